From an optimization exercise on the open Yosys and OpenROAD flow, aimed at small area; shortcuts taken in it are not production practice.
The RTL was checked by simulation tests, not by an equivalence proof against the original design.
Runs are listed by start time; runs that overlapped did not see each other's results, and the first one shown may already differ from the original design.
Not every run is shown, and edits may drop behaviour that the tests do not exercise.
Power is estimated from default activity; no workload was simulated.

## flow/design.v

```verilog
module yuv_to_rgb (
input            clk             ,  
input            rst_n           ,  
input            start_conversion,  
input      [7:0] y               , 
input      [7:0] u               ,
input      [7:0] v               ,
output reg [7:0] r               , 
output reg [7:0] g               , 
output reg [7:0] b               ,
output reg       pixel_ready        
);
parameter signed [15:0] C_1_402 = 16'h059C;   
parameter signed [15:0] C_0_344 = 16'h0160;   
parameter signed [15:0] C_0_714 = 16'h02DB;   
parameter signed [15:0] C_1_772 = 16'h0716;   
wire signed [15:0] y_s;
wire signed [15:0] u_s;
wire signed [15:0] v_s;
wire signed [31:0] r_temp;
wire signed [31:0] g_temp;
wire signed [31:0] b_temp;
assign y_s = y;
assign u_s = u - 128;   
assign v_s = v - 128;   
assign r_temp = y_s + ((v_s * C_1_402) >>> 10);
assign g_temp = y_s - ((u_s * C_0_344) >>> 10) - ((v_s * C_0_714) >>> 10);
assign b_temp = y_s + ((u_s * C_1_772) >>> 10);
always @(posedge clk or negedge rst_n)	
	if (~rst_n)	            r <= 8'h00; else
	if (start_conversion) begin	
		if (r_temp < 0)	    r <= 8'h00; else
		if (r_temp > 255) 	r <= 8'hFF; else
											    r <= r_temp[7:0];
	end
always @(posedge clk or negedge rst_n)	
	if (~rst_n)	            g <= 8'h00; else
	if (start_conversion) begin	
		if (g_temp < 0)	    g <= 8'h00; else
		if (g_temp > 255) 	g <= 8'hFF; else
											    g <= g_temp[7:0];
	end
always @(posedge clk or negedge rst_n)	
	if (~rst_n)	            b <= 8'h00; else
	if (start_conversion) begin	
		if (b_temp < 0)	    b <= 8'h00; else
		if (b_temp > 255) 	b <= 8'hFF; else
											    b <= b_temp[7:0];
	end
always @(posedge clk or negedge rst_n)
	if (~rst_n)     	        pixel_ready <= 1'b0; else
	if (pixel_ready)          pixel_ready <= 1'b0; else
	if (start_conversion)	    pixel_ready <= 1'b1;
endmodule
module yuv422_to_rgb (
input             pclk               ,  
input             presetn            ,  
input      [31:0] paddr              ,  
input      [31:0] pwdata             ,  
output reg [31:0] prdata             ,  
input         	  pwrite             ,  
input         	  psel               ,  
input         	  penable            , 
output            pslverr            ,  
output            pready             ,  
output reg        irq                ,  
output reg [95:0] rgb_out               
);
localparam IDLE    = 3'd0;
localparam LOAD    = 3'd1;
localparam CONVERT = 3'd2;
reg  [7:0] yuv_mem [0:7];     
reg  [7:0] y0;                
reg  [7:0] u0;                
reg  [7:0] y1;                
reg  [7:0] v0;                
reg  [7:0] y2;                
reg  [7:0] u1;                
reg  [7:0] y3;                
reg  [7:0] v1;                
wire [7:0] r0;                
wire [7:0] g0;                
wire [7:0] b0;                
wire [7:0] r1;                
wire [7:0] g1;                
wire [7:0] b1;                
wire [7:0] r2;                
wire [7:0] g2;                
wire [7:0] b2;                
wire [7:0] r3;                
wire [7:0] g3;                
wire [7:0] b3;                
reg        cnt_writes;        
reg  [2:0] state;             
reg        start_conversion;  
wire [3:0] result_ready;      
yuv_to_rgb conv0 (.clk(pclk), .rst_n(presetn), .start_conversion(start_conversion), .y(y0), .u(u0), .v(v0), .r(r0), .g(g0), .b(b0), .pixel_ready(result_ready[0]));
yuv_to_rgb conv1 (.clk(pclk), .rst_n(presetn), .start_conversion(start_conversion), .y(y1), .u(u0), .v(v0), .r(r1), .g(g1), .b(b1), .pixel_ready(result_ready[1]));
yuv_to_rgb conv2 (.clk(pclk), .rst_n(presetn), .start_conversion(start_conversion), .y(y2), .u(u1), .v(v1), .r(r2), .g(g2), .b(b2), .pixel_ready(result_ready[2]));
yuv_to_rgb conv3 (.clk(pclk), .rst_n(presetn), .start_conversion(start_conversion), .y(y3), .u(u1), .v(v1), .r(r3), .g(g3), .b(b3), .pixel_ready(result_ready[3]));
assign pready  = 1'b1;
assign pslverr = 1'b0;
always @(posedge pclk or negedge presetn)
	if (~presetn)	prdata <= 32'd0; else
	if (psel & ~penable & ~pwrite)	
		case(paddr[7:0])
			8'h20: prdata <= (state == IDLE) ? {32'hFFFFFFFF} : {32'd0};
			8'h30: prdata <= {rgb_out[95:72], 8'd0};   
			8'h34: prdata <= {rgb_out[71:48], 8'd0};   
			8'h38: prdata <= {rgb_out[47:24], 8'd0};   
			8'h3c: prdata <= {rgb_out[23:0], 8'd0};   
		endcase           
always @(posedge pclk or negedge presetn)
	if (~presetn)	                        cnt_writes <= 'd0; else
	if (psel & penable & pready & pwrite)	cnt_writes <= cnt_writes + 'd1;
always @(posedge pclk or negedge presetn)
	if (~presetn)	                                     start_conversion <= 1'b0; else
	if (start_conversion)                              start_conversion <= 1'b0; else
	if (psel & penable & pready & pwrite & cnt_writes) start_conversion <= 1'b1;
always @(posedge pclk or negedge presetn)
	if (~presetn)      	irq <= 1'b0; else
	if (irq)					  irq <= 1'b0; else
	if (&result_ready)	irq <= 1'b1;
always @(posedge pclk or negedge presetn)
	if (~presetn)	                                                  state <= IDLE; else
	case(state)
		IDLE    : if (psel & ~penable & pwrite)                       state <= LOAD;     
		LOAD    : if (psel & penable & pready & pwrite & cnt_writes)  state <= CONVERT;  
		CONVERT : if (&result_ready)                                  state <= IDLE;     
	endcase
always @(posedge pclk or negedge presetn)
	if (~presetn) begin	yuv_mem[0] <= 8'd0;
	                    yuv_mem[1] <= 8'd0;
	                    yuv_mem[2] <= 8'd0;
	                    yuv_mem[3] <= 8'd0;
	                    yuv_mem[4] <= 8'd0;
	                    yuv_mem[5] <= 8'd0;
	                    yuv_mem[6] <= 8'd0;
	                    yuv_mem[7] <= 8'd0; end else
	if (psel & pwrite & ~penable) 
		case (paddr[7:0])                               
      8'h10: begin yuv_mem[0] <= pwdata[7:0];           
									 yuv_mem[1] <= pwdata[15:8];          
									 yuv_mem[2] <= pwdata[23:16];         
									 yuv_mem[3] <= pwdata[31:24]; end     
      8'h14: begin yuv_mem[4] <= pwdata[7:0];           
                   yuv_mem[5] <= pwdata[15:8];          
                   yuv_mem[6] <= pwdata[23:16];         
                   yuv_mem[7] <= pwdata[31:24]; end     
    endcase
always @(posedge pclk or negedge presetn)
	if (~presetn)	            rgb_out <= 96'd0; else
	if (&result_ready)	      rgb_out <= {r0, g0, b0, r1, g1, b1, r2, g2, b2, r3, g3, b3};  
always @(posedge pclk or negedge presetn)
	if (~presetn)	                    y0 <= 'd0; else
	if ((state == LOAD) & cnt_writes) y0 <= yuv_mem[0];
always @(posedge pclk or negedge presetn)
	if (~presetn)	                    u0 <= 'd0; else
	if ((state == LOAD) & cnt_writes) u0 <= yuv_mem[1];
always @(posedge pclk or negedge presetn)
	if (~presetn)	                    y1 <= 'd0; else
	if ((state == LOAD) & cnt_writes) y1 <= yuv_mem[2];
always @(posedge pclk or negedge presetn)
	if (~presetn)	                    v0 <= 'd0; else
	if ((state == LOAD) & cnt_writes) v0 <= yuv_mem[3];
always @(posedge pclk or negedge presetn)
	if (~presetn)	                    y2 <= 'd0; else
	if ((state == LOAD) & cnt_writes) y2 <= yuv_mem[4];
always @(posedge pclk or negedge presetn)
	if (~presetn)	                    u1 <= 'd0; else
	if ((state == LOAD) & cnt_writes) u1 <= yuv_mem[5];
always @(posedge pclk or negedge presetn)
	if (~presetn)	                    y3 <= 'd0; else
	if ((state == LOAD) & cnt_writes) y3 <= yuv_mem[6];
always @(posedge pclk or negedge presetn)
	if (~presetn)	                    v1 <= 'd0; else
	if ((state == LOAD) & cnt_writes) v1 <= yuv_mem[7];
endmodule
```

## flow/run.sh

```bash
#!/bin/bash
# synth_recipe.tcl (not shown) runs the flow's synth.tcl, then flattens the netlist and writes it again
# the make line also repeats each setting of config.mk as NAME=value (left out here)
make -C /OpenROAD-flow-scripts/flow DESIGN_CONFIG=/design/flow/config.mk WORK_HOME=/design/flow/orfs CLKGATE_MAP_FILE= SYNTH_SCRIPT=/design/flow/synth_recipe.tcl finish
```

## flow/config.mk

```make
export PLATFORM = sky130hd
export DESIGN_NAME = yuv422_to_rgb
export DESIGN_NICKNAME = yuv422_to_rgb
export VERILOG_FILES = /design/flow/design.v
export SDC_FILE = /design/flow/constraint.sdc
export NUM_CORES = 4
export LEC_CHECK = 0
export CAP_MARGIN = 20
export CORE_MARGIN = 2
export CORE_UTILIZATION = 40
export SLEW_MARGIN = 20
```

## flow/constraint.sdc

```tcl
create_clock -name core_clock -period 9.0 [get_ports {pclk}]
set_input_delay 1.8000 -clock core_clock [delete_from_list [all_inputs] [get_ports {pclk}]]
set_output_delay 1.8000 -clock core_clock [all_outputs]
set_load 0.01 [all_outputs]
```

==> impl_metrics.ini, run 1 <==
[worst_hold_path]
hold_path.class = register to register
hold_start = irq
hold_path_end = irq
hold_depth = 1

[power]
vdd_drop_max_uv = 140
p_clk_share_pct = 23.0
p_per_area_nw_per_um2 = 212
seqPwrFrac_pct = 27.4
combPwrFrac_pct = 49.6
totalPowerFinal_mw = 7.12
swShare_pct = 40.9
p_leak_nw = 17.5
p_switching_mw = 2.91
intPower_mw = 4.20

[setup_path]
worstReg2RegEnd = conv1.g[4]
critical_path_arrival_ns = 8.33
worstReg2RegStart = v0[1]
required_ns = 9.51
path_max_fanout = 8
rrSetupSlack_ns = 1.19
r2r_cells = 26
crit_path_end_kind = register
crit_type = register to register
critPathLaunchType = register

[logic_synthesis]
yosys_warnings = 3
synth-simple-area-share_pct = 5.73
synth_async_sr_flop_share_pct = 100
synth_top_family_by_area = adder cells
synth_xor_area_share_pct = 4.40
synthAdderAreaFrac_pct = 30.3
syn_avg_cell_area_um2 = 10.5
synth_mux_area_share_pct = 9.33
syn_nets = 3480
synthesis.area_um2 = 29400
netlist_instances = 2791
synth-compound-area-share_pct = 13.3
ys_types = 70
ys_ff_latch = 354
ys_seq_area_share_pct = 30.1
synth_flop_cell = dfrtp_1
synth_edf_count = 0

[final_layout]
largest_register_ff_count = 96
reg_top3 = rgb_out (96), yuv_mem (64), prdata (25)
fillers = 6701
final_nets = 3633
top_register = rgb_out
num_antenna_cells = 0
utilization_pct = 46.0
area_delta_synth_final_pct = 14.1
layout-drive-gt1-share_pct = 12.4
final_area_um2 = 33600

[timing]
fin_tns_setup_ns = 0
worst_slew_pin_slew_ns = 1.04
slew_headroom_pct = 30.5
grt_setup_unrepaired = no
max_freq_mhz = 128
maxSlewViolCount = 0
holdWs_ns = 0.426
fin_crit_ns = 7.81
finalHoldViolations = 0
fin_crit_sh_pct = 86.8
finalSetupViolCount = 0
timing.clock.skew_ns = 0.0315

[cts]
cts.path.max_buffers = 3
cts_tree = yes
cts_sinks = 354
ctsResizeCount = 0
clockRootBuffer = clkbuf_16
numCtsBuffers = 39
cts_hold_buf = 0
clk_pin_slew_ns = 0.06
post_cts_buffers = 0
worstSkewPairLatency_ns = 0.58
htree_levels = 2

[floorplanning]
core-area_um2 = 73000
die_x_um = 275
num_rows = 99
die_h_um = 275
pin_count = 200
die-area_um2 = 75800
start_util_pct = 40.4

[global_routing]
grt_max_degree = 181
antenna_found_initial = 3
grt_pass1_vias = 21467
overflow = 0
globalRouteTotalUtil_pct = 20.9
grt_pass1_wl_mm = 122

[detailed_routing]
vias = 20821
drt_first_pass_iters = 5
drc = 0
avgViaCountPerCell = 5.29
drt-total-wl_mm = 78.5
routedWlPerCell_um = 20.0
final_antenna_net_count = 0
drt-initial-drc-count = 1151

[placement]
placed_area_um2 = 32200
dp_hpwl_mm = 64.6
gp_congestion = 0.898
io_buffers = 173

[job]
cap_violations = 0

[run_status]
status = no timing/DRC/antenna violations
## power groups by stage
stage	combinational (mW)	clock, mW	sequential [mW]
CTS	3.54	1.68	1.95
global placement	3.43	0	1.97
detailed placement	3.51	0	1.98
finish	3.53	1.64	1.95
global route	3.99	1.75	1.97
floorplan	2.61	0	1.90
## routing by layer
| metal | routed length (µm) | track usage [%] | vias up |
|---|---|---|---|
| li1 | - | - | 9980 |
| met1 | 34900 | 27.4 | 10343 |
| met2 | 38800 | 37.0 | 404 |
| met3 | 2770 | 2.17 | 94 |
| met4 | 2050 | 5.56 | 0 |
| met5 | 0 | 0 | - |
## critical path, stage by stage, from the launching register on
cell      delay [ns]
dfrtp_1         0.55
inv_1           0.15
ha_1            0.37
fa_1            0.51
fa_1            0.50
inv_1           0.05
fa_1            0.54
inv_1           0.05
fa_1            0.51
inv_1           0.04
ha_1            0.26
a21oi_1         0.07
o21ai_0         0.32
a31oi_1         0.19
xnor2_1         0.36
inv_1           0.11
fa_1            0.45
ha_1            0.35
a21o_1          0.18
a21oi_1         0.22
o21ai_0         0.13
a21oi_1         0.23
o21bai_1        0.08
a21oi_1         0.37
o21ai_0         0.21
mux2i_1         0.61
o221a_2         0.32
## cell usage in the layout, fill, tap and decap left out, drive strengths merged, types with 8 or more instances in the layout
master,n
xnor2,103
mux2,188
o221ai,35
mux2i,9
dfrtp,354
o211ai,8
o21ai,140
nand2b,11
nor3,24
o221a,34
a211oi,15
mux4,24
nor2b,17
clkinv,14
a311oi,16
nand2,116
a21o,56
clkbuf,47
fa,154
nand3,15
a221o,10
nor2,119
inv,448
a41oi,24
o21a,29
buf,20
a21oi,106
o21bai,34
ha,466
xor2,45
clkdlybuf4s50,171
or2,14
## worst max path at each step
stage / from / to / slack (ns) / depth (start not counted)
final: v0[1] / conv1.g[4] / 1.19 / 26
after global routing: v0[6] / conv1.g[5] / 0.63 / 28
after CTS: v1[1] / conv2.g[4] / 1.15 / 26
after detailed placement: v1[1] / conv2.g[4] / 1.18 / 26
after global placement: v1[1] / conv2.g[5] / 1.14 / 26
after floorplan: v0[7] / conv1.g[0] / 1.97 / 28
## stage by stage
| step | worst slack [ns] | std cells |
|---|---|---|
| global placement | 1.14 | 3860 |
| floorplan | 1.97 | 2791 |
| CTS | 1.15 | 3931 |
| global route | 0.635 | 3933 |
| finish | 1.19 | 3933 |
| detailed placement | 1.18 | 3860 |
## synth_stat cells (all sizes together), types with 15 or more instances
cell      n  share of area (%)
o21bai   34               0.87
a211oi   15               0.43
xor2     45                1.3
nor3     24               0.41
clkbuf   59               0.75
dfrtp   354                 30
o221a    34                1.3
nand2   116                1.5
a21o     56                1.4
mux4     24                1.8
o221ai   35                1.1
buf      20               0.37
o21ai   140                2.4
ha      466                 20
mux2    188                7.2
a311oi   16               0.48
fa      154                 10
xnor2   103                3.1
nor2b    17               0.36
nand3    15               0.25
inv     447                5.7
a41oi    24               0.71
nor2    119                1.5
a21oi   106                1.8
o21a     29               0.74
## final cells by class
class	count	area (µm²)	area share, %
multi-input cells	1911	18600	55.4
well taps	959	1200	3.57
clock buffers	47	1050	3.11
flip-flops and latches	354	8860	26.4
clock inverters	24	283	0.842
inverters	447	1680	4.99
repair buffers	191	1920	5.71
## cells by family (layout without fill, tap and decap cells)
logic type	after synthesis	in the layout
fa+ha+maj	620	620
other cells	2	2
xor+xnor	148	148
mux	221	221
flops	354	354
buf+inv	526	709
compound gates	560	560
simple gates	360	360
==> run 2, diff against run 1 <==
==> flow/design.v (replaced) <==
module yuv_to_rgb (
input      [31:0] yuv,   
output     [47:0] rgb    
);
function [19:0] add;   
input [19:0] a, b; input cin;
integer i; reg c;
begin c = cin;
  for (i = 0; i < 20; i = i + 1) begin
    add[i] = a[i] ^ b[i] ^ c;
    c = (a[i] & b[i]) | (c & (a[i] ^ b[i]));
  end
end endfunction
function [7:0] addclamp;   
input [7:0] y; input [8:0] t;
integer i; reg c; reg [7:0] s;
begin c = 1'b0;
  for (i = 0; i < 8; i = i + 1) begin
    s[i] = y[i] ^ t[i] ^ c;
    c = (y[i] & t[i]) | (c & (y[i] ^ t[i]));
  end
  addclamp = (c == t[8]) ? s : {8{c}};
end endfunction
wire [7:0] y0 = yuv[7:0];
wire [7:0] u  = yuv[15:8];
wire [7:0] y1 = yuv[23:16];
wire [7:0] v  = yuv[31:24];
wire [19:0] us = {{12{~u[7]}}, ~u[7], u[6:0]};
wire [19:0] vs = {{12{~v[7]}}, ~v[7], v[6:0]};
wire [19:0] pr = add(add(add(vs<<10, vs<<8, 1'b0), add(vs<<7, vs<<4, 1'b0), 1'b0), add(vs<<3, vs<<2, 1'b0), 1'b0);
wire [19:0] pgu = add(add(us<<8, us<<6, 1'b0), us<<5, 1'b0);
wire [19:0] pgv = add(add(add(vs<<9, vs<<7, 1'b0), add(vs<<6, vs<<4, 1'b0), 1'b0), add(add(vs<<3, vs<<1, 1'b0), vs, 1'b0), 1'b0);
wire [19:0] pb = add(add(add(us<<10, us<<9, 1'b0), add(us<<8, us<<4, 1'b0), 1'b0), add(us<<2, us<<1, 1'b0), 1'b0);
wire [19:0] ng = add(~{{10{pgu[19]}}, pgu[19:10]}, ~{{10{pgv[19]}}, pgv[19:10]}, 1'b0) + 20'd2;
assign rgb = {addclamp(y0, pr[18:10]), addclamp(y0, ng[8:0]), addclamp(y0, pb[18:10]),
              addclamp(y1, pr[18:10]), addclamp(y1, ng[8:0]), addclamp(y1, pb[18:10])};
endmodule
module yuv422_to_rgb (
input             pclk               ,
input             presetn            ,
input      [31:0] paddr              ,
input      [31:0] pwdata             ,
output reg [31:0] prdata             ,
input             pwrite             ,
input             psel               ,
input             penable            ,
output            pslverr            ,
output            pready             ,
output reg        irq                ,
output reg [95:0] rgb_out
);
wire wr_setup  = psel & ~penable &  pwrite;
wire rd_setup  = psel & ~penable & ~pwrite;
wire wr_access = psel &  penable &  pwrite;
reg        cnt_writes;
reg        loaded;      
reg        conv1;       
reg        conv2;       
reg        wr_yuv;      
reg [47:0] pix_mem [0:1];
wire idle = ~loaded & ~conv1 & ~conv2;
assign pready  = 1'b1;
assign pslverr = 1'b0;
always @(posedge pclk or negedge presetn)
	if (~presetn) begin
		cnt_writes <= 1'b0;
		loaded     <= 1'b0;
		conv1      <= 1'b0;
		conv2      <= 1'b0;
		irq        <= 1'b0;
		wr_yuv     <= 1'b0;
	end else begin
		if (wr_access) cnt_writes <= ~cnt_writes;
		conv1  <= wr_access & cnt_writes & ~conv1;
		conv2  <= conv1 & ~conv2;
		irq    <= conv2 & ~irq;
		loaded <= loaded ? ~(wr_access & cnt_writes) : (wr_setup & ~conv1 & ~conv2);
		wr_yuv <= wr_setup & (paddr[7:0] == 8'h10 || paddr[7:0] == 8'h14);
	end
wire [47:0] pix_new;
yuv_to_rgb conv (.yuv(pwdata), .rgb(pix_new));
always @(posedge pclk or negedge presetn)
	if (~presetn) begin
		pix_mem[0] <= {2{24'h008800}};
		pix_mem[1] <= {2{24'h008800}};
	end else if (wr_yuv)
		pix_mem[paddr[2]] <= pix_new;
always @(posedge pclk or negedge presetn)
	if (~presetn) rgb_out <= 96'd0; else
	if (conv2)    rgb_out <= {pix_mem[0], pix_mem[1]};
reg [23:0] pix;
always @(*)
	case (paddr[3:2])
		2'd0: pix = rgb_out[95:72];
		2'd1: pix = rgb_out[71:48];
		2'd2: pix = rgb_out[47:24];
		default: pix = rgb_out[23:0];
	endcase
always @(posedge pclk or negedge presetn)
	if (~presetn) prdata <= 32'd0; else
	if (rd_setup)
		case (paddr[7:0])
			8'h20: prdata <= {32{idle}};
			8'h30, 8'h34, 8'h38, 8'h3c: prdata <= {pix, 8'd0};
		endcase
endmodule
==> impl_metrics.ini, run 2 <==
[logic_synthesis]
synth_flop_cell = dfrtp_1
ys_ff_latch = 223
syn_nets = 1375
synth-simple-area-share_pct = 5.67
synthAdderAreaFrac_pct = 24.7
post-synth-top-count-cell = dfrtp_1
yosys_warnings = 3
synthesis.area_um2 = 13800
synth_mux_area_share_pct = 11.7
synth_top_family_by_area = adder cells
synthTopCellsByCount = 215 x dfrtp_1, 148 x inv_1, 147 x fa_1
ys_seq_area_share_pct = 40.4
synth_top_area_cell = dfrtp_1
synth_edf_count = 0
synth-compound-area-share_pct = 10.1
ys_types = 50
synth_xor_area_share_pct = 1.09
synth_async_sr_flop_share_pct = 100
netlist.area_leader.share_pct = 38.9
netlist_instances = 1125
synth_area_leaders = dfrtp_1 39%, fa_1 21%, mux2_2 7.8%
syn_avg_cell_area_um2 = 12.3

[final_layout]
mostFrequentLayoutCell = dfrtp_1
final_nets = 1612
utilization_pct = 52.5
num_antenna_cells = 0
fillers = 2977
layout_common_cells = 214 x dfrtp_1, 162 x clkdlybuf4s50_1, 119 x inv_1
area_delta_synth_final_pct = 30.3
reg_top3 = pix_mem (96), rgb_out (96), prdata (25)
layout-drive-gt1-share_pct = 31.4

[setup_path]
path_max_fanout = 3
max_stage_delay_ns = 0.54
critical-path-slowest-cell = fa_2
crit_path_end_kind = register
critical_path_arrival_ns = 10.20
rrSetupSlack_ns = 6.90
required_ns = 9.43
crit_type = primary input to register
cp_common_cell = fa_2
critPathLaunchType = primary input
r2r_cells = 2
worstReg2RegEnd = rgb_out[17]
crit_start = pwdata[24]
worstReg2RegStart = conv2

[global_routing]
antenna_found_initial = 0
grt_pass1_wl_mm = 55.7
grt_max_degree = 93
grt_pass1_vias = 10028
overflow = 0
globalRouteTotalUtil_pct = 19.7

[detailed_routing]
drc = 0
avgViaCountPerCell = 5.12
drt_first_pass_iters = 5
vias = 9390
final_antenna_net_count = 0
drt-initial-drc-count = 385
drt-total-wl_mm = 34.9
routedWlPerCell_um = 19.0

[timing]
finalSetupViolCount = 32
finalHoldViolations = 0
setup_ws_ns = -0.768
fin_crit_ns = 9.77
timing.clock.skew_ns = 0.0238
fin_crit_sh_pct = 109
worst_slew_pin_slew_ns = 1.05
maxSlewViolCount = 0
grt_setup_unrepaired = yes
slew_headroom_pct = 30.2
max_freq_mhz = 102

[worst_hold_path]
hold_depth = 1
hold_path.class = register to register
hold_start = irq
hold_path_end = irq

[floorplanning]
die-area_um2 = 36100
num_rows = 68
core-area_um2 = 34300
pin_count = 200
die_h_um = 190
start_util_pct = 40.3
die_x_um = 190

[cts]
cts_sinks = 223
cts_tree = yes
numCtsBuffers = 24
htree_levels = 1
clk_pin_slew_ns = 0.06
worstSkewPairLatency_ns = 0.53
cts_hold_buf = 0
clockRootBuffer = clkbuf_16
cts.path.max_buffers = 3

[job]
cap_violations = 0

[run_status]
so_faults = negative setup slack
status = finished with violations

[placement]
io_buffers = 173
dp_hpwl_mm = 26.3
gp_congestion = 0.848
[run 2: changes by cell type after synthesis, moves of 25 or more]
cell      change
ha_1        -432
inv_1       -299
dfrtp_1     -139
nor2_1      -102
xnor2_1      -97
mux2_2       -92
a21oi_1      -87
o21ai_0      -82
a21o_1       -52
xor2_1       -42
o21bai_1     -34
o221a_2      -34
clkbuf_1     -25
o221ai_1     -25
[run 2: worst max path at each step]
stage / end / slack, ns
floorplan: pix_mem[0][37] / -1.06
finish: pix_mem[1][39] / -0.77
global route: pix_mem[1][39] / -1.0
CTS: pix_mem[1][39] / -0.88
detailed placement: pix_mem[0][15] / -1.78
global placement: pix_mem[1][39] / -1.66
[run 2: repair_timing]
action / in CTS / in global routing
pin swaps: 42 / 52
hold endpoints to repair: 0 / 0
resized for setup: 91 / 95
endpoints found under the setup margin: 96 / 96
buffers inserted: 5 / 5
[run 2: area by class of cell]
type	count	area (µm²)	area share (%)
Clock buffer	34	668	3.71
Clock inverter	9	141	0.785
Inverter	148	564	3.13
Multi-Input combinational cell	690	7930	44.0
Sequential cell	223	5590	31.1
Tap cell	455	569	3.16
Timing Repair Buffer	275	2550	14.1
[run 2: routing by layer]
metal	part of all wire, %	track usage (%)	vias up
met5	0	0	-
met4	1.8	4.32	0
met3	4.2	1.70	39
met2	49	33.1	197
met1	45	27.9	4873
li1	-	-	4281
[run 2: metrics by stage]
stage               cell area [µm²]  instances  setup TNS, ns  hold slack (ns)  setup WS [ns]
detailed placement            16600       1781        -113.92            0.423          -1.78
CTS                           17700       1829         -22.78            0.431         -0.878
global placement              16600       1781        -103.03            0.420          -1.66
floorplan                     13900       1125         -28.87            0.443          -1.06
finish                        18000       1834         -17.88            0.423         -0.768
global route                  18000       1834         -25.62            0.478         -0.997
[run 2: kinds of logic after synthesis]
logic type	after synthesis
AO/OA/AOI/OAI	192
XOR/XNOR	12
adder cells (fa/ha/maj)	185
buffers and inverters	212
flip-flops	223
multiplexers	120
other	2
AND/OR/NAND/NOR	179
[run 2: worst max-delay path, delay by kind of cell]
kind / cells / cell delay, ns
fa+ha+maj: 19 / 6.94
buf+inv: 8 / 0.46
simple gates: 1 / 0.04
xor+xnor: 1 / 0.17
compound gates: 3 / 0.81
Power of run 2 is left out: the tool's default activity adds up to more than one toggle a clock period on the data nets, which glitch-free logic cannot reach.
==> run 3, diff against run 2 <==
==> flow/design.v (replaced) <==
module yuv_terms (
input      [7:0]  U,
input      [7:0]  V,
output     [26:0] t
);
wire t1 = V[1] | V[0];
wire t2 = V[2] | t1;
wire t3 = ~V[0];
wire t4 = (V[3] & t3) | (V[3] & t2) | (t3 & t2);
wire t5 = ~V[1];
wire t6 = (V[4] & t5) | (V[4] & t4) | (t5 & t4);
wire t7 = ~V[2];
wire t8, t9;
fa fa_t8 (.a(V[5]), .b(t7), .c(V[0]), .s(t8), .co(t9));
wire t10 = t8 & t6;
wire t11 = ~V[3];
wire t12, t13;
fa fa_t12 (.a(V[6]), .b(t11), .c(V[1]), .s(t12), .co(t13));
wire t14 = (t9 & t12) | (t9 & t10) | (t12 & t10);
wire t15, t16;
fa fa_t15 (.a(V[7]), .b(V[2]), .c(V[0]), .s(t15), .co(t16));
wire t17 = ~V[4];
wire t18, t19;
fa fa_t18 (.a(t17), .b(t13), .c(t15), .s(t18), .co(t19));
wire t20 = t18 | t14;
wire t21 = ~V[5];
wire t22, t23;
fa fa_t22 (.a(t21), .b(V[3]), .c(V[1]), .s(t22), .co(t23));
wire t24, t25;
fa fa_t24 (.a(t16), .b(t22), .c(t19), .s(t24), .co(t25));
wire t26 = t24 ^ t20;
wire t27 = t24 | t20;
wire t28 = ~V[6];
wire t29, t30;
fa fa_t29 (.a(t28), .b(V[4]), .c(V[2]), .s(t29), .co(t30));
wire t31, t32;
fa fa_t31 (.a(t3), .b(t23), .c(t29), .s(t31), .co(t32));
wire t33, t34;
fa fa_t33 (.a(t31), .b(t25), .c(t27), .s(t33), .co(t34));
wire t35 = ~V[7];
wire t36, t37;
fa fa_t36 (.a(t35), .b(V[5]), .c(V[3]), .s(t36), .co(t37));
wire t38, t39;
fa fa_t38 (.a(t5), .b(t30), .c(t36), .s(t38), .co(t39));
wire t40, t41;
fa fa_t40 (.a(t32), .b(t38), .c(t34), .s(t40), .co(t41));
wire t42, t43;
fa fa_t42 (.a(V[6]), .b(V[4]), .c(t7), .s(t42), .co(t43));
wire t44, t45;
fa fa_t44 (.a(t37), .b(t42), .c(t39), .s(t44), .co(t45));
wire t46, t47;
fa fa_t46 (.a(t44), .b(t41), .c(t40), .s(t46), .co(t47));
wire t48, t49;
fa fa_t48 (.a(V[7]), .b(V[5]), .c(t11), .s(t48), .co(t49));
wire t50, t51;
fa fa_t50 (.a(t43), .b(t48), .c(t45), .s(t50), .co(t51));
wire t52, t53;
fa fa_t52 (.a(t50), .b(t47), .c(t46), .s(t52), .co(t53));
wire t54, t55;
fa fa_t54 (.a(V[6]), .b(t17), .c(t49), .s(t54), .co(t55));
wire t56, t57;
fa fa_t56 (.a(t54), .b(t51), .c(t53), .s(t56), .co(t57));
wire t58, t59;
fa fa_t58 (.a(V[7]), .b(t21), .c(t55), .s(t58), .co(t59));
wire t60, t61;
fa fa_t60 (.a(t58), .b(t57), .c(t56), .s(t60), .co(t61));
wire t62, t63;
fa fa_t62 (.a(t28), .b(t59), .c(t61), .s(t62), .co(t63));
wire t64 = t35 ^ t63 ^ t62;
wire t65 = U[1] | U[0];
wire t66, t67;
fa fa_t66 (.a(U[2]), .b(U[0]), .c(t65), .s(t66), .co(t67));
wire t68, t69;
fa fa_t68 (.a(U[3]), .b(U[1]), .c(t67), .s(t68), .co(t69));
wire t70 = t66 | t68;
wire t71 = ~U[0];
wire t72, t73;
fa fa_t72 (.a(U[4]), .b(U[2]), .c(t71), .s(t72), .co(t73));
wire t74 = (t72 & t69) | (t72 & t70) | (t69 & t70);
wire t75 = ~U[1];
wire t76, t77;
fa fa_t76 (.a(U[5]), .b(U[3]), .c(t75), .s(t76), .co(t77));
wire t78 = (t73 & t76) | (t73 & t74) | (t76 & t74);
wire t79 = ~U[2];
wire t80, t81;
fa fa_t80 (.a(U[6]), .b(U[4]), .c(t79), .s(t80), .co(t81));
wire t82 = (t77 & t80) | (t77 & t78) | (t80 & t78);
wire t83, t84;
fa fa_t83 (.a(U[7]), .b(U[5]), .c(U[0]), .s(t83), .co(t84));
wire t85 = ~U[3];
wire t86, t87;
fa fa_t86 (.a(t85), .b(t81), .c(t83), .s(t86), .co(t87));
wire t88 = t86 | t82;
wire t89 = ~U[4];
wire t90, t91;
fa fa_t90 (.a(U[6]), .b(t89), .c(U[1]), .s(t90), .co(t91));
wire t92, t93;
fa fa_t92 (.a(t84), .b(t90), .c(t87), .s(t92), .co(t93));
wire t94 = t92 | t88;
wire t95 = ~U[5];
wire t96, t97;
fa fa_t96 (.a(U[7]), .b(t95), .c(U[2]), .s(t96), .co(t97));
wire t98, t99;
fa fa_t98 (.a(t91), .b(t96), .c(t93), .s(t98), .co(t99));
wire t100 = t98 ^ t94;
wire t101 = t98 & t94;
wire t102, t103;
fa fa_t102 (.a(U[6]), .b(t85), .c(U[0]), .s(t102), .co(t103));
wire t104 = ~t102;
wire t105, t106;
fa fa_t105 (.a(t97), .b(t104), .c(t99), .s(t105), .co(t106));
wire t107 = t105 ^ t101;
wire t108 = t105 & t101;
wire t109, t110;
fa fa_t109 (.a(U[7]), .b(t89), .c(U[1]), .s(t109), .co(t110));
wire t111 = ~t106;
wire t112, t113;
fa fa_t112 (.a(t103), .b(t109), .c(t111), .s(t112), .co(t113));
wire t114 = t112 ^ t108;
wire t115 = t112 & ~t108;
wire t116, t117;
fa fa_t116 (.a(t95), .b(U[2]), .c(t110), .s(t116), .co(t117));
wire t118, t119;
fa fa_t118 (.a(t116), .b(t113), .c(t115), .s(t118), .co(t119));
wire t120 = ~U[6];
wire t121, t122;
fa fa_t121 (.a(t120), .b(U[3]), .c(t117), .s(t121), .co(t122));
wire t123, t124;
fa fa_t123 (.a(t121), .b(t119), .c(t118), .s(t123), .co(t124));
wire t125 = ~U[7];
wire t126, t127;
fa fa_t126 (.a(t125), .b(U[4]), .c(t122), .s(t126), .co(t127));
wire t128, t129;
fa fa_t128 (.a(t126), .b(t124), .c(t123), .s(t128), .co(t129));
wire t130, t131;
fa fa_t130 (.a(U[5]), .b(t127), .c(t129), .s(t130), .co(t131));
wire t132, t133;
fa fa_t132 (.a(U[6]), .b(t131), .c(t130), .s(t132), .co(t133));
wire t134 = U[7] ^ t133 ^ t132;
wire t135 = U[1] | U[0];
wire t136, t137;
fa fa_t136 (.a(U[2]), .b(U[0]), .c(t135), .s(t136), .co(t137));
wire t138, t139;
fa fa_t138 (.a(U[3]), .b(U[1]), .c(t137), .s(t138), .co(t139));
wire t140 = t136 | t138;
wire t141, t142;
fa fa_t141 (.a(U[4]), .b(U[2]), .c(t71), .s(t141), .co(t142));
wire t143 = (t141 & t139) | (t141 & t140) | (t139 & t140);
wire t144 = V[1] | V[0];
wire t145, t146;
fa fa_t145 (.a(V[2]), .b(V[0]), .c(t144), .s(t145), .co(t146));
wire t147, t148;
fa fa_t147 (.a(V[3]), .b(V[1]), .c(t146), .s(t147), .co(t148));
wire t149 = t145 | t147;
wire t150, t151;
fa fa_t150 (.a(V[4]), .b(V[2]), .c(t148), .s(t150), .co(t151));
wire t152 = t149 | t150;
wire t153, t154;
fa fa_t153 (.a(V[5]), .b(V[3]), .c(V[0]), .s(t153), .co(t154));
wire t155, t156;
fa fa_t155 (.a(t153), .b(t151), .c(t152), .s(t155), .co(t156));
wire t157, t158;
fa fa_t157 (.a(V[6]), .b(V[4]), .c(V[1]), .s(t157), .co(t158));
wire t159, t160;
fa fa_t159 (.a(t154), .b(t157), .c(t156), .s(t159), .co(t160));
wire t161 = t155 | t159;
wire t162, t163;
fa fa_t162 (.a(V[7]), .b(V[5]), .c(V[2]), .s(t162), .co(t163));
wire t164, t165;
fa fa_t164 (.a(t158), .b(t162), .c(t160), .s(t164), .co(t165));
wire t166 = t161 & t164;
wire t167, t168;
fa fa_t167 (.a(V[6]), .b(V[3]), .c(V[0]), .s(t167), .co(t168));
wire t169, t170;
fa fa_t169 (.a(t163), .b(t167), .c(t165), .s(t169), .co(t170));
wire t171 = t166 | t169;
wire t172, t173;
fa fa_t172 (.a(V[7]), .b(V[4]), .c(V[1]), .s(t172), .co(t173));
wire t174, t175;
fa fa_t174 (.a(t168), .b(t172), .c(t170), .s(t174), .co(t175));
wire t176 = t171 & t174;
wire t177, t178;
fa fa_t177 (.a(U[5]), .b(U[3]), .c(V[5]), .s(t177), .co(t178));
wire t179, t180;
fa fa_t179 (.a(U[1]), .b(t7), .c(V[0]), .s(t179), .co(t180));
wire t181, t182;
fa fa_t181 (.a(t173), .b(t142), .c(t177), .s(t181), .co(t182));
wire t183 = ~t179;
wire t184, t185;
fa fa_t184 (.a(t183), .b(t181), .c(t143), .s(t184), .co(t185));
wire t186, t187;
fa fa_t186 (.a(t184), .b(t175), .c(t176), .s(t186), .co(t187));
wire t188, t189;
fa fa_t188 (.a(U[6]), .b(U[4]), .c(V[6]), .s(t188), .co(t189));
wire t190, t191;
fa fa_t190 (.a(U[2]), .b(t11), .c(V[1]), .s(t190), .co(t191));
wire t192 = ~t180;
wire t193, t194;
fa fa_t193 (.a(t178), .b(t192), .c(t188), .s(t193), .co(t194));
wire t195 = ~t190;
wire t196, t197;
fa fa_t196 (.a(t195), .b(t182), .c(t193), .s(t196), .co(t197));
wire t198, t199;
fa fa_t198 (.a(t196), .b(t185), .c(t187), .s(t198), .co(t199));
wire t200, t201;
fa fa_t200 (.a(U[7]), .b(U[5]), .c(V[7]), .s(t200), .co(t201));
wire t202, t203;
fa fa_t202 (.a(U[3]), .b(t17), .c(V[2]), .s(t202), .co(t203));
wire t204 = ~t191;
wire t205, t206;
fa fa_t205 (.a(t189), .b(t204), .c(t200), .s(t205), .co(t206));
wire t207 = ~t202;
wire t208, t209;
fa fa_t208 (.a(t207), .b(t194), .c(t205), .s(t208), .co(t209));
wire t210, t211;
fa fa_t210 (.a(t197), .b(t208), .c(t199), .s(t210), .co(t211));
wire t212 = t198 ^ t210;
wire t213 = t198 & t210;
wire t214, t215;
fa fa_t214 (.a(U[6]), .b(t89), .c(V[5]), .s(t214), .co(t215));
wire t216 = ~t201;
wire t217, t218;
fa fa_t217 (.a(V[3]), .b(t216), .c(t203), .s(t217), .co(t218));
wire t219 = ~t217;
wire t220, t221;
fa fa_t220 (.a(t214), .b(t206), .c(t219), .s(t220), .co(t221));
wire t222, t223;
fa fa_t222 (.a(t209), .b(t220), .c(t211), .s(t222), .co(t223));
wire t224 = t213 ^ t222;
wire t225 = t213 | t222;
wire t226, t227;
fa fa_t226 (.a(U[7]), .b(t95), .c(V[6]), .s(t226), .co(t227));
wire t228, t229;
fa fa_t228 (.a(t17), .b(t215), .c(t226), .s(t228), .co(t229));
wire t230 = ~t218;
wire t231, t232;
fa fa_t231 (.a(t230), .b(t228), .c(t221), .s(t231), .co(t232));
wire t233, t234;
fa fa_t233 (.a(t231), .b(t223), .c(t225), .s(t233), .co(t234));
wire t235, t236;
fa fa_t235 (.a(U[6]), .b(t35), .c(V[5]), .s(t235), .co(t236));
wire t237 = ~t235;
wire t238, t239;
fa fa_t238 (.a(t227), .b(t237), .c(t229), .s(t238), .co(t239));
wire t240, t241;
fa fa_t240 (.a(t238), .b(t232), .c(t234), .s(t240), .co(t241));
wire t242, t243;
fa fa_t242 (.a(U[7]), .b(V[6]), .c(t236), .s(t242), .co(t243));
wire t244 = ~t242;
wire t245, t246;
fa fa_t245 (.a(t244), .b(t239), .c(t241), .s(t245), .co(t246));
wire t247 = ~t246;
wire t248, t249;
fa fa_t248 (.a(V[7]), .b(t243), .c(t247), .s(t248), .co(t249));
assign t[0] = t26;
assign t[1] = t33;
assign t[2] = t40;
assign t[3] = t46;
assign t[4] = t52;
assign t[5] = t56;
assign t[6] = t60;
assign t[7] = t62;
assign t[8] = t64;
assign t[9] = t186;
assign t[10] = t198;
assign t[11] = t212;
assign t[12] = t224;
assign t[13] = t233;
assign t[14] = t240;
assign t[15] = t245;
assign t[16] = t248;
assign t[17] = t249;
assign t[18] = t100;
assign t[19] = t107;
assign t[20] = t114;
assign t[21] = t118;
assign t[22] = t123;
assign t[23] = t128;
assign t[24] = t130;
assign t[25] = t132;
assign t[26] = t134;
endmodule
module yuv_to_rgb (
input      [7:0]  y0,
input      [7:0]  y1,
input      [26:0] t,
output     [47:0] rgb
);
wire p1 = y0[0] ^ t[0];
wire p2 = y0[0] & t[0];
wire p3 = ~t[1];
wire p4, p5;
fa fa_p4 (.a(y0[1]), .b(p3), .c(p2), .s(p4), .co(p5));
wire p6, p7;
fa fa_p6 (.a(y0[2]), .b(t[2]), .c(p5), .s(p6), .co(p7));
wire p8, p9;
fa fa_p8 (.a(y0[3]), .b(t[3]), .c(p7), .s(p8), .co(p9));
wire p10 = ~t[4];
wire p11, p12;
fa fa_p11 (.a(y0[4]), .b(p10), .c(p9), .s(p11), .co(p12));
wire p13, p14;
fa fa_p13 (.a(y0[5]), .b(t[5]), .c(p12), .s(p13), .co(p14));
wire p15 = ~t[6];
wire p16, p17;
fa fa_p16 (.a(y0[6]), .b(p15), .c(p14), .s(p16), .co(p17));
wire p18, p19;
fa fa_p18 (.a(y0[7]), .b(t[7]), .c(p17), .s(p18), .co(p19));
wire r_y0_sel = p19 ^ ~t[8];
wire [7:0] r_y0 = {(r_y0_sel ? p19 : p18), (r_y0_sel ? p19 : p16), (r_y0_sel ? p19 : p13), (r_y0_sel ? p19 : p11), (r_y0_sel ? p19 : p8), (r_y0_sel ? p19 : p6), (r_y0_sel ? p19 : p4), (r_y0_sel ? p19 : p1)};
wire p20 = y0[0] ^ t[9];
wire p21 = y0[0] & t[9];
wire p22 = ~t[10];
wire p23, p24;
fa fa_p23 (.a(y0[1]), .b(p22), .c(p21), .s(p23), .co(p24));
wire p25, p26;
fa fa_p25 (.a(y0[2]), .b(t[11]), .c(p24), .s(p25), .co(p26));
wire p27 = ~t[12];
wire p28, p29;
fa fa_p28 (.a(y0[3]), .b(p27), .c(p26), .s(p28), .co(p29));
wire p30, p31;
fa fa_p30 (.a(y0[4]), .b(t[13]), .c(p29), .s(p30), .co(p31));
wire p32, p33;
fa fa_p32 (.a(y0[5]), .b(t[14]), .c(p31), .s(p32), .co(p33));
wire p34, p35;
fa fa_p34 (.a(y0[6]), .b(t[15]), .c(p33), .s(p34), .co(p35));
wire p36 = ~t[16];
wire p37, p38;
fa fa_p37 (.a(y0[7]), .b(p36), .c(p35), .s(p37), .co(p38));
wire g_y0_sel = p38 ^ t[17];
wire [7:0] g_y0 = {(g_y0_sel ? p38 : p37), (g_y0_sel ? p38 : p34), (g_y0_sel ? p38 : p32), (g_y0_sel ? p38 : p30), (g_y0_sel ? p38 : p28), (g_y0_sel ? p38 : p25), (g_y0_sel ? p38 : p23), (g_y0_sel ? p38 : p20)};
wire p39 = y0[0] ^ t[18];
wire p40 = y0[0] & ~t[18];
wire p41 = ~t[19];
wire p42, p43;
fa fa_p42 (.a(y0[1]), .b(p41), .c(p40), .s(p42), .co(p43));
wire p44 = ~t[20];
wire p45, p46;
fa fa_p45 (.a(y0[2]), .b(p44), .c(p43), .s(p45), .co(p46));
wire p47 = ~t[21];
wire p48, p49;
fa fa_p48 (.a(y0[3]), .b(p47), .c(p46), .s(p48), .co(p49));
wire p50 = ~t[22];
wire p51, p52;
fa fa_p51 (.a(y0[4]), .b(p50), .c(p49), .s(p51), .co(p52));
wire p53, p54;
fa fa_p53 (.a(y0[5]), .b(t[23]), .c(p52), .s(p53), .co(p54));
wire p55 = ~t[24];
wire p56, p57;
fa fa_p56 (.a(y0[6]), .b(p55), .c(p54), .s(p56), .co(p57));
wire p58 = ~t[25];
wire p59, p60;
fa fa_p59 (.a(y0[7]), .b(p58), .c(p57), .s(p59), .co(p60));
wire b_y0_sel = p60 ^ t[26];
wire [7:0] b_y0 = {(b_y0_sel ? p60 : p59), (b_y0_sel ? p60 : p56), (b_y0_sel ? p60 : p53), (b_y0_sel ? p60 : p51), (b_y0_sel ? p60 : p48), (b_y0_sel ? p60 : p45), (b_y0_sel ? p60 : p42), (b_y0_sel ? p60 : ~p39)};
wire p61 = y1[0] ^ t[0];
wire p62 = y1[0] & t[0];
wire p63, p64;
fa fa_p63 (.a(y1[1]), .b(p3), .c(p62), .s(p63), .co(p64));
wire p65, p66;
fa fa_p65 (.a(y1[2]), .b(t[2]), .c(p64), .s(p65), .co(p66));
wire p67, p68;
fa fa_p67 (.a(y1[3]), .b(t[3]), .c(p66), .s(p67), .co(p68));
wire p69, p70;
fa fa_p69 (.a(y1[4]), .b(p10), .c(p68), .s(p69), .co(p70));
wire p71, p72;
fa fa_p71 (.a(y1[5]), .b(t[5]), .c(p70), .s(p71), .co(p72));
wire p73, p74;
fa fa_p73 (.a(y1[6]), .b(p15), .c(p72), .s(p73), .co(p74));
wire p75, p76;
fa fa_p75 (.a(y1[7]), .b(t[7]), .c(p74), .s(p75), .co(p76));
wire r_y1_sel = p76 ^ ~t[8];
wire [7:0] r_y1 = {(r_y1_sel ? p76 : p75), (r_y1_sel ? p76 : p73), (r_y1_sel ? p76 : p71), (r_y1_sel ? p76 : p69), (r_y1_sel ? p76 : p67), (r_y1_sel ? p76 : p65), (r_y1_sel ? p76 : p63), (r_y1_sel ? p76 : p61)};
wire p77 = y1[0] ^ t[9];
wire p78 = y1[0] & t[9];
wire p79, p80;
fa fa_p79 (.a(y1[1]), .b(p22), .c(p78), .s(p79), .co(p80));
wire p81, p82;
fa fa_p81 (.a(y1[2]), .b(t[11]), .c(p80), .s(p81), .co(p82));
wire p83, p84;
fa fa_p83 (.a(y1[3]), .b(p27), .c(p82), .s(p83), .co(p84));
wire p85, p86;
fa fa_p85 (.a(y1[4]), .b(t[13]), .c(p84), .s(p85), .co(p86));
wire p87, p88;
fa fa_p87 (.a(y1[5]), .b(t[14]), .c(p86), .s(p87), .co(p88));
wire p89, p90;
fa fa_p89 (.a(y1[6]), .b(t[15]), .c(p88), .s(p89), .co(p90));
wire p91, p92;
fa fa_p91 (.a(y1[7]), .b(p36), .c(p90), .s(p91), .co(p92));
wire g_y1_sel = p92 ^ t[17];
wire [7:0] g_y1 = {(g_y1_sel ? p92 : p91), (g_y1_sel ? p92 : p89), (g_y1_sel ? p92 : p87), (g_y1_sel ? p92 : p85), (g_y1_sel ? p92 : p83), (g_y1_sel ? p92 : p81), (g_y1_sel ? p92 : p79), (g_y1_sel ? p92 : p77)};
wire p93 = y1[0] ^ t[18];
wire p94 = y1[0] & ~t[18];
wire p95, p96;
fa fa_p95 (.a(y1[1]), .b(p41), .c(p94), .s(p95), .co(p96));
wire p97, p98;
fa fa_p97 (.a(y1[2]), .b(p44), .c(p96), .s(p97), .co(p98));
wire p99, p100;
fa fa_p99 (.a(y1[3]), .b(p47), .c(p98), .s(p99), .co(p100));
wire p101, p102;
fa fa_p101 (.a(y1[4]), .b(p50), .c(p100), .s(p101), .co(p102));
wire p103, p104;
fa fa_p103 (.a(y1[5]), .b(t[23]), .c(p102), .s(p103), .co(p104));
wire p105, p106;
fa fa_p105 (.a(y1[6]), .b(p55), .c(p104), .s(p105), .co(p106));
wire p107, p108;
fa fa_p107 (.a(y1[7]), .b(p58), .c(p106), .s(p107), .co(p108));
wire b_y1_sel = p108 ^ t[26];
wire [7:0] b_y1 = {(b_y1_sel ? p108 : p107), (b_y1_sel ? p108 : p105), (b_y1_sel ? p108 : p103), (b_y1_sel ? p108 : p101), (b_y1_sel ? p108 : p99), (b_y1_sel ? p108 : p97), (b_y1_sel ? p108 : p95), (b_y1_sel ? p108 : ~p93)};
assign rgb = {r_y0, g_y0, b_y0, r_y1, g_y1, b_y1};
endmodule
module fa (input a, input b, input c, output s, output co);
assign s  = a ^ b ^ c;
assign co = (a & b) | (a & c) | (b & c);
endmodule
module yuv422_to_rgb (
input             pclk               ,
input             presetn            ,
input      [31:0] paddr              ,
input      [31:0] pwdata             ,
output reg [31:0] prdata             ,
input             pwrite             ,
input             psel               ,
input             penable            ,
output            pslverr            ,
output            pready             ,
output reg        irq                ,
output reg [95:0] rgb_out
);
wire wr_setup  = psel & ~penable &  pwrite;
wire rd_setup  = psel & ~penable & ~pwrite;
wire wr_access = psel &  penable &  pwrite;
reg        cnt_writes;
reg        loaded;      
reg        conv1;       
reg        conv2;       
reg        wr0, wr1;    
reg [15:0] st_y;        
reg [26:0] st_t;        
reg [47:0] pix_mem [0:1];
wire idle = ~loaded & ~conv1 & ~conv2;
assign pready  = 1'b1;
assign pslverr = 1'b0;
always @(posedge pclk or negedge presetn)
	if (~presetn) begin
		cnt_writes <= 1'b0;
		loaded     <= 1'b0;
		conv1      <= 1'b0;
		conv2      <= 1'b0;
		irq        <= 1'b0;
		wr0        <= 1'b0;
		wr1        <= 1'b0;
	end else begin
		if (wr_access) cnt_writes <= ~cnt_writes;
		conv1  <= wr_access & cnt_writes & ~conv1;
		conv2  <= conv1 & ~conv2;
		irq    <= conv2 & ~irq;
		loaded <= loaded ? ~(wr_access & cnt_writes) : (wr_setup & ~conv1 & ~conv2);
		wr0    <= wr_setup & (paddr[7:0] == 8'h10);
		wr1    <= wr_setup & (paddr[7:0] == 8'h14);
	end
wire [26:0] terms;
yuv_terms chroma (.U(pwdata[15:8]), .V(pwdata[31:24]), .t(terms));
always @(posedge pclk) begin
	st_y <= {pwdata[23:16], pwdata[7:0]};
	st_t <= terms;
end
wire [47:0] pix_new;
yuv_to_rgb conv (.y0(st_y[7:0]), .y1(st_y[15:8]), .t(st_t), .rgb(pix_new));
always @(posedge pclk or negedge presetn)
	if (~presetn) begin
		pix_mem[0] <= {2{24'h008800}};
		pix_mem[1] <= {2{24'h008800}};
	end else begin
		if (wr0) pix_mem[0] <= pix_new;
		if (wr1) pix_mem[1] <= pix_new;
	end
always @(posedge pclk or negedge presetn)
	if (~presetn) rgb_out <= 96'd0; else
	if (conv2)    rgb_out <= {pix_mem[0], pix_mem[1]};
reg [23:0] pix;
always @(*)
	case (paddr[3:2])
		2'd0: pix = rgb_out[95:72];
		2'd1: pix = rgb_out[71:48];
		2'd2: pix = rgb_out[47:24];
		default: pix = rgb_out[23:0];
	endcase
always @(posedge pclk or negedge presetn)
	if (~presetn) prdata <= 32'd0; else
	if (rd_setup)
		case (paddr[7:0])
			8'h20: prdata <= {32{idle}};
			8'h30, 8'h34, 8'h38, 8'h3c: prdata <= {pix, 8'd0};
		endcase
endmodule
--- a/flow/config.mk
+++ b/flow/config.mk
@@ -10,2 +10,3 @@
 export CORE_UTILIZATION = 40
 export SLEW_MARGIN = 20
+export SYNTH_HIERARCHICAL = 1
==> impl_metrics.ini, run 3 <==
[logic_synthesis]
synth_edf_count = 0
synth_top_area_cell = dfrtp_1
syn_nets = 1216
synthTopCellsByCount = 216 x dfrtp_1, 192 x mux2_2, 133 x fa_1
netlist_instances = 1002
netlist.area_leader.share_pct = 38.3
synth_flop_cell = dfrtp_1
syn_avg_cell_area_um2 = 14.1
ys_types = 49
synth_area_leaders = dfrtp_1 38%, fa_1 19%, mux2_2 15%
synthesis.area_um2 = 14100
yosys_warnings = 8
synth_async_sr_flop_share_pct = 83.9
ys_ff_latch = 267
post-synth-top-count-cell = dfrtp_1
ys_seq_area_share_pct = 45.8

[floorplanning]
num_rows = 68
pin_count = 200
die-area_um2 = 36800
die_h_um = 192
die_x_um = 192
core-area_um2 = 34600
start_util_pct = 40.8

[final_layout]
final_nets = 1350
num_antenna_cells = 0
final_area_um2 = 16900
mostFrequentLayoutCell = dfrtp_1
area_delta_synth_final_pct = 19.8
layout-drive-gt1-share_pct = 27.2
stdcell_count = 1612
fillers = 3096
reg_top3 = pix_mem (96), rgb_out (96), st_t (27)
utilization_pct = 48.9
layout_common_cells = 213 x dfrtp_1, 192 x mux2_2, 170 x clkdlybuf4s50_1

[setup_path]
critical_path_arrival_ns = 9.15
path_max_fanout = 2
critPathLaunchType = primary input
crit_path_end_kind = register
crit_type = primary input to register
required_ns = 9.41

[global_routing]
grt_max_degree = 143
globalRouteTotalUtil_pct = 17.6
grt_pass1_vias = 8593
overflow = 0
grt_pass1_wl_mm = 50.1
antenna_found_initial = 0

[detailed_routing]
drt-total-wl_mm = 31.5
vias = 8122
drt-initial-drc-count = 420
routedWlPerCell_um = 19.5
avgViaCountPerCell = 5.04
final_antenna_net_count = 0
drt_first_pass_iters = 7
drc = 0

[placement]
place_inst = 1561
io_buffers = 173
placed_area_um2 = 16000
dp_hpwl_mm = 23.1
place_ws_ns = -0.630
gp_congestion = 0.837

[cts]
cts_tree = yes
worstSkewPairLatency_ns = 0.53
clockRootBuffer = clkbuf_16
cts.path.max_buffers = 3
clk_pin_slew_ns = 0.06
numCtsBuffers = 27
cts_sinks = 267
post_cts_buffers = 0
cts_hold_buf = 0
htree_levels = 1

[timing]
setup_ws_ns = 0.262
timing.clock.skew_ns = 0.0145
grt_setup_unrepaired = no
fin_crit_ns = 8.74
fin_crit_sh_pct = 97.1
max_freq_mhz = 114
slew_headroom_pct = 29.4
maxSlewViolCount = 0
worst_slew_pin_slew_ns = 1.06
finalHoldViolations = 0
finalSetupViolCount = 0

[worst_hold_path]
hold_path.class = register to register

[power]
vdd_drop_max_uv = 119
p_leak_nw = 7.56
p_per_area_nw_per_um2 = 238
totalPowerFinal_mw = 4.03

[job]
cap_violations = 0

[run_status]
status = no timing/DRC/antenna violations
## run 3: changes by cell type after synthesis, sizes merged, moves of 22 or more
cell and delta:
dfxtp +43, ha -22, o31ai -26, buf +41, inv -74, nand4 +24, mux2 +96, nand2 -85
a2bb2oi -24, a32oi +24
## run 3: worst max-delay path, stage by stage
cell and delay (ns):
clkdlybuf4s50_1 0.41, inv_1 0.09, nand2_1 0.07, fa_1 0.39, fa_2 0.35, fa_1 0.43
or3_1 0.34, fa_2 0.36, fa_2 0.35, fa_2 0.35, fa_2 0.34, fa_1 0.43
o21a_1 0.13, fa_2 0.37, fa_2 0.36, fa_2 0.35, fa_1 0.43, inv_1 0.07
ha_1 0.14, inv_1 0.05, fa_1 0.38, fa_2 0.35, fa_1 0.36, inv_1 0.07
fa_1 0.40
## run 3: routing by layer
layer  up-vias  wire (µm)  global-route usage, %
met5         -          0                      0
met4         0        414                   3.40
met3        38       1400                   2.21
met2       184      14700                   27.7
met1      4234      15000                   26.3
li1       3666          -                      -
## run 3: cell type report
class,instances,area [µm²],share of cell area (%)
clock buffers,48,835,4.93
clock inverters,2,17.5,0.103
inverters,74,278,1.64
multi-input cells,569,6810,40.2
flip-flops and latches,267,6480,38.3
well taps,455,569,3.36
repair buffers,197,1940,11.4
## run 3: path summary, 6_finish.rpt
path | slack (ns) | startpoint | to | cells after the start
setup / recovery | 0.26 | pwdata[25] | st_t[16] | 25
hold / removal | 0.43 | irq | irq | 1
setup reg to reg | 4.66 | st_y[0] | pix_mem[1][34] | 11
hold reg to reg | 0.43 | irq | irq | 1
max in group asynchronous | 6.24 | presetn | rgb_out[60] | 3
min in group asynchronous | 1.21 | presetn | irq | 1
## run 3: where the power goes
group	leakage, nW	switching, mW	total, mW	internal, mW
clock network	0.414	0.449	1.07	0.623
logic	3.81	0.824	1.51	0.685
registers	3.33	0.115	1.45	1.34
## run 3: what timing repair did
item                                    4_1_cts  5_1_grt
endpoints found under the setup margin        1        1
resized for setup                             2        5
cloned                                        0        0
## run 3: modules after synthesis (local to each module, per instance)
| module | copies in the design | area, µm² | flip-flops and latches |
|---|---|---|---|
| yuv422_to_rgb | 1 | 10100 | 267 |
| yuv_to_rgb | 1 | 806 | 0 |
| yuv_terms | 1 | 573 | 0 |
| fa | 133 | 20.0 | 0 |
## run 3: kinds of logic (layout without fill, tap and decap cells)
kind of cell	after synthesis	count (layout)	synth area share, %
AND/OR/NAND/NOR	111	111	3.84
other	2	2	0.0532
buffers and inverters	166	321	6.10
flip-flops	267	267	45.8
multiplexers	216	216	19.1
AO/OA/AOI/OAI	74	74	3.59
adder cells (fa/ha/maj)	161	161	21.1
XOR/XNOR	5	5	0.310
## run 3: per-stage QoR
stage          TNS [ns]  hold WS, ns
2_1_floorplan         0        0.446
3_5_place_dp      -1.15        0.430
4_1_cts               0        0.438
3_3_place_gp     -0.800        0.419
5_1_grt               0        0.445
6_report              0        0.427
==> run 4, diff against run 3 <==
--- a/flow/design.v
+++ b/flow/design.v
@@ -435,7 +435,6 @@
 reg        conv2;       
 reg        wr0, wr1;    
-reg [15:0] st_y;        
-reg [26:0] st_t;        
-reg [47:0] pix_mem [0:1];
+reg [31:0] yuv_mem [0:1];
+reg [47:0] pix01;       
 wire idle = ~loaded & ~conv1 & ~conv2;
 assign pready  = 1'b1;
@@ -459,30 +458,29 @@
 		wr1    <= wr_setup & (paddr[7:0] == 8'h14);
 	end
-wire [26:0] terms;
-yuv_terms chroma (.U(pwdata[15:8]), .V(pwdata[31:24]), .t(terms));
-always @(posedge pclk) begin
-	st_y <= {pwdata[23:16], pwdata[7:0]};
-	st_t <= terms;
-end
-wire [47:0] pix_new;
-yuv_to_rgb conv (.y0(st_y[7:0]), .y1(st_y[15:8]), .t(st_t), .rgb(pix_new));
 always @(posedge pclk or negedge presetn)
 	if (~presetn) begin
-		pix_mem[0] <= {2{24'h008800}};
-		pix_mem[1] <= {2{24'h008800}};
+		yuv_mem[0] <= 32'd0;
+		yuv_mem[1] <= 32'd0;
 	end else begin
-		if (wr0) pix_mem[0] <= pix_new;
-		if (wr1) pix_mem[1] <= pix_new;
+		if (wr0) yuv_mem[0] <= pwdata;
+		if (wr1) yuv_mem[1] <= pwdata;
 	end
+wire [31:0] cin = conv2 ? yuv_mem[1] : yuv_mem[0];
+wire [26:0] terms;
+wire [47:0] pix;
+yuv_terms chroma (.U(cin[15:8]), .V(cin[31:24]), .t(terms));
+yuv_to_rgb conv (.y0(cin[7:0]), .y1(cin[23:16]), .t(terms), .rgb(pix));
+always @(posedge pclk)
+	pix01 <= pix;
 always @(posedge pclk or negedge presetn)
 	if (~presetn) rgb_out <= 96'd0; else
-	if (conv2)    rgb_out <= {pix_mem[0], pix_mem[1]};
-reg [23:0] pix;
+	if (conv2)    rgb_out <= {pix01, pix};
+reg [23:0] rd_pix;
 always @(*)
 	case (paddr[3:2])
-		2'd0: pix = rgb_out[95:72];
-		2'd1: pix = rgb_out[71:48];
-		2'd2: pix = rgb_out[47:24];
-		default: pix = rgb_out[23:0];
+		2'd0: rd_pix = rgb_out[95:72];
+		2'd1: rd_pix = rgb_out[71:48];
+		2'd2: rd_pix = rgb_out[47:24];
+		default: rd_pix = rgb_out[23:0];
 	endcase
 always @(posedge pclk or negedge presetn)
@@ -491,5 +489,5 @@
 		case (paddr[7:0])
 			8'h20: prdata <= {32{idle}};
-			8'h30, 8'h34, 8'h38, 8'h3c: prdata <= {pix, 8'd0};
+			8'h30, 8'h34, 8'h38, 8'h3c: prdata <= {rd_pix, 8'd0};
 		endcase
 endmodule
==> impl_metrics.ini, run 4 <==
[detailed_routing]
drt-initial-drc-count = 441
vias = 8023
avgViaCountPerCell = 5.08
drt_first_pass_iters = 4
final_antenna_net_count = 0
drt-total-wl_mm = 30.6
drc = 0
routedWlPerCell_um = 19.4

[final_layout]
final_nets = 1325
layout-drive-gt1-share_pct = 30.4
reg_top3 = rgb_out (96), yuv_mem (64), pix01 (48)
top_register = rgb_out
layout_common_cells = 191 x dfrtp_1, 182 x mux2_2, 171 x clkdlybuf4s50_1
num_antenna_cells = 0
largest_register_ff_count = 96
mostFrequentLayoutCell = dfrtp_1
area_delta_synth_final_pct = 22.4

[global_routing]
antenna_found_initial = 0
busiest_layer = met2
grtUsageMet2_pct = 28.8
grt_max_degree = 126
use_met1_pct = 25.5
grt_pass1_vias = 8425
grt_pass1_wl_mm = 49.3
use_met3_pct = 2.80
globalRouteTotalUtil_pct = 17.8
overflow = 0

[setup_path]
worstReg2RegStart = conv2
max_stage_delay_ns = 0.51
crit_buf_inv = 4
required_ns = 9.41
r2r_cells = 29
cp_common_cell = fa_2
rrSetupSlack_ns = 0.1
worstReg2RegEnd = rgb_out[9]
path_max_fanout = 14
crit_type = register to register
crit_path_end_kind = register
path_delay_family = adder cells
critPathLaunchType = register
critical-path-slowest-cell = dfrtp_4
critical_path_arrival_ns = 9.31

[floorplanning]
pin_count = 200
die_x_um = 187
start_util_pct = 40.3
core-area_um2 = 33300
die-area_um2 = 35000
num_rows = 67
die_h_um = 187

[cts]
clockRootBuffer = clkbuf_16
cts_sinks = 240
cts_hold_buf = 0
worstSkewPairLatency_ns = 0.53
cts_tree = yes
cts.path.max_buffers = 3
clk_pin_slew_ns = 0.06
numCtsBuffers = 26
htree_levels = 1

[logic_synthesis]
ys_ff_latch = 240
ys_seq_area_share_pct = 42.9
synth_top_area_cell = dfrtp_1
synth_edf_count = 0
synthTopCellsByCount = 192 x dfrtp_1, 192 x mux2_2, 133 x fa_1
synth_async_sr_flop_share_pct = 80.0
syn_nets = 1191
syn_avg_cell_area_um2 = 13.7
netlist.area_leader.share_pct = 35.8
synthesis.area_um2 = 13400
synth_area_leaders = dfrtp_1 36%, fa_1 20%, mux2_2 16%
yosys_warnings = 8
netlist_instances = 977
synth_flop_cell = dfrtp_1
ys_types = 48

[worst_hold_path]
hold_path.class = register to register
hold_start = irq
hold_path_end = irq
hold_depth = 1

[power]
p_leak_nw = 7.31
vdd_drop_max_uv = 136
p_per_area_nw_per_um2 = 239

[job]
cap_violations = 0

[placement]
dp_hpwl_mm = 22.9
io_buffers = 173
gp_congestion = 0.865

[timing]
worst_slew_pin_slew_ns = 1.09
fin_crit_ns = 8.90
finalHoldViolations = 0
finalSetupViolCount = 0
fin_tns_setup_ns = 0
grt_setup_unrepaired = yes
maxSlewViolCount = 0
timing.clock.skew_ns = 0.0117
fin_crit_sh_pct = 98.9
slew_headroom_pct = 27.0
max_freq_mhz = 112
holdWs_ns = 0.422

[run_status]
status = no timing/DRC/antenna violations
## run 4: kinds of logic (layout without fill, tap and decap cells)
| family | count (synthesis) | count (layout) | share of synthesized area [%] |
|---|---|---|---|
| flip-flops | 240 | 240 | 42.9 |
| multiplexers | 216 | 216 | 20.1 |
| buffers and inverters | 168 | 322 | 6.50 |
| adder cells (fa/ha/maj) | 161 | 161 | 22.2 |
| AND/OR/NAND/NOR | 111 | 111 | 4.04 |
| AO/OA/AOI/OAI | 74 | 74 | 3.77 |
| XOR/XNOR | 5 | 5 | 0.326 |
| other | 2 | 2 | 0.0559 |
## run 4: cell type report
cell class                 count  area (µm²)
tap                          448         561
multi-input combinational    569        6960
inverter                      74         283
timing repair buffer         200        1960
sequential                   240        5770
fill                        2965       16800
clock buffer                  42         801
clock inverter                 6        96.3
## run 4: worst max-delay path by stage
stage,endpoint,cells after the start,start
floorplan,rgb_out[9],34,conv2
detailed placement,rgb_out[39],31,conv2
CTS,rgb_out[15],27,conv2
finish,rgb_out[9],29,conv2
global placement,rgb_out[33],29,conv2
global route,rgb_out[15],29,conv2
## run 4: worst register-to-register path: cells and delay by family, from the launching register on
kind,cells,cell delay (ns)
AO/OA/AOI/OAI,2,0.25
buffers and inverters,4,0.34
multiplexers,2,0.64
AND/OR/NAND/NOR,3,0.49
flip-flops,1,0.51
adder cells (fa/ha/maj),18,6.57
## run 4: report_power, final
| group | switching (mW) | internal (mW) |
|---|---|---|
| Sequential | 0.166 | 1.32 |
| Clock | 0.432 | 0.665 |
| Combinational | 0.606 | 0.728 |
## run 4: stage by stage
step / power [mW] / setup WS (ns) / util [%] / cells / instance area, µm²
CTS: 3.93 / 0.0207 / 49.1 / 1579 / 16400
finish: 3.92 / 0.0979 / 49.4 / 1579 / 16400
detailed placement: 2.83 / -0.0840 / 46.4 / 1530 / 15400
global route: 4.14 / -0.182 / 49.4 / 1579 / 16400
floorplan: 2.29 / -0.0570 / - / 977 / 13600
global placement: 2.80 / 0.0250 / 46.4 / 1530 / 15400
## run 4: routing by layer
layer  vias to the layer above  part of all wire, %
met5                         -                    0
met4                         0                  1.5
met3                        38                  4.7
met2                       185                   48
met1                      4201                   46
li1                       3599                    -
## run 4: Yosys stat by module, one instance, submodules excluded
module | times used | cell area, µm² | flip-flops and latches | cells
yuv422_to_rgb | 1 | 9380 | 240 | 607
yuv_to_rgb | 1 | 806 | 0 | 145
yuv_terms | 1 | 573 | 0 | 92
fa | 133 | 20.0 | 0 | 1
## run 4: what timing repair did
action	CTS	global route
pin swaps	0	3
setup endpoints to repair	7	17
resized for setup	5	19
setup buffers	1	0
==> run 5, diff against run 4 <==
--- a/flow/config.mk
+++ b/flow/config.mk
@@ -9,4 +9,5 @@
 export CORE_MARGIN = 2
 export CORE_UTILIZATION = 40
+export CTS_BUF_LIST = sky130_fd_sc_hd__clkbuf_4
 export SLEW_MARGIN = 20
 export SYNTH_HIERARCHICAL = 1
==> impl_metrics.ini, run 5 <==
[setup_path]
r2r_cells = 31
crit_path_end = rgb_out[39]
critical-path-slowest-cell = dfrtp_4
rrSetupSlack_ns = 0.12
worstReg2RegEnd = rgb_out[39]
path_max_fanout = 5
max_stage_delay_ns = 0.52
worstReg2RegStart = conv2
crit_path_end_kind = register
critPathLaunchType = register
crit_type = register to register
cp_common_cell = fa_2
critical_path_arrival_ns = 9.39
crit_start = conv2
required_ns = 9.51

[power]
combPwrFrac_pct = 34.4
seqPwrFrac_pct = 39.1
p_per_area_nw_per_um2 = 233
swShare_pct = 31.7
vdd_drop_max_uv = 87.6
intPower_mw = 2.61
p_leak_nw = 7.40
p_switching_mw = 1.21
p_clk_share_pct = 26.5

[timing]
max_freq_mhz = 113
grt_setup_unrepaired = yes
fin_crit_sh_pct = 98.7
setup_ws_ns = 0.117
holdWs_ns = 0.421
finalSetupViolCount = 0
slew_headroom_pct = 24.4
worst_slew_pin_slew_ns = 1.13
maxSlewViolCount = 0
finalHoldViolations = 0
fin_crit_ns = 8.88
timing.clock.skew_ns = 0.0524

[cts]
cts.path.max_buffers = 3
cts_tree = yes
htree_levels = 3
worstSkewPairLatency_ns = 0.65
numCtsBuffers = 67
cts_sinks = 240
clk_pin_slew_ns = 0.06
clockRootBuffer = clkbuf_4
cts_hold_buf = 0

[detailed_routing]
final_antenna_net_count = 0
avgViaCountPerCell = 4.97
drt-initial-drc-count = 384
drt_first_pass_iters = 4
drc = 0
drt-total-wl_mm = 30.8
routedWlPerCell_um = 18.6
vias = 8218

[floorplanning]
pin_count = 200
start_util_pct = 40.3
die_h_um = 187
die_x_um = 187
core-area_um2 = 33300
die-area_um2 = 35000
num_rows = 67

[logic_synthesis]
synth_xor_area_share_pct = 0.326
synth-simple-area-share_pct = 4.04
synthTopCellsByCount = 192 x dfrtp_1, 192 x mux2_2, 133 x fa_1
synth_mux_area_share_pct = 20.1
ys_ff_latch = 240
synth_async_sr_flop_share_pct = 80.0
ys_seq_area_share_pct = 42.9
synth-compound-area-share_pct = 3.77
synth_area_leaders = dfrtp_1 36%, fa_1 20%, mux2_2 16%
syn_nets = 1191
syn_avg_cell_area_um2 = 13.7
synth_flop_cell = dfrtp_1
netlist.area_leader.share_pct = 35.8
ys_types = 48
synth_top_family_by_area = adder cells
synth_top_area_cell = dfrtp_1
synth_edf_count = 0
synthesis.area_um2 = 13400
netlist_instances = 977
yosys_warnings = 8
synthAdderAreaFrac_pct = 22.2

[placement]
dp_hpwl_mm = 22.9
io_buffers = 173
place_ws_ns = -0.0840
gp_congestion = 0.865

[global_routing]
globalRouteTotalUtil_pct = 18.1
antenna_found_initial = 1
grt_pass1_wl_mm = 49.8
overflow = 0
grt_max_degree = 126
grt_pass1_vias = 8758

[final_layout]
top_register = rgb_out
layout_common_cells = 191 x dfrtp_1, 185 x mux2_2, 171 x clkdlybuf4s50_1
layout-drive-gt1-share_pct = 34.0
fillers = 3030
multi_input_area_um2 = 6910
final_nets = 1367
mostFrequentLayoutCell = dfrtp_1
largest_register_ff_count = 96
seq_area_um2 = 5770
area_delta_synth_final_pct = 22.1
reg_top3 = rgb_out (96), yuv_mem (64), pix01 (48)

[worst_hold_path]
hold_depth = 1
hold_path.class = register to register

[job]
cap_violations = 0

[run_status]
status = no timing/DRC/antenna violations
run 5: repair_timing:
action	CTS	global route
endpoints found under the setup margin	8	16
buffers inserted	1	1
resized for setup	5	7
pin swaps	0	3
run 5: kinds of logic (layout without fill, tap and decap cells):
family	count (synthesis)	in the layout
AOI/OAI and AO/OA	74	74
muxes	216	216
DFF	240	240
buffers and inverters	168	396
xor gates and xnor gates	5	5
adders and majority gates	161	161
and+or+nand+nor	111	111
other	2	3
run 5: area by class of cell:
| cell class | count | area share (%) |
|---|---|---|
| Timing Repair Buffer | 201 | 12.0 |
| Sequential cell | 240 | 35.2 |
| Antenna cell | 1 | 0.0153 |
| Clock inverter | 15 | 0.595 |
| Tap cell | 448 | 3.42 |
| Clock buffer | 106 | 4.85 |
| Inverter | 74 | 1.73 |
| Multi-Input combinational cell | 569 | 42.2 |
run 5: worst min-delay path by stage:
| stage | startpoint | endpoint |
|---|---|---|
| after floorplan | pix01[0] | rgb_out[48] |
| after global placement | irq | irq |
| after detailed placement | irq | irq |
| after CTS | irq | irq |
| after global routing | irq | irq |
| final | irq | irq |
run 5: critical path: cells and delay by family, from the launching register on:
kind | cells | cell delay, ns
adders and majority gates | 18 | 6.45
DFF | 1 | 0.52
and+or+nand+nor | 3 | 0.49
AOI/OAI and AO/OA | 2 | 0.21
buffers and inverters | 6 | 0.52
muxes | 2 | 0.60
run 5: per-layer routing:
| metal | vias up | share of wire [%] | global-route usage, % |
|---|---|---|---|
| met4 | 0 | 1.5 | 5.13 |
| met3 | 42 | 4.9 | 4.22 |
| met5 | - | 0 | 0 |
| li1 | 3726 | - | - |
| met2 | 206 | 48 | 28.8 |
| met1 | 4244 | 45 | 25.0 |
run 5: through the flow:
| step | cells | TNS, ns | cell area, µm² | util [%] | power [mW] |
|---|---|---|---|---|---|
| final | 1654 | 0 | 16400 | 49.3 | 3.81 |
| after detailed placement | 1530 | -0.288 | 15400 | 46.4 | 2.83 |
| after floorplan | 977 | -0.190 | 13600 | - | 2.29 |
| after CTS | 1652 | 0 | 16400 | 49.1 | 3.86 |
| after global routing | 1654 | -1.51 | 16400 | 49.3 | 4.07 |
| after global placement | 1530 | 0 | 15400 | 46.4 | 2.80 |
run 5: power groups by stage:
stage | combinational, mW | sequential [mW] | clock, mW
floorplan | 0.763 | 1.53 | 0
global placement | 1.29 | 1.51 | 0
detailed placement | 1.31 | 1.51 | 0
CTS | 1.32 | 1.49 | 1.05
global route | 1.43 | 1.52 | 1.11
finish | 1.31 | 1.49 | 1.01
run 5: modules after synthesis, one instance, submodules excluded:
module	area [µm²]	flip-flops and latches	cells	copies in the design
yuv422_to_rgb	9380	240	607	1
yuv_to_rgb	806	0	145	1
yuv_terms	573	0	92	1
fa	20.0	0	1	133
==> run 6, diff against run 5 <==
--- a/flow/config.mk
+++ b/flow/config.mk
@@ -9,5 +9,5 @@
 export CORE_MARGIN = 2
 export CORE_UTILIZATION = 40
-export CTS_BUF_LIST = sky130_fd_sc_hd__clkbuf_4
+export CTS_BUF_LIST = sky130_fd_sc_hd__clkbuf_2
 export SLEW_MARGIN = 20
 export SYNTH_HIERARCHICAL = 1
==> impl_metrics.ini, run 6 <==
[run_status]
status = no timing/DRC/antenna violations

[logic_synthesis]
syn_nets = 1191
ys_seq_area_share_pct = 42.9
synthesis.area_um2 = 13400
synth_edf_count = 0
ys_types = 48
netlist.area_leader.share_pct = 35.8
yosys_warnings = 8
synth_async_sr_flop_share_pct = 80.0
netlist_instances = 977
synth_flop_cell = dfrtp_1
synthTopCellsByCount = 192 x dfrtp_1, 192 x mux2_2, 133 x fa_1
ys_ff_latch = 240
synth_area_leaders = dfrtp_1 36%, fa_1 20%, mux2_2 16%
synth_top_area_cell = dfrtp_1
syn_avg_cell_area_um2 = 13.7

[setup_path]
cp_common_cell = fa_2
critical-path-slowest-cell = dfrtp_4
critical_path_arrival_ns = 9.59
crit_type = register to register
path_max_fanout = 5
max_stage_delay_ns = 0.53
crit_buf_inv = 6
required_ns = 9.70
path_delay_family = adder cells
rrSetupSlack_ns = 0.11
critPathLaunchType = register
crit_path_end_kind = register

[cts]
htree_levels = 3
worstSkewPairLatency_ns = 0.83
numCtsBuffers = 66
cts_sinks = 240
clk_pin_slew_ns = 0.10
cts_tree = yes
cts_hold_buf = 0
cts.path.max_buffers = 3
clockRootBuffer = clkbuf_2

[placement]
gp_congestion = 0.865
dp_hpwl_mm = 22.9
io_buffers = 173
place_ws_ns = -0.0840

[floorplanning]
start_util_pct = 40.3
die-area_um2 = 35000
die_h_um = 187
num_rows = 67
die_x_um = 187
core-area_um2 = 33300
pin_count = 200

[global_routing]
grt_pass1_wl_mm = 49.7
antenna_found_initial = 1
grt_max_degree = 126
globalRouteTotalUtil_pct = 18.2
overflow = 0
grt_pass1_vias = 8753

[timing]
fin_crit_ns = 8.89
grt_setup_unrepaired = yes
finalSetupViolCount = 0
timing.clock.skew_ns = 0.0973
slew_headroom_pct = 26.6
max_freq_mhz = 113
maxSlewViolCount = 0
finalHoldViolations = 0
holdWs_ns = 0.407
setup_ws_ns = 0.113
fin_crit_sh_pct = 98.7
worst_slew_pin_slew_ns = 1.10

[final_layout]
layout-drive-gt1-share_pct = 34.2
utilization_pct = 48.4
area_delta_synth_final_pct = 19.9
fillers = 3044
layout_common_cells = 191 x dfrtp_1, 183 x mux2_2, 171 x clkdlybuf4s50_1
final_nets = 1366
seq_area_um2 = 5770
reg_top3 = rgb_out (96), yuv_mem (64), pix01 (48)
mostFrequentLayoutCell = dfrtp_1
largest_register_ff_count = 96
multi_input_area_um2 = 6930
top_register = rgb_out

[detailed_routing]
final_antenna_net_count = 0
drt-initial-drc-count = 380
drt-total-wl_mm = 31.0
vias = 8225
routedWlPerCell_um = 18.8
drc = 0
avgViaCountPerCell = 4.98
drt_first_pass_iters = 4

[power]
p_leak_nw = 7.33
vdd_drop_max_uv = 81.3
p_per_area_nw_per_um2 = 221

[job]
cap_violations = 0

[worst_hold_path]
hold_path.class = register to register
## run 6: cell counts after synthesis
No cell type changed its count.
## run 6: layer usage
layer  track usage, %  share of wire [%]  vias to the layer above
li1                 -                  -                     3709
met1             24.8                 45                     4240
met2             28.9                 48                      226
met3             4.35                5.7                       50
met4             5.49                1.6                        0
met5                0                  0                        -
## run 6: cell type report
type,instances,share of cell area [%]
Antenna cell,2,0.0311
Multi-Input combinational cell,569,43.0
Clock buffer,104,3.23
Clock inverter,12,0.396
Sequential cell,240,35.8
Timing Repair Buffer,201,12.2
Inverter,74,1.76
Tap cell,448,3.48
## run 6: logic make-up after synthesis
kind of cell               Yosys count  synth area share (%)
DFF                                240                  42.9
muxes                              216                  20.1
buffers and inverters              168                  6.50
adders and majority gates          161                  22.2
and+or+nand+nor                    111                  4.04
AOI/OAI and AO/OA                   74                  3.77
xor gates and xnor gates             5                 0.326
other                                2                0.0559
## run 6: timing repair
action	in CTS	in global routing
cloned	0	0
pin swaps	0	3
setup buffers	1	1
resized for setup	5	12
endpoints found under the setup margin	8	16
## run 6: path summary, 6_finish.rpt
path                           from           to  cells past startpoint
setup / recovery              conv2  rgb_out[39]                     31
hold / removal             pix01[5]  rgb_out[53]                      1
setup reg to reg              conv2  rgb_out[39]                     31
hold reg to reg            pix01[5]  rgb_out[53]                      1
max in group asynchronous   presetn          irq                      2
min in group asynchronous   presetn   prdata[25]                      1
## run 6: modules after synthesis (local to each module, per instance)
module	times used	area, µm²
fa	133	20.0
yuv422_to_rgb	1	9380
yuv_terms	1	573
yuv_to_rgb	1	806
## run 6: stage by stage
step           std cells  setup TNS (ns)  total power, mW  instance area (µm²)
6_report            1650               0             3.56                16100
5_1_grt             1649           -1.33             3.81                16100
4_1_cts             1647               0             3.60                16000
3_5_place_dp        1530          -0.288             2.83                15400
3_3_place_gp        1530               0             2.80                15400
2_1_floorplan        977          -0.190             2.29                13600
## run 6: power breakdown
part	switching, mW	total (mW)	internal, mW	leakage (nW)
combinational	0.600	1.32	0.721	3.98
sequential	0.166	1.49	1.32	2.89
clock	0.448	0.753	0.306	0.461
==> run 7, diff against run 6 <==
==> flow/design.v (replaced) <==
module yuv_terms (
input      [7:0]  U,
input      [7:0]  V,
output     [26:0] t
);
wire t1 = V[1] | V[0];
wire t2 = V[2] | t1;
wire t3 = ~V[0];
wire t4 = (V[3] & t3) | (V[3] & t2) | (t3 & t2);
wire t5 = ~V[1];
wire t6 = (V[4] & t5) | (V[4] & t4) | (t5 & t4);
wire t7 = ~V[2];
wire t8, t9;
fa fa_t8 (.a(V[5]), .b(t7), .c(V[0]), .s(t8), .co(t9));
wire t10 = t8 & t6;
wire t11 = ~V[3];
wire t12, t13;
fa fa_t12 (.a(V[6]), .b(t11), .c(V[1]), .s(t12), .co(t13));
wire t14 = (t9 & t12) | (t9 & t10) | (t12 & t10);
wire t15, t16;
fa fa_t15 (.a(V[7]), .b(V[2]), .c(V[0]), .s(t15), .co(t16));
wire t17 = ~V[4];
wire t18, t19;
fa fa_t18 (.a(t17), .b(t13), .c(t15), .s(t18), .co(t19));
wire t20 = t18 | t14;
wire t21 = ~V[5];
wire t22, t23;
fa fa_t22 (.a(t21), .b(V[3]), .c(V[1]), .s(t22), .co(t23));
wire t24, t25;
fa fa_t24 (.a(t16), .b(t22), .c(t19), .s(t24), .co(t25));
wire t26 = t24 ^ t20;
wire t27 = t24 | t20;
wire t28 = ~V[6];
wire t29, t30;
fa fa_t29 (.a(t28), .b(V[4]), .c(V[2]), .s(t29), .co(t30));
wire t31, t32;
fa fa_t31 (.a(t3), .b(t23), .c(t29), .s(t31), .co(t32));
wire t33, t34;
fa fa_t33 (.a(t31), .b(t25), .c(t27), .s(t33), .co(t34));
wire t35 = ~V[7];
wire t36, t37;
fa fa_t36 (.a(t35), .b(V[5]), .c(V[3]), .s(t36), .co(t37));
wire t38, t39;
fa fa_t38 (.a(t5), .b(t30), .c(t36), .s(t38), .co(t39));
wire t40, t41;
fa fa_t40 (.a(t32), .b(t38), .c(t34), .s(t40), .co(t41));
wire t42, t43;
fa fa_t42 (.a(V[6]), .b(V[4]), .c(t7), .s(t42), .co(t43));
wire t44, t45;
fa fa_t44 (.a(t37), .b(t42), .c(t39), .s(t44), .co(t45));
wire t46, t47;
fa fa_t46 (.a(t44), .b(t41), .c(t40), .s(t46), .co(t47));
wire t48, t49;
fa fa_t48 (.a(V[7]), .b(V[5]), .c(t11), .s(t48), .co(t49));
wire t50, t51;
fa fa_t50 (.a(t43), .b(t48), .c(t45), .s(t50), .co(t51));
wire t52, t53;
fa fa_t52 (.a(t50), .b(t47), .c(t46), .s(t52), .co(t53));
wire t54, t55;
fa fa_t54 (.a(V[6]), .b(t17), .c(t49), .s(t54), .co(t55));
wire t56, t57;
fa fa_t56 (.a(t54), .b(t51), .c(t53), .s(t56), .co(t57));
wire t58, t59;
fa fa_t58 (.a(V[7]), .b(t21), .c(t55), .s(t58), .co(t59));
wire t60, t61;
fa fa_t60 (.a(t58), .b(t57), .c(t56), .s(t60), .co(t61));
wire t62, t63;
fa fa_t62 (.a(t28), .b(t59), .c(t61), .s(t62), .co(t63));
wire t64 = t35 ^ t63 ^ t62;
wire t65 = U[5] ^ U[3];
wire t66 = U[5] & U[3];
wire t67 = U[6] ^ U[4];
wire t68 = U[6] & U[4];
wire t69 = U[7] ^ U[5];
wire t70 = U[7] | U[5];
wire t71 = U[6] ^ U[4];
wire t72 = U[6] & ~U[4];
wire t73 = U[2] ^ U[0];
wire t74 = U[2] & U[0];
wire t75 = U[3] ^ U[1];
wire t76 = U[3] | U[1];
wire t77 = ~U[0];
wire t78, t79;
fa fa_t78 (.a(U[4]), .b(U[2]), .c(t77), .s(t78), .co(t79));
wire t80 = U[1] ^ t65;
wire t81 = ~U[1] | t65;
wire t82 = ~U[2];
wire t83, t84;
fa fa_t83 (.a(t82), .b(t66), .c(t67), .s(t83), .co(t84));
wire t85 = ~t68;
wire t86, t87;
fa fa_t86 (.a(U[3]), .b(t85), .c(t69), .s(t86), .co(t87));
wire t88 = t70 ^ t71;
wire t89 = t70 | ~t71;
wire t90 = ~U[5];
wire t91, t92;
fa fa_t91 (.a(U[7]), .b(t90), .c(t72), .s(t91), .co(t92));
wire t93 = (t74) & (~t75);
wire t94 = (t74) | (~t75);
wire t95 = (t76) & (t78);
wire t96 = (t76) | (t78);
wire t97 = (U[1]) | (U[0]);
wire t98 = (t94) & (t73);
wire t99 = (t93) | (t98);
wire t100 = (t94) & (t97);
wire t101 = (t99) | (t100);
wire t102 = (t96) & (t101);
wire t103 = (t95) | (t102);
wire t104 = (t96) & (t94);
wire t105 = V[5] ^ V[3];
wire t106 = V[5] & V[3];
wire t107 = V[6] ^ V[4];
wire t108 = V[6] | V[4];
wire t109 = V[7] ^ V[5];
wire t110 = V[7] & V[5];
wire t111 = V[6] ^ V[3];
wire t112 = V[6] | V[3];
wire t113 = V[7] ^ V[4];
wire t114 = V[7] & V[4];
wire t115 = V[5] ^ V[2];
wire t116 = V[5] | V[2];
wire t117 = V[6] ^ V[3];
wire t118 = V[6] & V[3];
wire t119 = V[7] ^ V[4];
wire t120 = V[7] | V[4];
wire t121 = V[5] ^ V[3];
wire t122 = V[5] & ~V[3];
wire t123 = V[6] ^ V[4];
wire t124 = V[6] & ~V[4];
wire t125 = V[2] ^ V[0];
wire t126 = V[2] & V[0];
wire t127 = V[3] ^ V[1];
wire t128 = V[3] | V[1];
wire t129 = V[4] ^ V[2];
wire t130 = V[4] | V[2];
wire t131 = V[0] ^ t105;
wire t132 = V[0] | t105;
wire t133 = ~t107;
wire t134, t135;
fa fa_t134 (.a(V[1]), .b(t106), .c(t133), .s(t134), .co(t135));
wire t136, t137;
fa fa_t136 (.a(V[2]), .b(t108), .c(t109), .s(t136), .co(t137));
wire t138 = ~t111;
wire t139, t140;
fa fa_t139 (.a(V[0]), .b(t110), .c(t138), .s(t139), .co(t140));
wire t141, t142;
fa fa_t141 (.a(V[1]), .b(t112), .c(t113), .s(t141), .co(t142));
wire t143 = ~t114;
wire t144, t145;
fa fa_t144 (.a(V[0]), .b(t143), .c(t115), .s(t144), .co(t145));
wire t146, t147;
fa fa_t146 (.a(t5), .b(t116), .c(t117), .s(t146), .co(t147));
wire t148 = ~t118;
wire t149, t150;
fa fa_t149 (.a(V[2]), .b(t148), .c(t119), .s(t149), .co(t150));
wire t151 = t120 ^ t121;
wire t152 = t120 | ~t121;
wire t153 = t122 ^ t123;
wire t154 = t122 | ~t123;
wire t155, t156;
fa fa_t155 (.a(V[7]), .b(t21), .c(t124), .s(t155), .co(t156));
wire t157 = (t126) & (~t127);
wire t158 = (t126) | (~t127);
wire t159 = (t128) & (~t129);
wire t160 = (t128) | (~t129);
wire t161 = (t130) & (~t131);
wire t162 = (t130) | (~t131);
wire t163 = (t132) & (t134);
wire t164 = (t132) | (t134);
wire t165 = (t135) & (t136);
wire t166 = (t135) | (t136);
wire t167 = (t137) & (t139);
wire t168 = (t137) | (t139);
wire t169 = (t140) & (t141);
wire t170 = (t140) | (t141);
wire t171 = (V[1]) | (V[0]);
wire t172 = (t158) & (t125);
wire t173 = (t157) | (t172);
wire t174 = (t162) & (t159);
wire t175 = (t161) | (t174);
wire t176 = (t162) & (t160);
wire t177 = (t166) & (t163);
wire t178 = (t165) | (t177);
wire t179 = (t166) & (t164);
wire t180 = (t170) & (t167);
wire t181 = (t169) | (t180);
wire t182 = (t170) & (t168);
wire t183 = (t158) & (t171);
wire t184 = (t173) | (t183);
wire t185 = (t179) & (t175);
wire t186 = (t178) | (t185);
wire t187 = (t179) & (t176);
wire t188 = (t187) & (t184);
wire t189 = (t186) | (t188);
wire t190 = (t187) & (t158);
wire t191 = (t182) & (t189);
wire t192 = (t181) | (t191);
wire t193 = (t182) & (t190);
wire t194, t195;
fa fa_t194 (.a(t79), .b(t80), .c(t142), .s(t194), .co(t195));
wire t196 = ~t144;
wire t197, t198;
fa fa_t197 (.a(t196), .b(t194), .c(t103), .s(t197), .co(t198));
wire t199 = t197 ^ t192;
wire t200 = t197 & t192;
wire t201, t202;
fa fa_t201 (.a(t81), .b(t83), .c(t146), .s(t201), .co(t202));
wire t203 = ~t145;
wire t204, t205;
fa fa_t204 (.a(t203), .b(t195), .c(t201), .s(t204), .co(t205));
wire t206, t207;
fa fa_t206 (.a(t204), .b(t198), .c(t200), .s(t206), .co(t207));
wire t208 = ~t86;
wire t209, t210;
fa fa_t209 (.a(t84), .b(t147), .c(t208), .s(t209), .co(t210));
wire t211, t212;
fa fa_t211 (.a(t202), .b(t209), .c(t205), .s(t211), .co(t212));
wire t213 = ~t149;
wire t214, t215;
fa fa_t214 (.a(t213), .b(t211), .c(t207), .s(t214), .co(t215));
wire t216 = ~t87;
wire t217, t218;
fa fa_t217 (.a(t88), .b(t151), .c(t216), .s(t217), .co(t218));
wire t219 = ~t150;
wire t220, t221;
fa fa_t220 (.a(t219), .b(t210), .c(t217), .s(t220), .co(t221));
wire t222, t223;
fa fa_t222 (.a(t220), .b(t212), .c(t215), .s(t222), .co(t223));
wire t224, t225;
fa fa_t224 (.a(t89), .b(t152), .c(t153), .s(t224), .co(t225));
wire t226, t227;
fa fa_t226 (.a(t91), .b(t224), .c(t218), .s(t226), .co(t227));
wire t228, t229;
fa fa_t228 (.a(t221), .b(t226), .c(t223), .s(t228), .co(t229));
wire t230, t231;
fa fa_t230 (.a(U[6]), .b(t154), .c(t92), .s(t230), .co(t231));
wire t232, t233;
fa fa_t232 (.a(t155), .b(t225), .c(t230), .s(t232), .co(t233));
wire t234, t235;
fa fa_t234 (.a(t227), .b(t232), .c(t229), .s(t234), .co(t235));
wire t236, t237;
fa fa_t236 (.a(U[6]), .b(U[7]), .c(t28), .s(t236), .co(t237));
wire t238 = ~t236;
wire t239, t240;
fa fa_t239 (.a(t238), .b(t156), .c(t231), .s(t239), .co(t240));
wire t241, t242;
fa fa_t241 (.a(t233), .b(t239), .c(t235), .s(t241), .co(t242));
wire t243, t244;
fa fa_t243 (.a(V[6]), .b(V[7]), .c(t237), .s(t243), .co(t244));
wire t245 = ~t243;
wire t246, t247;
fa fa_t246 (.a(t245), .b(t240), .c(t242), .s(t246), .co(t247));
wire t248 = ~t244;
wire t249 = t248 ^ t247 ^ t246;
wire t250 = U[7] ^ U[5];
wire t251 = U[7] | U[5];
wire t252 = U[6] ^ U[4];
wire t253 = ~U[6] & U[4];
wire t254 = U[7] ^ U[5];
wire t255 = ~U[7] | U[5];
wire t256 = U[6] ^ U[3];
wire t257 = U[6] | ~U[3];
wire t258 = U[7] ^ U[4];
wire t259 = U[7] & ~U[4];
wire t260 = U[5] ^ U[2];
wire t261 = ~U[5] & U[2];
wire t262 = U[6] ^ U[3];
wire t263 = ~U[6] & U[3];
wire t264 = U[2] ^ U[0];
wire t265 = U[2] | U[0];
wire t266 = U[3] ^ U[1];
wire t267 = U[3] | U[1];
wire t268, t269;
fa fa_t268 (.a(U[4]), .b(U[2]), .c(t77), .s(t268), .co(t269));
wire t270 = ~U[1];
wire t271, t272;
fa fa_t271 (.a(U[5]), .b(U[3]), .c(t270), .s(t271), .co(t272));
wire t273, t274;
fa fa_t273 (.a(U[6]), .b(U[4]), .c(t82), .s(t273), .co(t274));
wire t275, t276;
fa fa_t275 (.a(U[3]), .b(t77), .c(t250), .s(t275), .co(t276));
wire t277, t278;
fa fa_t277 (.a(U[1]), .b(t251), .c(t252), .s(t277), .co(t278));
wire t279, t280;
fa fa_t279 (.a(t82), .b(t253), .c(t254), .s(t279), .co(t280));
wire t281, t282;
fa fa_t281 (.a(U[0]), .b(t255), .c(t256), .s(t281), .co(t282));
wire t283 = ~t258;
wire t284, t285;
fa fa_t284 (.a(U[1]), .b(t257), .c(t283), .s(t284), .co(t285));
wire t286 = t259 ^ t260;
wire t287 = t259 | ~t260;
wire t288 = t261 ^ t262;
wire t289 = t261 | ~t262;
wire t290 = ~U[7];
wire t291, t292;
fa fa_t291 (.a(t290), .b(U[4]), .c(t263), .s(t291), .co(t292));
wire t293 = (~t265) & (t266);
wire t294 = (~t265) | (t266);
wire t295 = (~t267) & (~t268);
wire t296 = (~t267) | (~t268);
wire t297 = (~t269) & (~t271);
wire t298 = (~t269) | (~t271);
wire t299 = (~t272) & (~t273);
wire t300 = (~t272) | (~t273);
wire t301 = (~t274) & (t275);
wire t302 = (~t274) | (t275);
wire t303 = (t276) & (~t277);
wire t304 = (t276) | (~t277);
wire t305 = (t296) & (t293);
wire t306 = (t295) | (t305);
wire t307 = (t296) & (t294);
wire t308 = (t300) & (t297);
wire t309 = (t299) | (t308);
wire t310 = (t300) & (t298);
wire t311 = (t304) & (t301);
wire t312 = (t303) | (t311);
wire t313 = (t304) & (t302);
wire t314 = (~U[1]) & (~U[0]);
wire t315 = (t264) | (t314);
wire t316 = (t310) & (t306);
wire t317 = (t309) | (t316);
wire t318 = (t310) & (t307);
wire t319 = (t318) & (t315);
wire t320 = (t317) | (t319);
wire t321 = (t313) & (t320);
wire t322 = (t312) | (t321);
wire t323 = ~t278;
wire t324, t325;
fa fa_t324 (.a(t323), .b(t279), .c(t322), .s(t324), .co(t325));
wire t326, t327;
fa fa_t326 (.a(t280), .b(t281), .c(t325), .s(t326), .co(t327));
wire t328, t329;
fa fa_t328 (.a(t282), .b(t284), .c(t327), .s(t328), .co(t329));
wire t330, t331;
fa fa_t330 (.a(t286), .b(t285), .c(t329), .s(t330), .co(t331));
wire t332, t333;
fa fa_t332 (.a(t287), .b(t288), .c(t331), .s(t332), .co(t333));
wire t334, t335;
fa fa_t334 (.a(t289), .b(t291), .c(t333), .s(t334), .co(t335));
wire t336, t337;
fa fa_t336 (.a(t90), .b(t292), .c(t335), .s(t336), .co(t337));
wire t338 = ~U[6];
wire t339, t340;
fa fa_t339 (.a(U[5]), .b(t338), .c(t337), .s(t339), .co(t340));
wire t341 = U[6] ^ U[7] ^ t340;
assign t[0] = t26;
assign t[1] = t33;
assign t[2] = t40;
assign t[3] = t46;
assign t[4] = t52;
assign t[5] = t56;
assign t[6] = t60;
assign t[7] = t62;
assign t[8] = t64;
assign t[9] = t199;
assign t[10] = t206;
assign t[11] = t214;
assign t[12] = t222;
assign t[13] = t228;
assign t[14] = t234;
assign t[15] = t241;
assign t[16] = t246;
assign t[17] = t249;
assign t[18] = t324;
assign t[19] = t326;
assign t[20] = t328;
assign t[21] = t330;
assign t[22] = t332;
assign t[23] = t334;
assign t[24] = t336;
assign t[25] = t339;
assign t[26] = t341;
endmodule
module yuv_to_rgb (
input      [7:0]  y0,
input      [7:0]  y1,
input      [26:0] t,
output     [47:0] rgb
);
wire p1 = y0[0] ^ t[0];
wire p2 = y0[0] & t[0];
wire p3 = ~t[1];
wire p4, p5;
fa fa_p4 (.a(y0[1]), .b(p2), .c(p3), .s(p4), .co(p5));
wire p6, p7;
fa fa_p6 (.a(y0[2]), .b(t[2]), .c(p5), .s(p6), .co(p7));
wire p8, p9;
fa fa_p8 (.a(y0[3]), .b(p7), .c(t[3]), .s(p8), .co(p9));
wire p10 = ~t[4];
wire p11, p12;
fa fa_p11 (.a(y0[4]), .b(p9), .c(p10), .s(p11), .co(p12));
wire p13, p14;
fa fa_p13 (.a(y0[5]), .b(t[5]), .c(p12), .s(p13), .co(p14));
wire p15 = ~t[6];
wire p16, p17;
fa fa_p16 (.a(y0[6]), .b(p14), .c(p15), .s(p16), .co(p17));
wire p18, p19;
fa fa_p18 (.a(y0[7]), .b(t[7]), .c(p17), .s(p18), .co(p19));
wire r_y0_sel = p19 ^ ~t[8];
wire [7:0] r_y0 = {(r_y0_sel ? p19 : p18), (r_y0_sel ? p19 : p16), (r_y0_sel ? p19 : p13), (r_y0_sel ? p19 : p11), (r_y0_sel ? p19 : p8), (r_y0_sel ? p19 : p6), (r_y0_sel ? p19 : p4), (r_y0_sel ? p19 : p1)};
wire p20 = y0[0] ^ t[9];
wire p21 = y0[0] & t[9];
wire p22, p23;
fa fa_p22 (.a(y0[1]), .b(p21), .c(t[10]), .s(p22), .co(p23));
wire p24, p25;
fa fa_p24 (.a(y0[2]), .b(t[11]), .c(p23), .s(p24), .co(p25));
wire p26, p27;
fa fa_p26 (.a(y0[3]), .b(t[12]), .c(p25), .s(p26), .co(p27));
wire p28, p29;
fa fa_p28 (.a(y0[4]), .b(t[13]), .c(p27), .s(p28), .co(p29));
wire p30, p31;
fa fa_p30 (.a(y0[5]), .b(t[14]), .c(p29), .s(p30), .co(p31));
wire p32, p33;
fa fa_p32 (.a(y0[6]), .b(t[15]), .c(p31), .s(p32), .co(p33));
wire p34 = ~t[16];
wire p35, p36;
fa fa_p35 (.a(y0[7]), .b(p34), .c(p33), .s(p35), .co(p36));
wire g_y0_sel = p36 ^ t[17];
wire [7:0] g_y0 = {(g_y0_sel ? p36 : p35), (g_y0_sel ? p36 : p32), (g_y0_sel ? p36 : p30), (g_y0_sel ? p36 : p28), (g_y0_sel ? p36 : p26), (g_y0_sel ? p36 : p24), (g_y0_sel ? p36 : p22), (g_y0_sel ? p36 : p20)};
wire p37 = y0[0] ^ t[18];
wire p38 = y0[0] & t[18];
wire p39, p40;
fa fa_p39 (.a(y0[1]), .b(p38), .c(t[19]), .s(p39), .co(p40));
wire p41, p42;
fa fa_p41 (.a(y0[2]), .b(t[20]), .c(p40), .s(p41), .co(p42));
wire p43, p44;
fa fa_p43 (.a(y0[3]), .b(t[21]), .c(p42), .s(p43), .co(p44));
wire p45, p46;
fa fa_p45 (.a(y0[4]), .b(t[22]), .c(p44), .s(p45), .co(p46));
wire p47, p48;
fa fa_p47 (.a(y0[5]), .b(t[23]), .c(p46), .s(p47), .co(p48));
wire p49, p50;
fa fa_p49 (.a(y0[6]), .b(t[24]), .c(p48), .s(p49), .co(p50));
wire p51, p52;
fa fa_p51 (.a(y0[7]), .b(t[25]), .c(p50), .s(p51), .co(p52));
wire b_y0_sel = p52 ^ t[26];
wire [7:0] b_y0 = {(b_y0_sel ? p52 : p51), (b_y0_sel ? p52 : p49), (b_y0_sel ? p52 : p47), (b_y0_sel ? p52 : p45), (b_y0_sel ? p52 : p43), (b_y0_sel ? p52 : p41), (b_y0_sel ? p52 : p39), (b_y0_sel ? p52 : p37)};
wire p53 = y1[0] ^ t[0];
wire p54 = y1[0] & t[0];
wire p55, p56;
fa fa_p55 (.a(y1[1]), .b(p54), .c(p3), .s(p55), .co(p56));
wire p57, p58;
fa fa_p57 (.a(y1[2]), .b(t[2]), .c(p56), .s(p57), .co(p58));
wire p59, p60;
fa fa_p59 (.a(y1[3]), .b(p58), .c(t[3]), .s(p59), .co(p60));
wire p61, p62;
fa fa_p61 (.a(y1[4]), .b(p60), .c(p10), .s(p61), .co(p62));
wire p63, p64;
fa fa_p63 (.a(y1[5]), .b(t[5]), .c(p62), .s(p63), .co(p64));
wire p65, p66;
fa fa_p65 (.a(y1[6]), .b(p64), .c(p15), .s(p65), .co(p66));
wire p67, p68;
fa fa_p67 (.a(y1[7]), .b(t[7]), .c(p66), .s(p67), .co(p68));
wire r_y1_sel = p68 ^ ~t[8];
wire [7:0] r_y1 = {(r_y1_sel ? p68 : p67), (r_y1_sel ? p68 : p65), (r_y1_sel ? p68 : p63), (r_y1_sel ? p68 : p61), (r_y1_sel ? p68 : p59), (r_y1_sel ? p68 : p57), (r_y1_sel ? p68 : p55), (r_y1_sel ? p68 : p53)};
wire p69 = y1[0] ^ t[9];
wire p70 = y1[0] & t[9];
wire p71, p72;
fa fa_p71 (.a(y1[1]), .b(p70), .c(t[10]), .s(p71), .co(p72));
wire p73, p74;
fa fa_p73 (.a(y1[2]), .b(t[11]), .c(p72), .s(p73), .co(p74));
wire p75, p76;
fa fa_p75 (.a(y1[3]), .b(t[12]), .c(p74), .s(p75), .co(p76));
wire p77, p78;
fa fa_p77 (.a(y1[4]), .b(t[13]), .c(p76), .s(p77), .co(p78));
wire p79, p80;
fa fa_p79 (.a(y1[5]), .b(t[14]), .c(p78), .s(p79), .co(p80));
wire p81, p82;
fa fa_p81 (.a(y1[6]), .b(t[15]), .c(p80), .s(p81), .co(p82));
wire p83, p84;
fa fa_p83 (.a(y1[7]), .b(p34), .c(p82), .s(p83), .co(p84));
wire g_y1_sel = p84 ^ t[17];
wire [7:0] g_y1 = {(g_y1_sel ? p84 : p83), (g_y1_sel ? p84 : p81), (g_y1_sel ? p84 : p79), (g_y1_sel ? p84 : p77), (g_y1_sel ? p84 : p75), (g_y1_sel ? p84 : p73), (g_y1_sel ? p84 : p71), (g_y1_sel ? p84 : p69)};
wire p85 = y1[0] ^ t[18];
wire p86 = y1[0] & t[18];
wire p87, p88;
fa fa_p87 (.a(y1[1]), .b(p86), .c(t[19]), .s(p87), .co(p88));
wire p89, p90;
fa fa_p89 (.a(y1[2]), .b(t[20]), .c(p88), .s(p89), .co(p90));
wire p91, p92;
fa fa_p91 (.a(y1[3]), .b(t[21]), .c(p90), .s(p91), .co(p92));
wire p93, p94;
fa fa_p93 (.a(y1[4]), .b(t[22]), .c(p92), .s(p93), .co(p94));
wire p95, p96;
fa fa_p95 (.a(y1[5]), .b(t[23]), .c(p94), .s(p95), .co(p96));
wire p97, p98;
fa fa_p97 (.a(y1[6]), .b(t[24]), .c(p96), .s(p97), .co(p98));
wire p99, p100;
fa fa_p99 (.a(y1[7]), .b(t[25]), .c(p98), .s(p99), .co(p100));
wire b_y1_sel = p100 ^ t[26];
wire [7:0] b_y1 = {(b_y1_sel ? p100 : p99), (b_y1_sel ? p100 : p97), (b_y1_sel ? p100 : p95), (b_y1_sel ? p100 : p93), (b_y1_sel ? p100 : p91), (b_y1_sel ? p100 : p89), (b_y1_sel ? p100 : p87), (b_y1_sel ? p100 : p85)};
assign rgb = {r_y0, g_y0, b_y0, r_y1, g_y1, b_y1};
endmodule
module fa (input a, input b, input c, output s, output co);
assign s  = a ^ b ^ c;
assign co = (a & b) | (a & c) | (b & c);
endmodule
module yuv422_to_rgb (
input             pclk               ,
input             presetn            ,
input      [31:0] paddr              ,
input      [31:0] pwdata             ,
output reg [31:0] prdata             ,
input             pwrite             ,
input             psel               ,
input             penable            ,
output            pslverr            ,
output            pready             ,
output reg        irq                ,
output reg [95:0] rgb_out
);
wire wr_setup  = psel & ~penable &  pwrite;
wire rd_setup  = psel & ~penable & ~pwrite;
wire wr_access = psel &  penable &  pwrite;
reg        cnt_writes;
reg        loaded;      
reg        conv1;       
reg        conv2;       
reg        wr0, wr1;    
reg [31:0] yuv_mem [0:1];
reg [47:0] pix01;       
wire idle = ~loaded & ~conv1 & ~conv2;
assign pready  = 1'b1;
assign pslverr = 1'b0;
always @(posedge pclk or negedge presetn)
	if (~presetn) begin
		cnt_writes <= 1'b0;
		loaded     <= 1'b0;
		conv1      <= 1'b0;
		conv2      <= 1'b0;
		irq        <= 1'b0;
		wr0        <= 1'b0;
		wr1        <= 1'b0;
	end else begin
		if (wr_access) cnt_writes <= ~cnt_writes;
		conv1  <= wr_access & cnt_writes & ~conv1;
		conv2  <= conv1 & ~conv2;
		irq    <= conv2 & ~irq;
		loaded <= loaded ? ~(wr_access & cnt_writes) : (wr_setup & ~conv1 & ~conv2);
		wr0    <= wr_setup & (paddr[7:0] == 8'h10);
		wr1    <= wr_setup & (paddr[7:0] == 8'h14);
	end
always @(posedge pclk or negedge presetn)
	if (~presetn) begin
		yuv_mem[0] <= 32'd0;
		yuv_mem[1] <= 32'd0;
	end else begin
		if (wr0) yuv_mem[0] <= pwdata;
		if (wr1) yuv_mem[1] <= pwdata;
	end
wire [31:0] cin = conv2 ? yuv_mem[1] : yuv_mem[0];
wire [26:0] terms;
wire [47:0] pix;
yuv_terms chroma (.U(cin[15:8]), .V(cin[31:24]), .t(terms));
yuv_to_rgb conv (.y0(cin[7:0]), .y1(cin[23:16]), .t(terms), .rgb(pix));
always @(posedge pclk)
	pix01 <= pix;
always @(posedge pclk or negedge presetn)
	if (~presetn) rgb_out <= 96'd0; else
	if (conv2)    rgb_out <= {pix01, pix};
reg [23:0] rd_pix;
always @(*)
	case (paddr[3:2])
		2'd0: rd_pix = rgb_out[95:72];
		2'd1: rd_pix = rgb_out[71:48];
		2'd2: rd_pix = rgb_out[47:24];
		default: rd_pix = rgb_out[23:0];
	endcase
always @(posedge pclk or negedge presetn)
	if (~presetn) prdata <= 32'd0; else
	if (rd_setup)
		case (paddr[7:0])
			8'h20: prdata <= {32{idle}};
			8'h30, 8'h34, 8'h38, 8'h3c: prdata <= {rd_pix, 8'd0};
		endcase
endmodule
==> flow/flow/run.sh (new file) <==
#!/bin/bash
# The standard layout flow (standard.sh), with the port buffers that
# placement inserts made from the smallest buffer cell. standard.sh's output
# goes to standard.log; each ORFS step keeps its own log under orfs/logs.
export BUFFER_PORTS_ARGS="-buffer_cell sky130_fd_sc_hd__buf_1"
bash standard.sh > standard.log 2>&1
==> flow/standard.sh (new file) <==
#!/bin/bash
# synth_recipe.tcl (not shown) runs the flow's synth.tcl, then flattens the netlist and writes it again
# the make line also repeats each setting of config.mk as NAME=value (left out here)
make -C /OpenROAD-flow-scripts/flow DESIGN_CONFIG=/design/flow/config.mk WORK_HOME=/design/flow/orfs CLKGATE_MAP_FILE= SYNTH_SCRIPT=/design/flow/synth_recipe.tcl "${@:-finish}"
--- a/flow/config.mk
+++ b/flow/config.mk
@@ -9,5 +9,5 @@
 export CORE_MARGIN = 2
 export CORE_UTILIZATION = 40
-export CTS_BUF_LIST = sky130_fd_sc_hd__clkbuf_2
+export CTS_BUF_LIST = sky130_fd_sc_hd__clkbuf_2 sky130_fd_sc_hd__clkbuf_4
 export SLEW_MARGIN = 20
 export SYNTH_HIERARCHICAL = 1
removed: flow/run.sh
==> impl_metrics.ini, run 7 <==
[run_status]
status = no timing/DRC/antenna violations

[power]
totalPowerFinal_mw = 3.34
combPwrFrac_pct = 28.6
intPower_mw = 2.25
seqPwrFrac_pct = 41.8
p_per_area_nw_per_um2 = 219
p_leak_nw = 7.05
p_switching_mw = 1.10
swShare_pct = 32.8
vdd_drop_max_uv = 91.4
p_clk_share_pct = 29.5

[detailed_routing]
routedWlPerCell_um = 18.1
avgViaCountPerCell = 4.96
drt-total-wl_mm = 30.5
drc = 0
drt_first_pass_iters = 5
final_antenna_net_count = 0
vias = 8350
drt-initial-drc-count = 438

[timing]
max_freq_mhz = 125
worst_slew_pin_slew_ns = 1.07
fin_crit_ns = 7.99
finalHoldViolations = 0
slew_headroom_pct = 28.5
timing.clock.skew_ns = 0.0617
fin_tns_setup_ns = 0
setup_ws_ns = 1.01
fin_crit_sh_pct = 88.8
grt_setup_unrepaired = no
maxSlewViolCount = 0
finalSetupViolCount = 0

[final_layout]
utilization_pct = 45.5
area_delta_synth_final_pct = 11.7
seq_area_um2 = 5770
top_register = rgb_out
final_nets = 1406
reg_top3 = rgb_out (96), yuv_mem (64), pix01 (48)
multi_input_area_um2 = 6950
mostFrequentLayoutCell = mux2_2
layout-drive-gt1-share_pct = 29.2
largest_register_ff_count = 96
fillers = 3114
layout_common_cells = 192 x mux2_2, 191 x dfrtp_1, 170 x buf_1

[cts]
cts.path.max_buffers = 3
cts_tree = yes
cts_hold_buf = 0
clk_pin_slew_ns = 0.07
post_cts_buffers = 0
numCtsBuffers = 61
clockRootBuffer = clkbuf_4
worstSkewPairLatency_ns = 0.73
htree_levels = 2
cts_sinks = 240
ctsResizeCount = 0

[placement]
io_buffers = 173
gp_congestion = 0.852
place_ws_ns = 0.725
dp_hpwl_mm = 22.9

[worst_hold_path]
hold_start = irq
hold_path.class = register to register

[logic_synthesis]
synth-simple-area-share_pct = 4.20
synth_top_area_cell = dfrtp_1
synth_mux_area_share_pct = 19.8
synth-compound-area-share_pct = 3.89
netlist.area_leader.share_pct = 35.2
ys_types = 44
synthesis.area_um2 = 13600
ys_seq_area_share_pct = 42.3
netlist_instances = 1027
synth_top_family_by_area = adder cells
synth_area_leaders = dfrtp_1 35%, fa_1 17%, mux2_2 16%
synthAdderAreaFrac_pct = 22.4
synth_edf_count = 0
synthTopCellsByCount = 192 x dfrtp_1, 192 x mux2_2, 116 x fa_1
syn_avg_cell_area_um2 = 13.3
syn_nets = 1252
synth_flop_cell = dfrtp_1
synth_async_sr_flop_share_pct = 80.0
ys_ff_latch = 240
yosys_warnings = 8
synth_xor_area_share_pct = 0.449

[job]
cap_violations = 0

[setup_path]
critPathLaunchType = register
critical_path_arrival_ns = 8.60
worstReg2RegStart = conv2
required_ns = 9.61
crit_start = conv2
path_max_fanout = 24
crit_type = register to register
crit_path_end_kind = register

[floorplanning]
num_rows = 67
core-area_um2 = 33500
die_x_um = 189
start_util_pct = 40.7
die_h_um = 189
pin_count = 200
die-area_um2 = 35600

[global_routing]
grt_max_degree = 79
grt_pass1_wl_mm = 48.3
overflow = 0
grt_pass1_vias = 8639
antenna_found_initial = 2
globalRouteTotalUtil_pct = 17.5
-- run 7: cell count changes in the layout (fill, tap and decap cells not counted), moves of 13 or more --
cell | before | now
fa_2 | 23 | 0
o21ai_0 | 22 | 35
buf_4 | 27 | 11
clkdlybuf4s50_1 | 171 | 0
clkbuf_4 | 0 | 107
clkbuf_2 | 104 | 2
inv_1 | 66 | 93
buf_1 | 0 | 170
o21ai_1 | 13 | 0
ha_1 | 10 | 40
-- run 7: power groups by stage --
| stage | Clock (mW) | Sequential [mW] | Combinational, mW |
|---|---|---|---|
| finish | 0.986 | 1.40 | 0.957 |
| global route | 1.09 | 1.42 | 1.06 |
| CTS | 1.03 | 1.40 | 0.968 |
| detailed placement | 0 | 1.42 | 0.966 |
| global placement | 0 | 1.41 | 0.945 |
| floorplan | 0 | 1.44 | 0.677 |
-- run 7: final cells by class --
type                    count  area share [%]
diodes                      1          0.0164
clock buffers             106            5.22
clock inverters             9           0.451
inverters                  93            2.29
multi-input cells         600            45.6
flip-flops and latches    240            37.8
well taps                 448            3.68
repair buffers            185            4.92
-- run 7: metrics by stage --
stage | cell area, µm² | std cells | hold slack (ns)
2_1_floorplan | 13600 | 1027 | 0.439
3_5_place_dp | 14400 | 1566 | 0.421
3_3_place_gp | 14400 | 1566 | 0.411
6_report | 15200 | 1682 | 0.432
5_1_grt | 15200 | 1682 | 0.455
4_1_cts | 15200 | 1681 | 0.437
-- run 7: cells by family after synthesis --
| family | after synthesis |
|---|---|
| compound gates | 79 |
| xor+xnor | 7 |
| fa+ha+maj | 178 |
| buf+inv | 187 |
| flops | 240 |
| mux | 216 |
| other cells | 2 |
| simple gates | 118 |
-- run 7: routing by layer --
metal,vias to the layer above,global-route usage [%],part of all wire (%)
li1,3852,-,-
met1,4236,23.3,45
met2,217,28.5,48
met3,43,3.84,5.2
met4,2,5.68,2.0
met5,-,0,0.043
-- run 7: modules after synthesis (local to each module, per instance) --
module	cells	copies in the design	flops+latches
yuv_terms	168	1	0
fa	1	116	0
yuv_to_rgb	136	1	0
yuv422_to_rgb	607	1	240
-- run 7: critical path, stage by stage (launching register included) --
cell	delay, ns
dfrtp_4	0.66
mux2_2	0.48
inv_1	0.25
ha_1	0.35
fa_1	0.50
inv_1	0.07
o22ai_1	0.07
o221a_2	0.27
maj3_1	0.37
fa_1	0.40
fa_1	0.40
fa_1	0.41
fa_1	0.40
fa_1	0.39
fa_1	0.39
fa_1	0.39
fa_1	0.39
xnor2_1	0.14
xnor2_1	0.81
o21ai_0	0.39
mux2_2	0.35
-- run 7: worst paths after layout --
check / to / slack [ns] / depth (start not counted)
max: rgb_out[24] / 1.01 / 20
min: irq / 0.43 / 1
max reg2reg: rgb_out[24] / 1.01 / 20
min reg2reg: irq / 0.43 / 1
max in group asynchronous: yuv_mem[1][29] / 6.52 / 2
min in group asynchronous: prdata[28] / 1.17 / 1
==> run 8, diff against run 7 <==
--- a/flow/config.mk
+++ b/flow/config.mk
@@ -9,5 +9,5 @@
 export CORE_MARGIN = 2
 export CORE_UTILIZATION = 40
-export CTS_BUF_LIST = sky130_fd_sc_hd__clkbuf_2 sky130_fd_sc_hd__clkbuf_4
+export CTS_BUF_LIST = sky130_fd_sc_hd__clkbuf_4
 export SLEW_MARGIN = 20
 export SYNTH_HIERARCHICAL = 1
==> impl_metrics.ini, run 8 <==
[detailed_routing]
drt_first_pass_iters = 5
vias = 8350
drc = 0
drt-initial-drc-count = 438
drt-total-wl_mm = 30.5
routedWlPerCell_um = 18.1
avgViaCountPerCell = 4.96
final_antenna_net_count = 0

[logic_synthesis]
netlist.area_leader.share_pct = 35.2
synthTopCellsByCount = 192 x dfrtp_1, 192 x mux2_2, 116 x fa_1
synth_edf_count = 0
synth_async_sr_flop_share_pct = 80.0
synth_top_area_cell = dfrtp_1
ys_types = 44
syn_nets = 1252
syn_avg_cell_area_um2 = 13.3
synth_flop_cell = dfrtp_1
synthesis.area_um2 = 13600
yosys_warnings = 8
ys_ff_latch = 240
ys_seq_area_share_pct = 42.3
netlist_instances = 1027
synth_area_leaders = dfrtp_1 35%, fa_1 17%, mux2_2 16%

[cts]
ctsResizeCount = 0
cts_tree = yes
htree_levels = 2
cts.path.max_buffers = 3
cts_hold_buf = 0
post_cts_buffers = 0
clockRootBuffer = clkbuf_4
worstSkewPairLatency_ns = 0.73
numCtsBuffers = 61
cts_sinks = 240
clk_pin_slew_ns = 0.07

[placement]
placed_area_um2 = 14400
gp_congestion = 0.852
dp_hpwl_mm = 22.9
io_buffers = 173
place_inst = 1566

[timing]
fin_tns_setup_ns = 0
holdWs_ns = 0.432
fin_crit_sh_pct = 88.8
finalSetupViolCount = 0
maxSlewViolCount = 0
worst_slew_pin_slew_ns = 1.07
finalHoldViolations = 0
grt_setup_unrepaired = no
fin_crit_ns = 7.99
slew_headroom_pct = 28.5
timing.clock.skew_ns = 0.0617
max_freq_mhz = 125

[setup_path]
max_stage_delay_ns = 0.81
crit_chain = mux2_2 -> inv_1 -> ha_1 -> fa_1 -> inv_1 -> o22ai_1 -> o221a_2 -> maj3_1 -> fa_1 -> fa_1 -> fa_1 -> fa_1 -> fa_1 -> fa_1 -> fa_1 -> fa_1 -> xnor2_1 -> xnor2_1 -> o21ai_0 -> mux2_2
worstReg2RegStart = conv2
worstReg2RegEnd = rgb_out[24]
cp_common_cell = fa_1
crit_type = register to register
critical-path-slowest-cell = xnor2_1
required_ns = 9.61
critical_path_arrival_ns = 8.60
r2r_cells = 20
critPathLaunchType = register
path_delay_family = adder cells
crit_path_end_kind = register
crit_buf_inv = 2
rrSetupSlack_ns = 1.01
path_max_fanout = 24

[final_layout]
seq_area_um2 = 5770
final_area_um2 = 15200
layout-drive-gt1-share_pct = 29.2
top_register = rgb_out
layout_common_cells = 192 x mux2_2, 191 x dfrtp_1, 170 x buf_1
reg_top3 = rgb_out (96), yuv_mem (64), pix01 (48)
fillers = 3114
largest_register_ff_count = 96
multi_input_area_um2 = 6950
final_nets = 1406
area_delta_synth_final_pct = 11.7
stdcell_count = 1682
mostFrequentLayoutCell = mux2_2

[run_status]
status = no timing/DRC/antenna violations

[global_routing]
busiest_layer = met2
antenna_found_initial = 2
use_met1_pct = 23.3
grtUsageMet2_pct = 28.5
globalRouteTotalUtil_pct = 17.5
grt_pass1_vias = 8639
grt_pass1_wl_mm = 48.3
overflow = 0
grt_max_degree = 79
use_met3_pct = 3.84

[worst_hold_path]
hold_path.class = register to register
hold_start = irq
hold_depth = 1
hold_path_end = irq

[job]
cap_violations = 0

[power]
vdd_drop_max_uv = 91.4
p_per_area_nw_per_um2 = 219
p_leak_nw = 7.05

[floorplanning]
num_rows = 67
die_h_um = 189
pin_count = 200
die_x_um = 189
core-area_um2 = 33500
die-area_um2 = 35600
start_util_pct = 40.7
-- run 8: cell counts in the layout (fill, tap and decap cells not counted) --
No cell type changed its count.
-- run 8: cell type report --
cell class	instances	share of cell area, %
Antenna cell	1	0.0164
Clock buffer	106	5.22
Clock inverter	9	0.451
Inverter	93	2.29
Multi-Input combinational cell	600	45.6
Sequential cell	240	37.8
Tap cell	448	3.68
Timing Repair Buffer	185	4.92
-- run 8: layer usage --
layer	wire length, µm	share of wire, %
met3	1590	5.2
met2	14700	48
met4	608	2.0
met5	13	0.043
met1	13600	45
-- run 8: stage by stage --
stage,util [%],setup slack [ns],power (mW)
6_report,45.5,1.01,3.34
5_1_grt,45.5,0.616,3.57
4_1_cts,45.4,0.713,3.40
3_5_place_dp,42.8,0.725,2.39
3_3_place_gp,42.8,0.909,2.36
2_1_floorplan,-,1.46,2.12
-- run 8: worst max path at each step --
stage	from	endpoint	slack (ns)	cells past startpoint
detailed placement	conv2	rgb_out[15]	0.73	21
global route	conv2	rgb_out[31]	0.62	20
floorplan	conv2	rgb_out[33]	1.46	28
global placement	conv2	rgb_out[15]	0.91	21
finish	conv2	rgb_out[24]	1.01	20
CTS	conv2	rgb_out[15]	0.71	21
-- run 8: Yosys stat by module (local to each module, per instance) --
module         copies in the design  cells  flops+latches  cell area [µm²]
yuv422_to_rgb                     1    607            240             9380
yuv_terms                         1    168              0             1160
yuv_to_rgb                        1    136              0              772
fa                              116      1              0             20.0
-- run 8: power by group --
group / internal, mW / switching [mW] / leakage [nW]
Sequential: 1.27 / 0.126 / 2.91
Combinational: 0.419 / 0.538 / 3.62
Clock: 0.554 / 0.432 / 0.515
-- run 8: cell families (layout without fill, tap and decap cells) --
| kind of cell | Yosys count | count (layout) | share of synthesized area (%) |
|---|---|---|---|
| other | 2 | 3 | 0.0551 |
| adder cells (fa/ha/maj) | 178 | 178 | 22.4 |
| XOR/XNOR | 7 | 7 | 0.449 |
| AO/OA/AOI/OAI | 79 | 79 | 3.89 |
| buffers and inverters | 187 | 393 | 6.92 |
| AND/OR/NAND/NOR | 118 | 118 | 4.20 |
| flip-flops | 240 | 240 | 42.3 |
| multiplexers | 216 | 216 | 19.8 |
==> run 9, diff against run 8 <==
==> flow/flow/run.sh (replaced) <==
#!/bin/bash
export BUFFER_PORTS_ARGS="-buffer_cell sky130_fd_sc_hd__buf_1"
export CTS_ARGS="-sink_clustering_enable -repair_clock_nets -dont_use_dummy_load -buf_list sky130_fd_sc_hd__clkbuf_4"
bash standard.sh > standard.log 2>&1
--- a/flow/config.mk
+++ b/flow/config.mk
@@ -9,5 +9,4 @@
 export CORE_MARGIN = 2
 export CORE_UTILIZATION = 40
-export CTS_BUF_LIST = sky130_fd_sc_hd__clkbuf_4
 export SLEW_MARGIN = 20
 export SYNTH_HIERARCHICAL = 1
==> impl_metrics.ini, run 9 <==
[run_status]
status = no timing/DRC/antenna violations

[detailed_routing]
drc = 0
drt_first_pass_iters = 5
routedWlPerCell_um = 18.6
vias = 8259
avgViaCountPerCell = 5.07
final_antenna_net_count = 0
drt-initial-drc-count = 427
drt-total-wl_mm = 30.3

[logic_synthesis]
syn_avg_cell_area_um2 = 13.3
synth_edf_count = 0
synth_async_sr_flop_share_pct = 80.0
syn_nets = 1252
synthesis.area_um2 = 13600
netlist.area_leader.share_pct = 35.2
netlist_instances = 1027
ys_types = 44
synth_area_leaders = dfrtp_1 35%, fa_1 17%, mux2_2 16%
ys_seq_area_share_pct = 42.3
synth_top_area_cell = dfrtp_1
yosys_warnings = 8
ys_ff_latch = 240
synth_flop_cell = dfrtp_1
synthTopCellsByCount = 192 x dfrtp_1, 192 x mux2_2, 116 x fa_1

[setup_path]
critical-path-slowest-cell = xnor2_1
critical_path_arrival_ns = 8.53
cp_common_cell = fa_1
path_max_fanout = 24
crit_path_end_kind = register
max_stage_delay_ns = 0.81
required_ns = 9.59
critPathLaunchType = register
crit_type = register to register
crit_chain = mux2_2 -> inv_1 -> ha_1 -> fa_1 -> inv_1 -> o22ai_1 -> o221a_2 -> maj3_1 -> fa_1 -> fa_1 -> fa_1 -> fa_1 -> fa_1 -> fa_1 -> fa_1 -> fa_1 -> xnor2_1 -> xnor2_1 -> o21ai_0 -> mux2_2

[floorplanning]
num_rows = 67
start_util_pct = 40.7
die_x_um = 189
die-area_um2 = 35600
die_h_um = 189
pin_count = 200
core-area_um2 = 33500

[job]
cap_violations = 0

[power]
vdd_drop_max_uv = 79.3
p_leak_nw = 6.81
p_per_area_nw_per_um2 = 204

[cts]
ctsResizeCount = 0
cts.path.max_buffers = 3
numCtsBuffers = 61
cts_tree = yes
clk_pin_slew_ns = 0.06
htree_levels = 2
cts_hold_buf = 0
cts_sinks = 240
post_cts_buffers = 0
worstSkewPairLatency_ns = 0.70
clockRootBuffer = clkbuf_4

[final_layout]
area_delta_synth_final_pct = 8.77
mostFrequentLayoutCell = mux2_2
top_register = rgb_out
layout_common_cells = 192 x mux2_2, 191 x dfrtp_1, 170 x buf_1
layout-drive-gt1-share_pct = 26.5
final_nets = 1406
utilization_pct = 44.3
largest_register_ff_count = 96
reg_top3 = rgb_out (96), yuv_mem (64), pix01 (48)

[timing]
maxSlewViolCount = 0
finalSetupViolCount = 0
timing.clock.skew_ns = 0.0811
setup_ws_ns = 1.06
fin_crit_ns = 7.94
max_freq_mhz = 126
fin_tns_setup_ns = 0
slew_headroom_pct = 26.8
worst_slew_pin_slew_ns = 1.10
finalHoldViolations = 0
fin_crit_sh_pct = 88.2
grt_setup_unrepaired = no

[worst_hold_path]
hold_path.class = register to register

[placement]
gp_congestion = 0.852
dp_hpwl_mm = 22.9
io_buffers = 173
place_ws_ns = 0.725

[global_routing]
grt_pass1_vias = 8580
grt_max_degree = 79
globalRouteTotalUtil_pct = 17.3
antenna_found_initial = 2
overflow = 0
grt_pass1_wl_mm = 48.0
[run 9: cell counts after synthesis]
No cell type changed its count.
[run 9: power breakdown]
part           total, mW  internal [mW]  switching (mW)
clock              0.677          0.305           0.372
combinational      0.955          0.419           0.537
sequential          1.40           1.27           0.125
total               3.03           2.00            1.03
[run 9: logic make-up (layout without fill, tap and decap cells)]
| group | Yosys count | in the layout | synth area share, % |
|---|---|---|---|
| XOR/XNOR | 7 | 7 | 0.449 |
| other | 2 | 3 | 0.0551 |
| AND/OR/NAND/NOR | 118 | 118 | 4.20 |
| multiplexers | 216 | 216 | 19.8 |
| flip-flops | 240 | 240 | 42.3 |
| buffers and inverters | 187 | 339 | 6.92 |
| AO/OA/AOI/OAI | 79 | 79 | 3.89 |
| adder cells (fa/ha/maj) | 178 | 178 | 22.4 |
[run 9: metrics by stage]
| stage | hold slack [ns] | area [µm²] | power (mW) | instances |
|---|---|---|---|---|
| after floorplan | 0.439 | 13600 | 2.12 | 1027 |
| after global placement | 0.411 | 14400 | 2.36 | 1566 |
| after detailed placement | 0.421 | 14400 | 2.39 | 1566 |
| after CTS | 0.419 | 14800 | 3.08 | 1627 |
| after global routing | 0.454 | 14800 | 3.25 | 1628 |
| final | 0.431 | 14800 | 3.03 | 1628 |
[run 9: per-module statistics from Yosys (local to each module, per instance)]
module / copies in the design / cells / flops+latches
yuv422_to_rgb: 1 / 607 / 240
yuv_terms: 1 / 168 / 0
yuv_to_rgb: 1 / 136 / 0
fa: 116 / 1 / 0
[run 9: cell type report]
class,instances,area [µm²]
antenna,1,2.50
timing repair buffer,185,749
fill,3124,18700
tap,448,561
inverter,93,349
clock buffer,61,458
sequential,240,5770
multi-input combinational,600,6950
[run 9: metal layers]
metal  GRT usage (%)  wire [µm]  vias to the layer above  part of all wire [%]
li1                -          -                     3795                     -
met1            23.2      13600                     4203                    45
met2            28.3      14500                      217                    48
met3            3.76       1580                       42                   5.2
met4            5.32        571                        2                   1.9
met5               0         13                        -                 0.043
[run 9: final timing paths]
path / start / endpoint / slack (ns) / depth (start not counted)
hold reg to reg: irq / irq / 0.43 / 1
hold / removal: irq / irq / 0.43 / 1
max in group asynchronous: presetn / yuv_mem[1][21] / 6.48 / 2
setup / recovery: conv2 / rgb_out[24] / 1.06 / 20
min in group asynchronous: presetn / rgb_out[24] / 1.19 / 1
setup reg to reg: conv2 / rgb_out[24] / 1.06 / 20
[run 9: worst max-delay path, delay by kind of cell (launching register included)]
kind,cells,cell delay (ns)
adder cells (fa/ha/maj),11,4.37
buffers and inverters,2,0.31
multiplexers,2,0.83
flip-flops,1,0.66
XOR/XNOR,2,0.96
AO/OA/AOI/OAI,3,0.72
==> run 10, diff against run 9 <==
==> flow/flow/run.sh (replaced) <==
#!/bin/bash
export BUFFER_PORTS_ARGS="-buffer_cell sky130_fd_sc_hd__buf_1"
export CTS_ARGS="-sink_clustering_enable -repair_clock_nets -dont_use_dummy_load -buf_list sky130_fd_sc_hd__clkbuf_4 -sink_clustering_size 10 -sink_clustering_max_diameter 50"
bash standard.sh > standard.log 2>&1
==> impl_metrics.ini, run 10 <==
[logic_synthesis]
ys_types = 44
syn_avg_cell_area_um2 = 13.3
syn_nets = 1252
synth_edf_count = 0
synthTopCellsByCount = 192 x dfrtp_1, 192 x mux2_2, 116 x fa_1
ys_ff_latch = 240
yosys_warnings = 8
synthesis.area_um2 = 13600
netlist.area_leader.share_pct = 35.2
synth_area_leaders = dfrtp_1 35%, fa_1 17%, mux2_2 16%
synth_async_sr_flop_share_pct = 80.0
synth_flop_cell = dfrtp_1
ys_seq_area_share_pct = 42.3
synth_top_area_cell = dfrtp_1
netlist_instances = 1027

[timing]
finalSetupViolCount = 0
finalHoldViolations = 0
grt_setup_unrepaired = no
holdWs_ns = 0.435
fin_tns_setup_ns = 0
worst_slew_pin_slew_ns = 1.07
fin_crit_ns = 8.02
slew_headroom_pct = 28.9
fin_crit_sh_pct = 89.1
maxSlewViolCount = 0
timing.clock.skew_ns = 0.0788
max_freq_mhz = 125

[cts]
clk_pin_slew_ns = 0.10
clockRootBuffer = clkbuf_4
worstSkewPairLatency_ns = 0.72
cts_sinks = 240
ctsResizeCount = 0
cts.path.max_buffers = 3
cts_tree = yes
cts_hold_buf = 0
numCtsBuffers = 31
htree_levels = 1
post_cts_buffers = 0

[detailed_routing]
drt_first_pass_iters = 4
drt-initial-drc-count = 451
vias = 8126
wl_met2_mm = 14.3
drc = 0
met3WireLength_mm = 1.76
drt-total-wl_mm = 30.0
final_antenna_net_count = 0
avgViaCountPerCell = 5.09
dr.max_layer_used = met5
routedWlPerCell_um = 18.8
drt-met1-wl_mm = 13.4

[power]
vdd_drop_max_uv = 92.7
p_per_area_nw_per_um2 = 195
p_leak_nw = 6.67

[final_layout]
multi_input_area_um2 = 6950
top_register = rgb_out
reg_top3 = rgb_out (96), yuv_mem (64), pix01 (48)
stdcell_count = 1598
layout-drive-gt1-share_pct = 24.5
seq_area_um2 = 5770
final_area_um2 = 14600
mostFrequentLayoutCell = mux2_2
final_nets = 1376
fillers = 3121
largest_register_ff_count = 96
area_delta_synth_final_pct = 7.12
layout_common_cells = 192 x mux2_2, 191 x dfrtp_1, 170 x buf_1

[setup_path]
required_ns = 9.59
crit_type = register to register
critical_path_arrival_ns = 8.61
r2r_cells = 20
critPathLaunchType = register
crit_path_end_kind = register
path_max_fanout = 24

[global_routing]
grt_pass1_wl_mm = 47.5
grt_max_degree = 79
globalRouteTotalUtil_pct = 17.1
antenna_found_initial = 2
grt_pass1_vias = 8342
overflow = 0

[floorplanning]
core-area_um2 = 33500
num_rows = 67
start_util_pct = 40.7
die_h_um = 189
die-area_um2 = 35600
pin_count = 200
die_x_um = 189

[placement]
io_buffers = 173
place_inst = 1566
gp_congestion = 0.852
placed_area_um2 = 14400
dp_hpwl_mm = 22.9

[worst_hold_path]
hold_path.class = register to register
hold_depth = 1

[job]
cap_violations = 0

[run_status]
status = no timing/DRC/antenna violations
run 10: path summary, 6_finish.rpt:
kind | startpoint | endpoint | slack [ns]
worst min-delay path | irq | irq | 0.44
min in group asynchronous | presetn | prdata[24] | 1.13
worst min register to register | irq | irq | 0.44
worst max register to register | conv2 | rgb_out[7] | 0.98
worst max-delay path | conv2 | rgb_out[7] | 0.98
max in group asynchronous | presetn | yuv_mem[1][21] | 6.44
run 10: kinds of logic after synthesis:
family	share of synthesized area [%]
compound gates	3.89
xor+xnor	0.449
fa+ha+maj	22.4
buf+inv	6.92
flops	42.3
mux	19.8
other cells	0.0551
simple gates	4.20
run 10: cell type report:
type	instances	share of cell area [%]
clock buffers	31	1.59
repair buffers	185	5.13
diodes	1	0.0171
multi-input cells	600	47.6
flip-flops and latches	240	39.5
inverters	93	2.39
well taps	448	3.84
run 10: report_power, final:
part / switching, mW / internal [mW] / leakage, nW
clock network: 0.338 / 0.157 / 0.143
logic: 0.535 / 0.419 / 3.62
registers: 0.125 / 1.27 / 2.91
total: 0.999 / 1.85 / 6.67
run 10: critical path: stages, from the launching register on:
cell     delay (ns)
dfrtp_4        0.68
mux2_2         0.48
inv_1          0.25
ha_1           0.35
fa_1           0.50
inv_1          0.07
o22ai_1        0.07
o221a_2        0.27
maj3_1         0.37
fa_1           0.40
fa_1           0.40
fa_1           0.41
fa_1           0.40
fa_1           0.39
fa_1           0.39
fa_1           0.39
fa_1           0.39
xnor2_1        0.14
xnor2_1        0.81
o21ai_0        0.38
mux2_2         0.35
run 10: per-stage QoR:
step	setup slack (ns)	util [%]	power [mW]
finish	0.980	43.6	2.84
global route	0.587	43.6	3.05
CTS	0.720	43.5	2.89
detailed placement	0.725	42.8	2.39
global placement	0.909	42.8	2.36
floorplan	1.46	-	2.12
run 10: Yosys stat by module, one instance, submodules excluded:
module	cells	times used	area, µm²
yuv422_to_rgb	607	1	9380
yuv_terms	168	1	1160
yuv_to_rgb	136	1	772
fa	1	116	20.0
run 10: layer usage:
metal / vias to the layer above / GRT usage [%]
li1: 3707 / -
met1: 4148 / 23.3
met2: 225 / 28.3
met3: 44 / 3.24
met4: 2 / 3.94
met5: - / 0
==> run 11, diff against run 10 <==
==> flow/flow/run.sh (replaced) <==
#!/bin/bash
export BUFFER_PORTS_ARGS="-buffer_cell sky130_fd_sc_hd__buf_1"
export CTS_ARGS="-sink_clustering_enable -repair_clock_nets -dont_use_dummy_load -buf_list sky130_fd_sc_hd__clkbuf_8 -sink_clustering_size 12 -sink_clustering_max_diameter 60"
bash standard.sh > standard.log 2>&1
==> impl_metrics.ini, run 11 <==
[logic_synthesis]
netlist_instances = 1027
synth_area_leaders = dfrtp_1 35%, fa_1 17%, mux2_2 16%
synthAdderAreaFrac_pct = 22.4
syn_nets = 1252
synth-compound-area-share_pct = 3.89
netlist.area_leader.share_pct = 35.2
ys_seq_area_share_pct = 42.3
ys_types = 44
yosys_warnings = 8
syn_avg_cell_area_um2 = 13.3
synth_mux_area_share_pct = 19.8
synthTopCellsByCount = 192 x dfrtp_1, 192 x mux2_2, 116 x fa_1
ys_ff_latch = 240
synth_edf_count = 0
synthesis.area_um2 = 13600
synth_top_area_cell = dfrtp_1
synth_top_family_by_area = adder cells
synth_async_sr_flop_share_pct = 80.0
synth_xor_area_share_pct = 0.449
synth-simple-area-share_pct = 4.20
synth_flop_cell = dfrtp_1

[detailed_routing]
drt-total-wl_mm = 30.0
drc = 0
final_antenna_net_count = 0
vias = 8044
drt-initial-drc-count = 425
drt_first_pass_iters = 5
avgViaCountPerCell = 5.06
routedWlPerCell_um = 18.9

[setup_path]
critical_path_arrival_ns = 8.42
crit_type = register to register
cp_common_cell = fa_1
crit_path_end_kind = register
crit_chain = mux2_2 -> inv_1 -> ha_1 -> fa_1 -> inv_1 -> o22ai_1 -> o221a_2 -> maj3_1 -> fa_1 -> fa_1 -> fa_1 -> fa_1 -> fa_1 -> fa_1 -> fa_1 -> fa_1 -> xnor2_1 -> xnor2_1 -> o21ai_0 -> mux2_2
required_ns = 9.43
max_stage_delay_ns = 0.82
critPathLaunchType = register
critical-path-slowest-cell = xnor2_1
path_max_fanout = 24

[floorplanning]
core-area_um2 = 33500
pin_count = 200
start_util_pct = 40.7
die-area_um2 = 35600
die_h_um = 189
num_rows = 67
die_x_um = 189

[final_layout]
area_delta_synth_final_pct = 7.81
layout-drive-gt1-share_pct = 24.1
final_nets = 1369
num_antenna_cells = 0
reg_top3 = rgb_out (96), yuv_mem (64), pix01 (48)
layout_common_cells = 192 x mux2_2, 191 x dfrtp_1, 170 x buf_1
mostFrequentLayoutCell = mux2_2
largest_register_ff_count = 96
top_register = rgb_out

[timing]
fin_tns_setup_ns = 0
fin_crit_sh_pct = 88.7
maxSlewViolCount = 0
slew_headroom_pct = 29.0
finalSetupViolCount = 0
max_freq_mhz = 125
worst_slew_pin_slew_ns = 1.06
timing.clock.skew_ns = 0.0307
fin_crit_ns = 7.99
grt_setup_unrepaired = no
finalHoldViolations = 0

[job]
cap_violations = 0

[cts]
cts_tree = yes
post_cts_buffers = 0
worstSkewPairLatency_ns = 0.55
numCtsBuffers = 24
htree_levels = 1
cts_sinks = 240
ctsResizeCount = 0
cts.path.max_buffers = 3
cts_hold_buf = 0
clk_pin_slew_ns = 0.08
clockRootBuffer = clkbuf_8

[global_routing]
antenna_found_initial = 1
globalRouteTotalUtil_pct = 17.0
grt_max_degree = 79
overflow = 0
grt_pass1_vias = 8296
grt_pass1_wl_mm = 47.4

[power]
vdd_drop_max_uv = 101
intPower_mw = 1.93
combPwrFrac_pct = 32.6
seqPwrFrac_pct = 47.7
totalPowerFinal_mw = 2.93
p_clk_share_pct = 19.7
swShare_pct = 34.2
p_per_area_nw_per_um2 = 199
p_switching_mw = 1.00
p_leak_nw = 6.70

[placement]
gp_congestion = 0.852
dp_hpwl_mm = 22.9
io_buffers = 173

[worst_hold_path]
hold_path.class = register to register

[run_status]
status = no timing/DRC/antenna violations
run 11: cell counts after synthesis:
Identical to the previous run, type by type.
run 11: kinds of logic (layout without fill, tap and decap cells):
family | Yosys count | count (layout)
flops | 240 | 240
mux | 216 | 216
buf+inv | 187 | 302
fa+ha+maj | 178 | 178
simple gates | 118 | 118
compound gates | 79 | 79
xor+xnor | 7 | 7
other cells | 2 | 2
run 11: final timing paths:
path,startpoint,endpoint,slack (ns),cells past startpoint
setup / recovery,conv2,rgb_out[7],1.01,20
setup reg to reg,conv2,rgb_out[7],1.01,20
min in group asynchronous,presetn,prdata[25],1.32,1
max in group asynchronous,presetn,yuv_mem[1][27],6.32,2
hold reg to reg,irq,irq,0.43,1
hold / removal,irq,irq,0.43,1
run 11: Yosys stat by module, one instance, submodules excluded:
| module | cells | times used | flops+latches |
|---|---|---|---|
| yuv422_to_rgb | 607 | 1 | 240 |
| yuv_terms | 168 | 1 | 0 |
| yuv_to_rgb | 136 | 1 | 0 |
| fa | 1 | 116 | 0 |
run 11: through the flow:
stage	instances	util [%]	hold slack, ns	setup slack, ns	area (µm²)
2_1_floorplan	1027	-	0.439	1.46	13600
3_3_place_gp	1566	42.8	0.411	0.909	14400
3_5_place_dp	1566	42.8	0.421	0.725	14400
4_1_cts	1590	43.8	0.438	0.740	14700
5_1_grt	1590	43.9	0.456	0.599	14700
6_report	1590	43.9	0.431	1.01	14700
run 11: final cells by class:
cell class / count / area, µm²
Fill cell: 3100 / 18800
Sequential cell: 240 / 5770
Timing Repair Buffer: 185 / 749
Clock buffer: 24 / 330
Multi-Input combinational cell: 600 / 6950
Tap cell: 448 / 561
Inverter: 93 / 349
run 11: power groups by stage:
stage,clock [mW],combinational (mW),sequential (mW)
after global placement,0,0.945,1.41
after floorplan,0,0.677,1.44
after CTS,0.612,0.967,1.40
after detailed placement,0,0.966,1.42
after global routing,0.648,1.06,1.42
final,0.577,0.953,1.40
run 11: per-layer routing:
| layer | part of all wire, % | vias to the layer above | GRT usage, % |
|---|---|---|---|
| met5 | 0.043 | - | 0 |
| met4 | 1.8 | 2 | 3.82 |
| met3 | 5.1 | 39 | 2.83 |
| met2 | 48 | 193 | 28.4 |
| met1 | 45 | 4121 | 23.4 |
| li1 | - | 3689 | - |
run 11: critical path: cells and delay by family (launching register included):
family | cells | cell delay (ns)
AOI/OAI and AO/OA | 3 | 0.72
buffers and inverters | 2 | 0.32
xor gates and xnor gates | 2 | 0.96
DFF | 1 | 0.66
muxes | 2 | 0.83
adders and majority gates | 11 | 4.39
==> run 12, diff against run 11 <==
==> flow/flow/run.sh (replaced) <==
#!/bin/bash
# The standard layout flow (standard.sh: ORFS with the standard
# synthesis), with two changes to how the layout is made:
#  - the buffers that placement puts on every input and output port are made
#    from the smallest buffer cell (buf_1) instead of clkdlybuf4s50_1;
#  - clock tree synthesis uses clkbuf_8 buffers on sink clusters of at most
#    12 flip-flops within 60 um, and no dummy loads.
# standard.sh's output goes to standard.log; each ORFS step keeps its own
# full log under orfs/logs.
export BUFFER_PORTS_ARGS="-buffer_cell sky130_fd_sc_hd__buf_1"
export CTS_ARGS="-sink_clustering_enable -repair_clock_nets -dont_use_dummy_load -buf_list sky130_fd_sc_hd__clkbuf_8 -sink_clustering_size 12 -sink_clustering_max_diameter 60"
bash standard.sh > standard.log 2>&1
==> impl_metrics.ini, run 12 <==
[run_status]
status = no timing/DRC/antenna violations

[timing]
max_freq_mhz = 125
finalSetupViolCount = 0
finalHoldViolations = 0
worst_slew_pin_slew_ns = 1.06
fin_crit_sh_pct = 88.7
slew_headroom_pct = 29.0
grt_setup_unrepaired = no
fin_crit_ns = 7.99
timing.clock.skew_ns = 0.0307
fin_tns_setup_ns = 0
setup_ws_ns = 1.01
maxSlewViolCount = 0

[detailed_routing]
drt_first_pass_iters = 5
dr.max_layer_used = met5
avgViaCountPerCell = 5.06
final_antenna_net_count = 0
vias = 8044
routedWlPerCell_um = 18.9
drt-initial-drc-count = 425
drt-total-wl_mm = 30.0
wl_met2_mm = 14.4
drt-met1-wl_mm = 13.6
met3WireLength_mm = 1.53
drc = 0

[setup_path]
critical-path-slowest-cell = xnor2_1
max_stage_delay_ns = 0.82
cp_common_cell = fa_1
rrSetupSlack_ns = 1.01
worstReg2RegEnd = rgb_out[7]
crit_path_end = rgb_out[7]
crit_start = conv2
path_max_fanout = 24
r2r_cells = 20
worstReg2RegStart = conv2
required_ns = 9.43
critical_path_arrival_ns = 8.42
crit_type = register to register
critPathLaunchType = register
crit_path_end_kind = register
crit_chain = mux2_2 -> inv_1 -> ha_1 -> fa_1 -> inv_1 -> o22ai_1 -> o221a_2 -> maj3_1 -> fa_1 -> fa_1 -> fa_1 -> fa_1 -> fa_1 -> fa_1 -> fa_1 -> fa_1 -> xnor2_1 -> xnor2_1 -> o21ai_0 -> mux2_2

[cts]
post_cts_buffers = 0
worstSkewPairLatency_ns = 0.55
ctsResizeCount = 0
clockRootBuffer = clkbuf_8
cts.path.max_buffers = 3
numCtsBuffers = 24
cts_hold_buf = 0
cts_tree = yes
cts_sinks = 240
clk_pin_slew_ns = 0.08
htree_levels = 1

[worst_hold_path]
hold_depth = 1
hold_path.class = register to register

[final_layout]
layout_common_cells = 192 x mux2_2, 191 x dfrtp_1, 170 x buf_1
fillers = 3100
final_nets = 1369
layout-drive-gt1-share_pct = 24.1
mostFrequentLayoutCell = mux2_2
reg_top3 = rgb_out (96), yuv_mem (64), pix01 (48)
final_area_um2 = 14700
top_register = rgb_out
num_antenna_cells = 0
area_delta_synth_final_pct = 7.81
largest_register_ff_count = 96
utilization_pct = 43.9

[global_routing]
grt_pass1_vias = 8296
globalRouteTotalUtil_pct = 17.0
overflow = 0
grt_max_degree = 79
grt_pass1_wl_mm = 47.4
antenna_found_initial = 1

[logic_synthesis]
synth_edf_count = 0
synthesis.area_um2 = 13600
synth_area_leaders = dfrtp_1 35%, fa_1 17%, mux2_2 16%
syn_nets = 1252
netlist.area_leader.share_pct = 35.2
syn_avg_cell_area_um2 = 13.3
yosys_warnings = 8
synth_flop_cell = dfrtp_1
ys_ff_latch = 240
synth_top_area_cell = dfrtp_1
netlist_instances = 1027
ys_seq_area_share_pct = 42.3
synth_async_sr_flop_share_pct = 80.0
ys_types = 44
synthTopCellsByCount = 192 x dfrtp_1, 192 x mux2_2, 116 x fa_1

[power]
p_per_area_nw_per_um2 = 199
p_leak_nw = 6.70
vdd_drop_max_uv = 101

[floorplanning]
die_x_um = 189
die_h_um = 189
die-area_um2 = 35600
core-area_um2 = 33500
num_rows = 67
start_util_pct = 40.7
pin_count = 200

[placement]
gp_congestion = 0.852
io_buffers = 173
placed_area_um2 = 14400
place_ws_ns = 0.725
dp_hpwl_mm = 22.9

[job]
cap_violations = 0
## run 12: where the power goes
part           switching, mW  total, mW  internal (mW)
Clock                  0.340      0.577          0.237
Combinational          0.535      0.953          0.419
Sequential             0.126       1.40           1.27
## run 12: worst min-delay path by stage
stage / from / end / slack, ns
after detailed placement: irq / irq / 0.42
after floorplan: pix01[0] / rgb_out[48] / 0.44
after global placement: irq / irq / 0.41
after global routing: irq / irq / 0.46
final: irq / irq / 0.43
after CTS: irq / irq / 0.44
## run 12: area by class of cell
class	instances	area [µm²]	share of cell area, %
multi-input combinational	600	6950	47.2
sequential	240	5770	39.2
timing repair buffer	185	749	5.10
tap	448	561	3.81
inverter	93	349	2.37
clock buffer	24	330	2.25
## run 12: cells by family after synthesis
| group | after synthesis | synth area share, % |
|---|---|---|
| AND/OR/NAND/NOR | 118 | 4.20 |
| adder cells (fa/ha/maj) | 178 | 22.4 |
| flip-flops | 240 | 42.3 |
| AO/OA/AOI/OAI | 79 | 3.89 |
| other | 2 | 0.0551 |
| XOR/XNOR | 7 | 0.449 |
| buffers and inverters | 187 | 6.92 |
| multiplexers | 216 | 19.8 |
## run 12: modules after synthesis, one instance, submodules excluded
module / cells / area (µm²) / flip-flops and latches / times used
yuv_to_rgb: 136 / 772 / 0 / 1
fa: 1 / 20.0 / 0 / 116
yuv_terms: 168 / 1160 / 0 / 1
yuv422_to_rgb: 607 / 9380 / 240 / 1
## run 12: per-layer routing
layer	GRT usage, %	vias to the layer above
li1	-	3689
met1	23.4	4121
met2	28.4	193
met3	2.83	39
met4	3.82	2
met5	0	-
## run 12: critical path: cells and delay by family (launching register included)
kind	cells	cell delay, ns
flops	1	0.66
fa+ha+maj	11	4.39
xor+xnor	2	0.96
compound gates	3	0.72
mux	2	0.83
buf+inv	2	0.32
## run 12: stage by stage
stage	std cells	hold slack (ns)	total power, mW
3_3_place_gp	1566	0.411	2.36
2_1_floorplan	1027	0.439	2.12
5_1_grt	1590	0.456	3.13
4_1_cts	1590	0.438	2.98
3_5_place_dp	1566	0.421	2.39
6_report	1590	0.431	2.93
==> run 13, diff against run 12 <==
--- a/flow/design.v
+++ b/flow/design.v
@@ -519,5 +519,6 @@
 reg        conv2;       
 reg        wr0, wr1;    
-reg [31:0] yuv_mem [0:1];
+reg [31:0] yuv_mem [0:1];   
+reg        written0, written1;   
 reg [47:0] pix01;       
 wire idle = ~loaded & ~conv1 & ~conv2;
@@ -544,11 +545,17 @@
 always @(posedge pclk or negedge presetn)
 	if (~presetn) begin
-		yuv_mem[0] <= 32'd0;
-		yuv_mem[1] <= 32'd0;
+		written0 <= 1'b0;
+		written1 <= 1'b0;
 	end else begin
-		if (wr0) yuv_mem[0] <= pwdata;
-		if (wr1) yuv_mem[1] <= pwdata;
+		if (wr0) written0 <= 1'b1;
+		if (wr1) written1 <= 1'b1;
 	end
-wire [31:0] cin = conv2 ? yuv_mem[1] : yuv_mem[0];
+always @(posedge pclk) begin
+	if (wr0) yuv_mem[0] <= pwdata;
+	if (wr1) yuv_mem[1] <= pwdata;
+end
+wire sel1 = conv2 & written1;
+wire sel0 = ~conv2 & written0;
+wire [31:0] cin = ({32{sel1}} & yuv_mem[1]) | ({32{sel0}} & yuv_mem[0]);
 wire [26:0] terms;
 wire [47:0] pix;
==> impl_metrics.ini, run 13 <==
[logic_synthesis]
syn_avg_cell_area_um2 = 13.7
synth_async_sr_flop_share_pct = 53.7
synth_xor_area_share_pct = 0.463
yosys_warnings = 8
synth_edf_count = 64
synth_top_area_cell = dfrtp_1
synthesis.area_um2 = 13200
synthTopCellsByCount = 130 x dfrtp_1, 116 x fa_1, 96 x mux2_2
synth-compound-area-share_pct = 6.13
synth-simple-area-share_pct = 4.52
ys_types = 48
netlist_instances = 965
synthAdderAreaFrac_pct = 23.1
syn_nets = 1190
ys_ff_latch = 242
post-synth-top-count-cell = dfrtp_1
ys_seq_area_share_pct = 46.4
synth_top_family_by_area = adder cells
synth_mux_area_share_pct = 12.4
synth_area_leaders = dfrtp_1 25%, fa_1 18%, edfxtp_1 15%
netlist.area_leader.share_pct = 24.6
synth_flop_cell = dfrtp_1

[setup_path]
crit_chain = nor2b_2 -> a22o_1 -> inv_1 -> ha_1 -> inv_1 -> fa_1 -> maj3_1 -> a221oi_1 -> o31ai_1 -> a22o_1 -> ha_1 -> fa_1 -> fa_1 -> fa_1 -> fa_1 -> fa_1 -> fa_1 -> fa_1 -> inv_1 -> fa_1 -> nor2_1 -> o21ai_0 -> mux2_2
path_max_fanout = 16
critical-path-slowest-cell = fa_1
crit_path_end_kind = register
required_ns = 9.46
crit_buf_inv = 3
critical_path_arrival_ns = 8.86
crit_type = register to register
max_stage_delay_ns = 0.62
cp_common_cell = fa_1
path_delay_family = adder cells
critPathLaunchType = register

[timing]
maxSlewViolCount = 0
worst_slew_pin_slew_ns = 0.940
fin_crit_ns = 8.41
finalHoldViolations = 0
fin_tns_setup_ns = 0
slew_headroom_pct = 37.3
finalSetupViolCount = 0
max_freq_mhz = 119
timing.clock.skew_ns = 0.0702
fin_crit_sh_pct = 93.4
grt_setup_unrepaired = no

[cts]
cts_sinks = 242
clockRootBuffer = clkbuf_8
cts_tree = yes
cts.path.max_buffers = 3
htree_levels = 1
numCtsBuffers = 27
clk_pin_slew_ns = 0.08
worstSkewPairLatency_ns = 0.57

[detailed_routing]
final_antenna_net_count = 0
met3WireLength_mm = 1.79
routedWlPerCell_um = 18.8
drc = 0
wl_met2_mm = 12.8
drt_first_pass_iters = 4
drt-total-wl_mm = 28.8
vias = 7739
drt-met1-wl_mm = 13.7
drt-initial-drc-count = 402
avgViaCountPerCell = 5.05
dr.max_layer_used = met4

[final_layout]
final_nets = 1318
mostFrequentLayoutCell = buf_1
area_delta_synth_final_pct = 8.66
reg_top3 = rgb_out (96), yuv_mem (64), pix01 (48)
multi_input_area_um2 = 6190
layout-drive-gt1-share_pct = 17.0
num_antenna_cells = 0
largest_register_ff_count = 96
seq_area_um2 = 6140
fillers = 3020
top_register = rgb_out
layout_common_cells = 170 x buf_1, 129 x dfrtp_1, 116 x fa_1

[worst_hold_path]
hold_path.class = register to register

[placement]
io_buffers = 173
dp_hpwl_mm = 21.9
gp_congestion = 0.879

[global_routing]
grt_pass1_wl_mm = 44.8
globalRouteTotalUtil_pct = 16.8
antenna_found_initial = 0
overflow = 0
grt_pass1_vias = 7837
grt_max_degree = 67

[floorplanning]
die_x_um = 186
num_rows = 66
core-area_um2 = 32500
pin_count = 200
die-area_um2 = 34600
die_h_um = 186
start_util_pct = 40.7

[job]
cap_violations = 0

[power]
vdd_drop_max_uv = 97.0
p_leak_nw = 6.10
totalPowerFinal_mw = 2.91
p_per_area_nw_per_um2 = 203

[run_status]
status = no timing/DRC/antenna violations
[run 13: cell count changes after synthesis, sizes merged, moves of 2 or more]
cell	delta
buf	-6
a22o	+32
mux2	-96
or2	+2
dfrtp	-62
clkbuf	+2
edfxtp	+64
[run 13: what timing repair did]
item | CTS | global route
endpoints found under the hold margin | 0 | 0
hold buffers | 0 | 0
resized for setup | 0 | 2
buffers inserted | 0 | 0
endpoints found under the setup margin | 0 | 18
[run 13: layer usage]
layer	up-vias	track usage, %
met5	-	0
met1	3918	24.7
li1	3550	-
met3	38	3.07
met4	0	3.50
met2	233	26.3
[run 13: metrics by stage]
stage / setup WS (ns) / hold WS, ns / util (%) / instance area, µm² / cells
after floorplan: 1.44 / 0.430 / - / 13200 / 965
after global placement: 0.364 / 0.413 / 43.0 / 14000 / 1506
after detailed placement: 0.246 / 0.423 / 43.0 / 14000 / 1506
after CTS: 0.268 / 0.416 / 44.1 / 14400 / 1533
after global routing: 0.121 / 0.441 / 44.2 / 14400 / 1533
final: 0.590 / 0.422 / 44.2 / 14400 / 1533
[run 13: worst paths after layout]
check / startpoint / endpoint / slack [ns] / cells past startpoint
worst max-delay path: conv2 / rgb_out[39] / 0.59 / 23
worst min-delay path: pix01[26] / rgb_out[74] / 0.42 / 1
worst max register to register: conv2 / rgb_out[39] / 0.59 / 23
worst min register to register: pix01[26] / rgb_out[74] / 0.42 / 1
max in group asynchronous: presetn / rgb_out[26] / 6.15 / 2
min in group asynchronous: presetn / prdata[23] / 1.38 / 1
[run 13: cells by family (layout without fill, tap and decap cells)]
logic type / Yosys count / in the layout
flip-flops: 242 / 242
buffers and inverters: 183 / 309
adder cells (fa/ha/maj): 178 / 178
AND/OR/NAND/NOR: 122 / 122
multiplexers: 120 / 120
AO/OA/AOI/OAI: 111 / 111
XOR/XNOR: 7 / 7
other: 2 / 2
[run 13: modules after synthesis, one instance, submodules excluded]
module | cell area (µm²) | flip-flops and latches | times used
fa | 20.0 | 0 | 116
yuv422_to_rgb | 8970 | 242 | 1
yuv_terms | 1160 | 0 | 1
yuv_to_rgb | 772 | 0 | 1
[run 13: final cells by class]
type	instances	area share [%]
timing repair buffer	189	5.40
inverter	93	2.43
clock buffer	27	2.58
tap	442	3.85
sequential	242	42.7
multi-input combinational	540	43.0
[run 13: power breakdown]
| group | switching (mW) | leakage, nW | internal [mW] | total [mW] |
|---|---|---|---|---|
| registers | 0.127 | 2.62 | 1.31 | 1.44 |
| logic | 0.480 | 3.28 | 0.387 | 0.867 |
| clock network | 0.342 | 0.194 | 0.264 | 0.606 |
==> run 14, diff against run 13 <==
--- a/flow/config.mk
+++ b/flow/config.mk
@@ -8,5 +8,6 @@
 export CAP_MARGIN = 20
 export CORE_MARGIN = 2
-export CORE_UTILIZATION = 40
+export CORE_UTILIZATION = 55
+export PLACE_DENSITY = 0.7
 export SLEW_MARGIN = 20
 export SYNTH_HIERARCHICAL = 1
==> impl_metrics.ini, run 14 <==
[run_status]
status = no timing/DRC/antenna violations

[setup_path]
max_stage_delay_ns = 0.71
r2r_cells = 22
crit_chain = nor2b_2 -> buf_4 -> a22o_1 -> inv_1 -> fa_1 -> nor2_1 -> a221oi_1 -> a221oi_1 -> o221a_2 -> maj3_1 -> fa_1 -> fa_1 -> fa_1 -> fa_1 -> fa_1 -> fa_1 -> fa_1 -> fa_1 -> fa_1 -> nor2_1 -> o21ai_0 -> mux2_2
crit_buf_inv = 2
worstReg2RegStart = conv2
required_ns = 9.45
crit_path_end_kind = register
critical_path_arrival_ns = 8.96
critPathLaunchType = register
critical-path-slowest-cell = nor2b_2
path_delay_family = adder cells
cp_common_cell = fa_1
rrSetupSlack_ns = 0.49
crit_type = register to register
path_max_fanout = 19
worstReg2RegEnd = rgb_out[6]

[detailed_routing]
drt-initial-drc-count = 706
drt-met1-wl_mm = 12.5
final_antenna_net_count = 0
avgViaCountPerCell = 5.62
wl_met2_mm = 12.9
routedWlPerCell_um = 19.5
vias = 7934
drt_first_pass_iters = 5
dr.max_layer_used = met4
drt-total-wl_mm = 27.5
drc = 0
met3WireLength_mm = 1.47

[logic_synthesis]
ys_seq_area_share_pct = 46.4
synthTopCellsByCount = 130 x dfrtp_1, 116 x fa_1, 96 x mux2_2
netlist_instances = 965
synthesis.area_um2 = 13200
synth_async_sr_flop_share_pct = 53.7
synth_edf_count = 64
synth_flop_cell = dfrtp_1
syn_avg_cell_area_um2 = 13.7
post-synth-top-count-cell = dfrtp_1
synth_area_leaders = dfrtp_1 25%, fa_1 18%, edfxtp_1 15%
ys_ff_latch = 242
yosys_warnings = 8
synth_top_area_cell = dfrtp_1
syn_nets = 1190
netlist.area_leader.share_pct = 24.6
ys_types = 48

[final_layout]
num_antenna_cells = 0
top_register = rgb_out
area_delta_synth_final_pct = 7.46
fillers = 1902
layout_common_cells = 170 x buf_1, 129 x dfrtp_1, 116 x fa_1
mostFrequentLayoutCell = buf_1
utilization_pct = 60.4
largest_register_ff_count = 96
layout-drive-gt1-share_pct = 17.1
reg_top3 = rgb_out (96), yuv_mem (64), pix01 (48)
final_nets = 1319

[power]
vdd_drop_max_uv = 120
totalPowerFinal_mw = 2.90
p_per_area_nw_per_um2 = 204
p_leak_nw = 6.10

[global_routing]
grt_pass1_wl_mm = 44.3
grt_max_degree = 69
grt_pass1_vias = 8047
overflow = 0
globalRouteTotalUtil_pct = 22.2
antenna_found_initial = 0

[cts]
worstSkewPairLatency_ns = 0.56
cts_sinks = 242
numCtsBuffers = 25
cts.path.max_buffers = 3
cts_tree = yes
clockRootBuffer = clkbuf_8
clk_pin_slew_ns = 0.08
ctsResizeCount = 0
post_cts_buffers = 0
htree_levels = 1
cts_hold_buf = 0

[timing]
finalSetupViolCount = 0
grt_setup_unrepaired = no
max_freq_mhz = 118
holdWs_ns = 0.430
maxSlewViolCount = 0
timing.clock.skew_ns = 0.0632
finalHoldViolations = 0
fin_crit_sh_pct = 94.5
worst_slew_pin_slew_ns = 0.993
setup_ws_ns = 0.493
fin_crit_ns = 8.51
fin_tns_setup_ns = 0
slew_headroom_pct = 33.8

[floorplanning]
die_h_um = 159
start_util_pct = 56.2
die_x_um = 159
pin_count = 200
num_rows = 56
core-area_um2 = 23500
die-area_um2 = 25300

[worst_hold_path]
hold_start = irq
hold_path.class = register to register
hold_depth = 1
hold_path_end = irq

[job]
cap_violations = 0

[placement]
io_buffers = 173
dp_hpwl_mm = 20.7
gp_congestion = 0.880
place_ws_ns = 0.208
-- run 14: layer usage --
metal,global-route usage (%),vias up
met5,0,-
met4,5.99,0
met3,3.07,45
met2,35.6,276
met1,32.3,4044
li1,-,3569
-- run 14: cell type report --
class | count | area (µm²) | share of cell area (%)
Clock buffer | 25 | 344 | 2.42
Sequential cell | 242 | 6140 | 43.2
Timing Repair Buffer | 192 | 798 | 5.61
Multi-Input combinational cell | 540 | 6190 | 43.5
Tap cell | 319 | 399 | 2.81
Inverter | 93 | 349 | 2.45
-- run 14: per-module statistics from Yosys (local to each module, per instance) --
module | flip-flops and latches | cells inside
fa | 0 | 1
yuv422_to_rgb | 242 | 545
yuv_terms | 0 | 168
yuv_to_rgb | 0 | 136
-- run 14: cells by family (layout without fill, tap and decap cells) --
logic type | after synthesis | in the layout | synth area share (%)
simple gates | 122 | 122 | 4.52
other cells | 2 | 2 | 0.0568
flops | 242 | 242 | 46.4
mux | 120 | 120 | 12.4
fa+ha+maj | 178 | 178 | 23.1
compound gates | 111 | 111 | 6.13
buf+inv | 183 | 310 | 6.99
xor+xnor | 7 | 7 | 0.463
-- run 14: worst max path at each step --
| stage | startpoint | end | cells after the start |
|---|---|---|---|
| floorplan | conv2 | rgb_out[33] | 26 |
| global placement | conv2 | rgb_out[13] | 22 |
| detailed placement | conv2 | rgb_out[12] | 22 |
| CTS | conv2 | rgb_out[12] | 22 |
| global route | conv2 | rgb_out[6] | 22 |
| finish | conv2 | rgb_out[6] | 22 |
-- run 14: where the power goes --
group	total, mW	leakage [nW]	internal, mW	switching, mW
registers	1.43	2.62	1.31	0.119
logic	0.886	3.30	0.389	0.498
clock network	0.583	0.180	0.246	0.337
total	2.90	6.10	1.95	0.954
-- run 14: per-stage QoR --
stage / area (µm²) / std cells
4_1_cts: 14200 / 1411
6_report: 14200 / 1411
3_5_place_dp: 13900 / 1386
3_3_place_gp: 13900 / 1386
5_1_grt: 14200 / 1411
2_1_floorplan: 13200 / 965
==> run 15, diff against run 14 <==
--- a/flow/flow/run.sh
+++ b/flow/flow/run.sh
@@ -9,4 +9,4 @@
 # full log under orfs/logs.
 export BUFFER_PORTS_ARGS="-buffer_cell sky130_fd_sc_hd__buf_1"
-export CTS_ARGS="-sink_clustering_enable -repair_clock_nets -dont_use_dummy_load -buf_list sky130_fd_sc_hd__clkbuf_8 -sink_clustering_size 12 -sink_clustering_max_diameter 60"
+export CTS_ARGS="-sink_clustering_enable -repair_clock_nets -dont_use_dummy_load -buf_list sky130_fd_sc_hd__clkbuf_8 -sink_clustering_size 16 -sink_clustering_max_diameter 60"
 bash standard.sh > standard.log 2>&1
--- a/flow/config.mk
+++ b/flow/config.mk
@@ -8,6 +8,5 @@
 export CAP_MARGIN = 20
 export CORE_MARGIN = 2
-export CORE_UTILIZATION = 55
-export PLACE_DENSITY = 0.7
+export CORE_UTILIZATION = 40
 export SLEW_MARGIN = 20
 export SYNTH_HIERARCHICAL = 1
==> impl_metrics.ini, run 15 <==
[final_layout]
layout_common_cells = 170 x buf_1, 129 x dfrtp_1, 116 x fa_1
final_area_um2 = 14300
seq_area_um2 = 6140
largest_register_ff_count = 96
top_register = rgb_out
num_antenna_cells = 0
final_nets = 1315
area_delta_synth_final_pct = 8.35
mostFrequentLayoutCell = buf_1
multi_input_area_um2 = 6190
reg_top3 = rgb_out (96), yuv_mem (64), pix01 (48)
fillers = 3036
layout-drive-gt1-share_pct = 16.8

[setup_path]
crit_chain = nor2b_2 -> a22o_1 -> inv_1 -> ha_1 -> inv_1 -> fa_1 -> maj3_1 -> a221oi_1 -> o31ai_1 -> a22o_1 -> ha_1 -> fa_1 -> fa_1 -> fa_1 -> fa_1 -> fa_1 -> fa_1 -> fa_1 -> inv_1 -> fa_1 -> nor2_1 -> o21ai_0 -> mux2_2
crit_type = register to register
path_max_fanout = 16
critical-path-slowest-cell = fa_1
critPathLaunchType = register
path_delay_family = adder cells
cp_common_cell = fa_1
crit_buf_inv = 3
critical_path_arrival_ns = 8.85
max_stage_delay_ns = 0.62
rrSetupSlack_ns = 0.61
crit_path_end_kind = register
required_ns = 9.46

[power]
combPwrFrac_pct = 30.1
p_switching_mw = 0.944
p_per_area_nw_per_um2 = 201
vdd_drop_max_uv = 124
intPower_mw = 1.94
seqPwrFrac_pct = 50.0
swShare_pct = 32.8
p_leak_nw = 6.08
p_clk_share_pct = 19.9

[global_routing]
grt_pass1_vias = 7828
grt_pass1_wl_mm = 44.7
overflow = 0
grt_max_degree = 67
globalRouteTotalUtil_pct = 16.8
antenna_found_initial = 0

[detailed_routing]
drt-total-wl_mm = 28.8
drt_first_pass_iters = 4
drc = 0
avgViaCountPerCell = 5.08
final_antenna_net_count = 0
routedWlPerCell_um = 18.8
vias = 7766
drt-initial-drc-count = 351

[logic_synthesis]
synth_area_leaders = dfrtp_1 25%, fa_1 18%, edfxtp_1 15%
netlist_instances = 965
syn_avg_cell_area_um2 = 13.7
syn_nets = 1190
ys_seq_area_share_pct = 46.4
synth_async_sr_flop_share_pct = 53.7
synthTopCellsByCount = 130 x dfrtp_1, 116 x fa_1, 96 x mux2_2
synth_edf_count = 64
netlist.area_leader.share_pct = 24.6
yosys_warnings = 8
synth_flop_cell = dfrtp_1
post-synth-top-count-cell = dfrtp_1
ys_ff_latch = 242
synthesis.area_um2 = 13200
synth_top_area_cell = dfrtp_1
ys_types = 48

[run_status]
status = no timing/DRC/antenna violations

[floorplanning]
die_x_um = 186
die_h_um = 186
die-area_um2 = 34600
core-area_um2 = 32500
pin_count = 200
num_rows = 66
start_util_pct = 40.7

[placement]
gp_congestion = 0.879
placed_area_um2 = 14000
dp_hpwl_mm = 21.9
io_buffers = 173

[timing]
fin_crit_sh_pct = 93.2
finalSetupViolCount = 0
max_freq_mhz = 119
worst_slew_pin_slew_ns = 0.945
fin_tns_setup_ns = 0
timing.clock.skew_ns = 0.0804
grt_setup_unrepaired = no
maxSlewViolCount = 0
slew_headroom_pct = 37.0
fin_crit_ns = 8.39
finalHoldViolations = 0

[cts]
clockRootBuffer = clkbuf_8
clk_pin_slew_ns = 0.09
worstSkewPairLatency_ns = 0.57
cts_sinks = 242
cts_tree = yes
htree_levels = 1
cts_hold_buf = 0
cts.path.max_buffers = 3
numCtsBuffers = 24

[job]
cap_violations = 0

[worst_hold_path]
hold_path.class = register to register
run 15: per-stage QoR:
stage | util (%) | power [mW] | hold slack, ns | cells | setup slack (ns)
2_1_floorplan | - | 2.10 | 0.430 | 965 | 1.44
3_3_place_gp | 43.0 | 2.31 | 0.413 | 1506 | 0.364
3_5_place_dp | 43.0 | 2.34 | 0.423 | 1506 | 0.246
4_1_cts | 44.0 | 2.91 | 0.419 | 1530 | 0.291
5_1_grt | 44.1 | 3.08 | 0.432 | 1530 | 0.109
6_report | 44.1 | 2.88 | 0.417 | 1530 | 0.612
run 15: kinds of logic (layout without fill, tap and decap cells):
group,count (synthesis),after routing,synth area share [%]
AO/OA/AOI/OAI,111,111,6.13
XOR/XNOR,7,7,0.463
adder cells (fa/ha/maj),178,178,23.1
buffers and inverters,183,306,6.99
flip-flops,242,242,46.4
multiplexers,120,120,12.4
other,2,2,0.0568
AND/OR/NAND/NOR,122,122,4.52
run 15: final timing paths:
check | cells after the start | startpoint | to
hold reg to reg | 1 | pix01[26] | rgb_out[74]
setup reg to reg | 23 | conv2 | rgb_out[39]
setup / recovery | 23 | conv2 | rgb_out[39]
hold / removal | 1 | pix01[26] | rgb_out[74]
max in group asynchronous | 2 | presetn | rgb_out[26]
min in group asynchronous | 1 | presetn | rgb_out[86]
run 15: timing repair:
item | 4_1_cts | 5_1_grt
resized for setup | 0 | 2
setup buffers | 0 | 0
setup endpoints to repair | 0 | 19
run 15: per-module statistics from Yosys, one instance, submodules excluded:
module | cells inside | cell area, µm²
yuv_to_rgb | 136 | 772
fa | 1 | 20.0
yuv_terms | 168 | 1160
yuv422_to_rgb | 545 | 8970
run 15: worst reg2reg max path: cells and delay by family (launching register included):
family	cells	cell delay, ns
adder cells (fa/ha/maj)	12	4.93
AO/OA/AOI/OAI	5	1.35
AND/OR/NAND/NOR	2	0.76
flip-flops	1	0.50
buffers and inverters	3	0.45
multiplexers	1	0.33
run 15: layout make-up:
cell class / instances / share of cell area, %
Sequential cell: 242 / 42.8
Timing Repair Buffer: 189 / 5.41
Inverter: 93 / 2.43
Multi-Input combinational cell: 540 / 43.2
Tap cell: 442 / 3.86
Clock buffer: 24 / 2.30
run 15: power by group through the flow:
stage / logic (mW) / registers, mW / clock network, mW
after floorplan: 0.625 / 1.48 / 0
after global placement: 0.849 / 1.46 / 0
after detailed placement: 0.871 / 1.46 / 0
after CTS: 0.874 / 1.44 / 0.599
after global routing: 0.973 / 1.46 / 0.638
final: 0.868 / 1.44 / 0.573
run 15: layer usage:
metal / global-route usage (%) / up-vias / wire [µm]
met5: 0 / - / 0
met4: 3.65 / 0 / 510
met3: 2.72 / 38 / 1660
met2: 26.2 / 234 / 12800
met1: 24.7 / 3942 / 13800
li1: - / 3552 / -
==> run 16, diff against run 15 <==
--- a/flow/flow/run.sh
+++ b/flow/flow/run.sh
@@ -9,4 +9,4 @@
 # full log under orfs/logs.
 export BUFFER_PORTS_ARGS="-buffer_cell sky130_fd_sc_hd__buf_1"
-export CTS_ARGS="-sink_clustering_enable -repair_clock_nets -dont_use_dummy_load -buf_list sky130_fd_sc_hd__clkbuf_8 -sink_clustering_size 16 -sink_clustering_max_diameter 60"
+export CTS_ARGS="-sink_clustering_enable -repair_clock_nets -dont_use_dummy_load -buf_list sky130_fd_sc_hd__clkbuf_16 -sink_clustering_size 40 -sink_clustering_max_diameter 80"
 bash standard.sh > standard.log 2>&1
==> impl_metrics.ini, run 16 <==
[run_status]
status = no timing/DRC/antenna violations

[detailed_routing]
vias = 7720
drt_first_pass_iters = 5
avgViaCountPerCell = 5.08
routedWlPerCell_um = 18.8
drc = 0
drt-total-wl_mm = 28.6
drt-initial-drc-count = 460
final_antenna_net_count = 0

[logic_synthesis]
synth_flop_cell = dfrtp_1
synthesis.area_um2 = 13200
synth_mux_area_share_pct = 12.4
ys_ff_latch = 242
synth_top_area_cell = dfrtp_1
synth_async_sr_flop_share_pct = 53.7
syn_nets = 1190
ys_types = 48
yosys_warnings = 8
ys_seq_area_share_pct = 46.4
syn_avg_cell_area_um2 = 13.7
synth-simple-area-share_pct = 4.52
netlist.area_leader.share_pct = 24.6
synth_top_family_by_area = adder cells
synth_xor_area_share_pct = 0.463
netlist_instances = 965
synth_area_leaders = dfrtp_1 25%, fa_1 18%, edfxtp_1 15%
synth-compound-area-share_pct = 6.13
synthAdderAreaFrac_pct = 23.1
synth_edf_count = 64
post-synth-top-count-cell = dfrtp_1
synthTopCellsByCount = 130 x dfrtp_1, 116 x fa_1, 96 x mux2_2

[floorplanning]
pin_count = 200
die-area_um2 = 34600
start_util_pct = 40.7
core-area_um2 = 32500
die_x_um = 186
die_h_um = 186
num_rows = 66

[setup_path]
crit_path_end_kind = register
path_max_fanout = 16
max_stage_delay_ns = 0.62
required_ns = 9.34
critical-path-slowest-cell = fa_1
critPathLaunchType = register
cp_common_cell = fa_1
crit_type = register to register
path_delay_family = adder cells
crit_chain = nor2b_2 -> a22o_1 -> inv_1 -> ha_1 -> inv_1 -> fa_1 -> maj3_1 -> a221oi_1 -> o31ai_1 -> a22o_1 -> ha_1 -> fa_1 -> fa_1 -> fa_1 -> fa_1 -> fa_1 -> fa_1 -> fa_1 -> inv_1 -> fa_1 -> nor2_1 -> o21ai_0 -> mux2_2
crit_buf_inv = 3
critical_path_arrival_ns = 8.81

[final_layout]
reg_top3 = rgb_out (96), yuv_mem (64), pix01 (48)
layout-drive-gt1-share_pct = 16.0
utilization_pct = 44.1
area_delta_synth_final_pct = 8.31
largest_register_ff_count = 96
layout_common_cells = 170 x buf_1, 129 x dfrtp_1, 116 x fa_1
num_antenna_cells = 0
stdcell_count = 1519
mostFrequentLayoutCell = buf_1
final_nets = 1304
top_register = rgb_out

[global_routing]
antenna_found_initial = 0
grt_max_degree = 67
grt_pass1_wl_mm = 44.3
globalRouteTotalUtil_pct = 16.7
overflow = 0
grt_pass1_vias = 7703

[timing]
fin_tns_setup_ns = 0
maxSlewViolCount = 0
slew_headroom_pct = 37.4
finalHoldViolations = 0
worst_slew_pin_slew_ns = 0.939
holdWs_ns = 0.442
max_freq_mhz = 118
timing.clock.skew_ns = 0.0270
fin_crit_ns = 8.47
finalSetupViolCount = 0
fin_crit_sh_pct = 94.1
grt_setup_unrepaired = no

[placement]
io_buffers = 173
gp_congestion = 0.879
place_inst = 1506
dp_hpwl_mm = 21.9

[cts]
post_cts_buffers = 0
numCtsBuffers = 13
cts_tree = yes
clk_pin_slew_ns = 0.09
cts.path.max_buffers = 3
worstSkewPairLatency_ns = 0.49
htree_levels = 1
cts_sinks = 242
clockRootBuffer = clkbuf_16

[job]
cap_violations = 0

[power]
p_leak_nw = 6.06
p_per_area_nw_per_um2 = 201
totalPowerFinal_mw = 2.89
vdd_drop_max_uv = 119

[worst_hold_path]
hold_path.class = register to register
run 16: report_power, final:
group          switching [mW]  internal (mW)
Sequential              0.128           1.31
Combinational           0.478          0.387
Clock                   0.323          0.260
Total                   0.928           1.96
run 16: timing repair:
action,4_1_cts,5_1_grt
endpoints found under the setup margin,0,20
resized for setup,0,2
hold buffers,0,0
run 16: worst paths after layout:
check | cells past startpoint | startpoint | end | slack [ns]
setup / recovery | 23 | conv2 | rgb_out[38] | 0.53
hold / removal | 1 | irq | irq | 0.44
setup reg to reg | 23 | conv2 | rgb_out[38] | 0.53
hold reg to reg | 1 | irq | irq | 0.44
max in group asynchronous | 2 | presetn | prdata[20] | 6.09
min in group asynchronous | 1 | presetn | prdata[23] | 1.47
run 16: cell families (layout without fill, tap and decap cells):
group | Yosys count | after routing
mux | 120 | 120
buf+inv | 183 | 295
flops | 242 | 242
other cells | 2 | 2
fa+ha+maj | 178 | 178
simple gates | 122 | 122
compound gates | 111 | 111
xor+xnor | 7 | 7
run 16: metal layers:
metal  up-vias  part of all wire [%]  global-route usage (%)
met2       216                    45                    26.1
met4         0                   1.8                    3.18
met1      3942                    48                    24.8
li1       3532                     -                       -
met5         -                     0                       0
met3        30                   5.7                    2.64
run 16: area by class of cell:
cell class | count | area (µm²)
inverter | 93 | 349
fill | 3029 | 18200
sequential | 242 | 6140
tap | 442 | 553
timing repair buffer | 189 | 776
clock buffer | 13 | 325
multi-input combinational | 540 | 6190
run 16: Yosys stat by module (local to each module, per instance):
module,flops+latches,cells,area [µm²],times used
yuv422_to_rgb,242,545,8970,1
fa,0,1,20.0,116
yuv_to_rgb,0,136,772,1
yuv_terms,0,168,1160,1
run 16: through the flow:
step	cell area, µm²	setup WS (ns)
2_1_floorplan	13200	1.44
3_5_place_dp	14000	0.246
6_report	14300	0.529
3_3_place_gp	14000	0.364
5_1_grt	14300	0.0185
4_1_cts	14300	0.231
==> run 17, diff against run 16 <==
==> flow/flow/run.sh (replaced) <==
#!/bin/bash
# The standard layout flow (standard.sh: ORFS with the standard
# synthesis), with two changes to how the layout is made:
#  - the buffers that placement puts on every input and output port are made
#    from the smallest buffer cell (buf_1) instead of clkdlybuf4s50_1;
#  - clock tree synthesis uses clkbuf_8 buffers on sink clusters of at most
#    16 flip-flops within 60 um, and no dummy loads.
# standard.sh's output goes to standard.log; each ORFS step keeps its own
# full log under orfs/logs.
export BUFFER_PORTS_ARGS="-buffer_cell sky130_fd_sc_hd__buf_1"
export CTS_ARGS="-sink_clustering_enable -repair_clock_nets -dont_use_dummy_load -buf_list sky130_fd_sc_hd__clkbuf_8 -sink_clustering_size 16 -sink_clustering_max_diameter 60"
bash standard.sh > standard.log 2>&1
==> impl_metrics.ini, run 17 <==
[logic_synthesis]
synth_top_area_cell = dfrtp_1
synthesis.area_um2 = 13200
ys_ff_latch = 242
syn_nets = 1190
synthTopCellsByCount = 130 x dfrtp_1, 116 x fa_1, 96 x mux2_2
yosys_warnings = 8
post-synth-top-count-cell = dfrtp_1
syn_avg_cell_area_um2 = 13.7
netlist_instances = 965
ys_types = 48
netlist.area_leader.share_pct = 24.6
synth_flop_cell = dfrtp_1
synth_area_leaders = dfrtp_1 25%, fa_1 18%, edfxtp_1 15%
synth_async_sr_flop_share_pct = 53.7
synth_edf_count = 64
ys_seq_area_share_pct = 46.4

[power]
vdd_drop_max_uv = 124
combPwrFrac_pct = 30.1
p_clk_share_pct = 19.9
intPower_mw = 1.94
p_leak_nw = 6.08
swShare_pct = 32.8
p_per_area_nw_per_um2 = 201
p_switching_mw = 0.944
seqPwrFrac_pct = 50.0

[run_status]
status = no timing/DRC/antenna violations

[timing]
fin_crit_sh_pct = 93.2
setup_ws_ns = 0.612
max_freq_mhz = 119
fin_crit_ns = 8.39
fin_tns_setup_ns = 0
slew_headroom_pct = 37.0
finalHoldViolations = 0
timing.clock.skew_ns = 0.0804
maxSlewViolCount = 0
worst_slew_pin_slew_ns = 0.945
grt_setup_unrepaired = no
finalSetupViolCount = 0

[detailed_routing]
drc = 0
final_antenna_net_count = 0
routedWlPerCell_um = 18.8
vias = 7766
drt_first_pass_iters = 4
drt-total-wl_mm = 28.8
drt-initial-drc-count = 351
avgViaCountPerCell = 5.08

[setup_path]
cp_common_cell = fa_1
crit_type = register to register
max_stage_delay_ns = 0.62
critPathLaunchType = register
required_ns = 9.46
crit_buf_inv = 3
crit_chain = nor2b_2 -> a22o_1 -> inv_1 -> ha_1 -> inv_1 -> fa_1 -> maj3_1 -> a221oi_1 -> o31ai_1 -> a22o_1 -> ha_1 -> fa_1 -> fa_1 -> fa_1 -> fa_1 -> fa_1 -> fa_1 -> fa_1 -> inv_1 -> fa_1 -> nor2_1 -> o21ai_0 -> mux2_2
critical_path_arrival_ns = 8.85
critical-path-slowest-cell = fa_1
path_max_fanout = 16
path_delay_family = adder cells
crit_path_end_kind = register

[floorplanning]
start_util_pct = 40.7
die_h_um = 186
core-area_um2 = 32500
die-area_um2 = 34600
die_x_um = 186
pin_count = 200
num_rows = 66

[final_layout]
num_antenna_cells = 0
fillers = 3036
area_delta_synth_final_pct = 8.35
final_area_um2 = 14300
reg_top3 = rgb_out (96), yuv_mem (64), pix01 (48)
utilization_pct = 44.1
layout-drive-gt1-share_pct = 16.8
layout_common_cells = 170 x buf_1, 129 x dfrtp_1, 116 x fa_1
largest_register_ff_count = 96
top_register = rgb_out
final_nets = 1315
mostFrequentLayoutCell = buf_1

[global_routing]
grt_max_degree = 67
globalRouteTotalUtil_pct = 16.8
overflow = 0
grt_pass1_wl_mm = 44.7
antenna_found_initial = 0
grt_pass1_vias = 7828

[placement]
place_ws_ns = 0.246
dp_hpwl_mm = 21.9
placed_area_um2 = 14000
gp_congestion = 0.879
io_buffers = 173

[cts]
clk_pin_slew_ns = 0.09
clockRootBuffer = clkbuf_8
cts_tree = yes
numCtsBuffers = 24
cts_sinks = 242
cts.path.max_buffers = 3
htree_levels = 1
worstSkewPairLatency_ns = 0.57

[worst_hold_path]
hold_path.class = register to register

[job]
cap_violations = 0
[run 17: per-stage QoR]
step / instances / power (mW) / hold WS, ns
final: 1530 / 2.88 / 0.417
after floorplan: 965 / 2.10 / 0.430
after global placement: 1506 / 2.31 / 0.413
after global routing: 1530 / 3.08 / 0.432
after CTS: 1530 / 2.91 / 0.419
after detailed placement: 1506 / 2.34 / 0.423
[run 17: power groups by stage]
stage / Sequential (mW) / Clock (mW) / Combinational [mW]
floorplan: 1.48 / 0 / 0.625
global placement: 1.46 / 0 / 0.849
detailed placement: 1.46 / 0 / 0.871
CTS: 1.44 / 0.599 / 0.874
global route: 1.46 / 0.638 / 0.973
finish: 1.44 / 0.573 / 0.868
[run 17: worst paths after layout]
check	startpoint	to	slack, ns	cells past startpoint
max reg2reg	conv2	rgb_out[39]	0.61	23
max in group asynchronous	presetn	rgb_out[26]	6.10	2
min reg2reg	pix01[26]	rgb_out[74]	0.42	1
min	pix01[26]	rgb_out[74]	0.42	1
max	conv2	rgb_out[39]	0.61	23
min in group asynchronous	presetn	rgb_out[86]	1.39	1
[run 17: cell families (layout without fill, tap and decap cells)]
kind of cell | count (synthesis) | after routing | share of synthesized area [%]
AO/OA/AOI/OAI | 111 | 111 | 6.13
XOR/XNOR | 7 | 7 | 0.463
adder cells (fa/ha/maj) | 178 | 178 | 23.1
buffers and inverters | 183 | 306 | 6.99
flip-flops | 242 | 242 | 46.4
multiplexers | 120 | 120 | 12.4
other | 2 | 2 | 0.0568
AND/OR/NAND/NOR | 122 | 122 | 4.52
[run 17: modules after synthesis, one instance, submodules excluded]
module / cells / flops+latches / cell area (µm²)
fa: 1 / 0 / 20.0
yuv_to_rgb: 136 / 0 / 772
yuv_terms: 168 / 0 / 1160
yuv422_to_rgb: 545 / 242 / 8970
[run 17: layout make-up]
type / instances / area [µm²] / share of cell area, %
Inverter: 93 / 349 / 2.43
Clock buffer: 24 / 330 / 2.30
Tap cell: 442 / 553 / 3.86
Multi-Input combinational cell: 540 / 6190 / 43.2
Timing Repair Buffer: 189 / 776 / 5.41
Sequential cell: 242 / 6140 / 42.8
[run 17: timing repair]
action	CTS	global route
setup endpoints to repair	0	19
buffers inserted	0	0
hold buffers	0	0
resized for setup	0	2
hold endpoints to repair	0	0
[run 17: routing by layer]
metal / vias to the layer above / routed length [µm] / global-route usage [%] / share of wire, %
li1: 3552 / - / - / -
met1: 3942 / 13800 / 24.7 / 48
met2: 234 / 12800 / 26.2 / 44
met3: 38 / 1660 / 2.72 / 5.8
met4: 0 / 510 / 3.65 / 1.8
met5: - / 0 / 0 / 0

## afterwards: timing with drivers on the ports
How much do the figures lean on ideal ports? The routed layouts below were timed once more, with nothing changed but the port constraints.
Step 1: set_driving_cell puts a clkbuf_16 on pclk and a buf_2 on each other input, an assumption about the parent block.
Step 2 moves the port delays by t, midway between the first and last clock arrival at a register: inputs arrive t later, outputs are due t later. That takes back most of the time a late clock gives input paths.
Three values: ideal ports, drivers, drivers and shift; two values: the first two.
run	shift t [ns]	setup WS [ns]	hold WS [ns]	worst setup path after step 2	worst slew at a driven data input, ns
run 1	0.630	1.189 / 1.189 / 1.189	0.426 / 0.426 / 0.426	register to register	0.05
run 2	0.561	-0.768 / -0.769 / -1.330	0.423 / 0.423 / 0.423	input to register	0.05
run 3	0.579	0.262 / 0.291 / -0.288	0.427 / 0.427 / 0.427	input to register	0.05
run 4	0.575	0.098 / 0.098 / 0.098	0.422 / 0.422 / 0.422	register to register	0.05
run 5	0.663	0.117 / 0.117 / 0.117	0.421 / 0.421 / 0.421	register to register	0.05
run 6	0.830	0.113 / 0.113 / 0.113	0.407 / 0.407 / 0.407	register to register	0.05
run 7	0.744	1.011 / 1.011 / 1.011	0.432 / 0.432 / 0.432	register to register	0.07
run 8	0.744	1.011 / 1.011 / 1.011	0.432 / 0.432 / 0.432	register to register	0.07
run 9	0.710	1.059 / 1.059 / 1.059	0.431 / 0.431 / 0.431	register to register	0.07
run 10	0.731	0.980 / 0.980 / 0.980	0.435 / 0.435 / 0.435	register to register	0.07
run 11	0.583	1.013 / 1.013 / 1.013	0.431 / 0.431 / 0.431	register to register	0.07
run 12	0.583	1.013 / 1.013 / 1.013	0.431 / 0.431 / 0.431	register to register	0.07
run 13	0.578	0.590 / 0.590 / 0.590	0.422 / 0.422 / 0.422	register to register	0.06
run 14	0.572	0.493 / 0.493 / 0.493	0.430 / 0.430 / 0.430	register to register	0.04
run 15	0.571	0.612 / 0.612 / 0.612	0.417 / 0.417 / 0.417	register to register	0.06
run 16	0.520	0.529 / 0.529 / 0.529	0.442 / 0.442 / 0.442	register to register	0.06
run 17	0.571	0.612 / 0.612 / 0.612	0.417 / 0.417 / 0.417	register to register	0.06
Met with ideal ports but missed after step 2: setup timing in run 3. The setup slack of run 2, which loses most, moves by -0.001 ns with the drivers and by -0.562 ns with both steps.
